Context: an optimization exercise on an open-source flow, tuned for small area, a short achievable clock period and few clock cycles. The choices shown serve that exercise and are no tape-out recipe. Only simulation tests tie the RTL to the original design; equivalence was not proved. Runs are listed by start time; runs that overlapped did not see each other's results, and the first one shown may already differ from the original design. The series may have gaps, and a smaller design here may also do less where the tests do not look. Power figures rest on the tool's default switching activity, not on a simulated workload.

$ cat design.v
module ctrl(
    input wire                   clk,
	input wire					 rst,
	input wire                   stallreq_from_id,  
	output wire[5:0]              stall       
);
    assign stall = (rst==1'b1)? 6'b000000: ((stallreq_from_id)? 6'b000011:6'b000000); 
endmodule
module PC
(
    input  wire         clk,
    input  wire         rst,
    input  wire         br_flag,     
    input  wire [31: 0] br_addr,     
    input  wire [ 5: 0] stall,
    output reg  [31: 0] pc
);
    always @(posedge clk, posedge rst) begin
        if(rst) begin
            pc   <= 32'hFFFFFFFC;
        end
        else if(stall[0]==1'b0) begin
            if(br_flag) pc <= br_addr;
            else pc <= pc + 32'd4;
        end
    end
endmodule
module IF_ID
(
    input  wire         clk,
    input  wire         rst,
    input  wire [31: 0] if_pc,
    input  wire [31: 0] if_inst,
    input wire  [ 5: 0] stall,
    output reg  [31: 0] id_pc,       
    output reg  [31: 0] id_inst      
);
    always @(posedge clk, posedge rst) begin
        if(rst) begin
            id_pc   <= 32'b0;
            id_inst <= 32'b0;
        end
        else if(stall[1]==1'b1&&stall[2]==1'b0) begin
            id_pc   <= 32'b0;
            id_inst <= 32'b0;
        end else if (stall[1]==1'b0) begin
            id_pc   <= if_pc;
            id_inst <= if_inst;
        end
    end
endmodule
module ID
(
    input  wire [31: 0] pc,          
    input  wire [31: 0] inst,        
    input  wire         ex_wreg_i,   
    input  wire [ 4: 0] ex_wd_i,     
    input  wire [31: 0] ex_wdata_i,  
    input  wire         mem_wreg_i,  
    input  wire [ 4: 0] mem_wd_i,    
    input  wire [31: 0] mem_wdata_i, 
    output reg  [ 4: 0] r1addr,      
    input  wire [31: 0] r1data,
    output reg  [ 4: 0] r2addr,      
    input  wire [31: 0] r2data,
    output reg [31: 0] opr1,        
    output reg [31: 0] opr2,        
    output reg  [ 3: 0] aluop,       
    output wire [31: 0] offset,
    output reg          wreg,        
    output reg  [ 4: 0] wraddr,
    output reg          br_flag,     
    output reg  [31: 0] br_addr,     
    output reg         stallreq     
);
    wire [ 5: 0] opcode    = inst[31:26];
    wire [ 4: 0] rs        = inst[25:21];
    wire [ 4: 0] rt        = inst[20:16];
    wire [ 4: 0] rd        = inst[15:11];
    wire [ 4: 0] sa        = inst[10: 6];
    wire [ 5: 0] funct     = inst[ 5: 0];
    wire [15: 0] immediate = inst[15: 0];
    wire [25: 0] j_offset  = inst[25: 0];
    wire [ 2: 0] sel       = inst[ 3: 0];
    wire [31: 0] zero_ext = {16'b0, immediate};
    wire [31: 0] sign_ext = {{16{immediate[15]}}, immediate};
    wire [31: 0] lui_ext  = {immediate, 16'b0};
    wire [31: 0] pcp4      = pc + 32'd4;
    wire [31: 0] br_target = pcp4 + (sign_ext << 2);
    reg  [31: 0] ext_imme;
    reg          r1read;
    reg          r2read;
    assign offset = sign_ext;
    always @(*) begin
        aluop     <= 4'h0;
        r1read    <= 1'b0;
        r2read    <= 1'b0;
        wreg      <= 1'b0;
        r1addr    <=  rs;
        r2addr    <=  rt;
        wraddr    <=  rd;
        ext_imme  <= 32'b0;
        br_flag   <= 1'b0;
        br_addr   <= 32'b0;
        stallreq <= 1'b0;
        case (opcode)
            6'b000000: begin
                case (funct)
                    6'b000000: begin
                        aluop     <= 4'h5;
                        r2read    <= 1'b1;
                        wreg      <= 1'b1;
                        ext_imme  <=  sa;
                    end
                    6'b000010: begin
                        aluop     <= 4'h6;
                        r2read    <= 1'b1;
                        wreg      <= 1'b1;
                        ext_imme  <=  sa;
                    end
                    6'b000011: begin
                        aluop     <= 4'h7;
                        r2read    <= 1'b1;
                        wreg      <= 1'b1;
                        ext_imme  <=  sa;
                    end
                    6'b000100: begin
                        aluop     <= 4'h5;
                        r1read    <= 1'b1;
                        r2read    <= 1'b1;
                        wreg      <= 1'b1;
                    end
                    6'b000110: begin
                        aluop     <= 4'h6;
                        r1read    <= 1'b1;
                        r2read    <= 1'b1;
                        wreg      <= 1'b1;
                    end
                    6'b000111: begin
                        aluop     <= 4'h7;
                        r1read    <= 1'b1;
                        r2read    <= 1'b1;
                        wreg      <= 1'b1;
                    end
                    6'b001000: begin
                        r1read    <= 1'b1;
                        br_flag   <= 1'b1;
                        br_addr   <= opr1;
                    end
                    6'b100000,
                    6'b100001: begin
                        aluop     <= 4'hA;
                        r1read    <= 1'b1;
                        r2read    <= 1'b1;
                        wreg      <= 1'b1;
                    end
                    6'b100010,
                    6'b100011: begin
                        aluop     <= 4'hB;
                        r1read    <= 1'b1;
                        r2read    <= 1'b1;
                        wreg      <= 1'b1;
                    end
                    6'b100100: begin
                        aluop     <= 4'h1;
                        r1read    <= 1'b1;
                        r2read    <= 1'b1;
                        wreg      <= 1'b1;
                    end
                    6'b100101: begin
                        aluop     <= 4'h2;
                        r1read    <= 1'b1;
                        r2read    <= 1'b1;
                        wreg      <= 1'b1;
                    end
                    6'b100110: begin
                        aluop     <= 4'h3;
                        r1read    <= 1'b1;
                        r2read    <= 1'b1;
                        wreg      <= 1'b1;
                    end
                    6'b100111: begin
                        aluop     <= 4'h4;
                        r1read    <= 1'b1;
                        r2read    <= 1'b1;
                        wreg      <= 1'b1;
                    end
                    6'b101010: begin
                        aluop     <= 4'h8;
                        r1read    <= 1'b1;
                        r2read    <= 1'b1;
                        wreg      <= 1'b1;
                    end
                    6'b101011: begin
                        aluop     <= 4'h9;
                        r1read    <= 1'b1;
                        r2read    <= 1'b1;
                        wreg      <= 1'b1;
                    end
                endcase
            end
            6'b000010: begin
                br_flag   <= 1'b1;
                br_addr   <= {pcp4[31:28], j_offset, 2'b00};
            end
            6'b000011: begin
                aluop     <= 4'hC;
                wreg      <= 1'b1;
                wraddr    <= 5'd31;
                br_flag   <= 1'b1;
                br_addr   <= {pcp4[31:28], j_offset, 2'b00};
            end
            6'b000100: begin
                r1read    <= 1'b1;
                r2read    <= 1'b1;
                br_flag   <= opr1 == opr2;
                br_addr   <= br_target;
            end
            6'b000101: begin
                r1read    <= 1'b1;
                r2read    <= 1'b1;
                br_flag   <= !(opr1 == opr2);
                br_addr   <= br_target;
            end
            6'b000110: if(rt == 5'b0) begin
                r1read    <= 1'b1;
                br_flag   <= $signed(opr1) <= $signed(32'd0);
                br_addr   <= br_target;
            end
            6'b000111: if(rt == 5'b0) begin
                r1read    <= 1'b1;
                br_flag   <= $signed(opr1) > $signed(32'd0);
                br_addr   <= br_target;
            end
            6'b001000,
            6'b001001: begin
                aluop     <= 4'hA;
                r1read    <= 1'b1;
                wreg      <= 1'b1;
                wraddr    <=  rt;
                ext_imme  <=  sign_ext;
            end
            6'b001010: begin
                aluop     <= 4'h8;
                r1read    <= 1'b1;
                wreg      <= 1'b1;
                wraddr    <=  rt;
                ext_imme  <=  sign_ext;
            end
            6'b001011: begin
                aluop     <= 4'h9;
                r1read    <= 1'b1;
                wreg      <= 1'b1;
                wraddr    <=  rt;
                ext_imme  <=  sign_ext;
            end
            6'b001100: begin
                aluop     <= 4'h1;
                r1read    <= 1'b1;
                wreg      <= 1'b1;
                wraddr    <=  rt;
                ext_imme  <=  zero_ext;
            end
            6'b001101: begin
                aluop     <= 4'h2;
                r1read    <= 1'b1;
                wreg      <= 1'b1;
                wraddr    <=  rt;
                ext_imme  <=  zero_ext;
            end
            6'b001110: begin
                aluop     <= 4'h3;
                r1read    <= 1'b1;
                wreg      <= 1'b1;
                wraddr    <=  rt;
                ext_imme  <=  zero_ext;
            end
            6'b001111: if(rs == 5'b0) begin
                aluop     <= 4'h2;
                r1read    <= 1'b1;
                wreg      <= 1'b1;
                wraddr    <=  rt;
                ext_imme  <=  lui_ext;
            end
            6'b100011: begin
                aluop     <= 4'hD;
                r1read    <= 1'b1;
                wreg      <= 1'b1;
                wraddr    <= rt;
                stallreq  <= 1'b1;
            end
            6'b101011: begin
                aluop     <= 4'hE;
                r1read    <= 1'b1;
                r2read    <= 1'b1;
            end
        endcase
    end
    always @(*) begin
       if ((r1read==1'b1)&&(ex_wreg_i==1'b1)&&(ex_wd_i==r1addr)&&(r1addr!=5'd0))begin
            opr1<=ex_wdata_i;
       end else if ((r1read==1'b1)&&(mem_wreg_i==1'b1)&&(mem_wd_i==r1addr)&&(r1addr!=5'd0))begin
            opr1<=mem_wdata_i;
       end else if(r1read == 1'b1) begin
	  	    opr1<= r1data;
	   end else if(r1read == 1'b0) begin
	  	    opr1<= ext_imme;
	   end else begin
	        opr1= 32'b0;
	   end
    end
    always @(*) begin
       if ((r2read==1'b1)&&(ex_wreg_i==1'b1)&&(ex_wd_i==r2addr)&&(r2addr!=5'd0))begin
            opr2<=ex_wdata_i;
       end else if ((r2read==1'b1)&&(mem_wreg_i==1'b1)&&(mem_wd_i==r2addr)&&(r2addr!=5'd0))begin
            opr2<=mem_wdata_i;
       end else if(r2read == 1'b1) begin
	  	    opr2<= r2data;
	   end else if(r2read == 1'b0) begin
	  	    opr2<= ext_imme;
	   end else begin
	        opr2= 32'b0;
	   end
    end
endmodule
module RegFile
(
    input  wire         clk,
    input  wire         rst,
    input  wire [ 4: 0] r1addr,
    output reg [31: 0] r1data,
    input  wire [ 4: 0] r2addr,
    output reg [31: 0] r2data,
    input  wire         wen,        
    input  wire [ 4: 0] waddr,      
    input  wire [31: 0] wdata       
);
    reg  [31: 0] GPR [31: 0];  
    always @(posedge clk) begin
        if(!rst) begin
            if(wen) GPR[waddr] <= wdata;
        end
    end
    always @(*)begin
        if(rst== 1'b1) begin     
            r1data<=32'b0;
        end else if(r1addr==5'b0) begin 
            r1data<=32'b0;
        end else if((r1addr==waddr)&&wen) begin
            r1data<=wdata;
        end else r1data<=GPR[r1addr];
    end
    always @(*)begin
        if(rst== 1'b1) begin     
            r2data<=32'b0;
        end else if(r2addr==5'b0) begin 
            r2data<=32'b0;
        end else if((r2addr==waddr)&&wen) begin
            r2data<=wdata;
        end else r2data<=GPR[r2addr];
    end
endmodule
module ID_EX
(
    input  wire         clk,
    input  wire         rst,
    input  wire [31: 0] id_pc,
    input  wire [ 3: 0] id_aluop,
    input  wire [31: 0] id_opr1,
    input  wire [31: 0] id_opr2,
    input  wire [31: 0] id_offset,
    input  wire         id_wreg,
    input  wire [ 4: 0] id_wraddr,
    input  wire [ 5: 0] stall,
    output reg  [31: 0] ex_pc,
    output reg  [ 3: 0] ex_aluop,    
    output reg  [31: 0] ex_opr1,     
    output reg  [31: 0] ex_opr2,     
    output reg  [31: 0] ex_offset,
    output reg          ex_wreg,     
    output reg  [ 4: 0] ex_wraddr
);
    always @(posedge clk, posedge rst) begin
        if(rst) begin
            ex_pc      <= 32'b0;
            ex_aluop   <= 4'h0;
            ex_opr1    <= 32'b0;
            ex_opr2    <= 32'b0;
            ex_offset  <= 32'b0;
            ex_wreg    <= 1'b0;
            ex_wraddr  <= 5'b0;
        end
        else if (stall[2]==1'b1&&stall[3]==1'b0) begin
            ex_pc      <= 32'b0;
            ex_aluop   <= 4'h0;
            ex_opr1    <= 32'b0;
            ex_opr2    <= 32'b0;
            ex_offset  <= 32'b0;
            ex_wreg    <= 1'b0;
            ex_wraddr  <= 5'b0;
        end
        else if (stall[2]==1'b0) begin
            ex_pc      <= id_pc;
            ex_aluop   <= id_aluop;
            ex_opr1    <= id_opr1;
            ex_opr2    <= id_opr2;
            ex_offset  <= id_offset;
            ex_wreg    <= id_wreg;
            ex_wraddr  <= id_wraddr;
        end
    end
endmodule
module EX 
(
    input  wire [31: 0] pc,
    input  wire [ 3: 0] aluop,
    input  wire [31: 0] opr1,
    input  wire [31: 0] opr2,
    input  wire [31: 0] offset,
    input  wire         ex_wreg_i,
    output reg          ex_wreg_o,
    input  wire [ 4: 0] ex_wraddr_i,
    output reg  [ 4: 0] ex_wraddr_o,
    output reg  [31: 0] alures,
    output reg          m_wen,       
    output reg  [31: 0] m_addr,      
    output reg  [31: 0] m_dout       
);
    wire [31: 0] abs_opr1 = opr1[31] ? ~opr1 + 32'd1 : opr1;
    wire [31: 0] abs_opr2 = opr2[31] ? ~opr2 + 32'd1 : opr2;
    always @(*) begin
        ex_wreg_o <= ex_wreg_i;
        ex_wraddr_o<=ex_wraddr_i;
    end
    always @(*) begin
        case (aluop)
            4'h5:  alures <= opr2 << opr1[4:0];
            4'h6:  alures <= opr2 >> opr1[4:0];
            4'h7:  alures <= ($signed(opr2)) >>> opr1[4:0];
            4'hA:  alures <= opr1 + opr2;
            4'hB:  alures <= opr1 - opr2;
            4'h1:  alures <= opr1 & opr2;
            4'h2:   alures <= opr1 | opr2;
            4'h3:  alures <= opr1 ^ opr2;
            4'h4:  alures <= ~(opr1 | opr2);
            4'h8:  alures <= $signed(opr1) < $signed(opr2);
            4'h9: alures <= opr1 < opr2;
            4'hC:  alures <= pc + 32'd8;
            default:   alures <= 32'b0;
        endcase
    end
    wire [31: 0] sl_addr = opr1 + offset;
    always @(*) begin
        m_wen   <= 1'b0;
        m_addr  <= 32'b0;
        m_dout  <= 32'b0;
        case (aluop)
            4'hD: begin
                m_addr  <= sl_addr;
            end
            4'hE:  begin
                m_addr  <= sl_addr;
                m_dout  <= opr2;
                m_wen   <= 1'b1;
            end
        endcase
    end
endmodule
module EX_MEM
(
    input  wire            clk,
    input  wire            rst,
    input  wire [ 3: 0] ex_aluop, 
    input  wire [31: 0] ex_alures,
    input  wire         ex_m_wen,
    input  wire [31: 0] ex_m_addr,
    input  wire [31: 0] ex_m_dout,
    input  wire         ex_wreg,
    input  wire [ 4: 0] ex_wraddr,
    input  wire [ 5: 0] stall,
    output reg  [ 3: 0] mem_aluop, 
    output reg  [31: 0] mem_alures,
    output reg          mem_m_wen,       
    output reg  [31: 0] mem_m_addr,
    output reg  [31: 0] mem_m_dout,
    output reg          mem_wreg,
    output reg  [ 4: 0] mem_wraddr
);
    always @(posedge clk, posedge rst) begin
        if(rst) begin
            mem_aluop   <= 4'h0;
            mem_alures  <= 32'b0;
            mem_m_wen   <= 1'b0;
            mem_m_addr  <= 32'b0;
            mem_m_dout  <= 32'b0;
            mem_wreg    <= 1'b0;
            mem_wraddr  <= 5'b0;
        end else if(stall[3] == 1'b1 && stall[4] == 1'b0) begin
            mem_aluop   <= 4'h0;
            mem_alures  <= 32'b0;
            mem_m_wen   <= 1'b0;
            mem_m_addr  <= 32'b0;
            mem_m_dout  <= 32'b0;
            mem_wreg    <= 1'b0;
            mem_wraddr  <= 5'b0;
        end else if (stall[4] == 1'b0) begin
            mem_aluop   <= ex_aluop;
            mem_alures  <= ex_alures;
            mem_m_wen   <= ex_m_wen;
            mem_m_addr  <= ex_m_addr;
            mem_m_dout  <= ex_m_dout;
            mem_wreg    <= ex_wreg;
            mem_wraddr  <= ex_wraddr;
        end
    end
endmodule
module MEM
(
    input wire  [ 3: 0] aluop_i,         
    input wire  [31: 0] alures_i,        
    input wire          m_wen_i,         
    input wire  [31: 0] m_addr_i,        
    input wire  [31: 0] m_dout_i,        
    input wire          wreg_i,          
    input wire  [ 4: 0] wraddr_i,        
    input wire  [31: 0] m_din_i,         
    output reg  [ 3: 0] aluop_o,         
    output reg  [31: 0] alures_o,        
    output reg          wreg_o,          
    output reg  [ 4: 0] wraddr_o,        
    output reg          data_wen_o,      
    output reg  [31: 0] data_addr_o,     
    output reg  [31: 0] data_dout_o,     
    output reg  [31: 0] m_din_o          
);
    always @ (*) begin
        aluop_o     <= aluop_i;
        alures_o    <= alures_i;
        wreg_o      <= wreg_i;
        wraddr_o    <= wraddr_i;
        data_wen_o  <= m_wen_i;
        data_addr_o <= m_addr_i;
        data_dout_o <= m_dout_i;
        m_din_o     <= m_din_i;
    end
endmodule
module MEM_WB
(
    input  wire         clk,
    input  wire         rst,
    input  wire [ 3: 0] mem_aluop, 
    input  wire [31: 0] mem_alures,
    input  wire [31: 0] mem_m_din,
    input  wire         mem_wreg,
    input  wire [ 4: 0] mem_wraddr,
    input  wire [ 5: 0] stall,
    output reg  [ 3: 0] wb_aluop, 
    output reg  [31: 0] wb_alures,
    output reg  [31: 0] wb_m_din,    
    output reg          wb_wreg,     
    output reg  [ 4: 0] wb_wraddr    
);
    always @(posedge clk, posedge rst) begin
        if(rst) begin
            wb_aluop  <= 4'h0;
            wb_alures <= 32'b0;
            wb_m_din  <= 32'b0;
            wb_wreg   <= 1'b0;
            wb_wraddr <= 5'b0;
        end else if(stall[4] == 1'b1 && stall[5] == 1'b0) begin
         wb_aluop  <= 4'h0;
            wb_alures <= 32'b0;
            wb_m_din  <= 32'b0;
            wb_wreg   <= 1'b0;
            wb_wraddr <= 5'b0;
        end else if(stall[4] == 1'b0) begin
            wb_aluop  <= mem_aluop;
            wb_alures <= mem_alures;
            wb_m_din  <= mem_m_din;
            wb_wreg   <= mem_wreg;
            wb_wraddr <= mem_wraddr;
        end
    end
endmodule
module WB
(
    input  wire [ 3: 0] aluop_i,
    input  wire [31: 0] alures_i,
    input  wire [31: 0] m_din_i,     
    input  wire         wreg_i,      
    input  wire [ 4: 0] wraddr_i,    
    output reg          wreg_o,      
    output reg  [ 4: 0] wraddr_o,    
    output reg  [31: 0] wrdata_o     
);
    wire        [31: 0] wb_wrdata;
    assign wb_wrdata = (aluop_i == 4'hD) ? m_din_i : alures_i;
    always @ (*) begin
        wreg_o      <= wreg_i;
        wraddr_o    <= wraddr_i;
        wrdata_o    <= wb_wrdata;
    end
endmodule
module miniMIPS_Top
(
    input  wire         clk,
    input  wire         rst,
    output wire [31: 0] inst_addr,
    input  wire [31: 0] inst_data,
    output wire         data_wen,
    output wire [31: 0] data_addr,
    output wire [31: 0] data_dout,
    input  wire [31: 0] data_din
);
    wire [31: 0] if_pc;
    wire [31: 0] if_inst;
    wire [31: 0] id_pc;
    wire [31: 0] id_inst;
    wire         br_flag;
    wire [31: 0] br_addr;
    wire [ 4: 0] r1addr;
    wire [31: 0] r1data;
    wire [ 4: 0] r2addr;
    wire [31: 0] r2data;
    wire [31: 0] id_opr1;
    wire [31: 0] id_opr2;
    wire [31: 0] id_offset;
    wire [ 3: 0] id_aluop;
    wire         id_wreg;
    wire [ 4: 0] id_wraddr;
    wire [31: 0] ex_pc;
    wire [ 3: 0] ex_aluop;
    wire [31: 0] ex_opr1;
    wire [31: 0] ex_opr2;
    wire [31: 0] ex_offset;
    wire         ex_wreg;
    wire [ 4: 0] ex_wraddr;
    wire [31: 0] ex_alures;
    wire         ex_m_wen;
    wire [31: 0] ex_m_addr;
    wire [31: 0] ex_m_dout;
    wire [ 3: 0] mem_aluop;
    wire [31: 0] mem_alures;
    wire         mem_wreg;
    wire [ 4: 0] mem_wraddr;
    wire         mem_m_wen;
    wire [31: 0] mem_m_addr;
    wire [31: 0] mem_m_dout;
    wire [31: 0] mem_m_din_o;
    wire [ 3: 0] mem_aluop_o;
    wire [31: 0] mem_alures_o;
    wire         mem_wreg_o;
    wire [ 4: 0] mem_wraddr_o;
    wire [ 3: 0] wb_aluop;
    wire [31: 0] wb_alures;
    wire [31: 0] wb_m_din;
    wire         wb_wreg;
    wire [ 4: 0] wb_wraddr;
    wire [31: 0] wb_wrdata;
    wire         wb_wreg_o;
    wire [ 4: 0] wb_wraddr_o;
    wire         stallreq_from_id;
    wire         stallreq_from_ex;
    wire [ 5: 0] stall;
    wire [31: 0] mem_fwd_data;
    assign mem_fwd_data = (mem_aluop_o == 4'hD) ? mem_m_din_o : mem_alures_o;
    wire ex_wreg_i;
    assign ex_wreg_i=ex_wreg;
    wire ex_wreg_o;
    wire [4:0]ex_wraddr_i;
    assign ex_wraddr_i=ex_wraddr;
    wire [4:0]ex_wraddr_o;
    ctrl ctrl
    (
        .clk(clk),
        .rst(rst),
        .stallreq_from_id(stallreq_from_id),
        .stall(stall)
    );
    PC pc
    (
        .clk        ( clk       ),
        .rst        ( rst       ),
        .br_flag    ( br_flag   ),
        .br_addr    ( br_addr   ),
        .pc         ( if_pc     ),
        .stall      ( stall     )
    );
    assign inst_addr = if_pc;
    assign if_inst   = inst_data;
    IF_ID if_id (
        .clk        ( clk       ),
        .rst        ( rst       ),
        .if_pc      ( if_pc     ),
        .if_inst    ( if_inst   ),
        .id_pc      ( id_pc     ),
        .id_inst    ( id_inst   ),
        .stall      ( stall     )
    );
    ID id
    (
        .pc         ( id_pc     ),
        .inst       ( id_inst   ),
        .r1addr     ( r1addr    ),
        .r1data     ( r1data    ),
        .r2addr     ( r2addr    ),
        .r2data     ( r2data    ),
        .opr1       ( id_opr1   ),
        .opr2       ( id_opr2   ),
        .aluop      ( id_aluop  ),
        .offset     ( id_offset ),
        .wreg       ( id_wreg   ),
        .wraddr     ( id_wraddr ),
        .br_flag    ( br_flag   ),
        .br_addr    ( br_addr   ),
        .ex_wreg_i  ( ex_wreg_o   ),
        .ex_wd_i    ( ex_wraddr_o ),
        .ex_wdata_i ( ex_alures ),
        .mem_wreg_i ( mem_wreg_o),
        .mem_wd_i   ( mem_wraddr_o),
        .mem_wdata_i( mem_fwd_data),
        .stallreq   ( stallreq_from_id)
    );
    RegFile rf
    (
        .clk        ( clk        ),
        .rst        ( rst        ), 
        .r1addr     ( r1addr     ),
        .r1data     ( r1data     ),
        .r2addr     ( r2addr     ),
        .r2data     ( r2data     ),
        .wen       ( wb_wreg_o  ),
        .waddr     ( wb_wraddr_o), 
        .wdata     ( wb_wrdata  )
    );
    ID_EX id_ex ( 
        .clk        ( clk       ),
        .rst        ( rst       ),
        .id_pc      ( id_pc     ),
        .id_aluop   ( id_aluop  ),
        .id_opr1    ( id_opr1   ),
        .id_opr2    ( id_opr2   ),
        .id_offset  ( id_offset ),
        .id_wreg    ( id_wreg   ),
        .id_wraddr  ( id_wraddr ),
        .ex_pc      ( ex_pc     ),
        .ex_aluop   ( ex_aluop  ),
        .ex_opr1    ( ex_opr1   ),
        .ex_opr2    ( ex_opr2   ),
        .ex_offset  ( ex_offset ),
        .ex_wreg    ( ex_wreg   ),
        .ex_wraddr  ( ex_wraddr ),
        .stall      ( stall     )
    );
    EX ex 
    (
        .pc         ( ex_pc     ),
        .aluop      ( ex_aluop  ),
        .opr1       ( ex_opr1   ),
        .opr2       ( ex_opr2   ),
        .offset     ( ex_offset ),
        .alures     ( ex_alures ),
        .m_wen      ( ex_m_wen  ),
        .m_addr     ( ex_m_addr ),
        .m_dout     ( ex_m_dout ),
        .ex_wreg_i  (ex_wreg_i),
        .ex_wreg_o  (ex_wreg_o),
        .ex_wraddr_i(ex_wraddr_i),
        .ex_wraddr_o(ex_wraddr_o)
    );
    EX_MEM ex_mem ( 
        .clk        ( clk           ),
        .rst        ( rst           ),
        .ex_aluop   ( ex_aluop      ),
        .ex_alures  ( ex_alures     ),
        .ex_m_wen   ( ex_m_wen      ),
        .ex_m_addr  ( ex_m_addr     ),
        .ex_m_dout  ( ex_m_dout     ),
        .ex_wreg    ( ex_wreg_o       ),
        .ex_wraddr  ( ex_wraddr     ),
        .stall      ( stall         ),
        .mem_aluop  ( mem_aluop     ),
        .mem_alures ( mem_alures    ),
        .mem_m_wen  ( mem_m_wen     ),
        .mem_m_addr ( mem_m_addr    ),
        .mem_m_dout ( mem_m_dout    ),
        .mem_wreg   ( mem_wreg      ),
        .mem_wraddr ( mem_wraddr    )
    );
    MEM mem(
        .aluop_i    ( mem_aluop     ),
        .alures_i   ( mem_alures    ),
        .m_wen_i    ( mem_m_wen     ),
        .m_addr_i   ( mem_m_addr    ),
        .m_dout_i   ( mem_m_dout    ),
        .wreg_i     ( mem_wreg      ),
        .wraddr_i   ( mem_wraddr    ),
        .m_din_i    ( data_din      ),
        .aluop_o    ( mem_aluop_o   ),
        .alures_o   ( mem_alures_o  ),
        .wreg_o     ( mem_wreg_o    ),
        .wraddr_o   ( mem_wraddr_o  ),
        .data_wen_o ( data_wen      ),
        .data_addr_o( data_addr     ),
        .data_dout_o( data_dout     ),
        .m_din_o    ( mem_m_din_o   )
    );
    MEM_WB mem_wb (
        .clk        ( clk           ),
        .rst        ( rst           ),
        .mem_aluop  ( mem_aluop_o   ),
        .mem_alures ( mem_alures_o  ),
        .mem_m_din  ( mem_m_din_o   ),
        .mem_wreg   ( mem_wreg_o    ),
        .mem_wraddr ( mem_wraddr_o  ),
        .stall      ( stall         ),
        .wb_aluop   ( wb_aluop      ),
        .wb_alures  ( wb_alures     ),
        .wb_m_din   ( wb_m_din      ),
        .wb_wreg    ( wb_wreg       ),
        .wb_wraddr  ( wb_wraddr     )
    );
    WB wb(
        .aluop_i    ( wb_aluop      ),
        .alures_i   ( wb_alures     ),
        .m_din_i    ( wb_m_din      ),
        .wreg_i     ( wb_wreg       ),
        .wraddr_i   ( wb_wraddr     ),
        .wreg_o     ( wb_wreg_o     ),
        .wraddr_o   ( wb_wraddr_o   ),
        .wrdata_o   ( wb_wrdata     )
    );
endmodule
$ cat run.sh
#!/bin/bash
# synth_recipe.tcl (not shown) runs the flow's synth.tcl, then flattens the netlist and writes it again
# the make line also repeats each setting of config.mk as NAME=value (left out here)
make -C /OpenROAD-flow-scripts/flow DESIGN_CONFIG=/design/flow/config.mk WORK_HOME=/design/flow/orfs CLKGATE_MAP_FILE= SYNTH_SCRIPT=/design/flow/synth_recipe.tcl finish
$ cat config.mk
export PLATFORM = sky130hd
export DESIGN_NAME = miniMIPS_Top
export DESIGN_NICKNAME = miniMIPS_Top
export VERILOG_FILES = /design/flow/design.v
export SDC_FILE = /design/flow/constraint.sdc
export NUM_CORES = 4
export LEC_CHECK = 0
export CAP_MARGIN = 20
export CORE_MARGIN = 2
export CORE_UTILIZATION = 40
export SLEW_MARGIN = 20
$ cat constraint.sdc
create_clock -name core_clock -period 9.0 [get_ports {clk}]
set_input_delay 1.8000 -clock core_clock [delete_from_list [all_inputs] [get_ports {clk}]]
set_output_delay 1.8000 -clock core_clock [all_outputs]
set_load 0.01 [all_outputs]
==> flow_metrics.py, run 1 <==
metrics = {
    "run_status": {
        "status": "complete, no violations",
    },
    "die": {
        "core-area_sq_um": 194600,
        "die-area_sq_um": 199200,
        "io_pins": 163,
        "num_rows": 162,
        "die_w_microns": 446.3,
        "start_util": 0.4021,
        "die_height_microns": 446.3,
    },
    "worst_setup_path": {
        "cp-end-kind": "register",
        "worstPathRequired_ns": 9.68,
        "critPathArrivalTime_ns": 8.72,
        "r2r-end": "pc.pc[20]$_DFFE_PP1N_",
        "critical_path_class": "register to register",
        "r2r_slack_ns": 0.96,
        "cp_top_family": "compound AO/OA/AOI/OAI gates",
        "crit-reg2reg-launch": "id_ex.ex_opr1[0]$_DFF_PP0_",
        "cp_slowest_cell": "a211oi_1",
        "ff2ff_path_depth": 23,
        "cp_cell_sequence": "inv_1, ha_1, fa_1, or2_2, a221oi_1, o221ai_1, o31ai_1, xor2_1, nor2_1, a211oi_1, a211oi_2, xor2_1, nor4_1, and4_1, nand4_1, nor4_2, buf_4, and4bb_1, o211ai_4, nand2_4, buf_4, o21ai_1, a222oi_1",
        "slowest_delay_ns": 0.72,
        "start_kind": "register",
        "cp_max_fo": 58,
        "crit_buf_inv": 3,
    },
    "yosys": {
        "synthesis.area_sq_um": 78240,
        "netlist.area_leader.share": 0.3930,
        "yosysSeqAreaShare": 0.5211,
        "yosysWarnings": 10,
        "synthTopCellsByArea": "edfxtp_1 (39%), mux4_2 (17%), dfrtp_1 (12%)",
        "synth_commonest_cells": "edfxtp_1 (1024), mux4_2 (589), nor2_1 (395)",
        "ys_types": 109,
        "synth_most_common_cell": "edfxtp_1",
        "synth_seq_cells": 1423,
        "synth_edf_count": 1024,
        "syn_avg_cell_area_sq_um": 13.56,
        "async_flop_share": 0.2804,
        "synth_top_area_cell": "edfxtp_1",
        "dominantRegCellSynth": "edfxtp_1",
        "netlist_instances": 5769,
    },
    "sta": {
        "worstMarginPinSlew_ns": 1.214,
        "maxSlewHeadroom": 0.1886,
        "clock.fmax_mhz": 124.4,
        "period_share": 0.8932,
        "setup_violations": 0,
        "rsz0062_at_grt": "false",
        "hold_viol": 0,
        "drv_slew": 0,
        "skew_ns": 0.06886,
        "fin_ws_ns": 0.9611,
        "hold_ws_ns": 0.3539,
        "post-route-min-period_ns": 8.039,
    },
    "global_routing": {
        "grt_max_degree": 151,
        "grt_pass1_wl_mm": 426.2,
        "antenna_found_initial": 12,
        "grt-ovfl-total": 0,
        "grt_pass1_vias": 56058,
        "grt_usage": 0.3011,
    },
    "power_and_ir_drop": {
        "p_total_mw": 17.23,
        "leakage_nw": 31.69,
        "ir_drop_mv": 0.2177,
        "pwr_density_cell_nw_per_um2": 193.8,
    },
    "clocking": {
        "clk_pin_slew_ns": 0.07,
        "clockRootBuffer": "clkbuf_16",
        "postCtsHoldBufs": 0,
        "clock_path_buffers": 3,
        "clk_latency_ns": 0.84,
        "cts_resized": 0,
        "cts_inserted_buffers": 158,
        "clock_sinks": 1423,
        "cts_tree": "built",
        "postCtsSetupBuffers": 0,
        "htree_levels": 4,
    },
    "placement": {
        "place_congestion": 1.029,
        "hpwl_mm": 207.7,
        "place_area_sq_um": 83460,
        "io_buffers": 162,
        "post-place-ws_ns": 0.8242,
    },
    "min_path": {
        "min-delay-start": "ex_mem.mem_alures[29]$_DFF_PP0_",
        "min_to": "mem_wb.wb_alures[29]$_DFF_PP0_",
        "hold_path_class": "register to register",
        "min_path_cells": 0,
    },
    "final_layout": {
        "stdcell_area_sq_um": 88910,
        "area_delta_synth_final_pct": 13.64,
        "utilization": 0.4569,
        "drive_gt1_frac": 0.2135,
        "fin_nets": 6148,
    },
    "run": {
        "drv_cap": 0,
    },
    "detailed_routing": {
        "route.detailed.wl_per_inst_microns": 35.39,
        "viasPerCell": 6.610,
        "drt-initial-drc-count": 8292,
        "vias": 56724,
        "wl_mm": 303.7,
        "dr.pass1.iters": 7,
        "drtAntennaViolNets": 0,
        "drc": 0,
    },
}
==> state kept, by name, summed over array words and instances (netlist names), 5 cells and up <==
register           cells
id_ex.ex_pc           32
ex_mem.mem_alures     32
id_ex.ex_offset       16
rf.GPR              1024
if_id.id_pc           32
id_ex.ex_opr2         32
pc.pc                 32
ex_mem.mem_m_dout     32
mem_wb.wb_m_din       32
if_id.id_inst         32
id_ex.ex_wraddr        5
mem_wb.wb_wraddr       5
ex_mem.mem_m_addr     32
ex_mem.mem_wraddr      5
mem_wb.wb_alures      32
id_ex.ex_opr1         32
==> report_power, final <==
group	switching, mW	internal (mW)	total, mW
Sequential	0.363	7.35	7.71
Combinational	1.65	1.08	2.73
Clock	2.88	3.90	6.78
Total	4.90	12.3	17.2
==> layout make-up <==
cell class                 count  area, sq um
inverter                     199        750.7
clock buffer                 194         4254
antenna                        2        5.005
fill                       17199       105700
sequential                  1423        40810
clock inverter               101         1181
multi-input combinational   3751        35350
timing repair buffer         370         3383
tap                         2542         3181
==> cell families (layout without fill, tap and decap cells) <==
| group | count (synthesis) | after routing | share of synthesized area |
|---|---|---|---|
| buf+inv | 595 | 864 | 0.03216 |
| flops | 1423 | 1423 | 0.5211 |
| mux | 872 | 872 | 0.2068 |
| xor+xnor | 170 | 170 | 0.01903 |
| fa+ha+maj | 179 | 179 | 0.02901 |
| other cells | 0 | 2 | 0 |
| compound gates | 1153 | 1153 | 0.1048 |
| simple gates | 1377 | 1377 | 0.08706 |
==> metal layers <==
layer | vias to the layer above | wire, microns | track usage | part of all wire
met5 | - | 64 | 0 | 0.00021
met4 | 10 | 22480 | 0.1872 | 0.074
met3 | 858 | 27530 | 0.06295 | 0.091
met2 | 3354 | 142000 | 0.4796 | 0.47
met1 | 29252 | 111700 | 0.3761 | 0.37
li1 | 23250 | - | - | -
==> per-stage QoR <==
step	cells	setup TNS [ns]
after CTS	8580	0
final	8582	0
after global placement	8281	0
after global routing	8581	0
after detailed placement	8285	0
after floorplan	5769	-305.83
==> cells in the final DEF, fill, tap and decap left out, types with 64 or more instances in the layout <==
cell             instances
clkbuf_16              162
nand3_1                115
mux2_2                  64
edfxtp_1              1024
nor3_1                 126
a211oi_1                70
ha_1                   175
xnor2_1                115
dfrtp_1                355
nor2b_1                 88
a21oi_1                247
inv_1                  186
mux4_2                 589
a22oi_1                 89
nor2_1                 356
nand2_1                292
buf_4                  192
mux2i_1                218
o21ai_0                158
clkdlybuf4s50_1        162
==> worst reg2reg max path: cells and delay by family (launching register included) <==
kind | cells | cell delay (ns)
AND/OR/NAND/NOR | 8 | 2.16
flip-flops | 1 | 0.42
AO/OA/AOI/OAI | 8 | 3.14
buffers and inverters | 3 | 0.89
XOR/XNOR | 2 | 0.44
adder cells (fa/ha/maj) | 2 | 0.82
==> worst max path at each step <==
stage | from | endpoint | depth (start not counted)
after floorplan | rst | rf.GPR[11][0]$_DFFE_PP_ | 3
after global placement | rst | pc.pc[4]$_DFFE_PP1N_ | 16
after detailed placement | rst | pc.pc[20]$_DFFE_PP1N_ | 19
after CTS | id_ex.ex_opr1[0]$_DFF_PP0_ | pc.pc[18]$_DFFE_PP1N_ | 23
after global routing | id_ex.ex_opr1[0]$_DFF_PP0_ | pc.pc[20]$_DFFE_PP1N_ | 23
final | id_ex.ex_opr1[0]$_DFF_PP0_ | pc.pc[20]$_DFFE_PP1N_ | 23
Testbench counts, summed over its fixed seeds: cycles 60,340.
==> run 2: changes to the inputs <==
==> design.v (replaced) <==
module miniMIPS_Top
(
    input  wire         clk,
    input  wire         rst,
    output wire [31: 0] inst_addr,
    input  wire [31: 0] inst_data,
    output wire         data_wen,
    output wire [31: 0] data_addr,
    output wire [31: 0] data_dout,
    input  wire [31: 0] data_din
);
    reg  [31: 0] fpc;            
    reg  [31: 0] d_inst;         
    reg  [31: 0] e_op1;
    reg  [31: 0] e_op2;
    reg  [31: 0] e_aux;          
    reg  [ 4: 0] e_rd;           
    reg          e_wen;
    reg          e_sub;
    reg  [ 1: 0] e_rsel;         
    reg  [ 1: 0] e_lop;          
    reg          e_sltu;
    reg          e_shr;          
    reg          e_sar;          
    reg          e_load;
    reg          e_store;
    reg          e_br;
    reg  [ 1: 0] e_bc;           
    reg          e_jr;
    wire [31: 0] b_in  = e_sub ? ~e_op2 : e_op2;
    wire [33: 0] sum34 = {1'b0, e_op1, 1'b1} + {1'b0, b_in, e_sub};
    wire [32: 0] sum33 = sum34[33:1];
    wire [31: 0] sum   = sum33[31:0];
    wire         slt_s = (e_op1[31] ^ e_op2[31]) ? e_op1[31] : sum[31];
    wire         slt_u = ~sum33[32];
    wire         slt   = e_sltu ? slt_u : slt_s;
    reg  [31: 0] lres;
    always @(*) begin
        case (e_lop)
            2'd0: lres = e_op1 & e_op2;
            2'd1: lres = e_op1 | e_op2;
            2'd2: lres = e_op1 ^ e_op2;
            default: lres = ~(e_op1 | e_op2);
        endcase
    end
    wire [31: 0] sh_in;
    wire [31: 0] sh_out;
    wire [31: 0] sh_r;
    genvar gi;
    generate
        for (gi = 0; gi < 32; gi = gi + 1) begin : g_rev
            assign sh_in[gi]  = e_shr ? e_op2[gi] : e_op2[31-gi];
            assign sh_out[gi] = e_shr ? sh_r[gi]  : sh_r[31-gi];
        end
    endgenerate
    wire         sh_fill = e_sar & e_op2[31];
    wire [63: 0] sh_w    = {{32{sh_fill}}, sh_in} >> e_op1[4:0];
    assign sh_r = sh_w[31:0];
    reg  [31: 0] alu_res;
    always @(*) begin
        case (e_rsel)
            2'd0: alu_res = sum;
            2'd1: alu_res = lres;
            2'd2: alu_res = {31'b0, slt};
            default: alu_res = sh_out;
        endcase
    end
    wire [31: 0] ex_res = e_load ? data_din : alu_res;
    assign data_addr = sum;
    assign data_wen  = e_store;
    assign data_dout = e_aux;
    wire         eq    = (e_op1 == e_op2);
    wire         bcnd  = e_bc[1] ? (e_op1[31] | eq) : eq;
    wire         taken = e_br & (bcnd ^ e_bc[0]);
    wire [31: 0] seq_or_jr = e_jr ? e_op1 : fpc;
    assign inst_addr = taken ? e_aux : seq_or_jr;
    wire [31: 0] pc_inc = inst_addr + 32'd4;
    wire [31: 0] rf [0:31];
    assign rf[0] = 32'b0;
    generate
        for (gi = 1; gi < 32; gi = gi + 1) begin : g_rf
            reg [31: 0] q;
            always @(posedge clk) begin
                if (e_wen && e_rd == gi) q <= ex_res;
            end
            assign rf[gi] = q;
        end
    endgenerate
    wire [ 5: 0] opc   = d_inst[31:26];
    wire [ 4: 0] rs    = d_inst[25:21];
    wire [ 4: 0] rt    = d_inst[20:16];
    wire [ 4: 0] rd    = d_inst[15:11];
    wire [ 4: 0] sa    = d_inst[10: 6];
    wire [ 5: 0] fn    = d_inst[ 5: 0];
    wire [15: 0] imm   = d_inst[15: 0];
    wire         i_mem   = opc[5];                        
    wire         i_ialu  = ~opc[5] & opc[3];              
    wire         i_low   = ~opc[5] & ~opc[3];             
    wire         i_spec  = i_low & ~opc[2] & ~opc[1];     
    wire         i_j     = i_low & ~opc[2] & opc[1];      
    wire         i_jal   = i_j & opc[0];
    wire         i_br    = i_low & opc[2];
    wire         i_load  = i_mem & ~opc[3];
    wire         i_store = i_mem & opc[3];
    wire         r_alu   = fn[5];                         
    wire         r_jr    = ~fn[5] & fn[3];
    wire         r_sh    = ~fn[5] & ~fn[3];
    wire         r_shi   = r_sh & ~fn[2];                 
    reg  [ 4: 0] dst;
    always @(*) begin
        if (i_spec)      dst = r_jr ? 5'd0 : rd;
        else if (i_jal)  dst = 5'd31;
        else if (i_ialu | i_load) dst = rt;
        else             dst = 5'd0;
    end
    reg          c_sub;
    reg  [ 1: 0] c_rsel;
    reg  [ 1: 0] c_lop;
    reg          c_sltu;
    always @(*) begin
        c_sub  = 1'b0;
        c_rsel = 2'd0;
        c_lop  = 2'd0;
        c_sltu = 1'b0;
        if (i_spec) begin
            if (r_sh) c_rsel = 2'd3;
            else if (fn[3]) begin            
                c_sub = 1'b1; c_rsel = 2'd2; c_sltu = fn[0];
            end else if (fn[2]) begin        
                c_rsel = 2'd1; c_lop = fn[1:0];
            end else begin                   
                c_sub = fn[1];
            end
        end else if (i_ialu) begin
            case (opc[2:0])
                3'b010: begin c_sub = 1'b1; c_rsel = 2'd2; end
                3'b011: begin c_sub = 1'b1; c_rsel = 2'd2; c_sltu = 1'b1; end
                3'b100: begin c_rsel = 2'd1; c_lop = 2'd0; end
                3'b101: begin c_rsel = 2'd1; c_lop = 2'd1; end
                3'b110: begin c_rsel = 2'd1; c_lop = 2'd2; end
                3'b111: begin c_rsel = 2'd1; c_lop = 2'd1; end    
                default: ;
            endcase
        end
    end
    wire [31: 0] sext = {{16{imm[15]}}, imm};
    reg  [31: 0] imm32;
    always @(*) begin
        if (i_jal)                                imm32 = 32'b0;
        else if (i_ialu & (opc[2:0] == 3'b111))   imm32 = {imm, 16'b0};
        else if (i_ialu & opc[2])                 imm32 = {16'b0, imm};
        else                                      imm32 = sext;
    end
    wire         use_imm = ~i_low | i_jal;
    wire         use_sa  = i_spec & r_shi;
    wire [31: 0] br_target = fpc + {sext[29:0], 2'b00};
    wire [31: 0] rs_rf = rf[rs];
    wire [31: 0] rt_rf = rf[rt];
    wire         hit_s = e_wen & (e_rd == rs);
    wire         hit_t = e_wen & (e_rd == rt);
    wire [31: 0] op1_o = use_sa ? {27'b0, sa} : (i_jal ? pc_inc : rs_rf);
    wire [31: 0] op2_o = use_imm ? imm32 : rt_rf;
    wire [31: 0] aux_o = i_store ? rt_rf : br_target;
    wire [31: 0] op1_n = (hit_s & ~use_sa & ~i_jal) ? ex_res : op1_o;
    wire [31: 0] op2_n = (hit_t & ~use_imm)          ? ex_res : op2_o;
    wire [31: 0] aux_n = (hit_t & i_store)           ? ex_res : aux_o;
    wire [31: 0] j_target = {fpc[31:28], d_inst[25:0], 2'b00};
    always @(posedge clk, posedge rst) begin
        if (rst) begin
            fpc    <= 32'b0;
            d_inst <= 32'b0;
        end else begin
            fpc    <= i_j ? j_target : pc_inc;
            d_inst <= inst_data;
        end
    end
    always @(posedge clk, posedge rst) begin
        if (rst) begin
            e_rd    <= 5'd0;
            e_wen   <= 1'b0;
            e_load  <= 1'b0;
            e_store <= 1'b0;
            e_br    <= 1'b0;
            e_jr    <= 1'b0;
        end else begin
            e_rd    <= dst;
            e_wen   <= (dst != 5'd0);
            e_load  <= i_load;
            e_store <= i_store;
            e_br    <= i_br;
            e_jr    <= i_spec & r_jr;
        end
    end
    always @(posedge clk) begin
        e_op1  <= op1_n;
        e_op2  <= op2_n;
        e_aux  <= aux_n;
        e_sub  <= c_sub;
        e_rsel <= c_rsel;
        e_lop  <= c_lop;
        e_sltu <= c_sltu;
        e_shr  <= fn[1];
        e_sar  <= fn[0];
        e_bc   <= opc[1:0];
    end
endmodule
==> run 2 against run 1 <==
Still clean on timing, DRC and antenna. Critical path depth decreased by 11. Register-to-register slack improved by 1.2 ns. Via count down 4.1%. Sequential power fell by 7.4%. Synthesized cell count down 11%. Core utilization increased by 0.65 points. Sequential share of layout area increased by 3.5 points. Power is 0.68% higher. Die area down 24%. Critical endpoint is now inst_addr[12]. Largest power group unchanged.
==> flow_metrics.py, run 2 <==
metrics = {
    "worst_setup_path": {
        "cp_max_fo": 45,
        "crit-reg2reg-launch": "e_op1[0]$_DFF_P_",
        "r2r_slack_ns": 2.17,
        "cp-end-kind": "output port",
        "ff2ff_path_depth": 15,
        "critPathArrivalTime_ns": 5.77,
        "start_kind": "register",
        "critical_path_class": "register to output port",
        "crit_start": "e_op1[0]$_DFF_P_",
        "endpoint": "inst_addr[12]",
        "worstPathRequired_ns": 7.20,
        "r2r-end": "e_op1[30]$_DFF_P_",
    },
    "run_status": {
        "status": "complete, no violations",
    },
    "sta": {
        "clock.fmax_mhz": 132.0,
        "setup_violations": 0,
        "skew_ns": 0.05330,
        "finalSetupTns_ns": 0,
        "rsz0062_at_grt": "false",
        "period_share": 0.8414,
        "drv_slew": 0,
        "post-route-min-period_ns": 7.573,
        "hold_viol": 0,
        "hold_ws_ns": 0.4565,
        "fin_ws_ns": 1.427,
        "worstMarginPinSlew_ns": 1.297,
        "maxSlewHeadroom": 0.1292,
    },
    "placement": {
        "place_congestion": 0.9888,
        "dp_cells": 7066,
        "io_buffers": 161,
        "post-place-ws_ns": 2.279,
        "hpwl_mm": 183.1,
    },
    "global_routing": {
        "grt_usage": 0.3925,
        "grt_pass1_wl_mm": 411.4,
        "antenna_found_initial": 18,
        "grt_max_degree": 54,
        "grt_pass1_vias": 49925,
        "grt-ovfl-total": 0,
    },
    "die": {
        "core-area_sq_um": 147500,
        "io_pins": 163,
        "die-area_sq_um": 151400,
        "num_rows": 141,
        "die_height_microns": 389.1,
        "die_w_microns": 389.1,
        "start_util": 0.4023,
    },
    "detailed_routing": {
        "dr.pass1.iters": 12,
        "route.detailed.wl_per_inst_microns": 42.00,
        "viasPerCell": 7.437,
        "wl_mm": 307.2,
        "drt-initial-drc-count": 11706,
        "drtAntennaViolNets": 0,
        "vias": 54403,
        "drc": 0,
    },
    "yosys": {
        "synth_top_area_cell": "edfxtp_1",
        "netlist_instances": 5152,
        "dominantRegCellSynth": "edfxtp_1",
        "syn_avg_cell_area_sq_um": 11.52,
        "synthesis.area_sq_um": 59330,
        "yosysWarnings": 1,
        "synth_seq_cells": 1171,
        "synth_edf_count": 992,
        "yosysSeqAreaShare": 0.5686,
        "netlist.area_leader.share": 0.5021,
        "synth_most_common_cell": "edfxtp_1",
        "synth_commonest_cells": "edfxtp_1 (992), a22oi_1 (878), nand2_1 (517)",
        "ys_types": 90,
        "async_flop_share": 0.06234,
        "synthTopCellsByArea": "edfxtp_1 (50%), a22oi_1 (11%), dfxtp_1 (3.6%)",
    },
    "clocking": {
        "postCtsHoldBufs": 0,
        "postCtsSetupBuffers": 0,
        "clockRootBuffer": "clkbuf_16",
        "cts_inserted_buffers": 119,
        "clk_pin_slew_ns": 0.06,
        "clock_path_buffers": 3,
        "clk_latency_ns": 0.80,
        "cts_resized": 0,
        "htree_levels": 3,
        "clock_sinks": 1171,
        "cts_tree": "built",
    },
    "power_and_ir_drop": {
        "pwr_density_cell_nw_per_um2": 253.8,
        "leakage_nw": 24.00,
        "ir_drop_mv": 0.1727,
        "p_total_mw": 17.35,
    },
    "final_layout": {
        "largest_reg_flops": 992,
        "nFillCells": 13276,
        "largest_register": "g_rf.q",
        "final_common_cell": "edfxtp_1",
        "layout_common_cells": "edfxtp_1 (992), a22oi_1 (878), nand2_1 (517), nor2_1 (231), a21oi_1 (203)",
        "drive_gt1_frac": 0.1184,
        "fin_nets": 5458,
        "area_delta_synth_final_pct": 15.20,
        "final_cells": 7315,
    },
    "run": {
        "drv_cap": 0,
    },
    "min_path": {
        "hold_path_class": "register to register",
    },
}
## run 2: cell types whose count changed after synthesis, moves of 75 or more
cell     before  now
buf_2        94   19
nand2_1     292  517
dfrtp_1     369   73
mux4_2      589   49
dfxtp_1       0  106
mux2i_1     218   86
a22oi_1      89  878
## run 2: kinds of logic after synthesis
kind of cell | Yosys count | share of synthesized area
xor+xnor | 120 | 0.01771
flops | 1171 | 0.5686
buf+inv | 498 | 0.03241
fa+ha+maj | 131 | 0.02775
simple gates | 1343 | 0.1039
mux | 195 | 0.04456
compound gates | 1694 | 0.2050
## run 2: report_power, final
group	switching [mW]	internal [mW]
sequential	0.398	6.74
clock	2.30	2.94
combinational	3.30	1.66
## run 2: worst min-delay path by stage
stage / from / end / slack, ns / cells past startpoint
2_1_floorplan: d_inst[26]$_DFF_PP0_ / e_bc[0]$_DFF_P_ / 0.38 / 0
3_3_place_gp: d_inst[26]$_DFF_PP0_ / e_bc[0]$_DFF_P_ / 0.44 / 0
3_5_place_dp: d_inst[26]$_DFF_PP0_ / e_bc[0]$_DFF_P_ / 0.43 / 0
4_1_cts: d_inst[26]$_DFF_PP0_ / e_bc[0]$_DFF_P_ / 0.46 / 0
5_1_grt: d_inst[26]$_DFF_PP0_ / e_bc[0]$_DFF_P_ / 0.50 / 0
6_report: d_inst[26]$_DFF_PP0_ / e_bc[0]$_DFF_P_ / 0.46 / 0
## run 2: layout make-up
class | instances | area (sq um) | share of cell area
multi-input combinational | 3483 | 24490 | 0.3583
clock inverter | 82 | 935.9 | 0.01369
sequential | 1171 | 33750 | 0.4937
timing repair buffer | 348 | 3080 | 0.04507
clock buffer | 141 | 3112 | 0.04553
inverter | 138 | 519.2 | 0.007597
tap | 1930 | 2415 | 0.03533
antenna | 22 | 55.05 | 0.0008054
## run 2: layer usage
metal | share of wire | track usage | vias to the layer above
met3 | 0.18 | 0.1949 | 1611
met2 | 0.40 | 0.5422 | 5944
met1 | 0.33 | 0.4768 | 26246
met4 | 0.090 | 0.2664 | 18
li1 | - | - | 20584
met5 | 0.00061 | 0.006380 | -
## run 2: worst max-delay path: stages, from the launching register on
cell	delay (ns)
dfxtp_2	0.31
buf_4	0.45
inv_2	0.40
ha_1	0.41
nor4_1	0.67
nand4_1	0.16
o2bb2a_1	0.40
mux2_2	0.71
buf_4	0.49
nor2_1	0.09
a21oi_1	0.26
inv_1	0.08
clkdlybuf4s50_1	0.49
## run 2: stage by stage
step | area [sq um] | utilization
5_1_grt | 68310 | 0.4631
6_report | 68350 | 0.4634
3_5_place_dp | 64140 | 0.4349
2_1_floorplan | 59330 | -
4_1_cts | 68190 | 0.4624
3_3_place_gp | 64140 | 0.4349
Testbench counts for the RTL of run 2, summed over its fixed seeds: cycles 53,830.
==> run 3: changes to the inputs <==
--- a/design.v
+++ b/design.v
@@ -11,11 +11,16 @@
 );
     reg  [31: 0] fpc;            
     reg  [31: 0] d_inst;         
+    reg  [31: 0] d_rs;           
+    reg  [31: 0] d_rt;
+    reg          d_hs;           
+    reg          d_ht;
     reg  [31: 0] e_op1;
     reg  [31: 0] e_op2;
     reg  [31: 0] e_aux;          
-    reg  [ 4: 0] e_rd;           
-    reg          e_wen;
+    reg  [31: 0] e_addr;         
+    reg  [ 4: 0] e_rd;
+    reg          e_wen;          
     reg          e_sub;
     reg  [ 1: 0] e_rsel;         
     reg  [ 1: 0] e_lop;          
@@ -24,9 +29,9 @@
     reg          e_sar;          
     reg          e_load;
     reg          e_store;
-    reg          e_br;
+    reg          e_br;           
     reg  [ 1: 0] e_bc;           
-    reg          e_jr;
+    reg          e_pred;         
     wire [31: 0] b_in  = e_sub ? ~e_op2 : e_op2;
     wire [33: 0] sum34 = {1'b0, e_op1, 1'b1} + {1'b0, b_in, e_sub};
     wire [32: 0] sum33 = sum34[33:1];
@@ -66,15 +71,13 @@
         endcase
     end
     wire [31: 0] ex_res = e_load ? data_din : alu_res;
-    assign data_addr = sum;
+    assign inst_addr = fpc;
+    assign data_addr = e_addr;
     assign data_wen  = e_store;
     assign data_dout = e_aux;
-    wire         eq    = (e_op1 == e_op2);
-    wire         bcnd  = e_bc[1] ? (e_op1[31] | eq) : eq;
-    wire         taken = e_br & (bcnd ^ e_bc[0]);
-    wire [31: 0] seq_or_jr = e_jr ? e_op1 : fpc;
-    assign inst_addr = taken ? e_aux : seq_or_jr;
-    wire [31: 0] pc_inc = inst_addr + 32'd4;
+    wire         eq_e   = (e_op1 == e_op2);
+    wire         cnd_e  = (e_bc[1] ? (e_op1[31] | eq_e) : eq_e) ^ e_bc[0];
+    wire         miss   = e_br & (cnd_e ^ e_pred);
     wire [31: 0] rf [0:31];
     assign rf[0] = 32'b0;
     generate
@@ -102,10 +105,10 @@
     wire         i_br    = i_low & opc[2];
     wire         i_load  = i_mem & ~opc[3];
     wire         i_store = i_mem & opc[3];
-    wire         r_alu   = fn[5];                         
     wire         r_jr    = ~fn[5] & fn[3];
     wire         r_sh    = ~fn[5] & ~fn[3];
     wire         r_shi   = r_sh & ~fn[2];                 
+    wire         i_jr    = i_spec & r_jr;
     reg  [ 4: 0] dst;
     always @(*) begin
         if (i_spec)      dst = r_jr ? 5'd0 : rd;
@@ -153,25 +156,64 @@
     end
     wire         use_imm = ~i_low | i_jal;
     wire         use_sa  = i_spec & r_shi;
+    wire [31: 0] rs_rf = d_rs;
+    wire [31: 0] rt_rf = d_rt;
+    wire         hit_s = d_hs;           
+    wire         hit_t = d_ht;
+    wire [31: 0] rs_v  = hit_s ? ex_res : rs_rf;
+    wire [31: 0] rt_v  = hit_t ? ex_res : rt_rf;
+    wire [31: 0] pc_inc    = fpc + 32'd4;
     wire [31: 0] br_target = fpc + {sext[29:0], 2'b00};
-    wire [31: 0] rs_rf = rf[rs];
-    wire [31: 0] rt_rf = rf[rt];
-    wire         hit_s = e_wen & (e_rd == rs);
-    wire         hit_t = e_wen & (e_rd == rt);
+    wire [31: 0] j_target  = {fpc[31:28], d_inst[25:0], 2'b00};
+    wire         stall   = i_mem & hit_s;
+    wire         bubble  = stall | miss;
+    wire [31: 0] addr_n  = rs_rf + sext;
+    wire [31: 0] bs      = (hit_s & e_load) ? data_din : rs_rf;
+    wire [31: 0] bt      = (hit_t & e_load) ? data_din : rt_rf;
+    wire         eq_d    = (bs == bt);
+    wire         cnd_d   = (opc[1] ? (bs[31] | eq_d) : eq_d) ^ opc[0];
+    wire         dep_alu = ((hit_s | (hit_t & ~opc[1])) & ~e_load);
+    wire         pred    = imm[15];                       
+    wire         tk_d    = dep_alu ? pred : cnd_d;
     wire [31: 0] op1_o = use_sa ? {27'b0, sa} : (i_jal ? pc_inc : rs_rf);
     wire [31: 0] op2_o = use_imm ? imm32 : rt_rf;
-    wire [31: 0] aux_o = i_store ? rt_rf : br_target;
     wire [31: 0] op1_n = (hit_s & ~use_sa & ~i_jal) ? ex_res : op1_o;
     wire [31: 0] op2_n = (hit_t & ~use_imm)          ? ex_res : op2_o;
-    wire [31: 0] aux_n = (hit_t & i_store)           ? ex_res : aux_o;
-    wire [31: 0] j_target = {fpc[31:28], d_inst[25:0], 2'b00};
+    wire [31: 0] aux_n = i_store ? rt_v : (pred ? pc_inc : br_target);
+    reg  [31: 0] fpc_n;
+    always @(*) begin
+        if (miss)                 fpc_n = e_aux;
+        else if (stall)           fpc_n = fpc;
+        else if (i_jr)            fpc_n = rs_v;
+        else if (i_j)             fpc_n = j_target;
+        else if (i_br & tk_d)     fpc_n = br_target;
+        else                      fpc_n = pc_inc;
+    end
+    wire [ 4: 0] f_rs   = inst_data[25:21];
+    wire [ 4: 0] f_rt   = inst_data[20:16];
+    wire [31: 0] f_rs_v = (e_wen & (e_rd == f_rs)) ? ex_res : rf[f_rs];
+    wire [31: 0] f_rt_v = (e_wen & (e_rd == f_rt)) ? ex_res : rf[f_rt];
+    always @(posedge clk) begin
+        if (stall) begin
+            d_rs <= rs_v;
+            d_rt <= rt_v;
+        end else begin
+            d_rs <= f_rs_v;
+            d_rt <= f_rt_v;
+        end
+    end
     always @(posedge clk, posedge rst) begin
         if (rst) begin
             fpc    <= 32'b0;
             d_inst <= 32'b0;
+            d_hs   <= 1'b0;
+            d_ht   <= 1'b0;
         end else begin
-            fpc    <= i_j ? j_target : pc_inc;
-            d_inst <= inst_data;
+            fpc    <= fpc_n;
+            d_hs   <= ~bubble & (dst != 5'd0) & (dst == f_rs);
+            d_ht   <= ~bubble & (dst != 5'd0) & (dst == f_rt);
+            if (miss)        d_inst <= 32'b0;
+            else if (!stall) d_inst <= inst_data;
         end
     end
     always @(posedge clk, posedge rst) begin
@@ -181,20 +223,19 @@
             e_load  <= 1'b0;
             e_store <= 1'b0;
             e_br    <= 1'b0;
-            e_jr    <= 1'b0;
         end else begin
             e_rd    <= dst;
-            e_wen   <= (dst != 5'd0);
-            e_load  <= i_load;
-            e_store <= i_store;
-            e_br    <= i_br;
-            e_jr    <= i_spec & r_jr;
+            e_wen   <= (dst != 5'd0) & ~stall;
+            e_load  <= i_load & ~stall;
+            e_store <= i_store & ~stall;
+            e_br    <= i_br & dep_alu;
         end
     end
     always @(posedge clk) begin
         e_op1  <= op1_n;
         e_op2  <= op2_n;
         e_aux  <= aux_n;
+        e_addr <= addr_n;
         e_sub  <= c_sub;
         e_rsel <= c_rsel;
         e_lop  <= c_lop;
@@ -202,5 +243,6 @@
         e_shr  <= fn[1];
         e_sar  <= fn[0];
         e_bc   <= opc[1:0];
+        e_pred <= pred;
     end
 endmodule
--- a/config.mk
+++ b/config.mk
@@ -7,5 +7,6 @@
 export LEC_CHECK = 0
 export CAP_MARGIN = 20
 export CORE_MARGIN = 2
-export CORE_UTILIZATION = 40
+export CORE_UTILIZATION = 50
+export SETUP_SLACK_MARGIN = 5
 export SLEW_MARGIN = 20
==> run 3 against run 2 <==
Non-clock buffer count is 195 higher. Largest power group unchanged. Clock power up 11%. Synthesized cell count rose by 9.3%. Global-route usage is 9.9 points higher. Via count is 11% higher. Combinational power grew about 60%. Count of clock-buffer cells in the layout increased by 33.
==> flow_metrics.py, run 3 <==
metrics = {
    "sta": {
        "skew_ns": 0.03615,
        "hold_ws_ns": 0.4946,
        "period_share": 0.4603,
        "maxSlewHeadroom": 0.2052,
        "hold_viol": 0,
        "finalSetupTns_ns": 0,
        "fin_ws_ns": 4.858,
        "setup_violations": 0,
        "post-route-min-period_ns": 4.142,
        "worstMarginPinSlew_ns": 1.187,
        "drv_slew": 0,
        "clock.fmax_mhz": 241.4,
        "rsz0062_at_grt": "true",
    },
    "yosys": {
        "synth_top_area_cell": "edfxtp_1",
        "netlist_instances": 5629,
        "synth_commonest_cells": "edfxtp_1 (992), a22oi_1 (425), nand2_1 (360)",
        "yosysSeqAreaShare": 0.5491,
        "async_flop_share": 0.05831,
        "synthesis.area_sq_um": 65030,
        "synthTopCellsByArea": "edfxtp_1 (46%), dfxtp_1 (6.2%), a22oi_1 (4.9%)",
        "synth_seq_cells": 1269,
        "syn_avg_cell_area_sq_um": 11.55,
        "synth_edf_count": 992,
        "ys_types": 92,
        "synth_most_common_cell": "edfxtp_1",
        "netlist.area_leader.share": 0.4581,
        "dominantRegCellSynth": "edfxtp_1",
        "yosysWarnings": 1,
    },
    "worst_setup_path": {
        "cp_cell_sequence": "buf_4, buf_12, buf_16, xor2_1, ha_1, and2_1, or3b_1, a31o_4, a21boi_4, a31oi_1, xnor2_1, a211oi_4, a21oi_4, buf_12, a221oi_4, a21oi_2",
        "crit_buf_inv": 4,
        "cp_slowest_cell": "a211oi_4",
        "critPathArrivalTime_ns": 4.78,
        "crit_start": "e_sub$_DFF_P_",
        "cp_common_cell": "buf_12",
        "endpoint": "d_rt[26]$_DFF_P_",
        "r2r-end": "d_rt[26]$_DFF_P_",
        "ff2ff_path_depth": 16,
        "critical_path_class": "register to register",
        "cp-end-kind": "register",
        "path_depth": 16,
        "worstPathRequired_ns": 9.64,
        "cp_max_fo": 17,
        "start_kind": "register",
        "slowest_delay_ns": 0.51,
        "crit-reg2reg-launch": "e_sub$_DFF_P_",
        "cp_top_family": "compound AO/OA/AOI/OAI gates",
        "r2r_slack_ns": 4.86,
    },
    "final_layout": {
        "final_common_cell": "edfxtp_1",
        "area_delta_synth_final_pct": 20.55,
        "layout_common_cells": "edfxtp_1 (992), a22oi_1 (423), nand2_1 (347), buf_4 (272), a221oi_1 (266)",
        "largest_register": "g_rf.q",
        "final_cells": 7788,
        "drive_gt1_frac": 0.1850,
        "utilization": 0.6062,
        "largest_reg_flops": 992,
        "stdcell_area_sq_um": 78390,
        "fin_nets": 6150,
    },
    "placement": {
        "post-place-ws_ns": 2.938,
        "hpwl_mm": 193.1,
        "io_buffers": 161,
        "place_area_sq_um": 69700,
        "place_congestion": 1.025,
        "dp_cells": 7326,
    },
    "detailed_routing": {
        "met2_length_mm": 135.2,
        "dr.pass1.iters": 11,
        "drc": 0,
        "wl_met3_mm": 54.61,
        "vias": 60369,
        "viasPerCell": 7.752,
        "wl_mm": 335.8,
        "top_layer": "met5",
        "drt-initial-drc-count": 12340,
        "drtAntennaViolNets": 0,
        "route.detailed.wl_per_inst_microns": 43.12,
        "drt-met1-wl_mm": 106.7,
    },
    "global_routing": {
        "grt-ovfl-total": 0,
        "grt_usage": 0.4918,
        "grt_max_degree": 75,
        "grt_pass1_vias": 55738,
        "antenna_found_initial": 27,
        "grt_pass1_wl_mm": 449.9,
    },
    "clocking": {
        "clk_pin_slew_ns": 0.06,
        "clockRootBuffer": "clkbuf_16",
        "htree_levels": 4,
        "clock_sinks": 1269,
        "clk_latency_ns": 0.80,
        "clock_path_buffers": 3,
        "cts_inserted_buffers": 136,
        "cts_tree": "built",
    },
    "die": {
        "die_w_microns": 364.6,
        "die-area_sq_um": 133000,
        "io_pins": 163,
        "start_util": 0.5029,
        "num_rows": 132,
        "core-area_sq_um": 129300,
        "die_height_microns": 364.6,
    },
    "min_path": {
        "hold_path_class": "register to register",
        "min_path_cells": 2,
        "min-delay-start": "e_aux[7]$_DFF_P_",
    },
    "run": {
        "drv_cap": 0,
    },
    "power_and_ir_drop": {
        "p_total_mw": 22.35,
        "pwr_density_cell_nw_per_um2": 285.1,
        "leakage_nw": 27.74,
        "ir_drop_mv": 0.2194,
    },
    "run_status": {
        "status": "complete, no violations",
    },
}
-- run 3: changes by cell type in the layout (fill, tap and decap cells not counted), moves of 81 or more --
| cell | delta |
|---|---|
| a221oi_1 | +249 |
| a22o_1 | +232 |
| nand2_1 | -170 |
| buf_4 | +89 |
| o21ai_0 | +81 |
| a22oi_1 | -455 |
-- run 3: cell type report --
cell class / count / area (sq um)
Antenna cell: 24 / 60.06
Clock buffer: 174 / 3721
Clock inverter: 67 / 850.8
Fill cell: 10435 / 50930
Inverter: 152 / 594.3
Multi-Input combinational cell: 3811 / 29710
Sequential cell: 1269 / 35760
Tap cell: 1742 / 2180
Timing Repair Buffer: 543 / 5470
Timing Repair inverter: 6 / 45.04
-- run 3: worst min path at each step --
stage | slack (ns) | end
final | 0.49 | fpc[7]$_DFFE_PP0P_
after global routing | 0.52 | fpc[7]$_DFFE_PP0P_
after CTS | 0.49 | fpc[10]$_DFFE_PP0P_
after detailed placement | 0.48 | fpc[26]$_DFFE_PP0P_
after global placement | 0.48 | fpc[10]$_DFFE_PP0P_
after floorplan | 0.35 | e_bc[1]$_DFF_P_
-- run 3: worst reg2reg max path, delay by kind of cell, from the launching register on --
kind / cells / cell delay (ns)
AOI/OAI and AO/OA: 7 / 1.55
and+or+nand+nor: 2 / 0.68
buffers and inverters: 4 / 0.64
DFF: 1 / 0.41
adders and majority gates: 1 / 0.37
xor gates and xnor gates: 2 / 0.34
-- run 3: kinds of logic (layout without fill, tap and decap cells) --
family / count (synthesis) / count (layout) / share of synthesized area
compound gates: 1894 / 1896 / 0.2131
xor+xnor: 248 / 248 / 0.03340
fa+ha+maj: 165 / 165 / 0.03198
buf+inv: 552 / 942 / 0.03311
flops: 1269 / 1269 / 0.5491
mux: 219 / 219 / 0.04764
other cells: 0 / 24 / 0
simple gates: 1282 / 1283 / 0.09174
-- run 3: metal layers --
metal / GRT usage / vias to the layer above
met5: 0.01997 / -
met4: 0.4145 / 28
met3: 0.2065 / 2107
met2: 0.6993 / 6370
met1: 0.5735 / 28818
li1: - / 23046
-- run 3: power by group --
group	switching, mW	internal (mW)	leakage, nW
sequential	0.859	7.69	11.6
clock	2.51	3.33	2.23
combinational	4.92	3.04	14.0
total	8.28	14.1	27.7
-- run 3: timing repair --
action	in CTS	in global routing
cloned	15	11
setup endpoints to repair	951	441
pin swaps	62	72
setup buffers	106	65
endpoints found under the hold margin	0	0
gates resized for setup	381	261
hold buffers	0	0
Testbench counts for the RTL of run 3, summed over its fixed seeds: cycles 55,170.
==> run 4: changes to the inputs <==
--- a/design.v
+++ b/design.v
@@ -17,12 +17,18 @@
     reg          d_ht;
     reg  [31: 0] e_op1;
     reg  [31: 0] e_op2;
-    reg  [31: 0] e_aux;          
     reg  [31: 0] e_addr;         
     reg  [ 4: 0] e_rd;
     reg          e_wen;          
     reg          e_sub;
-    reg  [ 1: 0] e_rsel;         
+    reg          e_ssum;         
+    reg          e_slog;         
+    reg          e_sslt;         
+    reg          e_ssh;          
+    reg  [ 4: 0] e_sa;           
+    reg          w_en;           
+    reg  [ 4: 0] w_rd;
+    reg  [31: 0] w_res;
     reg  [ 1: 0] e_lop;          
     reg          e_sltu;
     reg          e_shr;          
@@ -59,22 +65,17 @@
         end
     endgenerate
     wire         sh_fill = e_sar & e_op2[31];
-    wire [63: 0] sh_w    = {{32{sh_fill}}, sh_in} >> e_op1[4:0];
+    wire [63: 0] sh_w    = {{32{sh_fill}}, sh_in} >> e_sa;
     assign sh_r = sh_w[31:0];
-    reg  [31: 0] alu_res;
-    always @(*) begin
-        case (e_rsel)
-            2'd0: alu_res = sum;
-            2'd1: alu_res = lres;
-            2'd2: alu_res = {31'b0, slt};
-            default: alu_res = sh_out;
-        endcase
-    end
-    wire [31: 0] ex_res = e_load ? data_din : alu_res;
+    wire [31: 0] ex_res = ({32{e_ssum}} & sum)
+                        | ({32{e_slog}} & lres)
+                        | {31'b0, e_sslt & slt}
+                        | ({32{e_ssh}}  & sh_out)
+                        | ({32{e_load}} & data_din);
     assign inst_addr = fpc;
     assign data_addr = e_addr;
     assign data_wen  = e_store;
-    assign data_dout = e_aux;
+    assign data_dout = e_op2;
     wire         eq_e   = (e_op1 == e_op2);
     wire         cnd_e  = (e_bc[1] ? (e_op1[31] | eq_e) : eq_e) ^ e_bc[0];
     wire         miss   = e_br & (cnd_e ^ e_pred);
@@ -84,7 +85,7 @@
         for (gi = 1; gi < 32; gi = gi + 1) begin : g_rf
             reg [31: 0] q;
             always @(posedge clk) begin
-                if (e_wen && e_rd == gi) q <= ex_res;
+                if (w_en && w_rd == gi) q <= w_res;
             end
             assign rf[gi] = q;
         end
@@ -154,7 +155,7 @@
         else if (i_ialu & opc[2])                 imm32 = {16'b0, imm};
         else                                      imm32 = sext;
     end
-    wire         use_imm = ~i_low | i_jal;
+    wire         use_imm = i_ialu | i_load | i_jal;
     wire         use_sa  = i_spec & r_shi;
     wire [31: 0] rs_rf = d_rs;
     wire [31: 0] rt_rf = d_rt;
@@ -168,21 +169,19 @@
     wire         stall   = i_mem & hit_s;
     wire         bubble  = stall | miss;
     wire [31: 0] addr_n  = rs_rf + sext;
-    wire [31: 0] bs      = (hit_s & e_load) ? data_din : rs_rf;
-    wire [31: 0] bt      = (hit_t & e_load) ? data_din : rt_rf;
-    wire         eq_d    = (bs == bt);
-    wire         cnd_d   = (opc[1] ? (bs[31] | eq_d) : eq_d) ^ opc[0];
-    wire         dep_alu = ((hit_s | (hit_t & ~opc[1])) & ~e_load);
+    wire         eq_d    = (rs_rf == rt_rf);
+    wire         cnd_d   = (opc[1] ? (rs_rf[31] | eq_d) : eq_d) ^ opc[0];
+    wire         dep_alu = hit_s | (hit_t & ~opc[1]);
     wire         pred    = imm[15];                       
     wire         tk_d    = dep_alu ? pred : cnd_d;
     wire [31: 0] op1_o = use_sa ? {27'b0, sa} : (i_jal ? pc_inc : rs_rf);
     wire [31: 0] op2_o = use_imm ? imm32 : rt_rf;
     wire [31: 0] op1_n = (hit_s & ~use_sa & ~i_jal) ? ex_res : op1_o;
     wire [31: 0] op2_n = (hit_t & ~use_imm)          ? ex_res : op2_o;
-    wire [31: 0] aux_n = i_store ? rt_v : (pred ? pc_inc : br_target);
+    wire [31: 0] ea_n  = i_br ? (pred ? pc_inc : br_target) : addr_n;
     reg  [31: 0] fpc_n;
     always @(*) begin
-        if (miss)                 fpc_n = e_aux;
+        if (miss)                 fpc_n = e_addr;
         else if (stall)           fpc_n = fpc;
         else if (i_jr)            fpc_n = rs_v;
         else if (i_j)             fpc_n = j_target;
@@ -191,8 +190,10 @@
     end
     wire [ 4: 0] f_rs   = inst_data[25:21];
     wire [ 4: 0] f_rt   = inst_data[20:16];
-    wire [31: 0] f_rs_v = (e_wen & (e_rd == f_rs)) ? ex_res : rf[f_rs];
-    wire [31: 0] f_rt_v = (e_wen & (e_rd == f_rt)) ? ex_res : rf[f_rt];
+    wire [31: 0] f_rs_v = (e_wen & (e_rd == f_rs)) ? ex_res :
+                          (w_en  & (w_rd == f_rs)) ? w_res  : rf[f_rs];
+    wire [31: 0] f_rt_v = (e_wen & (e_rd == f_rt)) ? ex_res :
+                          (w_en  & (w_rd == f_rt)) ? w_res  : rf[f_rt];
     always @(posedge clk) begin
         if (stall) begin
             d_rs <= rs_v;
@@ -209,7 +210,7 @@
             d_hs   <= 1'b0;
             d_ht   <= 1'b0;
         end else begin
-            fpc    <= fpc_n;
+            fpc    <= {fpc_n[31:2], 2'b00};
             d_hs   <= ~bubble & (dst != 5'd0) & (dst == f_rs);
             d_ht   <= ~bubble & (dst != 5'd0) & (dst == f_rt);
             if (miss)        d_inst <= 32'b0;
@@ -231,13 +232,26 @@
             e_br    <= i_br & dep_alu;
         end
     end
+    always @(posedge clk, posedge rst) begin
+        if (rst) begin
+            w_en <= 1'b0;
+            w_rd <= 5'd0;
+        end else begin
+            w_en <= e_wen;
+            w_rd <= e_rd;
+        end
+    end
     always @(posedge clk) begin
+        w_res  <= ex_res;
         e_op1  <= op1_n;
         e_op2  <= op2_n;
-        e_aux  <= aux_n;
-        e_addr <= addr_n;
+        e_addr <= ea_n;
         e_sub  <= c_sub;
-        e_rsel <= c_rsel;
+        e_ssum <= (c_rsel == 2'd0) & ~i_load;
+        e_slog <= (c_rsel == 2'd1);
+        e_sslt <= (c_rsel == 2'd2);
+        e_ssh  <= (c_rsel == 2'd3);
+        e_sa   <= (c_rsel == 2'd3) ? op1_n[4:0] : 5'd0;
         e_lop  <= c_lop;
         e_sltu <= c_sltu;
         e_shr  <= fn[1];
--- a/config.mk
+++ b/config.mk
@@ -7,6 +7,6 @@
 export LEC_CHECK = 0
 export CAP_MARGIN = 20
 export CORE_MARGIN = 2
-export CORE_UTILIZATION = 50
+export CORE_UTILIZATION = 45
 export SETUP_SLACK_MARGIN = 5
 export SLEW_MARGIN = 20
==> run 4 against run 3 <==
Still clean. Via count down 1.2%. First-iteration DRC count is 5.2% lower. Flip-flop and latch count increased by 11. Worst hold slack lost 0.074 ns. Clock power shrank 1%. Setup slack better by 0.0014 ns. Synthesized cell count rose by 1.0%. Register-to-register slack better by 0.13 ns. Sequential power up 8.5%.
==> flow_metrics.py, run 4 <==
metrics = {
    "worst_setup_path": {
        "critPathArrivalTime_ns": 4.78,
        "cp_slowest_cell": "or4_1",
        "cp_max_fo": 22,
        "slowest_delay_ns": 0.66,
        "critical_path_class": "primary input to register",
        "cp_cell_sequence": "buf_4, nand3b_1, buf_4, nor2_4, buf_6, a22o_1, a221oi_1, nand3_1, or4_1, a221oi_2, a21oi_1",
        "worstPathRequired_ns": 9.64,
        "cp_common_cell": "buf_4",
        "start_kind": "primary input",
        "cp-end-kind": "register",
    },
    "yosys": {
        "netlist_instances": 5688,
        "synth_top_family_by_area": "compound AO/OA/AOI/OAI gates",
        "synth-xor-area-share": 0.02692,
        "synthesis.area_sq_um": 66220,
        "netlist.area_leader.share": 0.4652,
        "synth_top_area_cell": "edfxtp_1",
        "synth_seq_cells": 1280,
        "synth_compound_area_frac": 0.2169,
        "synthMuxAreaShare": 0.04595,
        "synth_edf_count": 1026,
        "yosysWarnings": 1,
        "ys_types": 93,
        "yosysSeqAreaShare": 0.5479,
        "yosys.area_share.simple": 0.09360,
        "async_flop_share": 0.06094,
        "synthAdderAreaFrac": 0.03272,
        "dominantRegCellSynth": "edfxtp_1",
        "synth_most_common_cell": "edfxtp_1",
        "syn_avg_cell_area_sq_um": 11.64,
        "synth_commonest_cells": "edfxtp_1 (1026), a22oi_1 (554), clkbuf_1 (349)",
        "synthTopCellsByArea": "edfxtp_1 (47%), a22oi_1 (6.3%), dfxtp_1 (5.3%)",
    },
    "detailed_routing": {
        "drt-initial-drc-count": 11694,
        "viasPerCell": 7.604,
        "vias": 59660,
        "route.detailed.wl_per_inst_microns": 41.94,
        "wl_mm": 329.0,
        "dr.pass1.iters": 10,
        "drtAntennaViolNets": 0,
        "drc": 0,
    },
    "clocking": {
        "cts_inserted_buffers": 137,
        "clockRootBuffer": "clkbuf_16",
        "clock_sinks": 1280,
        "postCtsHoldBufs": 0,
        "htree_levels": 4,
        "cts_tree": "built",
        "clk_latency_ns": 0.80,
        "clk_pin_slew_ns": 0.06,
        "clock_path_buffers": 3,
    },
    "sta": {
        "worstMarginPinSlew_ns": 1.244,
        "drv_slew": 0,
        "period_share": 0.4601,
        "finalSetupTns_ns": 0,
        "rsz0062_at_grt": "true",
        "setup_violations": 0,
        "hold_viol": 0,
        "clock.fmax_mhz": 241.5,
        "maxSlewHeadroom": 0.1694,
        "post-route-min-period_ns": 4.141,
        "skew_ns": 0.04807,
        "hold_ws_ns": 0.4210,
    },
    "run": {
        "drv_cap": 0,
    },
    "final_layout": {
        "utilization": 0.5287,
        "area_delta_synth_final_pct": 16.50,
        "largest_reg_flops": 992,
        "nFillCells": 12529,
        "largest_register": "g_rf.q",
        "final_common_cell": "edfxtp_1",
        "fin_nets": 6053,
        "layout_common_cells": "edfxtp_1 (1026), a22oi_1 (553), nand3_1 (327), nand2_1 (323), a21oi_1 (268)",
        "drive_gt1_frac": 0.1511,
        "stdcell_area_sq_um": 77150,
    },
    "global_routing": {
        "grt_pass1_wl_mm": 448.6,
        "grt_pass1_vias": 55996,
        "antenna_found_initial": 11,
        "grt_max_degree": 82,
        "grt_usage": 0.4248,
        "grt-ovfl-total": 0,
    },
    "run_status": {
        "status": "complete, no violations",
    },
    "placement": {
        "io_buffers": 159,
        "place_area_sq_um": 70740,
        "hpwl_mm": 192.8,
        "place_congestion": 1.002,
    },
    "die": {
        "start_util": 0.4539,
        "die-area_sq_um": 150200,
        "die_height_microns": 387.6,
        "io_pins": 163,
        "core-area_sq_um": 145900,
        "die_w_microns": 387.6,
        "num_rows": 140,
    },
    "power_and_ir_drop": {
        "leakage_nw": 27.05,
        "pwr_density_cell_nw_per_um2": 279.2,
        "ir_drop_mv": 0.1760,
    },
    "min_path": {
        "hold_path_class": "register to register",
    },
}
==> run 4: cell count changes after synthesis, sizes merged, moves of 37 or more <==
cell / delta
o21ai: -68
nand3: +119
or4: +51
nor3: -37
a22oi: +129
nand4: -55
nor2: -67
xor2: -46
a22o: -51
==> run 4: cell families after synthesis <==
| kind of cell | count (synthesis) |
|---|---|
| AO/OA/AOI/OAI | 1947 |
| adder cells (fa/ha/maj) | 172 |
| flip-flops | 1280 |
| multiplexers | 197 |
| AND/OR/NAND/NOR | 1281 |
| buffers and inverters | 607 |
| other | 2 |
| XOR/XNOR | 202 |
==> run 4: metrics by stage <==
stage / std cells / setup slack, ns / power, mW
after global routing: 7842 / 4.878 / 22.07
after floorplan: 5690 / 5.006 / 12.07
after detailed placement: 7517 / 2.722 / 15.23
final: 7846 / 4.859 / 21.54
after CTS: 7806 / 4.895 / 21.09
after global placement: 7517 / 2.743 / 15.18
==> run 4: cell type report <==
| class | count | area, sq um | share of cell area |
|---|---|---|---|
| Antenna cell | 5 | 12.51 | 0.0001622 |
| Timing Repair Buffer | 428 | 4084 | 0.05294 |
| Tap cell | 1917 | 2399 | 0.03109 |
| Inverter | 165 | 624.3 | 0.008093 |
| Multi-Input combinational cell | 3803 | 29140 | 0.3777 |
| Clock buffer | 192 | 3881 | 0.05031 |
| Sequential cell | 1280 | 36370 | 0.4714 |
| Clock inverter | 56 | 639.4 | 0.008288 |
==> run 4: repair_timing <==
item,4_1_cts,5_1_grt
resized for setup,225,119
setup buffers,40,35
pin swaps,17,18
cloned,1,0
endpoints found under the setup margin,192,104
==> run 4: worst max-delay path: cells and delay by family <==
kind            cells  cell delay, ns
simple gates        4            1.16
buf+inv             3            0.74
compound gates      4            1.00
==> run 4: power by group <==
group | total, mW | switching [mW] | internal, mW
registers | 9.28 | 1.57 | 7.71
logic | 6.48 | 4.05 | 2.43
clock network | 5.78 | 2.51 | 3.27
==> run 4: metal layers <==
layer	wire length [microns]	vias to the layer above	track usage
li1	-	23052	-
met1	112400	28840	0.5299
met2	136000	6058	0.6146
met3	52250	1694	0.1651
met4	28140	16	0.2722
met5	297	-	0
==> run 4: final timing paths <==
path / slack, ns / end / cells past startpoint / from
worst max-delay path: 4.86 / d_rs[14]$_DFF_P_ / 11 / inst_data[24]
worst min-delay path: 0.42 / w_en$_DFF_PP0_ / 0 / e_wen$_DFF_PP0_
worst max register to register: 4.99 / fpc[9]$_DFFE_PP0P_ / 9 / e_sa[2]$_SDFF_PN0_
worst min register to register: 0.42 / w_en$_DFF_PP0_ / 0 / e_wen$_DFF_PP0_
max in group asynchronous: 6.38 / d_inst[15]$_DFFE_PP0P_ / 3 / rst
min in group asynchronous: 1.39 / w_rd[1]$_DFF_PP0_ / 2 / rst
Testbench counts for the RTL of run 4, summed over its fixed seeds: cycles 55,394.
==> run 5: changes to the inputs <==
--- a/design.v
+++ b/design.v
@@ -38,11 +38,10 @@
     reg          e_br;           
     reg  [ 1: 0] e_bc;           
     reg          e_pred;         
-    wire [31: 0] b_in  = e_sub ? ~e_op2 : e_op2;
-    wire [33: 0] sum34 = {1'b0, e_op1, 1'b1} + {1'b0, b_in, e_sub};
+    wire [33: 0] sum34 = {1'b0, e_op1, 1'b1} + {1'b0, e_op2, e_sub};
     wire [32: 0] sum33 = sum34[33:1];
     wire [31: 0] sum   = sum33[31:0];
-    wire         slt_s = (e_op1[31] ^ e_op2[31]) ? e_op1[31] : sum[31];
+    wire         slt_s = (e_op1[31] ^ ~e_op2[31]) ? e_op1[31] : sum[31];
     wire         slt_u = ~sum33[32];
     wire         slt   = e_sltu ? slt_u : slt_s;
     reg  [31: 0] lres;
@@ -175,9 +174,9 @@
     wire         pred    = imm[15];                       
     wire         tk_d    = dep_alu ? pred : cnd_d;
     wire [31: 0] op1_o = use_sa ? {27'b0, sa} : (i_jal ? pc_inc : rs_rf);
-    wire [31: 0] op2_o = use_imm ? imm32 : rt_rf;
+    wire [31: 0] op2_o = (use_imm ? imm32 : rt_rf) ^ {32{c_sub}};
     wire [31: 0] op1_n = (hit_s & ~use_sa & ~i_jal) ? ex_res : op1_o;
-    wire [31: 0] op2_n = (hit_t & ~use_imm)          ? ex_res : op2_o;
+    wire [31: 0] op2_n = (hit_t & ~use_imm)          ? (ex_res ^ {32{c_sub}}) : op2_o;
     wire [31: 0] ea_n  = i_br ? (pred ? pc_inc : br_target) : addr_n;
     reg  [31: 0] fpc_n;
     always @(*) begin
==> run 5 against run 4 <==
Final cell count shrank 1.8%. Via count shrank 2.5%. Critical path depth is the same. Combinational power grew 3.2%. Power grew 1.2%. Synthesized cell count shrank 2.2%. Synthesized area shrank 2.0%. Sequential power shrank 2%. Count of clock-buffer cells in the layout shrank 28. Wire length shrank 4.4%. Critical endpoint is now d_rs[21]$_DFF_P_.
==> flow_metrics.py, run 5 <==
metrics = {
    "worst_setup_path": {
        "cp-end-kind": "register",
        "cp_max_fo": 17,
        "critPathArrivalTime_ns": 4.74,
        "critical_path_class": "primary input to register",
        "worstPathRequired_ns": 9.63,
        "start_kind": "primary input",
    },
    "yosys": {
        "ys_types": 92,
        "netlist.area_leader.share": 0.4747,
        "synth_seq_cells": 1280,
        "yosysSeqAreaShare": 0.5590,
        "netlist_instances": 5565,
        "synthesis.area_sq_um": 64910,
        "yosysWarnings": 1,
        "synth_most_common_cell": "edfxtp_1",
        "async_flop_share": 0.06094,
        "syn_avg_cell_area_sq_um": 11.66,
        "synth_commonest_cells": "edfxtp_1 (1026), a22oi_1 (538), clkbuf_1 (334)",
        "synthTopCellsByArea": "edfxtp_1 (47%), a22oi_1 (6.2%), dfxtp_1 (5.4%)",
        "dominantRegCellSynth": "edfxtp_1",
        "synth_edf_count": 1026,
        "synth_top_area_cell": "edfxtp_1",
    },
    "detailed_routing": {
        "viasPerCell": 7.543,
        "drt-initial-drc-count": 11862,
        "drtAntennaViolNets": 0,
        "drt-met1-wl_mm": 105.8,
        "top_layer": "met5",
        "drc": 0,
        "met2_length_mm": 128.4,
        "dr.pass1.iters": 11,
        "vias": 58140,
        "route.detailed.wl_per_inst_microns": 40.83,
        "wl_met3_mm": 52.79,
        "wl_mm": 314.7,
    },
    "clocking": {
        "clk_latency_ns": 0.81,
        "cts_tree": "built",
        "clock_sinks": 1280,
        "cts_inserted_buffers": 135,
        "htree_levels": 4,
        "clk_pin_slew_ns": 0.06,
        "postCtsHoldBufs": 0,
        "clockRootBuffer": "clkbuf_16",
        "clock_path_buffers": 3,
    },
    "sta": {
        "maxSlewHeadroom": 0.1807,
        "post-route-min-period_ns": 4.102,
        "drv_slew": 0,
        "fin_ws_ns": 4.898,
        "hold_viol": 0,
        "finalSetupTns_ns": 0,
        "rsz0062_at_grt": "true",
        "setup_violations": 0,
        "clock.fmax_mhz": 243.8,
        "skew_ns": 0.05530,
        "worstMarginPinSlew_ns": 1.227,
        "period_share": 0.4558,
    },
    "die": {
        "start_util": 0.4529,
        "die_height_microns": 383.8,
        "num_rows": 139,
        "core-area_sq_um": 143300,
        "die_w_microns": 383.8,
        "die-area_sq_um": 147300,
        "io_pins": 163,
    },
    "placement": {
        "hpwl_mm": 181.0,
        "place_congestion": 0.9945,
        "io_buffers": 159,
        "post-place-ws_ns": 2.652,
    },
    "power_and_ir_drop": {
        "pwr_density_cell_nw_per_um2": 286.8,
        "power_frac_clock": 0.274,
        "p_sw_frac": 0.3699,
        "switchingPower_mw": 8.059,
        "sequentialPowerShare": 0.419,
        "p_comb_frac": 0.307,
        "internal_power_mw": 13.73,
        "ir_drop_mv": 0.1993,
        "leakage_nw": 26.15,
    },
    "final_layout": {
        "area_delta_synth_final_pct": 17.05,
        "layout_common_cells": "edfxtp_1 (1026), a22oi_1 (538), nand2_1 (312), nand3_1 (306), a21oi_1 (291)",
        "largest_reg_flops": 992,
        "drive_gt1_frac": 0.1540,
        "fin_nets": 5887,
        "largest_register": "g_rf.q",
        "final_common_cell": "edfxtp_1",
    },
    "global_routing": {
        "grt_max_degree": 95,
        "grt_pass1_vias": 53718,
        "antenna_found_initial": 13,
        "grt_pass1_wl_mm": 425.9,
        "grt-ovfl-total": 0,
        "grt_usage": 0.4140,
    },
    "run_status": {
        "status": "complete, no violations",
    },
    "run": {
        "drv_cap": 0,
    },
    "min_path": {
        "hold_path_class": "register to register",
    },
}
==> run 5: cell types whose count changed in the layout (fill, tap and decap cells not counted), moves of 14 or more <==
cell and change:
clkbuf_1 -16, xnor2_1 +29, nand3_1 -21, a21oi_1 +23
a22oi_1 -15, dfxtp_4 +17, a221oi_1 +24, ha_1 -59
o21ai_0 +17, buf_4 -38, xor2_1 -40, a221oi_4 -14
==> run 5: stage by stage <==
step	util	cell area (sq um)	cells	hold WS [ns]	power, mW
2_1_floorplan	-	65060	5567	0.3731	12.02
3_3_place_gp	0.4829	69210	7371	0.4272	15.00
3_5_place_dp	0.4830	69210	7371	0.4077	15.05
4_1_cts	0.5247	75190	7673	0.4435	21.25
5_1_grt	0.5300	75950	7696	0.4559	22.35
6_report	0.5302	75980	7708	0.4460	21.79
==> run 5: metal layers <==
layer | up-vias | global-route usage
li1 | 22531 | -
met1 | 28049 | 0.5058
met2 | 5859 | 0.5926
met3 | 1683 | 0.1836
met4 | 18 | 0.2686
met5 | - | 0.0003249
==> run 5: cells by family (layout without fill, tap and decap cells) <==
kind of cell | after synthesis | after routing | share of synthesized area
fa+ha+maj | 133 | 133 | 0.02610
flops | 1280 | 1280 | 0.5590
compound gates | 1944 | 1944 | 0.2187
buf+inv | 584 | 810 | 0.03501
simple gates | 1254 | 1254 | 0.09282
mux | 178 | 178 | 0.04256
xor+xnor | 190 | 190 | 0.02564
other cells | 2 | 16 | 0.0001157
==> run 5: area by class of cell <==
cell class / count / area (sq um)
fill: 12355 / 67330
inverter: 174 / 654.4
clock inverter: 78 / 1112
tap: 1903 / 2381
clock buffer: 164 / 3588
antenna: 12 / 30.03
timing repair buffer: 394 / 3800
sequential: 1280 / 36430
multi-input combinational: 3703 / 27980
==> run 5: path summary, 6_finish.rpt <==
kind                                  start                   to  slack [ns]  depth (start not counted)
hold reg to reg             e_wen$_DFF_PP0_       w_en$_DFF_PP0_        0.45                          0
setup / recovery              inst_data[22]     d_rs[21]$_DFF_P_        4.90                         11
setup reg to reg           e_op1[6]$_DFF_P_             register        5.04                         21
min in group asynchronous               rst  fpc[18]$_DFFE_PP0P_        1.40                          2
max in group asynchronous               rst       d_hs$_DFF_PP0_        6.36                          3
hold / removal              e_wen$_DFF_PP0_       w_en$_DFF_PP0_        0.45                          0
==> run 5: worst max-delay path, cell delays in order <==
cell and delay [ns]:
buf_4 0.20, or3b_4 0.36, nor2_4 0.03, buf_4 0.27, buf_8 0.29, a22o_1 0.24
a221oi_1 0.26, nand3_1 0.18, or4_4 0.62, a221oi_1 0.33, a21oi_1 0.09
==> run 5: timing repair <==
item                       CTS  global route
resized for setup          266           151
setup endpoints to repair  194           102
pin swaps                   23            27
setup buffers               60            23
==> run 5: power groups by stage <==
stage          sequential, mW  combinational, mW  clock, mW
2_1_floorplan            8.64               3.38          0
3_3_place_gp             9.17               5.84          0
3_5_place_dp             9.19               5.86          0
4_1_cts                  9.03               6.25       5.97
5_1_grt                  9.15               7.00       6.19
6_report                 9.12               6.69       5.98
Testbench counts for the RTL of run 5, summed over its fixed seeds: cycles 55,394.
==> run 6: changes to the inputs <==
--- a/design.v
+++ b/design.v
@@ -15,6 +15,8 @@
     reg  [31: 0] d_rt;
     reg          d_hs;           
     reg          d_ht;
+    reg          d_ws;           
+    reg          d_wt;
     reg  [31: 0] e_op1;
     reg  [31: 0] e_op2;
     reg  [31: 0] e_addr;         
@@ -39,11 +41,9 @@
     reg  [ 1: 0] e_bc;           
     reg          e_pred;         
     wire [33: 0] sum34 = {1'b0, e_op1, 1'b1} + {1'b0, e_op2, e_sub};
-    wire [32: 0] sum33 = sum34[33:1];
-    wire [31: 0] sum   = sum33[31:0];
-    wire         slt_s = (e_op1[31] ^ ~e_op2[31]) ? e_op1[31] : sum[31];
-    wire         slt_u = ~sum33[32];
-    wire         slt   = e_sltu ? slt_u : slt_s;
+    wire [31: 0] sum   = sum34[32:1];
+    wire         b31   = ~e_op2[31];
+    wire         slt   = (e_op1[31] ^ b31) ? (e_sltu ? b31 : e_op1[31]) : sum[31];
     reg  [31: 0] lres;
     always @(*) begin
         case (e_lop)
@@ -156,8 +156,8 @@
     end
     wire         use_imm = i_ialu | i_load | i_jal;
     wire         use_sa  = i_spec & r_shi;
-    wire [31: 0] rs_rf = d_rs;
-    wire [31: 0] rt_rf = d_rt;
+    wire [31: 0] rs_rf = d_ws ? w_res : d_rs;
+    wire [31: 0] rt_rf = d_wt ? w_res : d_rt;
     wire         hit_s = d_hs;           
     wire         hit_t = d_ht;
     wire [31: 0] rs_v  = hit_s ? ex_res : rs_rf;
@@ -189,14 +189,12 @@
     end
     wire [ 4: 0] f_rs   = inst_data[25:21];
     wire [ 4: 0] f_rt   = inst_data[20:16];
-    wire [31: 0] f_rs_v = (e_wen & (e_rd == f_rs)) ? ex_res :
-                          (w_en  & (w_rd == f_rs)) ? w_res  : rf[f_rs];
-    wire [31: 0] f_rt_v = (e_wen & (e_rd == f_rt)) ? ex_res :
-                          (w_en  & (w_rd == f_rt)) ? w_res  : rf[f_rt];
+    wire [31: 0] f_rs_v = (w_en & (w_rd == f_rs)) ? w_res : rf[f_rs];
+    wire [31: 0] f_rt_v = (w_en & (w_rd == f_rt)) ? w_res : rf[f_rt];
     always @(posedge clk) begin
         if (stall) begin
-            d_rs <= rs_v;
-            d_rt <= rt_v;
+            d_rs <= rs_rf;
+            d_rt <= rt_rf;
         end else begin
             d_rs <= f_rs_v;
             d_rt <= f_rt_v;
@@ -208,10 +206,19 @@
             d_inst <= 32'b0;
             d_hs   <= 1'b0;
             d_ht   <= 1'b0;
+            d_ws   <= 1'b0;
+            d_wt   <= 1'b0;
         end else begin
             fpc    <= {fpc_n[31:2], 2'b00};
             d_hs   <= ~bubble & (dst != 5'd0) & (dst == f_rs);
             d_ht   <= ~bubble & (dst != 5'd0) & (dst == f_rt);
+            if (stall) begin                 
+                d_ws <= d_hs;
+                d_wt <= d_ht;
+            end else begin
+                d_ws <= ~miss & e_wen & (e_rd == f_rs);
+                d_wt <= ~miss & e_wen & (e_rd == f_rt);
+            end
             if (miss)        d_inst <= 32'b0;
             else if (!stall) d_inst <= inst_data;
         end
==> run 6 against run 5 <==
Design area increased by 0.29%. Core utilization decreased by 0.55 points. Combinational power increased by 3.9%. Global-route usage grew 0.96 points. Setup slack got worse by 0.18 ns. Critical endpoint is now d_rs[1]$_DFF_P_. Largest power group unchanged.
==> flow_metrics.py, run 6 <==
metrics = {
    "worst_setup_path": {
        "cp_max_fo": 12,
        "start_kind": "primary input",
        "crit-reg2reg-launch": "e_op2[21]$_DFF_P_",
        "critical_path_class": "primary input to register",
        "critPathArrivalTime_ns": 4.92,
        "cp-end-kind": "register",
        "crit_start": "inst_data[22]",
        "worstPathRequired_ns": 9.64,
    },
    "yosys": {
        "yosysSeqAreaShare": 0.5487,
        "synth_seq_cells": 1282,
        "synth_most_common_cell": "edfxtp_1",
        "netlist.area_leader.share": 0.4541,
        "synthesis.area_sq_um": 65610,
        "synth_commonest_cells": "edfxtp_1 (992), a221oi_1 (402), a22o_1 (382)",
        "synthTopCellsByArea": "edfxtp_1 (45%), dfxtp_1 (6.4%), a221oi_1 (5.4%)",
        "yosysWarnings": 1,
        "synth_edf_count": 992,
        "ys_types": 92,
        "dominantRegCellSynth": "edfxtp_1",
        "syn_avg_cell_area_sq_um": 11.71,
        "synth_top_area_cell": "edfxtp_1",
        "async_flop_share": 0.06240,
        "netlist_instances": 5603,
    },
    "final_layout": {
        "nFillCells": 12462,
        "multiInputGateArea_sq_um": 28680,
        "largest_reg_flops": 992,
        "final_common_cell": "edfxtp_1",
        "stdcell_area_sq_um": 76200,
        "layout_common_cells": "edfxtp_1 (992), a221oi_1 (397), a22o_1 (382), nand2_1 (355), o21ai_0 (255)",
        "drive_gt1_frac": 0.1527,
        "largest_register": "g_rf.q",
        "final_cells": 7807,
        "seqCellArea_sq_um": 36070,
        "utilization": 0.5247,
        "area_delta_synth_final_pct": 16.14,
        "fin_nets": 5976,
    },
    "die": {
        "die_height_microns": 385.8,
        "core-area_sq_um": 145200,
        "start_util": 0.4518,
        "die-area_sq_um": 148900,
        "io_pins": 163,
        "die_w_microns": 385.8,
        "num_rows": 140,
    },
    "placement": {
        "dp_cells": 7464,
        "place_area_sq_um": 70100,
        "place_congestion": 0.9772,
        "hpwl_mm": 188.4,
        "io_buffers": 159,
    },
    "run_status": {
        "status": "complete, no violations",
    },
    "global_routing": {
        "antenna_found_initial": 17,
        "grt_max_degree": 96,
        "grt_pass1_vias": 54960,
        "grt_usage": 0.4236,
        "grt_pass1_wl_mm": 437.4,
        "grt-ovfl-total": 0,
    },
    "detailed_routing": {
        "vias": 58869,
        "drtAntennaViolNets": 0,
        "dr.pass1.iters": 14,
        "drt-initial-drc-count": 11389,
        "drc": 0,
        "viasPerCell": 7.541,
        "route.detailed.wl_per_inst_microns": 41.35,
        "wl_mm": 322.8,
    },
    "sta": {
        "hold_viol": 0,
        "rsz0062_at_grt": "true",
        "post-route-min-period_ns": 4.282,
        "finalSetupTns_ns": 0,
        "period_share": 0.4757,
        "drv_slew": 0,
        "skew_ns": 0.04086,
        "maxSlewHeadroom": 0.1778,
        "setup_violations": 0,
        "clock.fmax_mhz": 233.6,
        "worstMarginPinSlew_ns": 1.230,
    },
    "power_and_ir_drop": {
        "ir_drop_mv": 0.1873,
        "pwr_density_cell_nw_per_um2": 278.1,
        "leakage_nw": 26.30,
    },
    "clocking": {
        "cts_inserted_buffers": 135,
        "cts_tree": "built",
        "clk_pin_slew_ns": 0.06,
        "clock_sinks": 1282,
        "postCtsHoldBufs": 0,
        "clockRootBuffer": "clkbuf_16",
        "htree_levels": 4,
        "clk_latency_ns": 0.81,
        "clock_path_buffers": 3,
    },
    "min_path": {
        "min-delay-start": "e_wen$_DFF_PP0_",
        "hold_path_class": "register to register",
    },
    "run": {
        "drv_cap": 0,
    },
}
-- run 6: cell types whose count changed in the layout (fill, tap and decap cells not counted), sizes merged, moves of 37 or more --
| cell | delta |
|---|---|
| a22oi | -350 |
| a22o | +183 |
| nand3 | -175 |
| a221oi | +129 |
| nand4 | +89 |
| o21ai | +55 |
| or4 | -53 |
| a21oi | -44 |
| nor2 | +44 |
| xor2 | +44 |
| mux2 | +39 |
| buf | +38 |
| nand2 | +37 |
-- run 6: area by class of cell --
type                            instances  share of cell area
Timing Repair Buffer                  442             0.05343
Timing Repair inverter                  1          0.00006568
Sequential cell                      1282              0.4734
Clock inverter                         84             0.01064
Antenna cell                            4           0.0001314
Tap cell                             1917             0.03148
Multi-Input combinational cell       3761              0.3763
Clock buffer                          161             0.04685
Inverter                              155            0.007701
-- run 6: final timing paths --
path,slack [ns],depth (start not counted),endpoint
worst min-delay path,0.41,0,w_en$_DFF_PP0_
worst max-delay path,4.72,12,d_rs[1]$_DFF_P_
min in group asynchronous,1.41,2,d_inst[29]$_DFFE_PP0P_
max in group asynchronous,6.37,3,d_inst[0]$_DFFE_PP0P_
worst min register to register,0.41,0,w_en$_DFF_PP0_
worst max register to register,5.00,12,fpc[30]$_DFFE_PP0P_
-- run 6: cells by family (layout without fill, tap and decap cells) --
group,count (synthesis),in the layout,share of synthesized area
compound gates,1955,1955,0.2216
xor+xnor,240,240,0.03204
fa+ha+maj,132,132,0.02552
buf+inv,566,843,0.03597
flops,1282,1282,0.5487
mux,229,229,0.05020
other cells,1,6,0.00005716
simple gates,1198,1203,0.08597
-- run 6: metal layers --
layer	track usage	part of all wire
met1	0.4977	0.33
met2	0.6147	0.41
met3	0.1845	0.16
met4	0.3100	0.10
met5	0.002924	0.00084
-- run 6: power by group --
part           internal (mW)  leakage, nW  switching, mW
Sequential              7.68         11.7          0.910
Clock                   3.13         2.16           2.53
Combinational           2.42         12.4           4.52
Total                   13.2         26.3           7.96
-- run 6: what timing repair did --
action	CTS	global route
setup buffers	75	13
setup endpoints to repair	167	105
pin swaps	34	10
gates cloned	4	2
resized for setup	179	99
-- run 6: through the flow --
step | total power [mW] | setup slack, ns | hold WS [ns]
final | 21.19 | 4.718 | 0.4110
after global routing | 21.77 | 4.806 | 0.4164
after CTS | 20.76 | 4.791 | 0.4125
after detailed placement | 15.10 | 2.779 | 0.3884
after global placement | 15.04 | 2.807 | 0.3993
after floorplan | 12.09 | 4.936 | 0.3454
-- run 6: worst max-delay path, stage by stage --
cell and delay, ns:
clkdlybuf4s50_1 0.49, buf_8 0.21, nor2_1 0.10, nand2_2 0.31, nor2_4 0.09, buf_12 0.16, buf_4 0.23, a221oi_1 0.35
nand3_1 0.11, or4_4 0.65, a221oi_4 0.31, a21oi_1 0.07
Testbench counts for the RTL of run 6, summed over its fixed seeds: cycles 55,394.
==> run 7: changes to the inputs <==
--- a/design.v
+++ b/design.v
@@ -17,6 +17,8 @@
     reg          d_ht;
     reg          d_ws;           
     reg          d_wt;
+    reg          d_vs;           
+    reg          d_vt;           
     reg  [31: 0] e_op1;
     reg  [31: 0] e_op2;
     reg  [31: 0] e_addr;         
@@ -31,6 +33,7 @@
     reg          w_en;           
     reg  [ 4: 0] w_rd;
     reg  [31: 0] w_res;
+    reg  [31: 0] v_res;          
     reg  [ 1: 0] e_lop;          
     reg          e_sltu;
     reg          e_shr;          
@@ -156,8 +159,8 @@
     end
     wire         use_imm = i_ialu | i_load | i_jal;
     wire         use_sa  = i_spec & r_shi;
-    wire [31: 0] rs_rf = d_ws ? w_res : d_rs;
-    wire [31: 0] rt_rf = d_wt ? w_res : d_rt;
+    wire [31: 0] rs_rf = d_ws ? w_res : (d_vs ? v_res : d_rs);
+    wire [31: 0] rt_rf = d_wt ? w_res : (d_vt ? v_res : d_rt);
     wire         hit_s = d_hs;           
     wire         hit_t = d_ht;
     wire [31: 0] rs_v  = hit_s ? ex_res : rs_rf;
@@ -165,9 +168,9 @@
     wire [31: 0] pc_inc    = fpc + 32'd4;
     wire [31: 0] br_target = fpc + {sext[29:0], 2'b00};
     wire [31: 0] j_target  = {fpc[31:28], d_inst[25:0], 2'b00};
-    wire         stall   = i_mem & hit_s;
+    wire         stall   = i_mem & (hit_s | d_ws | d_vs);
     wire         bubble  = stall | miss;
-    wire [31: 0] addr_n  = rs_rf + sext;
+    wire [31: 0] addr_n  = d_rs + sext;
     wire         eq_d    = (rs_rf == rt_rf);
     wire         cnd_d   = (opc[1] ? (rs_rf[31] | eq_d) : eq_d) ^ opc[0];
     wire         dep_alu = hit_s | (hit_t & ~opc[1]);
@@ -189,12 +192,12 @@
     end
     wire [ 4: 0] f_rs   = inst_data[25:21];
     wire [ 4: 0] f_rt   = inst_data[20:16];
-    wire [31: 0] f_rs_v = (w_en & (w_rd == f_rs)) ? w_res : rf[f_rs];
-    wire [31: 0] f_rt_v = (w_en & (w_rd == f_rt)) ? w_res : rf[f_rt];
+    wire [31: 0] f_rs_v = rf[f_rs];
+    wire [31: 0] f_rt_v = rf[f_rt];
     always @(posedge clk) begin
         if (stall) begin
-            d_rs <= rs_rf;
-            d_rt <= rt_rf;
+            d_rs <= rs_v;
+            d_rt <= rt_v;
         end else begin
             d_rs <= f_rs_v;
             d_rt <= f_rt_v;
@@ -208,16 +211,22 @@
             d_ht   <= 1'b0;
             d_ws   <= 1'b0;
             d_wt   <= 1'b0;
+            d_vs   <= 1'b0;
+            d_vt   <= 1'b0;
         end else begin
             fpc    <= {fpc_n[31:2], 2'b00};
             d_hs   <= ~bubble & (dst != 5'd0) & (dst == f_rs);
             d_ht   <= ~bubble & (dst != 5'd0) & (dst == f_rt);
             if (stall) begin                 
-                d_ws <= d_hs;
-                d_wt <= d_ht;
+                d_ws <= 1'b0;
+                d_wt <= 1'b0;
+                d_vs <= 1'b0;
+                d_vt <= 1'b0;
             end else begin
                 d_ws <= ~miss & e_wen & (e_rd == f_rs);
                 d_wt <= ~miss & e_wen & (e_rd == f_rt);
+                d_vs <= ~miss & w_en & (w_rd == f_rs);
+                d_vt <= ~miss & w_en & (w_rd == f_rt);
             end
             if (miss)        d_inst <= 32'b0;
             else if (!stall) d_inst <= inst_data;
@@ -249,6 +258,7 @@
     end
     always @(posedge clk) begin
         w_res  <= ex_res;
+        v_res  <= w_res;
         e_op1  <= op1_n;
         e_op2  <= op2_n;
         e_addr <= ea_n;
==> run 7 against run 6 <==
First-iteration DRC count rose by 1.4%. Still clean. Sequential share of layout area increased by 0.39 points. Highest routed layer unchanged. Critical path depth decreased by 2. Power rose by 18%. Sequential power increased by 13%. Largest power group unchanged. Wire length is 0.91% lower. Register-to-register slack got worse by 0.07 ns. Non-clock buffer count rose by 7. Flip-flop and latch count increased by 34. Synthesized area up 0.14%.
==> flow_metrics.py, run 7 <==
metrics = {
    "worst_setup_path": {
        "slowest_delay_ns": 0.66,
        "critPathArrivalTime_ns": 4.95,
        "crit_buf_inv": 3,
        "critical_path_class": "primary input to register",
        "cp_cell_sequence": "clkdlybuf4s15_2, or3_1, nor2_4, buf_4, buf_4, a22o_1, a221oi_1, nand4_1, nor3_1, o22ai_1",
        "start_kind": "primary input",
        "cp-end-kind": "register",
        "cp_common_cell": "buf_4",
        "cp_max_fo": 14,
        "cp_top_family": "simple AND/OR/NAND/NOR gates",
        "cp_slowest_cell": "or3_1",
        "worstPathRequired_ns": 9.74,
    },
    "sta": {
        "skew_ns": 0.06070,
        "hold_ws_ns": 0.3995,
        "worstMarginPinSlew_ns": 1.317,
        "setup_violations": 0,
        "rsz0062_at_grt": "true",
        "maxSlewHeadroom": 0.1189,
        "hold_viol": 0,
        "finalSetupTns_ns": 0,
        "drv_slew": 0,
        "clock.fmax_mhz": 237.4,
        "period_share": 0.4680,
        "post-route-min-period_ns": 4.212,
    },
    "detailed_routing": {
        "vias": 58514,
        "viasPerCell": 7.470,
        "wl_mm": 319.9,
        "dr.pass1.iters": 11,
        "drtAntennaViolNets": 0,
        "drt-initial-drc-count": 11546,
        "drc": 0,
        "route.detailed.wl_per_inst_microns": 40.84,
    },
    "global_routing": {
        "grt_max_degree": 65,
        "grt_pass1_vias": 54275,
        "grt_usage": 0.4187,
        "grt_pass1_wl_mm": 433.2,
        "antenna_found_initial": 16,
        "grt-ovfl-total": 0,
    },
    "yosys": {
        "synth_top_family_by_area": "compound AO/OA/AOI/OAI gates",
        "async_flop_share": 0.06231,
        "synth_seq_cells": 1316,
        "synth-xor-area-share": 0.02546,
        "syn_avg_cell_area_sq_um": 11.71,
        "synthTopCellsByArea": "edfxtp_1 (45%), dfxtp_1 (7.4%), a22o_1 (4.1%)",
        "synth_top_area_cell": "edfxtp_1",
        "synthAdderAreaFrac": 0.02548,
        "yosysSeqAreaShare": 0.5584,
        "netlist.area_leader.share": 0.4534,
        "yosys.area_share.simple": 0.08755,
        "dominantRegCellSynth": "edfxtp_1",
        "synth_commonest_cells": "edfxtp_1 (992), nand2_1 (385), a22oi_1 (342)",
        "synth_edf_count": 992,
        "netlist_instances": 5610,
        "synth_compound_area_frac": 0.2130,
        "synthMuxAreaShare": 0.05630,
        "ys_types": 87,
        "synth_most_common_cell": "edfxtp_1",
        "yosysWarnings": 1,
        "synthesis.area_sq_um": 65700,
    },
    "power_and_ir_drop": {
        "ir_drop_mv": 0.2088,
        "internal_power_mw": 14.90,
        "sequentialPowerShare": 0.388,
        "p_sw_frac": 0.4022,
        "power_frac_clock": 0.245,
        "leakage_nw": 26.87,
        "pwr_density_cell_nw_per_um2": 323.8,
        "switchingPower_mw": 10.03,
        "p_total_mw": 24.93,
        "p_comb_frac": 0.366,
    },
    "final_layout": {
        "area_delta_synth_final_pct": 17.21,
        "fin_nets": 5992,
        "stdcell_area_sq_um": 77000,
        "seqCellArea_sq_um": 36750,
        "largest_register": "g_rf.q",
        "utilization": 0.5303,
        "layout_common_cells": "edfxtp_1 (992), nand2_1 (380), a22oi_1 (342), a22o_1 (306), a221oi_1 (301)",
        "final_common_cell": "edfxtp_1",
        "drive_gt1_frac": 0.1588,
        "nFillCells": 12353,
        "multiInputGateArea_sq_um": 28340,
        "largest_reg_flops": 992,
    },
    "clocking": {
        "clockRootBuffer": "clkbuf_16",
        "clock_sinks": 1316,
        "cts_tree": "built",
        "clk_pin_slew_ns": 0.06,
        "htree_levels": 4,
        "clock_path_buffers": 3,
        "cts_inserted_buffers": 139,
        "clk_latency_ns": 0.85,
    },
    "placement": {
        "hpwl_mm": 189.6,
        "place_area_sq_um": 70450,
        "io_buffers": 159,
        "place_congestion": 1.006,
    },
    "die": {
        "num_rows": 140,
        "die_w_microns": 386.1,
        "die_height_microns": 386.1,
        "core-area_sq_um": 145200,
        "die-area_sq_um": 149100,
        "start_util": 0.4524,
        "io_pins": 163,
    },
    "run_status": {
        "status": "complete, no violations",
    },
    "min_path": {
        "hold_path_class": "register to register",
    },
    "run": {
        "drv_cap": 0,
    },
}
==> run 7: changes by cell type in the layout (fill, tap and decap cells not counted), sizes merged, moves of 30 or more <==
| cell | before | now |
|---|---|---|
| mux2i | 98 | 141 |
| a221oi | 403 | 304 |
| a21oi | 256 | 219 |
| dfxtp | 210 | 242 |
| o22ai | 10 | 42 |
| a22o | 382 | 306 |
| xor2 | 104 | 73 |
| nor3 | 47 | 77 |
| a22oi | 189 | 342 |
| nand4 | 121 | 90 |
| a31oi | 65 | 27 |
| nand3 | 137 | 208 |
| nor2 | 330 | 291 |
==> run 7: worst reg2reg max path: cells and delay by family (launching register included) <==
kind / cells / cell delay, ns
AO/OA/AOI/OAI: 2 / 0.88
buffers and inverters: 3 / 0.69
adder cells (fa/ha/maj): 1 / 0.27
flip-flops: 1 / 0.50
AND/OR/NAND/NOR: 5 / 1.68
==> run 7: metrics by stage <==
step,cells,setup WS (ns)
global route,7825,4.954
global placement,7487,2.887
floorplan,5611,5.092
CTS,7791,4.901
finish,7833,4.788
detailed placement,7487,2.885
==> run 7: logic make-up after synthesis <==
family	Yosys count
compound gates	1888
flops	1316
simple gates	1237
buf+inv	565
mux	280
xor+xnor	191
fa+ha+maj	132
other cells	1
==> run 7: power groups by stage <==
| stage | Clock (mW) | Combinational (mW) | Sequential, mW |
|---|---|---|---|
| 2_1_floorplan | 0 | 4.79 | 9.19 |
| 3_3_place_gp | 0 | 8.30 | 9.66 |
| 3_5_place_dp | 0 | 8.36 | 9.68 |
| 4_1_cts | 6.08 | 8.65 | 9.57 |
| 5_1_grt | 6.34 | 9.54 | 9.70 |
| 6_report | 6.12 | 9.13 | 9.68 |
==> run 7: layer usage <==
layer | wire, microns | vias up | track usage
met3 | 53280 | 1744 | 0.1812
li1 | - | 22778 | -
met5 | 160 | - | 0.001949
met2 | 128500 | 5941 | 0.5916
met4 | 30590 | 20 | 0.2980
met1 | 107300 | 28031 | 0.5105
==> run 7: layout make-up <==
cell class | instances | share of cell area
Sequential cell | 1316 | 0.4773
Multi-Input combinational cell | 3733 | 0.3681
Timing Repair Buffer | 449 | 0.05322
Clock buffer | 172 | 0.04839
Tap cell | 1917 | 0.03115
Clock inverter | 83 | 0.01399
Inverter | 155 | 0.007637
Antenna cell | 8 | 0.0002600
==> run 7: worst paths after layout <==
kind / slack, ns / from / endpoint / cells past startpoint
max: 4.79 / inst_data[22] / d_rs[25]$_DFF_P_ / 10
min in group asynchronous: 1.32 / rst / fpc[27]$_DFFE_PP0P_ / 2
max reg2reg: 4.93 / d_inst[31]$_DFFE_PP0P_ / e_sa[2]$_SDFF_PN0_ / 11
max in group asynchronous: 6.40 / rst / d_ws$_DFF_PP0_ / 3
min reg2reg: 0.40 / e_wen$_DFF_PP0_ / w_en$_DFF_PP0_ / 0
min: 0.40 / e_wen$_DFF_PP0_ / w_en$_DFF_PP0_ / 0
==> run 7: repair_timing <==
| action | in CTS | in global routing |
|---|---|---|
| cloned | 3 | 1 |
| hold buffers | 0 | 0 |
| resized for setup | 172 | 73 |
| pin swaps | 26 | 27 |
| setup endpoints to repair | 160 | 103 |
| buffers inserted | 46 | 33 |
Testbench counts for the RTL of run 7, summed over its fixed seeds: cycles 55,394.
==> run 8: changes to the inputs <==
--- a/config.mk
+++ b/config.mk
@@ -7,6 +7,7 @@
 export LEC_CHECK = 0
 export CAP_MARGIN = 20
 export CORE_MARGIN = 2
-export CORE_UTILIZATION = 45
+export CORE_UTILIZATION = 55
+export PLACE_DENSITY = 0.65
 export SETUP_SLACK_MARGIN = 5
 export SLEW_MARGIN = 20
==> run 8 against run 7 <==
Register-to-register slack about the same. Clock power fell by 0.7%. Flip-flop and latch count unchanged. Largest power group unchanged. Sequential power rose by 3.2%. Highest routed layer unchanged. Still clean on timing, DRC and antenna. Synthesized area unchanged. First-iteration DRC count increased by 2.9%. Global-route usage rose by 9.1 points.
==> flow_metrics.py, run 8 <==
metrics = {
    "worst_setup_path": {
        "worstPathRequired_ns": 9.72,
        "critPathArrivalTime_ns": 4.86,
        "cp_max_fo": 15,
        "cp_slowest_cell": "nor2_4",
        "cp_cell_sequence": "clkdlybuf4s15_2, nand3b_1, buf_4, buf_4, nor2_4, buf_4, buf_4, a221oi_1, nand4_1, nor3_2, o22ai_1",
        "cp_top_family": "buffers and inverters",
        "start_kind": "primary input",
        "cp_common_cell": "buf_4",
        "cp-end-kind": "register",
        "slowest_delay_ns": 0.66,
        "crit_buf_inv": 5,
        "critical_path_class": "primary input to register",
    },
    "clocking": {
        "cts_inserted_buffers": 138,
        "clockRootBuffer": "clkbuf_16",
        "cts_tree": "built",
        "clock_sinks": 1316,
        "clk_pin_slew_ns": 0.06,
        "clock_path_buffers": 3,
        "htree_levels": 4,
        "postCtsHoldBufs": 0,
        "clk_latency_ns": 0.82,
    },
    "final_layout": {
        "layout_common_cells": "edfxtp_1 (992), nand2_1 (381), a22oi_1 (342), a22o_1 (306), a221oi_1 (301)",
        "utilization": 0.6441,
        "largest_reg_flops": 992,
        "largest_register": "g_rf.q",
        "nFillCells": 9072,
        "area_delta_synth_final_pct": 15.91,
        "final_common_cell": "edfxtp_1",
        "fin_nets": 5960,
        "seqCellArea_sq_um": 36780,
        "final_cells": 7425,
        "multiInputGateArea_sq_um": 28280,
        "drive_gt1_frac": 0.1536,
    },
    "die": {
        "start_util": 0.5556,
        "die_w_microns": 349.6,
        "die_height_microns": 349.6,
        "die-area_sq_um": 122200,
        "num_rows": 126,
        "core-area_sq_um": 118200,
        "io_pins": 163,
    },
    "yosys": {
        "dominantRegCellSynth": "edfxtp_1",
        "synthesis.area_sq_um": 65700,
        "synth_edf_count": 992,
        "ys_types": 87,
        "syn_avg_cell_area_sq_um": 11.71,
        "synth_seq_cells": 1316,
        "synth_commonest_cells": "edfxtp_1 (992), nand2_1 (385), a22oi_1 (342)",
        "netlist_instances": 5610,
        "yosysWarnings": 1,
        "async_flop_share": 0.06231,
        "synth_most_common_cell": "edfxtp_1",
        "synthTopCellsByArea": "edfxtp_1 (45%), dfxtp_1 (7.4%), a22o_1 (4.1%)",
        "yosysSeqAreaShare": 0.5584,
        "netlist.area_leader.share": 0.4534,
        "synth_top_area_cell": "edfxtp_1",
    },
    "power_and_ir_drop": {
        "pwr_density_cell_nw_per_um2": 325.7,
        "ir_drop_mv": 0.2138,
        "leakage_nw": 26.67,
    },
    "detailed_routing": {
        "drt-initial-drc-count": 11882,
        "viasPerCell": 7.979,
        "drtAntennaViolNets": 0,
        "drc": 0,
        "vias": 59242,
        "wl_mm": 316.6,
        "route.detailed.wl_per_inst_microns": 42.64,
        "dr.pass1.iters": 15,
    },
    "sta": {
        "hold_viol": 0,
        "period_share": 0.4595,
        "post-route-min-period_ns": 4.135,
        "worstMarginPinSlew_ns": 1.219,
        "skew_ns": 0.04422,
        "rsz0062_at_grt": "true",
        "setup_violations": 0,
        "clock.fmax_mhz": 241.8,
        "finalSetupTns_ns": 0,
        "maxSlewHeadroom": 0.1862,
        "drv_slew": 0,
    },
    "global_routing": {
        "antenna_found_initial": 15,
        "grt_pass1_vias": 54941,
        "grt_usage": 0.5094,
        "grt_max_degree": 65,
        "grt_pass1_wl_mm": 431.4,
        "grt-ovfl-total": 0,
    },
    "placement": {
        "place_congestion": 1.032,
        "dp_cells": 7088,
        "hpwl_mm": 184.9,
        "io_buffers": 159,
    },
    "run": {
        "drv_cap": 0,
    },
    "run_status": {
        "status": "complete, no violations",
    },
    "min_path": {
        "hold_path_class": "register to register",
    },
}
## run 8: final timing paths
check / cells after the start / to / slack [ns] / from
max in group asynchronous: 3 / d_ws$_DFF_PP0_ / 6.30 / rst
min reg2reg: 0 / w_en$_DFF_PP0_ / 0.38 / e_wen$_DFF_PP0_
min in group asynchronous: 2 / fpc[25]$_DFFE_PP0P_ / 1.37 / rst
min: 0 / w_en$_DFF_PP0_ / 0.38 / e_wen$_DFF_PP0_
max: 11 / d_rs[25]$_DFF_P_ / 4.86 / inst_data[24]
max reg2reg: 10 / fpc[25]$_DFFE_PP0P_ / 4.94 / w_res[1]$_DFF_P_
## run 8: worst register-to-register path, cell delays in order, from the launching register on
cell and delay, ns:
dfxtp_2 0.79, mux2i_1 0.31, xnor2_2 0.55, nand4_1 0.41
nor4_4 0.38, a221oi_1 0.17, nor3_4 0.27, buf_12 0.27
mux2_2 0.42, a221oi_1 0.25, o21ai_0 0.13
## run 8: layout make-up
type                            count  area share
Antenna cell                       11   0.0003615
Clock buffer                      178     0.05034
Clock inverter                     78     0.01213
Sequential cell                  1316      0.4830
Inverter                          155    0.007673
Timing Repair Buffer              419     0.04983
Tap cell                         1536     0.02524
Multi-Input combinational cell   3732      0.3714
## run 8: where the power goes
group / switching, mW / total [mW] / internal [mW]
Sequential: 1.79 / 9.99 / 8.20
Combinational: 5.56 / 8.73 / 3.17
Clock: 2.58 / 6.08 / 3.50
Total: 9.93 / 24.8 / 14.9
## run 8: cell families (layout without fill, tap and decap cells)
group	after synthesis	count (layout)	synth area share
AOI/OAI and AO/OA	1888	1888	0.2130
xor gates and xnor gates	191	191	0.02546
adders and majority gates	132	132	0.02548
buffers and inverters	565	830	0.03373
DFF	1316	1316	0.5584
muxes	280	280	0.05630
other	1	13	0.00005708
and+or+nand+nor	1237	1239	0.08755
## run 8: metrics by stage
| step | cell area [sq um] | hold slack (ns) | worst slack [ns] | power (mW) |
|---|---|---|---|---|
| CTS | 75500 | 0.3698 | 4.998 | 24.10 |
| global placement | 69800 | 0.3595 | 3.124 | 17.88 |
| global route | 76130 | 0.3953 | 4.966 | 25.39 |
| detailed placement | 69800 | 0.3743 | 3.100 | 17.96 |
| floorplan | 65700 | 0.3454 | 5.092 | 13.98 |
| finish | 76150 | 0.3761 | 4.865 | 24.80 |
## run 8: metal layers
metal / up-vias / GRT usage / share of wire
li1: 22734 / - / -
met1: 28299 / 0.6104 / 0.32
met2: 6236 / 0.7183 / 0.40
met3: 1955 / 0.2204 / 0.17
met4: 18 / 0.3970 / 0.11
met5: - / 0.01020 / 0.0012
## run 8: repair_timing
item,in CTS,in global routing
setup buffers,40,27
setup endpoints to repair,166,98
cloned,2,0
resized for setup,165,89
pin swaps,22,14
==> run 9: changes to the inputs <==
--- a/design.v
+++ b/design.v
@@ -15,10 +15,6 @@
     reg  [31: 0] d_rt;
     reg          d_hs;           
     reg          d_ht;
-    reg          d_ws;           
-    reg          d_wt;
-    reg          d_vs;           
-    reg          d_vt;           
     reg  [31: 0] e_op1;
     reg  [31: 0] e_op2;
     reg  [31: 0] e_addr;         
@@ -33,7 +29,6 @@
     reg          w_en;           
     reg  [ 4: 0] w_rd;
     reg  [31: 0] w_res;
-    reg  [31: 0] v_res;          
     reg  [ 1: 0] e_lop;          
     reg          e_sltu;
     reg          e_shr;          
@@ -159,8 +154,8 @@
     end
     wire         use_imm = i_ialu | i_load | i_jal;
     wire         use_sa  = i_spec & r_shi;
-    wire [31: 0] rs_rf = d_ws ? w_res : (d_vs ? v_res : d_rs);
-    wire [31: 0] rt_rf = d_wt ? w_res : (d_vt ? v_res : d_rt);
+    wire [31: 0] rs_rf = d_rs;
+    wire [31: 0] rt_rf = d_rt;
     wire         hit_s = d_hs;           
     wire         hit_t = d_ht;
     wire [31: 0] rs_v  = hit_s ? ex_res : rs_rf;
@@ -168,14 +163,21 @@
     wire [31: 0] pc_inc    = fpc + 32'd4;
     wire [31: 0] br_target = fpc + {sext[29:0], 2'b00};
     wire [31: 0] j_target  = {fpc[31:28], d_inst[25:0], 2'b00};
-    wire         stall   = i_mem & (hit_s | d_ws | d_vs);
+    wire         stall   = i_mem & hit_s;
     wire         bubble  = stall | miss;
-    wire [31: 0] addr_n  = d_rs + sext;
+    wire [31: 0] addr_n  = rs_rf + sext;
     wire         eq_d    = (rs_rf == rt_rf);
     wire         cnd_d   = (opc[1] ? (rs_rf[31] | eq_d) : eq_d) ^ opc[0];
     wire         dep_alu = hit_s | (hit_t & ~opc[1]);
     wire         pred    = imm[15];                       
-    wire         tk_d    = dep_alu ? pred : cnd_d;
+    wire         br_same = ~opc[1] & (rs == rt);
+    wire [31: 0] zd_p    = e_op1 ^ e_op2;
+    wire [31: 0] zd_o    = {e_op1[30:0] | e_op2[30:0], e_sub};
+    wire         zd      = ~|(zd_p ^ zd_o);
+    wire         br_zd   = ~opc[1] & (rt == 5'd0) & hit_s & e_ssum;
+    wire         tk_d    = br_same ? ~opc[0] :
+                           br_zd   ? (zd ^ opc[0]) :
+                           dep_alu ? pred : cnd_d;
     wire [31: 0] op1_o = use_sa ? {27'b0, sa} : (i_jal ? pc_inc : rs_rf);
     wire [31: 0] op2_o = (use_imm ? imm32 : rt_rf) ^ {32{c_sub}};
     wire [31: 0] op1_n = (hit_s & ~use_sa & ~i_jal) ? ex_res : op1_o;
@@ -192,8 +194,10 @@
     end
     wire [ 4: 0] f_rs   = inst_data[25:21];
     wire [ 4: 0] f_rt   = inst_data[20:16];
-    wire [31: 0] f_rs_v = rf[f_rs];
-    wire [31: 0] f_rt_v = rf[f_rt];
+    wire [31: 0] f_rs_v = (e_wen & (e_rd == f_rs)) ? ex_res :
+                          (w_en  & (w_rd == f_rs)) ? w_res  : rf[f_rs];
+    wire [31: 0] f_rt_v = (e_wen & (e_rd == f_rt)) ? ex_res :
+                          (w_en  & (w_rd == f_rt)) ? w_res  : rf[f_rt];
     always @(posedge clk) begin
         if (stall) begin
             d_rs <= rs_v;
@@ -209,25 +213,10 @@
             d_inst <= 32'b0;
             d_hs   <= 1'b0;
             d_ht   <= 1'b0;
-            d_ws   <= 1'b0;
-            d_wt   <= 1'b0;
-            d_vs   <= 1'b0;
-            d_vt   <= 1'b0;
         end else begin
             fpc    <= {fpc_n[31:2], 2'b00};
             d_hs   <= ~bubble & (dst != 5'd0) & (dst == f_rs);
             d_ht   <= ~bubble & (dst != 5'd0) & (dst == f_rt);
-            if (stall) begin                 
-                d_ws <= 1'b0;
-                d_wt <= 1'b0;
-                d_vs <= 1'b0;
-                d_vt <= 1'b0;
-            end else begin
-                d_ws <= ~miss & e_wen & (e_rd == f_rs);
-                d_wt <= ~miss & e_wen & (e_rd == f_rt);
-                d_vs <= ~miss & w_en & (w_rd == f_rs);
-                d_vt <= ~miss & w_en & (w_rd == f_rt);
-            end
             if (miss)        d_inst <= 32'b0;
             else if (!stall) d_inst <= inst_data;
         end
@@ -244,7 +233,7 @@
             e_wen   <= (dst != 5'd0) & ~stall;
             e_load  <= i_load & ~stall;
             e_store <= i_store & ~stall;
-            e_br    <= i_br & dep_alu;
+            e_br    <= i_br & dep_alu & ~br_same & ~br_zd;
         end
     end
     always @(posedge clk, posedge rst) begin
@@ -258,7 +247,6 @@
     end
     always @(posedge clk) begin
         w_res  <= ex_res;
-        v_res  <= w_res;
         e_op1  <= op1_n;
         e_op2  <= op2_n;
         e_addr <= ea_n;
==> run 9 against run 8 <==
Still clean on timing, DRC and antenna. Clock power down 4.4%. Critical path depth down 1. Die area down 0.59%. Sequential share of layout area down 0.10 points. Combinational power down 24%. Count of clock-buffer cells in the layout down 12. Via count about the same. Worst hold slack better by 0.069 ns. Core utilization down 0.41 points. Synthesized area down 0.60%. Global-route usage down 1.1 points. Power down 13%. Largest power group unchanged. Highest routed layer unchanged.
==> flow_metrics.py, run 9 <==
metrics = {
    "worst_setup_path": {
        "cp-end-kind": "register",
        "cp_top_family": "simple AND/OR/NAND/NOR gates",
        "start_kind": "primary input",
        "slowest_delay_ns": 0.92,
        "r2r_slack_ns": 4.99,
        "critPathArrivalTime_ns": 4.82,
        "crit_buf_inv": 2,
        "crit-reg2reg-launch": "e_op2[1]$_DFF_P_",
        "critical_path_class": "primary input to register",
        "path_depth": 10,
        "endpoint": "d_rs[29]$_DFF_P_",
        "cp_slowest_cell": "nor2_4",
        "r2r-end": "e_op1[7]$_DFF_P_",
        "cp_cell_sequence": "buf_4, or3_4, nor2_4, buf_4, a22o_1, a221oi_1, nand3_1, or4_4, a221oi_1, a21oi_1",
        "ff2ff_path_depth": 11,
        "crit_start": "inst_data[22]",
        "worstPathRequired_ns": 9.68,
        "cp_max_fo": 15,
    },
    "yosys": {
        "synthAdderAreaFrac": 0.02564,
        "synth_compound_area_frac": 0.2165,
        "synth_commonest_cells": "edfxtp_1 (1026), a22oi_1 (539), clkbuf_1 (336)",
        "synthMuxAreaShare": 0.04198,
        "synth_top_family_by_area": "compound AO/OA/AOI/OAI gates",
        "async_flop_share": 0.06094,
        "netlist_instances": 5637,
        "synth-xor-area-share": 0.03092,
        "synthTopCellsByArea": "edfxtp_1 (47%), a22oi_1 (6.2%), dfxtp_1 (5.4%)",
        "dominantRegCellSynth": "edfxtp_1",
        "yosysWarnings": 1,
        "netlist.area_leader.share": 0.4718,
        "ys_types": 85,
        "synth_seq_cells": 1280,
        "syn_avg_cell_area_sq_um": 11.59,
        "yosys.area_share.simple": 0.09442,
        "synth_most_common_cell": "edfxtp_1",
        "synth_top_area_cell": "edfxtp_1",
        "synthesis.area_sq_um": 65310,
        "yosysSeqAreaShare": 0.5556,
        "synth_edf_count": 1026,
    },
    "placement": {
        "place_congestion": 1.027,
        "hpwl_mm": 180.5,
        "dp_cells": 7072,
        "io_buffers": 159,
    },
    "global_routing": {
        "grt_usage": 0.4979,
        "antenna_found_initial": 15,
        "grt_max_degree": 77,
        "grt_pass1_vias": 54048,
        "grt_pass1_wl_mm": 422.0,
        "grt-ovfl-total": 0,
    },
    "final_layout": {
        "drive_gt1_frac": 0.1463,
        "fin_nets": 5947,
        "largest_register": "g_rf.q",
        "final_common_cell": "edfxtp_1",
        "area_delta_synth_final_pct": 15.56,
        "final_cells": 7404,
        "largest_reg_flops": 992,
        "layout_common_cells": "edfxtp_1 (1026), a22oi_1 (538), nand2_1 (319), nand3_1 (315), a21oi_1 (287)",
    },
    "die": {
        "num_rows": 126,
        "start_util": 0.5538,
        "die_w_microns": 348.6,
        "io_pins": 163,
        "die-area_sq_um": 121500,
        "die_height_microns": 348.6,
        "core-area_sq_um": 117900,
    },
    "power_and_ir_drop": {
        "internal_power_mw": 13.56,
        "ir_drop_mv": 0.1955,
        "sequentialPowerShare": 0.427,
        "p_sw_frac": 0.3747,
        "p_comb_frac": 0.304,
        "pwr_density_cell_nw_per_um2": 287.2,
        "leakage_nw": 26.18,
        "power_frac_clock": 0.268,
        "switchingPower_mw": 8.122,
    },
    "sta": {
        "skew_ns": 0.02941,
        "maxSlewHeadroom": 0.2126,
        "rsz0062_at_grt": "true",
        "period_share": 0.4592,
        "drv_slew": 0,
        "finalSetupTns_ns": 0,
        "hold_viol": 0,
        "setup_violations": 0,
        "post-route-min-period_ns": 4.132,
        "clock.fmax_mhz": 242.0,
        "worstMarginPinSlew_ns": 1.178,
    },
    "detailed_routing": {
        "vias": 59197,
        "viasPerCell": 7.995,
        "drt-initial-drc-count": 12333,
        "drtAntennaViolNets": 0,
        "dr.pass1.iters": 13,
        "route.detailed.wl_per_inst_microns": 42.06,
        "drc": 0,
        "wl_mm": 311.4,
    },
    "clocking": {
        "postCtsHoldBufs": 0,
        "clock_path_buffers": 3,
        "htree_levels": 4,
        "clock_sinks": 1280,
        "cts_tree": "built",
        "clk_latency_ns": 0.77,
        "clockRootBuffer": "clkbuf_16",
        "cts_inserted_buffers": 134,
        "clk_pin_slew_ns": 0.06,
    },
    "run": {
        "drv_cap": 0,
    },
    "run_status": {
        "status": "complete, no violations",
    },
    "min_path": {
        "hold_path_class": "register to register",
        "min-delay-start": "e_rd[2]$_DFF_PP0_",
    },
}
## run 9: cell count changes in the layout (fill, tap and decap cells not counted), moves of 51 or more
cell | previous run | this run
mux2_2 | 80 | 29
buf_4 | 233 | 181
nand2_1 | 381 | 319
a22oi_1 | 342 | 538
a22o_1 | 306 | 193
dfxtp_1 | 189 | 127
a21oi_1 | 203 | 287
nand3_1 | 206 | 315
## run 9: cell type report
type | instances | area, sq um
Clock buffer | 166 | 3577
Sequential cell | 1280 | 36370
Multi-Input combinational cell | 3775 | 28160
Tap cell | 1536 | 1922
Clock inverter | 78 | 982.2
Antenna cell | 11 | 27.53
Inverter | 160 | 605.6
Fill cell | 9021 | 42460
Timing Repair Buffer | 398 | 3814
## run 9: layer usage
layer / wire length (microns) / track usage
met1: 101700 / 0.6055
met5: 264 / 0.009204
met4: 31140 / 0.3541
met2: 126500 / 0.7137
met3: 51830 / 0.2067
## run 9: power groups by stage
stage / Combinational, mW / Clock (mW) / Sequential (mW)
finish: 6.60 / 5.81 / 9.26
global route: 6.88 / 6.01 / 9.28
CTS: 6.23 / 5.79 / 9.15
detailed placement: 6.04 / 0 / 9.26
global placement: 5.99 / 0 / 9.25
floorplan: 3.57 / 0 / 8.63
## run 9: worst min-delay path by stage
stage                        endpoint  slack (ns)  cells past startpoint
CTS                 w_rd[2]$_DFF_PP0_        0.45                      0
global placement    w_rd[2]$_DFF_PP0_        0.43                      0
global route        w_rd[2]$_DFF_PP0_        0.47                      0
floorplan             e_bc[0]$_DFF_P_        0.35                      0
finish              w_rd[2]$_DFF_PP0_        0.44                      0
detailed placement     w_en$_DFF_PP0_        0.41                      0
## run 9: kinds of logic (layout without fill, tap and decap cells)
family | count (synthesis) | in the layout
XOR/XNOR | 229 | 229
flip-flops | 1280 | 1280
buffers and inverters | 585 | 802
other | 2 | 15
AO/OA/AOI/OAI | 1927 | 1927
multiplexers | 189 | 189
AND/OR/NAND/NOR | 1293 | 1294
adder cells (fa/ha/maj) | 132 | 132
## run 9: metrics by stage
step                  util  instance area, sq um  hold slack, ns  power [mW]  setup slack (ns)
floorplan                -                 65490          0.3454       12.21             5.000
global placement    0.5869                 69200          0.4339       15.24             2.794
detailed placement  0.5870                 69220          0.4144       15.30             2.812
CTS                 0.6333                 74680          0.4502       21.17             4.925
global route        0.6397                 75440          0.4710       22.17             4.957
finish              0.6400                 75470          0.4447       21.68             4.868
## run 9: worst reg2reg max path: stages (launching register included)
cell and delay, ns:
dfxtp_2 0.53, inv_1 0.09, ha_1 0.42, nor2b_1 0.21, o31ai_1 0.46, a21o_1 0.25
xnor2_1 0.08, a222oi_1 0.73, o221a_2 0.62, a211oi_1 0.15, a21oi_1 0.29, nor2_1 0.08
## run 9: repair_timing
item / in CTS / in global routing
setup endpoints to repair: 175 / 112
pin swaps: 22 / 8
resized for setup: 184 / 140
buffers inserted: 49 / 25
gates cloned: 1 / 1
Testbench counts for the RTL of run 9, summed over its fixed seeds: cycles 54,634.
==> run 10: changes to the inputs <==
--- a/config.mk
+++ b/config.mk
@@ -8,6 +8,8 @@
 export CAP_MARGIN = 20
 export CORE_MARGIN = 2
 export CORE_UTILIZATION = 55
+export CTS_CLUSTER_DIAMETER = 90
+export CTS_CLUSTER_SIZE = 20
 export PLACE_DENSITY = 0.65
 export SETUP_SLACK_MARGIN = 5
 export SLEW_MARGIN = 20
==> run 10 against run 9 <==
Sequential power barely moved. Combinational power barely moved. Fmax rose by 0.29%. Design area fell by 2.9%. Die area did not move. Clock skew rose by 0.017 ns. Via count fell by 1.1%. Largest power group unchanged. First-iteration DRC count fell by 7.2%. Sequential share of layout area rose by 1.5 points. Register-to-register slack got worse by 0.05 ns. Synthesized cell count did not move. Core utilization fell by 1.9 points.
==> flow_metrics.py, run 10 <==
metrics = {
    "sta": {
        "worstMarginPinSlew_ns": 1.210,
        "clock.fmax_mhz": 242.7,
        "hold_viol": 0,
        "hold_ws_ns": 0.4524,
        "period_share": 0.4578,
        "maxSlewHeadroom": 0.1922,
        "skew_ns": 0.04615,
        "rsz0062_at_grt": "true",
        "drv_slew": 0,
        "finalSetupTns_ns": 0,
        "post-route-min-period_ns": 4.121,
        "setup_violations": 0,
    },
    "power_and_ir_drop": {
        "ir_drop_mv": 0.2145,
        "power_frac_clock": 0.190,
        "p_comb_frac": 0.337,
        "p_sw_frac": 0.3944,
        "switchingPower_mw": 7.730,
        "internal_power_mw": 11.87,
        "sequentialPowerShare": 0.473,
        "leakage_nw": 25.07,
        "p_total_mw": 19.60,
        "pwr_density_cell_nw_per_um2": 267.5,
    },
    "final_layout": {
        "seqCellArea_sq_um": 36380,
        "final_common_cell": "edfxtp_1",
        "largest_reg_flops": 992,
        "layout_common_cells": "edfxtp_1 (1026), a22oi_1 (538), nand2_1 (319), nand3_1 (315), a21oi_1 (285)",
        "largest_register": "g_rf.q",
        "fin_nets": 5893,
        "nFillCells": 9244,
        "drive_gt1_frac": 0.1328,
        "area_delta_synth_final_pct": 12.19,
        "multiInputGateArea_sq_um": 28220,
    },
    "yosys": {
        "synth_seq_cells": 1280,
        "synthesis.area_sq_um": 65310,
        "synth_most_common_cell": "edfxtp_1",
        "synth_top_area_cell": "edfxtp_1",
        "synthTopCellsByArea": "edfxtp_1 (47%), a22oi_1 (6.2%), dfxtp_1 (5.4%)",
        "netlist.area_leader.share": 0.4718,
        "ys_types": 85,
        "yosysWarnings": 1,
        "async_flop_share": 0.06094,
        "syn_avg_cell_area_sq_um": 11.59,
        "dominantRegCellSynth": "edfxtp_1",
        "synth_edf_count": 1026,
        "synth_commonest_cells": "edfxtp_1 (1026), a22oi_1 (539), clkbuf_1 (336)",
        "netlist_instances": 5637,
        "yosysSeqAreaShare": 0.5556,
    },
    "placement": {
        "hpwl_mm": 180.5,
        "io_buffers": 159,
        "place_congestion": 1.027,
    },
    "die": {
        "io_pins": 163,
        "num_rows": 126,
        "die_height_microns": 348.6,
        "core-area_sq_um": 117900,
        "start_util": 0.5538,
        "die_w_microns": 348.6,
        "die-area_sq_um": 121500,
    },
    "clocking": {
        "clk_latency_ns": 0.73,
        "clk_pin_slew_ns": 0.09,
        "cts_inserted_buffers": 77,
        "clockRootBuffer": "clkbuf_16",
        "clock_sinks": 1280,
        "htree_levels": 3,
        "clock_path_buffers": 3,
        "cts_tree": "built",
    },
    "run": {
        "drv_cap": 0,
    },
    "detailed_routing": {
        "viasPerCell": 8.053,
        "wl_mm": 309.1,
        "drc": 0,
        "drt-initial-drc-count": 11440,
        "vias": 58536,
        "drtAntennaViolNets": 0,
        "route.detailed.wl_per_inst_microns": 42.52,
        "dr.pass1.iters": 13,
    },
    "worst_setup_path": {
        "cp-end-kind": "register",
        "cp_max_fo": 32,
        "worstPathRequired_ns": 9.56,
        "critical_path_class": "primary input to register",
        "cp_slowest_cell": "or4_1",
        "cp_cell_sequence": "buf_4, nand3b_1, buf_4, nor2_4, buf_6, a22o_1, a221oi_1, nand3_1, or4_1, a221oi_1, a21oi_1",
        "critPathArrivalTime_ns": 4.68,
        "slowest_delay_ns": 0.74,
        "start_kind": "primary input",
    },
    "min_path": {
        "hold_path_class": "register to register",
    },
    "global_routing": {
        "antenna_found_initial": 16,
        "grt_max_degree": 77,
        "grt_pass1_vias": 53439,
        "grt_pass1_wl_mm": 419.4,
        "grt_usage": 0.4950,
        "grt-ovfl-total": 0,
    },
    "run_status": {
        "status": "complete, no violations",
    },
}
[run 10: layer usage]
layer  global-route usage  up-vias  part of all wire
li1                     -    22573                 -
met1               0.6019    27883              0.33
met2               0.7058     6213              0.41
met3               0.2105     1853              0.17
met4               0.3538       14             0.099
met5             0.002001        -           0.00037
[run 10: layout make-up]
cell class / instances / area share
flip-flops and latches: 1280 / 0.4966
multi-input cells: 3774 / 0.3852
repair buffers: 402 / 0.05287
clock buffers: 95 / 0.02765
well taps: 1536 / 0.02623
inverters: 160 / 0.008317
clock inverters: 13 / 0.002767
diodes: 9 / 0.0003074
[run 10: timing repair]
action	CTS	global route
setup endpoints to repair	175	116
pin swaps	22	8
hold buffers	0	0
gates resized for setup	201	158
cloned	1	0
buffers inserted	56	23
[run 10: logic make-up (layout without fill, tap and decap cells)]
family	after synthesis	in the layout	synth area share
AO/OA/AOI/OAI	1927	1927	0.2165
flip-flops	1280	1280	0.5556
adder cells (fa/ha/maj)	132	132	0.02564
AND/OR/NAND/NOR	1293	1293	0.09442
XOR/XNOR	229	229	0.03092
other	2	13	0.0001150
buffers and inverters	585	670	0.03481
multiplexers	189	189	0.04198
[run 10: worst max-delay path, delay by kind of cell]
family / cells / cell delay (ns)
compound gates: 4 / 1.02
buf+inv: 3 / 0.71
simple gates: 4 / 1.10
[run 10: metrics by stage]
step | cells | setup slack [ns] | util | cell area, sq um
after floorplan | 5639 | 5.000 | - | 65490
after global placement | 7071 | 2.794 | 0.5869 | 69200
after detailed placement | 7072 | 2.812 | 0.5870 | 69220
after CTS | 7237 | 4.919 | 0.6147 | 72490
after global routing | 7261 | 4.955 | 0.6211 | 73240
final | 7269 | 4.879 | 0.6213 | 73260
[run 10: path summary, 6_finish.rpt]
| path | start | end | slack (ns) | cells after the start |
|---|---|---|---|---|
| setup / recovery | inst_data[23] | d_rs[28]$_DFF_P_ | 4.88 | 11 |
| hold / removal | e_wen$_DFF_PP0_ | w_en$_DFF_PP0_ | 0.45 | 0 |
| setup reg to reg | e_op2[1]$_DFF_P_ | fpc[5]$_DFFE_PP0P_ | 4.94 | 11 |
| hold reg to reg | e_wen$_DFF_PP0_ | w_en$_DFF_PP0_ | 0.45 | 0 |
| max in group asynchronous | rst | d_inst[15]$_DFFE_PP0P_ | 6.67 | 3 |
| min in group asynchronous | rst | fpc[28]$_DFFE_PP0P_ | 1.27 | 2 |
[run 10: power by group through the flow]
stage          Combinational, mW  Sequential (mW)  Clock [mW]
2_1_floorplan               3.57             8.63           0
3_3_place_gp                5.99             9.25           0
3_5_place_dp                6.04             9.26           0
4_1_cts                     6.27             9.14        3.68
5_1_grt                     6.90             9.29        3.87
6_report                    6.61             9.27        3.71
==> run 11: changes to the inputs <==
--- a/design.v
+++ b/design.v
@@ -26,9 +26,6 @@
     reg          e_sslt;         
     reg          e_ssh;          
     reg  [ 4: 0] e_sa;           
-    reg          w_en;           
-    reg  [ 4: 0] w_rd;
-    reg  [31: 0] w_res;
     reg  [ 1: 0] e_lop;          
     reg          e_sltu;
     reg          e_shr;          
@@ -82,7 +79,7 @@
         for (gi = 1; gi < 32; gi = gi + 1) begin : g_rf
             reg [31: 0] q;
             always @(posedge clk) begin
-                if (w_en && w_rd == gi) q <= w_res;
+                if (e_wen && e_rd == gi) q <= ex_res;
             end
             assign rf[gi] = q;
         end
@@ -195,9 +192,9 @@
     wire [ 4: 0] f_rs   = inst_data[25:21];
     wire [ 4: 0] f_rt   = inst_data[20:16];
     wire [31: 0] f_rs_v = (e_wen & (e_rd == f_rs)) ? ex_res :
-                          (w_en  & (w_rd == f_rs)) ? w_res  : rf[f_rs];
+                          rf[f_rs];
     wire [31: 0] f_rt_v = (e_wen & (e_rd == f_rt)) ? ex_res :
-                          (w_en  & (w_rd == f_rt)) ? w_res  : rf[f_rt];
+                          rf[f_rt];
     always @(posedge clk) begin
         if (stall) begin
             d_rs <= rs_v;
@@ -236,17 +233,7 @@
             e_br    <= i_br & dep_alu & ~br_same & ~br_zd;
         end
     end
-    always @(posedge clk, posedge rst) begin
-        if (rst) begin
-            w_en <= 1'b0;
-            w_rd <= 5'd0;
-        end else begin
-            w_en <= e_wen;
-            w_rd <= e_rd;
-        end
-    end
     always @(posedge clk) begin
-        w_res  <= ex_res;
         e_op1  <= op1_n;
         e_op2  <= op2_n;
         e_addr <= ea_n;
==> run 11 against run 10 <==
Still clean. Core utilization is 0.75 points higher. Non-clock buffer count is 44 higher. Global-route usage is 0.74 points higher. Register-to-register slack better by 0.03 ns. Die area is 2.3% lower. Synthesized cell count is 3.0% lower. Critical path type unchanged. Critical endpoint is now d_rt[3]$_DFFE_PP_. Largest power group unchanged.
==> flow_metrics.py, run 11 <==
metrics = {
    "die": {
        "core-area_sq_um": 114700,
        "die_height_microns": 344.5,
        "die-area_sq_um": 118700,
        "die_w_microns": 344.5,
        "io_pins": 163,
        "start_util": 0.5562,
        "num_rows": 124,
    },
    "clocking": {
        "clk_latency_ns": 0.73,
        "cts_inserted_buffers": 74,
        "clk_pin_slew_ns": 0.09,
        "cts_tree": "built",
        "htree_levels": 3,
        "clock_path_buffers": 3,
        "clockRootBuffer": "clkbuf_16",
        "postCtsHoldBufs": 0,
        "clock_sinks": 1242,
    },
    "detailed_routing": {
        "vias": 57614,
        "wl_mm": 306.0,
        "drtAntennaViolNets": 0,
        "route.detailed.wl_per_inst_microns": 42.80,
        "viasPerCell": 8.059,
        "drt-initial-drc-count": 11473,
        "dr.pass1.iters": 13,
        "drc": 0,
    },
    "global_routing": {
        "grt_pass1_vias": 53009,
        "grt-ovfl-total": 0,
        "antenna_found_initial": 16,
        "grt_usage": 0.5024,
        "grt_pass1_wl_mm": 413.3,
        "grt_max_degree": 91,
    },
    "yosys": {
        "ys_types": 82,
        "synth_seq_cells": 1242,
        "dominantRegCellSynth": "edfxtp_1",
        "synth_commonest_cells": "edfxtp_1 (1026), a22oi_1 (407), nand2_1 (360)",
        "synth_most_common_cell": "edfxtp_1",
        "synthAdderAreaFrac": 0.02625,
        "async_flop_share": 0.05797,
        "synth_compound_area_frac": 0.2138,
        "synth_edf_count": 1026,
        "synthMuxAreaShare": 0.04746,
        "netlist_instances": 5468,
        "synth-xor-area-share": 0.02980,
        "yosys.area_share.simple": 0.09225,
        "syn_avg_cell_area_sq_um": 11.66,
        "synth_top_family_by_area": "compound AO/OA/AOI/OAI gates",
        "synthTopCellsByArea": "edfxtp_1 (48%), a22oi_1 (4.8%), dfxtp_1 (4.5%)",
        "yosysWarnings": 1,
        "synthesis.area_sq_um": 63770,
        "yosysSeqAreaShare": 0.5566,
        "netlist.area_leader.share": 0.4831,
        "synth_top_area_cell": "edfxtp_1",
    },
    "run": {
        "drv_cap": 0,
    },
    "sta": {
        "clock.fmax_mhz": 245.3,
        "skew_ns": 0.05885,
        "finalSetupTns_ns": 0,
        "post-route-min-period_ns": 4.076,
        "rsz0062_at_grt": "true",
        "setup_violations": 0,
        "maxSlewHeadroom": 0.1644,
        "worstMarginPinSlew_ns": 1.248,
        "drv_slew": 0,
        "period_share": 0.4529,
        "hold_viol": 0,
    },
    "worst_setup_path": {
        "critical_path_class": "primary input to register",
        "worstPathRequired_ns": 9.42,
        "slowest_delay_ns": 0.58,
        "cp_cell_sequence": "buf_2, or2_4, buf_4, nor2_4, buf_4, buf_6, a221oi_1, nand4_1, nor3_2, o22ai_1",
        "cp_common_cell": "buf_4",
        "cp_slowest_cell": "nor3_2",
        "critPathArrivalTime_ns": 4.50,
        "crit_buf_inv": 4,
        "start_kind": "primary input",
        "cp_top_family": "simple AND/OR/NAND/NOR gates",
        "cp_max_fo": 17,
        "cp-end-kind": "register",
    },
    "power_and_ir_drop": {
        "pwr_density_cell_nw_per_um2": 268.4,
        "leakage_nw": 24.47,
        "p_total_mw": 19.35,
        "ir_drop_mv": 0.1901,
    },
    "final_layout": {
        "final_common_cell": "edfxtp_1",
        "utilization": 0.6287,
        "layout_common_cells": "edfxtp_1 (1026), a22oi_1 (407), nand2_1 (351), a221oi_1 (276), a22o_1 (260)",
        "final_cells": 7149,
        "largest_reg_flops": 992,
        "drive_gt1_frac": 0.1419,
        "area_delta_synth_final_pct": 13.04,
        "largest_register": "g_rf.q",
        "fin_nets": 5797,
    },
    "placement": {
        "io_buffers": 159,
        "hpwl_mm": 178.7,
        "place_congestion": 1.025,
        "dp_cells": 6943,
    },
    "run_status": {
        "status": "complete, no violations",
    },
    "min_path": {
        "hold_path_class": "register to register",
    },
}
[run 11: changes by cell type in the layout (fill, tap and decap cells not counted), moves of 29 or more]
cell / delta
a22o_1: +67
o22ai_1: +32
buf_4: +57
or4_4: -32
nand2_1: +32
or4_1: -30
nand4_1: +74
o21ai_0: +29
a22oi_1: -131
nand3_1: -125
xnor2_1: -29
a21oi_1: -59
[run 11: layer usage]
layer | track usage | up-vias | wire length, microns
li1 | - | 22074 | -
met1 | 0.5963 | 27398 | 96710
met2 | 0.7070 | 6095 | 122600
met3 | 0.2253 | 2037 | 52430
met4 | 0.3972 | 10 | 34150
met5 | 0.002804 | - | 101
[run 11: logic make-up after synthesis]
family	count (synthesis)
xor gates and xnor gates	217
and+or+nand+nor	1257
adders and majority gates	132
AOI/OAI and AO/OA	1857
DFF	1242
other	2
buffers and inverters	553
muxes	208
[run 11: worst min-delay path, cell delays in order (launching register included)]
cell and delay, ns:
dfxtp_1 0.33, nand2_1 0.06, nand2_1 0.04
[run 11: area by class of cell]
type                            count  area, sq um
Antenna cell                       12        30.03
Clock buffer                       90         1933
Clock inverter                     12        183.9
Fill cell                        9064        42570
Inverter                          148        594.3
Multi-Input combinational cell   3676        27800
Sequential cell                  1242        35570
Tap cell                         1512         1892
Timing Repair Buffer              446         4013
Timing Repair inverter             11        80.08
[run 11: timing repair]
| item | 4_1_cts | 5_1_grt |
|---|---|---|
| gates cloned | 2 | 11 |
| endpoints found under the setup margin | 1003 | 515 |
| setup buffers | 42 | 37 |
| pin swaps | 18 | 25 |
| resized for setup | 179 | 140 |
[run 11: through the flow]
stage / cell area [sq um] / hold slack (ns) / setup slack [ns]
4_1_cts: 71250 / 0.4535 / 4.951
6_report: 72090 / 0.4572 / 4.924
3_5_place_dp: 68070 / 0.4422 / 2.925
5_1_grt: 72060 / 0.4854 / 4.917
3_3_place_gp: 68070 / 0.4417 / 2.936
2_1_floorplan: 63780 / 0.3454 / 5.106
[run 11: path summary, 6_finish.rpt]
kind	cells after the start	slack [ns]	start	end
worst max-delay path	10	4.92	inst_data[20]	d_rt[3]$_DFFE_PP_
worst min-delay path	2	0.46	e_addr[6]$_DFF_P_	fpc[6]$_DFFE_PP0P_
worst max register to register	12	4.97	e_op1[8]$_DFF_P_	e_op1[24]$_DFF_P_
worst min register to register	2	0.46	e_addr[6]$_DFF_P_	fpc[6]$_DFFE_PP0P_
max in group asynchronous	3	6.77	rst	d_inst[15]$_DFFE_PP0P_
min in group asynchronous	3	1.64	rst	fpc[16]$_DFFE_PP0P_
[run 11: where the power goes]
group / total (mW) / switching, mW / internal (mW)
clock network: 3.54 / 1.99 / 1.55
registers: 8.51 / 0.756 / 7.75
logic: 7.30 / 4.88 / 2.42
Testbench counts for the RTL of run 11, summed over its fixed seeds: cycles 54,634.
==> run 12: changes to the inputs <==
--- a/design.v
+++ b/design.v
@@ -26,6 +26,9 @@
     reg          e_sslt;         
     reg          e_ssh;          
     reg  [ 4: 0] e_sa;           
+    reg          w_en;           
+    reg  [ 4: 0] w_rd;
+    reg  [31: 0] w_res;
     reg  [ 1: 0] e_lop;          
     reg          e_sltu;
     reg          e_shr;          
@@ -79,7 +82,7 @@
         for (gi = 1; gi < 32; gi = gi + 1) begin : g_rf
             reg [31: 0] q;
             always @(posedge clk) begin
-                if (e_wen && e_rd == gi) q <= ex_res;
+                if (w_en && w_rd == gi) q <= w_res;
             end
             assign rf[gi] = q;
         end
@@ -192,9 +195,9 @@
     wire [ 4: 0] f_rs   = inst_data[25:21];
     wire [ 4: 0] f_rt   = inst_data[20:16];
     wire [31: 0] f_rs_v = (e_wen & (e_rd == f_rs)) ? ex_res :
-                          rf[f_rs];
+                          (w_en  & (w_rd == f_rs)) ? w_res  : rf[f_rs];
     wire [31: 0] f_rt_v = (e_wen & (e_rd == f_rt)) ? ex_res :
-                          rf[f_rt];
+                          (w_en  & (w_rd == f_rt)) ? w_res  : rf[f_rt];
     always @(posedge clk) begin
         if (stall) begin
             d_rs <= rs_v;
@@ -233,7 +236,17 @@
             e_br    <= i_br & dep_alu & ~br_same & ~br_zd;
         end
     end
+    always @(posedge clk, posedge rst) begin
+        if (rst) begin
+            w_en <= 1'b0;
+            w_rd <= 5'd0;
+        end else begin
+            w_en <= e_wen;
+            w_rd <= e_rd;
+        end
+    end
     always @(posedge clk) begin
+        w_res  <= ex_res;
         e_op1  <= op1_n;
         e_op2  <= op2_n;
         e_addr <= ea_n;
--- a/config.mk
+++ b/config.mk
@@ -8,8 +8,8 @@
 export CAP_MARGIN = 20
 export CORE_MARGIN = 2
 export CORE_UTILIZATION = 55
-export CTS_CLUSTER_DIAMETER = 90
-export CTS_CLUSTER_SIZE = 20
+export CTS_CLUSTER_DIAMETER = 110
+export CTS_CLUSTER_SIZE = 24
 export PLACE_DENSITY = 0.65
 export SETUP_SLACK_MARGIN = 5
 export SLEW_MARGIN = 20
==> run 12 against run 11 <==
Still clean. Power is 1.5% lower. First-iteration DRC count fell by 1.3%. Worst hold slack got worse by 0.0043 ns. Count of clock-buffer cells in the layout decreased by 13. Setup slack got worse by 0.11 ns. Largest cell class unchanged. Largest power group unchanged.
==> flow_metrics.py, run 12 <==
metrics = {
    "power_and_ir_drop": {
        "p_total_mw": 19.05,
        "sequentialPowerShare": 0.486,
        "leakage_nw": 24.80,
        "power_frac_clock": 0.168,
        "internal_power_mw": 11.47,
        "ir_drop_mv": 0.1997,
        "p_sw_frac": 0.3980,
        "pwr_density_cell_nw_per_um2": 262.1,
        "p_comb_frac": 0.346,
        "switchingPower_mw": 7.583,
    },
    "sta": {
        "fin_ws_ns": 4.818,
        "post-route-min-period_ns": 4.182,
        "period_share": 0.4647,
        "skew_ns": 0.09362,
        "drv_slew": 0,
        "maxSlewHeadroom": 0.2128,
        "finalSetupTns_ns": 0,
        "setup_violations": 0,
        "hold_viol": 0,
        "worstMarginPinSlew_ns": 1.179,
        "rsz0062_at_grt": "true",
        "clock.fmax_mhz": 239.1,
        "hold_ws_ns": 0.4529,
    },
    "final_layout": {
        "seqCellArea_sq_um": 36380,
        "largest_register": "g_rf.q",
        "final_cells": 7238,
        "nFillCells": 9317,
        "final_common_cell": "edfxtp_1",
        "multiInputGateArea_sq_um": 28180,
        "area_delta_synth_final_pct": 11.31,
        "largest_reg_flops": 992,
        "utilization": 0.6164,
        "layout_common_cells": "edfxtp_1 (1026), a22oi_1 (538), nand2_1 (319), nand3_1 (315), a21oi_1 (287)",
        "stdcell_area_sq_um": 72690,
        "fin_nets": 5871,
        "drive_gt1_frac": 0.1257,
    },
    "yosys": {
        "yosysSeqAreaShare": 0.5556,
        "synthTopCellsByArea": "edfxtp_1 (47%), a22oi_1 (6.2%), dfxtp_1 (5.4%)",
        "yosysWarnings": 1,
        "netlist.area_leader.share": 0.4718,
        "synthesis.area_sq_um": 65310,
        "async_flop_share": 0.06094,
        "netlist_instances": 5637,
        "syn_avg_cell_area_sq_um": 11.59,
        "ys_types": 85,
        "synth_edf_count": 1026,
        "dominantRegCellSynth": "edfxtp_1",
        "synth_seq_cells": 1280,
        "synth_top_area_cell": "edfxtp_1",
        "synth_commonest_cells": "edfxtp_1 (1026), a22oi_1 (539), clkbuf_1 (336)",
        "synth_most_common_cell": "edfxtp_1",
    },
    "detailed_routing": {
        "wl_mm": 307.9,
        "viasPerCell": 7.996,
        "drc": 0,
        "route.detailed.wl_per_inst_microns": 42.54,
        "dr.pass1.iters": 9,
        "drt-initial-drc-count": 11328,
        "vias": 57873,
        "drtAntennaViolNets": 0,
    },
    "placement": {
        "place_congestion": 1.027,
        "hpwl_mm": 180.5,
        "io_buffers": 159,
        "post-place-ws_ns": 2.812,
        "place_area_sq_um": 69220,
        "dp_cells": 7072,
    },
    "global_routing": {
        "grt_pass1_wl_mm": 418.3,
        "antenna_found_initial": 9,
        "grt_usage": 0.4928,
        "grt_pass1_vias": 53231,
        "grt_max_degree": 77,
        "grt-ovfl-total": 0,
    },
    "clocking": {
        "clk_latency_ns": 0.80,
        "clock_path_buffers": 3,
        "cts_tree": "built",
        "postCtsHoldBufs": 0,
        "clockRootBuffer": "clkbuf_16",
        "htree_levels": 2,
        "clock_sinks": 1280,
        "clk_pin_slew_ns": 0.10,
        "cts_inserted_buffers": 60,
    },
    "run_status": {
        "status": "complete, no violations",
    },
    "worst_setup_path": {
        "ff2ff_path_depth": 12,
        "cp-end-kind": "register",
        "cp_top_family": "simple AND/OR/NAND/NOR gates",
        "critPathArrivalTime_ns": 4.83,
        "cp_slowest_cell": "buf_4",
        "critical_path_class": "primary input to register",
        "path_depth": 10,
        "worstPathRequired_ns": 9.65,
        "cp_max_fo": 21,
        "cp_cell_sequence": "buf_4, or3b_4, nor2_4, buf_4, a22o_1, a221oi_1, nand3_1, or4_1, a221oi_1, a21oi_1",
        "slowest_delay_ns": 0.64,
        "start_kind": "primary input",
        "crit_buf_inv": 2,
    },
    "die": {
        "die-area_sq_um": 121500,
        "start_util": 0.5538,
        "num_rows": 126,
        "die_w_microns": 348.6,
        "io_pins": 163,
        "die_height_microns": 348.6,
        "core-area_sq_um": 117900,
    },
    "min_path": {
        "min_path_cells": 0,
        "hold_path_class": "register to register",
    },
    "run": {
        "drv_cap": 0,
    },
}
## run 12: cell count changes after synthesis, moves of 36 or more
| cell | change |
|---|---|
| a22oi_1 | +132 |
| nand3_1 | +126 |
| nand4_1 | -74 |
| a22o_1 | -67 |
| a21oi_1 | +65 |
| or4_1 | +62 |
| o21ai_0 | -36 |
## run 12: logic make-up after synthesis
group           share of synthesized area
other cells                     0.0001150
fa+ha+maj                         0.02564
xor+xnor                          0.03092
simple gates                      0.09442
buf+inv                           0.03481
mux                               0.04198
compound gates                     0.2165
flops                              0.5556
## run 12: timing repair
item / in CTS / in global routing
pin swaps: 21 / 5
endpoints found under the setup margin: 171 / 113
gates cloned: 1 / 0
buffers inserted: 52 / 21
gates resized for setup: 203 / 142
## run 12: worst reg2reg max path, stage by stage (launching register included)
cell and delay (ns):
dfxtp_2 0.52, inv_1 0.09, ha_1 0.44, nor2b_1 0.27
o31ai_1 0.17, a21oi_2 0.29, a21oi_2 0.16, o41a_1 0.49
xnor2_1 0.15, o221a_2 0.41, a21oi_1 0.44, nor2_1 0.11
a211oi_2 0.35
## run 12: cell type report
| type | count | share of cell area |
|---|---|---|
| inverter | 160 | 0.008331 |
| tap | 1536 | 0.02644 |
| multi-input combinational | 3774 | 0.3877 |
| clock inverter | 6 | 0.001842 |
| antenna | 8 | 0.0002754 |
| sequential | 1280 | 0.5005 |
| clock buffer | 77 | 0.02167 |
| timing repair buffer | 397 | 0.05324 |
## run 12: power groups by stage
stage | clock network, mW | logic (mW) | registers (mW)
after floorplan | 0 | 3.57 | 8.63
after global placement | 0 | 5.99 | 9.25
after detailed placement | 0 | 6.04 | 9.26
after CTS | 3.17 | 6.26 | 9.14
after global routing | 3.36 | 6.89 | 9.27
final | 3.20 | 6.60 | 9.25
## run 12: layer usage
metal | routed length [microns] | up-vias | global-route usage | share of wire
li1 | - | 22514 | - | -
met3 | 51570 | 1745 | 0.2029 | 0.17
met2 | 126300 | 5922 | 0.7049 | 0.41
met1 | 100800 | 27680 | 0.6030 | 0.33
met5 | 115 | - | 0 | 0.00037
met4 | 29140 | 12 | 0.3491 | 0.095
## run 12: worst paths after layout
check,from,to,slack (ns)
worst max register to register,e_op2[1]$_DFF_P_,e_op1[23]$_DFF_P_,4.97
min in group asynchronous,rst,fpc[28]$_DFFE_PP0P_,1.21
worst max-delay path,inst_data[22],d_rs[23]$_DFF_P_,4.82
worst min register to register,e_wen$_DFF_PP0_,w_en$_DFF_PP0_,0.45
max in group asynchronous,rst,d_inst[15]$_DFFE_PP0P_,6.73
worst min-delay path,e_wen$_DFF_PP0_,w_en$_DFF_PP0_,0.45
Testbench counts for the RTL of run 12, summed over its fixed seeds: cycles 54,634.
==> run 13: changes to the inputs <==
--- a/design.v
+++ b/design.v
@@ -26,9 +26,6 @@
     reg          e_sslt;         
     reg          e_ssh;          
     reg  [ 4: 0] e_sa;           
-    reg          w_en;           
-    reg  [ 4: 0] w_rd;
-    reg  [31: 0] w_res;
     reg  [ 1: 0] e_lop;          
     reg          e_sltu;
     reg          e_shr;          
@@ -82,7 +79,7 @@
         for (gi = 1; gi < 32; gi = gi + 1) begin : g_rf
             reg [31: 0] q;
             always @(posedge clk) begin
-                if (w_en && w_rd == gi) q <= w_res;
+                if (e_wen && e_rd == gi) q <= ex_res;
             end
             assign rf[gi] = q;
         end
@@ -195,9 +192,9 @@
     wire [ 4: 0] f_rs   = inst_data[25:21];
     wire [ 4: 0] f_rt   = inst_data[20:16];
     wire [31: 0] f_rs_v = (e_wen & (e_rd == f_rs)) ? ex_res :
-                          (w_en  & (w_rd == f_rs)) ? w_res  : rf[f_rs];
+                          rf[f_rs];
     wire [31: 0] f_rt_v = (e_wen & (e_rd == f_rt)) ? ex_res :
-                          (w_en  & (w_rd == f_rt)) ? w_res  : rf[f_rt];
+                          rf[f_rt];
     always @(posedge clk) begin
         if (stall) begin
             d_rs <= rs_v;
@@ -236,17 +233,7 @@
             e_br    <= i_br & dep_alu & ~br_same & ~br_zd;
         end
     end
-    always @(posedge clk, posedge rst) begin
-        if (rst) begin
-            w_en <= 1'b0;
-            w_rd <= 5'd0;
-        end else begin
-            w_en <= e_wen;
-            w_rd <= e_rd;
-        end
-    end
     always @(posedge clk) begin
-        w_res  <= ex_res;
         e_op1  <= op1_n;
         e_op2  <= op2_n;
         e_addr <= ea_n;
--- a/config.mk
+++ b/config.mk
@@ -7,9 +7,9 @@
 export LEC_CHECK = 0
 export CAP_MARGIN = 20
 export CORE_MARGIN = 2
-export CORE_UTILIZATION = 55
-export CTS_CLUSTER_DIAMETER = 110
-export CTS_CLUSTER_SIZE = 24
-export PLACE_DENSITY = 0.65
+export CORE_UTILIZATION = 50
+export CTS_CLUSTER_DIAMETER = 90
+export CTS_CLUSTER_SIZE = 20
+export PLACE_DENSITY = 0.6
 export SETUP_SLACK_MARGIN = 5
 export SLEW_MARGIN = 20
==> run 13 against run 12 <==
Still clean. Final cell count up 1.4%. First-iteration DRC count fell by 0.18%. Fmax grew 1.5%. Synthesized area down 2.3%. Count of clock-buffer cells in the layout up 14. Critical path type unchanged. Largest power group unchanged. Highest routed layer unchanged.
==> flow_metrics.py, run 13 <==
metrics = {
    "sta": {
        "drv_slew": 0,
        "hold_viol": 0,
        "maxSlewHeadroom": 0.1576,
        "fin_ws_ns": 4.881,
        "skew_ns": 0.06030,
        "setup_violations": 0,
        "rsz0062_at_grt": "true",
        "post-route-min-period_ns": 4.119,
        "period_share": 0.4576,
        "clock.fmax_mhz": 242.8,
        "finalSetupTns_ns": 0,
        "worstMarginPinSlew_ns": 1.250,
    },
    "yosys": {
        "synthesis.area_sq_um": 63770,
        "netlist.area_leader.share": 0.4831,
        "synth_commonest_cells": "edfxtp_1 (1026), a22oi_1 (407), nand2_1 (360)",
        "synthAdderAreaFrac": 0.02625,
        "netlist_instances": 5468,
        "synth_top_area_cell": "edfxtp_1",
        "syn_avg_cell_area_sq_um": 11.66,
        "synth_seq_cells": 1242,
        "synth_compound_area_frac": 0.2138,
        "synth-xor-area-share": 0.02980,
        "yosysSeqAreaShare": 0.5566,
        "dominantRegCellSynth": "edfxtp_1",
        "yosys.area_share.simple": 0.09225,
        "ys_types": 82,
        "async_flop_share": 0.05797,
        "synthTopCellsByArea": "edfxtp_1 (48%), a22oi_1 (4.8%), dfxtp_1 (4.5%)",
        "synthMuxAreaShare": 0.04746,
        "synth_edf_count": 1026,
        "synth_most_common_cell": "edfxtp_1",
        "synth_top_family_by_area": "compound AO/OA/AOI/OAI gates",
        "yosysWarnings": 1,
    },
    "clocking": {
        "clock_sinks": 1242,
        "clock_path_buffers": 3,
        "cts_inserted_buffers": 75,
        "cts_tree": "built",
        "htree_levels": 3,
        "clk_pin_slew_ns": 0.08,
        "postCtsHoldBufs": 0,
        "clk_latency_ns": 0.73,
        "clockRootBuffer": "clkbuf_16",
    },
    "die": {
        "die_w_microns": 361.1,
        "io_pins": 163,
        "core-area_sq_um": 127000,
        "start_util": 0.5020,
        "num_rows": 131,
        "die-area_sq_um": 130400,
        "die_height_microns": 361.1,
    },
    "placement": {
        "dp_cells": 7099,
        "place_congestion": 1.002,
        "hpwl_mm": 193.1,
        "io_buffers": 159,
        "post-place-ws_ns": 3.118,
        "place_area_sq_um": 68320,
    },
    "detailed_routing": {
        "drc": 0,
        "dr.pass1.iters": 13,
        "wl_mm": 322.8,
        "viasPerCell": 7.878,
        "vias": 57843,
        "route.detailed.wl_per_inst_microns": 43.97,
        "drtAntennaViolNets": 0,
        "drt-initial-drc-count": 11308,
    },
    "final_layout": {
        "final_common_cell": "edfxtp_1",
        "nFillCells": 10511,
        "largest_register": "g_rf.q",
        "fin_nets": 5832,
        "area_delta_synth_final_pct": 14.18,
        "final_cells": 7342,
        "layout_common_cells": "edfxtp_1 (1026), a22oi_1 (407), nand2_1 (351), a221oi_1 (276), buf_4 (272)",
        "utilization": 0.5732,
        "largest_reg_flops": 992,
        "stdcell_area_sq_um": 72820,
        "drive_gt1_frac": 0.1510,
    },
    "worst_setup_path": {
        "crit_buf_inv": 2,
        "critical_path_class": "primary input to register",
        "cp_max_fo": 31,
        "cp_slowest_cell": "a222oi_1",
        "slowest_delay_ns": 0.88,
        "start_kind": "primary input",
        "cp_cell_sequence": "clkdlybuf4s50_1, a222oi_1, o211a_2, inv_1",
        "cp_top_family": "compound AO/OA/AOI/OAI gates",
        "cp-end-kind": "register",
        "critPathArrivalTime_ns": 4.42,
        "worstPathRequired_ns": 9.31,
    },
    "run": {
        "drv_cap": 0,
    },
    "power_and_ir_drop": {
        "ir_drop_mv": 0.1964,
        "pwr_density_cell_nw_per_um2": 269.5,
        "leakage_nw": 24.68,
    },
    "global_routing": {
        "grt_max_degree": 65,
        "grt-ovfl-total": 0,
        "grt_usage": 0.4797,
        "grt_pass1_vias": 54166,
        "grt_pass1_wl_mm": 433.8,
        "antenna_found_initial": 22,
    },
    "run_status": {
        "status": "complete, no violations",
    },
    "min_path": {
        "hold_path_class": "register to register",
    },
}
## run 13: cell types whose count changed after synthesis, moves of 62 or more
| cell | delta |
|---|---|
| a22oi_1 | -132 |
| nand3_1 | -126 |
| nand4_1 | +74 |
| a22o_1 | +67 |
| a21oi_1 | -65 |
| or4_1 | -62 |
## run 13: per-layer routing
metal  wire [microns]  vias up  track usage
met4            34010       25       0.3888
met5              372        -      0.01369
met1           102300    27997       0.5501
met2           135100     5793       0.7034
met3            51060     1880       0.1985
li1                 -    22148            -
## run 13: cells by family after synthesis
group,count (synthesis)
AO/OA/AOI/OAI,1857
multiplexers,208
flip-flops,1242
buffers and inverters,553
adder cells (fa/ha/maj),132
other,2
AND/OR/NAND/NOR,1257
XOR/XNOR,217
## run 13: final timing paths
| path | from | endpoint | slack [ns] | depth (start not counted) |
|---|---|---|---|---|
| worst max-delay path | data_din[3] | g_rf[18].q[3]$_DFFE_PP_ | 4.88 | 4 |
| worst min-delay path | e_addr[6]$_DFF_P_ | fpc[6]$_DFFE_PP0P_ | 0.46 | 2 |
| worst max register to register | fpc[2]$_DFFE_PP0P_ | fpc[27]$_DFFE_PP0P_ | 4.90 | 10 |
| worst min register to register | e_addr[6]$_DFF_P_ | fpc[6]$_DFFE_PP0P_ | 0.46 | 2 |
| max in group asynchronous | rst | d_inst[15]$_DFFE_PP0P_ | 6.36 | 3 |
| min in group asynchronous | rst | d_inst[12]$_DFFE_PP0P_ | 1.35 | 2 |
## run 13: layout make-up
cell class / instances / area, sq um / share of cell area
multi-input cells: 3675 / 27790 / 0.3816
well taps: 1662 / 2079 / 0.02856
flip-flops and latches: 1242 / 35600 / 0.4888
inverters: 148 / 616.8 / 0.008471
clock buffers: 91 / 1968 / 0.02703
diodes: 18 / 45.04 / 0.0006186
repair inverters: 16 / 117.6 / 0.001615
repair buffers: 476 / 4365 / 0.05995
clock inverters: 14 / 240.2 / 0.003299
## run 13: timing repair
action / 4_1_cts / 5_1_grt
resized for setup: 211 / 126
pin swaps: 21 / 19
hold endpoints to repair: 0 / 0
setup endpoints to repair: 1098 / 521
setup buffers: 62 / 41
gates cloned: 11 / 6
## run 13: per-stage QoR
stage	power (mW)	hold WS, ns
global placement	15.14	0.4422
floorplan	12.04	0.3454
CTS	19.00	0.4571
detailed placement	15.19	0.4426
finish	19.63	0.4572
global route	20.12	0.4873
## run 13: worst register-to-register path: stages, from the launching register on
cell and delay, ns:
dfrtp_1 0.55, and3_1 0.25, nand3_1 0.27, nor3_2 0.49, nand4_1 0.58, nor2_1 0.54, nand2_1 0.12, xor2_1 0.27
mux2i_1 0.28, a221oi_2 0.49, a21oi_1 0.13
## run 13: report_power, final
| group | switching (mW) | internal (mW) |
|---|---|---|
| sequential | 0.807 | 7.75 |
| combinational | 4.94 | 2.49 |
| clock | 2.04 | 1.60 |
Testbench counts for the RTL of run 13, summed over its fixed seeds: cycles 54,634.

[static timing again, ports no longer ideal]
The flow's constraints put no driver on any port. The routed layouts listed below were extracted and timed again, unchanged, in two steps. Step 1 sets driving cells, clkbuf_16 on the clock port and buf_2 on the other inputs (assumed; they add their load-dependent delay and slew). Step 2 times the ports against the registers' clock, not the clock port: input delays grow and output delays shrink by t, the midpoint of the rising clock arrivals with the driver on. Slacks: ideal ports / drivers / drivers and shift; pairs: ideal ports / drivers.
run | t (ns) | slack for setup (ns) | clock arrival spread, ns
run 1 | 0.889 | 0.961 / 0.961 / 0.671 | 0.069 / 0.069
run 2 | 0.850 | 1.427 / 1.350 / 2.171 | 0.054 / 0.054
run 3 | 0.859 | 4.858 / 4.759 / 3.900 | 0.038 / 0.038
run 4 | 0.859 | 4.859 / 4.917 / 4.059 | 0.049 / 0.049
run 5 | 0.858 | 4.898 / 4.823 / 3.965 | 0.066 / 0.066
run 6 | 0.873 | 4.718 / 4.767 / 3.894 | 0.043 / 0.043
run 7 | 0.899 | 4.788 / 4.827 / 3.927 | 0.068 / 0.067
run 8 | 0.875 | 4.865 / 4.926 / 4.051 | 0.044 / 0.044
run 9 | 0.839 | 4.868 / 4.878 / 4.039 | 0.030 / 0.030
run 10 | 0.789 | 4.879 / 4.802 / 4.013 | 0.047 / 0.048
run 11 | 0.778 | 4.924 / 4.965 / 4.190 | 0.058 / 0.059
run 12 | 0.831 | 4.818 / 4.796 / 3.966 | 0.108 / 0.107
run 13 | 0.774 | 4.881 / 4.899 / 4.156 | 0.060 / 0.060
After both steps setup and hold are still met in every run listed. For run 3, which loses most, drivers alone change the setup slack by -0.099 ns; drivers and shift together by -0.958 ns.
